This design comes from an exercise in tuning for small area, a short achievable clock period and few clock cycles per item on the open sky130 flow, not from production work.
At most, simulation tests tie the RTL to the original design; equivalence was not proved.
Order is by start time. A run may have started before the one above it ended, and the first run may already hold edits.
Some runs may be left out. An edit can pass the tests and still lose a function that they never use.
For run 2, only the layout was checked, not whether the RTL still works.
Power and IR drop assume default switching activity.

===== design/flow/run.sh =====
#!/bin/bash
# synth_recipe.tcl (not shown) runs the flow's synth.tcl, then flattens the netlist and writes it again
# the make line also repeats each setting of config.mk as NAME=value (left out here)
make -C /OpenROAD-flow-scripts/flow DESIGN_CONFIG=/design/flow/config.mk WORK_HOME=/design/flow/orfs CLKGATE_MAP_FILE= SYNTH_SCRIPT=/design/flow/synth_recipe.tcl finish

===== design/flow/config.mk =====
export PLATFORM = sky130hd
export DESIGN_NAME = proc
export DESIGN_NICKNAME = proc
export VERILOG_FILES = /design/flow/design.v
export SDC_FILE = /design/flow/constraint.sdc
export NUM_CORES = 4
export LEC_CHECK = 0
export CAP_MARGIN = 20
export CORE_MARGIN = 2
export CORE_UTILIZATION = 40
export SLEW_MARGIN = 20

===== design/flow/constraint.sdc =====
create_clock -name core_clock -period 20.0 [get_ports {clk}]
set_input_delay 4.0000 -clock core_clock [delete_from_list [all_inputs] [get_ports {clk}]]
set_output_delay 4.0000 -clock core_clock [all_outputs]
set_load 0.01 [all_outputs]

===== design/flow/design.v =====
`timescale 1ns / 1ps
module REG_DRE_32(
    input [31:0] D,
    output [31:0] Q,
    input CLK,
    input RES,
    input ENABLE
    );
    reg [31:0] Q_tmp;
    assign Q=Q_tmp;
    always @(posedge CLK)
    begin
      if(RES==1'b1)
        Q_tmp<=32'd0;        
      else if(ENABLE==1'b1)
        Q_tmp<=D;
      else
        Q_tmp<=Q_tmp;
    end
endmodule
`timescale 1ns / 1ps
module MUX_2x1_32(
    input [31:0] I0,
    input [31:0] I1,
    input S,
    output [31:0] Y
    );
    assign Y= (S==1'b0) ? I0 : I1;
endmodule
`timescale 1ns / 1ps
module program_counter(
    input [31:0] D,          
    input MODE,              
    input ENABLE,            
    input RES,               
    input CLK,               
    output [31:0] PC_OUT     
    );
    reg [31:0] pc_reg;
    assign PC_OUT = pc_reg;
    always @ (posedge CLK) begin
        if (RES == 1) begin
            pc_reg <= 32'h1A00_0000;
        end else begin
            if (ENABLE == 1) begin
                if (MODE == 1) begin
                    pc_reg <= D;
                end else begin
                    pc_reg <= pc_reg + 4;    
                end
            end  
        end    
    end
endmodule
`timescale 1ns / 1ps
module register 
    # (
       parameter DATA_WIDTH = 32,
       parameter ADDR_WIDTH = 5
    )
    (
        input  [DATA_WIDTH-1:0]   D,             
        input  [ADDR_WIDTH-1:0]   A_D,           
        input  [ADDR_WIDTH-1:0]   A_Q0,          
        input  [ADDR_WIDTH-1:0]   A_Q1,
        input                     write_enable,  
        input                     RES,           
        input                     CLK,           
        output [DATA_WIDTH-1:0]   Q0,            
        output [DATA_WIDTH-1:0]   Q1             
    );
    reg [DATA_WIDTH-1:0] regset [2**ADDR_WIDTH-1:0];
    integer i;
    always @ (posedge CLK) begin
        if (RES) begin
            for (i=0; i<2**ADDR_WIDTH; i=i+1)
                regset[i] <= 0;        
        end else begin
            if (write_enable & A_D != 0)  
                regset[A_D] <= D;
        end
    end
    assign Q0 = regset[A_Q0];
    assign Q1 = regset[A_Q1];
endmodule
`timescale 1ns / 1ps
module imm_gen(
    input  [31:0] instr,
    output reg [31:0] imm
);
    reg [6:0] op_code;
    always @ (instr) begin
        op_code = instr[6:0];
        case (op_code)
            7'h13  :begin
                if (instr[14:12] == 3'b001 || instr[14:12] == 3'b101) begin
                    imm = $unsigned(instr[24:20]);
                end else begin
                    imm = $signed(instr[31:20]);    
                end
            end
            7'h03,
            7'h67   : imm = $signed(instr[31:20]);
            7'h23  : imm = $signed({instr[31:25],instr[11:7]});
            7'h63 : imm = $signed({instr[31],instr[7],instr[30:25],instr[11:8]});
            7'h6f    : imm = $signed({instr[31],instr[19:12],instr[20],instr[30:21]});
            7'h17  : imm = instr[31:12] << 12;
            7'h37    : imm = instr[31:12] << 12; 
            default        : imm = $signed(instr[31:20]);
        endcase
    end
endmodule
`timescale 1ns / 1ps
module ALU_control(
    input  [3:0] ALUOp,
    input  [4:0] func_bits,
    output [5:0] alu_ctr    
);   
    reg [4:0] func;
    assign alu_ctr[5] = (ALUOp == 4'b0100) ? 1'b1 : 1'b0;
    always @ (ALUOp, func_bits) begin
        case (ALUOp)
            4'b0000,
            4'b0101,
            4'b0110,
            4'b0111,
            4'b1000: func = func_bits;
            4'b0001: begin
                if (func_bits[2:0] == 3'b101) begin  
                    if (func_bits[4] == 1'b1) begin
                        func = 5'b10101;
                    end else begin
                        func = 5'b00101;
                    end
                end else begin
                    func = {2'b00, func_bits[2:0]};    
                end
            end
            4'b0100: func = {2'b00, func_bits[2:0]};
            4'b0010,
            4'b0011,
            4'b1001: func = 5'b00000;
            default: func = 5'b00000;
        endcase
    end
    assign alu_ctr[4:0] = func; 
endmodule
`timescale 1ns / 1ps
module alu(
    input       [5:0]  alu_ctr,
    input       [31:0] alu_rs1,
    input       [31:0] alu_rs2,
    output reg  [31:0] alu_res,
    output reg         alu_cmp
    );
    always @ (alu_ctr, alu_rs1, alu_rs2) begin
        alu_res = 32'd0; 
        alu_cmp = 1'b0;
        case (alu_ctr)
            6'b000000 : alu_res = $signed(alu_rs1) + $signed(alu_rs2);
            6'b001000 : alu_res = $signed(alu_rs1) * $signed(alu_rs2);    
            6'b010000 : alu_res = $signed(alu_rs1) - $signed(alu_rs2);
            6'b000001 : alu_res = alu_rs1 << alu_rs2[4:0];
            6'b000010 : alu_res = ($signed(alu_rs1) < $signed(alu_rs2))     ? 32'd1 : 32'd0;
            6'b000011: alu_res = ($unsigned(alu_rs1) < $unsigned(alu_rs2)) ? 32'd1 : 32'd0;
            6'b000100 : alu_res = alu_rs1 ^ alu_rs2;
            6'b000101 : alu_res = alu_rs1 >> alu_rs2[4:0];
            6'b010101 : alu_res = $signed(alu_rs1) >>> alu_rs2[4:0];
            6'b000110  : alu_res = alu_rs1 | alu_rs2;
            6'b000111 : alu_res = alu_rs1 & alu_rs2;
            6'b100000 : alu_cmp = ($signed(alu_rs1) == $signed(alu_rs2))    ? 1 : 0;
            6'b100001 : alu_cmp = ($signed(alu_rs1) != $signed(alu_rs2))    ? 1 : 0;
            6'b100100 : alu_cmp = ($signed(alu_rs1) <  $signed(alu_rs2))    ? 1 : 0;
            6'b100101 : alu_cmp = ($signed(alu_rs1) >=  $signed(alu_rs2))   ? 1 : 0;
            6'b100110: alu_cmp = ($unsigned(alu_rs1) < $unsigned(alu_rs2)) ? 1 : 0;
            6'b100111: alu_cmp = ($unsigned(alu_rs1) >= $unsigned(alu_rs2)) ? 1 : 0;
             default : begin alu_res = 32'd0; alu_cmp = 1'b0; end
        endcase
    end
 endmodule
`timescale 1ns / 1ps
module ctrl(
    input clk,
    input res,
    input         instr_gnt,
    input         instr_r_valid,
    input  [6:0]  instr_opcode, 
    output reg        instr_req,
    input         data_gnt,
    input         data_r_valid, 
    output reg        data_req,
    output reg        data_write_enable,
    input         irq,
    output reg        irq_ack,
    input         mret,  
    input  [1:0]  times_required,
    output reg        mem_access,
    output reg        mem_write, 
    output        finished_once,     
    output reg        pc_en,
    output reg        pc_backup_en,
    output reg        instr_en,
    output reg        instr_rst,
    output        instr_clr,
    output        irq_id_en,
    output reg        irq_ack_id_en,
    output reg        INT,
    output reg        instr_done,
    output reg [13:0] ctr_code
);
    reg int_Q;
    reg int_D;
    reg int_running_Q;     
    reg int_running_D;
    reg int_rst;
    parameter INITIAL = 0, INSTR_WAIT_GNT = 1, INSTR_WAIT_VALID = 2, INSTR_EXE = 3, READ_DATA_WAIT_GNT = 4, 
              WRITE_DATA_WAIT_GNT = 5, DATA_WAIT_VALID = 6, INT_PROC = 7;  
    reg [2:0] cur_state, next_state;   
    always @ (posedge clk) begin
        if (res) begin
            cur_state     <= INITIAL;  
            int_Q         <= 1'b1;
            int_running_Q <= 1'b0;
        end else begin
            cur_state     <= next_state;
            int_Q         <= int_D;
            int_running_Q <= int_running_D;
        end
    end
    always @ (int_Q, irq, int_rst) begin
        int_D = 1'b1;
        case (int_Q)
            1'b0: begin
                if (int_rst) begin
                    int_D = 1'b1;
                end else begin
                    int_D = 1'b0;     
                end
            end
            1'b1: begin
                if(irq) begin
                    int_D = 1'b0;    
                end
            end
            default: int_D = 1'b1;
        endcase
    end
    assign irq_id_en = int_Q;
    always @ (int_running_Q, INT, int_rst) begin
        int_running_D = 1'b0;
        case (int_running_Q)
            1'b0 : begin
                if (INT) begin
                    int_running_D = 1'b1;
                end
            end
            1'b1 : begin
                if (int_rst) begin
                    int_running_D = 1'b0;
                end else begin
                    int_running_D = 1'b1;
                end
           end
           default : int_running_D = 1'b0;
        endcase
    end
    always @ (cur_state,instr_gnt,instr_r_valid,mem_access,mem_write,times_required,data_gnt,data_r_valid,int_Q,int_running_Q) begin
        case(cur_state)
            INITIAL       : begin
                next_state = INSTR_WAIT_GNT;
            end
            INSTR_WAIT_GNT: begin
               if (instr_gnt) begin
                    next_state = INSTR_WAIT_VALID;
               end else begin
                    next_state = INSTR_WAIT_GNT;
               end 
            end            
            INSTR_WAIT_VALID: begin
               if (instr_r_valid) begin
                    next_state = INSTR_EXE;
               end else begin
                    next_state = INSTR_WAIT_VALID;
               end 
            end 
            INSTR_EXE: begin
                if (mem_access) begin
                    if(mem_write) begin
                        next_state = WRITE_DATA_WAIT_GNT;
                    end else begin
                        next_state = READ_DATA_WAIT_GNT;    
                    end
                end else if (!int_Q && !int_running_Q) begin
                    next_state = INT_PROC;
                end else begin
                    next_state = INSTR_WAIT_GNT;
                end   
            end
            INT_PROC: begin
                next_state = INSTR_WAIT_GNT;
            end
            READ_DATA_WAIT_GNT: begin
                if (data_gnt) begin
                    next_state = DATA_WAIT_VALID;
                end else begin
                    next_state = READ_DATA_WAIT_GNT;
                end    
            end
            DATA_WAIT_VALID: begin
                if (data_r_valid) begin
                    if (times_required != 2'b00) begin
                        next_state = READ_DATA_WAIT_GNT;
                    end else if (!int_Q && !int_running_Q) begin
                        next_state = INT_PROC;
                    end else begin
                        next_state = INSTR_WAIT_GNT;
                    end
                end else begin
                    next_state = DATA_WAIT_VALID;
                end
            end
            WRITE_DATA_WAIT_GNT: begin
                if (data_gnt) begin
                    if (times_required != 2'b00) begin
                        next_state = WRITE_DATA_WAIT_GNT;
                    end else if(!int_Q && !int_running_Q) begin
                        next_state = INT_PROC;
                    end else begin
                        next_state = INSTR_WAIT_GNT;    
                    end
                end else begin
                    next_state = WRITE_DATA_WAIT_GNT;
                end    
            end
            default: begin
                    next_state = INSTR_WAIT_GNT;
            end  
        endcase    
    end
    assign instr_clr = (next_state == INSTR_WAIT_GNT) || (next_state == INT_PROC);
    assign finished_once = (cur_state == DATA_WAIT_VALID) ? (data_r_valid) : 
                           (cur_state == WRITE_DATA_WAIT_GNT) ? (data_gnt) : 1'b0;
    always @ (cur_state) begin
        instr_req         = 1'b0;
        data_req          = 1'b0;
        pc_en             = 1'b0;
        pc_backup_en      = 1'b0;
        instr_en          = 1'b0;
        instr_rst         = 1'b0;
        irq_ack_id_en     = 1'b0;
        data_write_enable = 1'b0;
        INT               = 1'b0; 
        irq_ack           = 1'b0;                
        case (cur_state)
            INITIAL       : begin
            end
            INSTR_WAIT_GNT: begin
                instr_req = 1'b1; 
                instr_rst = 1'b1;                        
            end                         
            INSTR_WAIT_VALID: begin
                instr_req = 1'b0;   
                instr_en  = 1'b1;            
            end       
            INSTR_EXE: begin   
                pc_en = 1'b1;
            end  
            READ_DATA_WAIT_GNT: begin
                data_req = 1'b1;
            end
            WRITE_DATA_WAIT_GNT: begin
                data_req = 1'b1;
                data_write_enable = 1'b1;
            end
            DATA_WAIT_VALID: begin
                data_req  = 1'b0;               
            end
            INT_PROC: begin
                irq_ack       = 1'b1; 
                instr_rst     = 1'b1; 
                pc_en         = 1'b1; 
                pc_backup_en  = 1'b1; 
                irq_ack_id_en = 1'b1;
                INT           = 1'b1;         
            end    
            default: begin
                instr_req         = 1'b0;
                data_req          = 1'b0;
                pc_en             = 1'b0;
                pc_backup_en      = 1'b0;
                instr_en          = 1'b0;
                instr_rst         = 1'b0;
                irq_ack_id_en     = 1'b0;
                data_write_enable = 1'b0;
                INT               = 1'b0;
                irq_ack           = 1'b0;
            end
        endcase
    end
    always @ (instr_opcode,mret) begin
        mem_access = 1'b0;
        mem_write  = 1'b0;
        int_rst    = 1'b0;
        ctr_code   = 14'b00_0000_0000_0000;
        case (instr_opcode)
            7'h33     : ctr_code = 14'b00_0010_0000_0000;
            7'h13  : ctr_code = 14'b00_0110_0000_0001;  
            7'h23  : begin 
                ctr_code = 14'b00_0100_0000_0010;
                mem_access = 1'b1;
                mem_write = 1'b1;
             end
            7'h03   : begin
                ctr_code = 14'b00_1110_0000_0011;
                mem_access = 1'b1;
             end
            7'h63 : ctr_code = 14'b01_0000_0010_0100;
            7'h67   : ctr_code = 14'b00_0010_1100_0101;
            7'h6f    : ctr_code = 14'b00_0010_1110_0110;
            7'h17  : ctr_code = 14'b00_0010_1000_0111;
            7'h37    : ctr_code = 14'b00_0011_1000_1000;
            7'h73   : begin
                if (mret) begin
                    int_rst  = 1'b1;
                    ctr_code = 14'b00_0000_0001_1001;
                end else begin
                    ctr_code = 14'b10_0010_0000_1001;
                end
            end
            default        : ctr_code = 14'b00_0000_0000_0000;
        endcase    
    end
    always @ (cur_state, mem_access, data_r_valid, times_required) begin
        instr_done = 1'b0;
        case (cur_state)
            INSTR_EXE: begin 
                if (!mem_access)
                    instr_done = 1'b1;  
            end  
            DATA_WAIT_VALID: begin
                if (data_r_valid && times_required == 2'b00)
                    instr_done = 1'b1;              
            end
            WRITE_DATA_WAIT_GNT: begin
                if (data_gnt && times_required == 2'b00)
                    instr_done = 1'b1;
            end 
            default: instr_done = 1'b0;
        endcase        
    end
endmodule
`timescale 1ns / 1ps
module CSR
#(
    parameter ID = 1
)
(
    input clk,
    input res,
    input request,
    input instr_done,
    input [11:0] A,
    input [31:0] mode,
    output [31:0] Q
);
    reg [63:0] RDINSTRET;
    reg [31:0] reg_data;
    always @ (posedge clk) begin
        if (res) begin
            RDINSTRET <= 64'd0;
        end else begin
            if (instr_done)
                RDINSTRET <= RDINSTRET + 1;
        end
    end
    always @ (A, RDINSTRET) begin
        case (A)
            12'hC02:  reg_data = RDINSTRET[31:0];
            12'hC82: reg_data = RDINSTRET[63:32];     
            12'hF14:        reg_data = ID; 
            default:              reg_data = 32'd0;
        endcase
    end
    assign Q = reg_data;
endmodule
`timescale 1ns / 1ps
module int_proc(
    input clk,
    input res,
    input enable,
    input  [4:0] irq_id_D,
    output reg [4:0] irq_id_Q
);
    always @ (posedge clk) begin
        if (res) begin
            irq_id_Q <= 5'b00000;
        end else if (enable) begin
            irq_id_Q <= irq_id_D;
        end
    end
endmodule
`timescale 1ns / 1ps
module mem_access_ctrl(
    input clk,
    input res,
    input access,
    input write,
    input finished_once,
    input [2:0] width,
    input [31:0] addr_pre,
    input [31:0] data_from_mem,
    input [31:0] data_from_reg,
    output reg [1:0] times_required, 
    output reg [3:0]  data_be,
    output reg [31:0] addr_post,
    output reg [31:0] data_to_mem,
    output reg [31:0] data_to_reg
);
    reg  [31:0] prev_value_Q, prev_value_D;     
    wire [31:0] starting_addr = {addr_pre[31:2], 2'b00};
    wire [1:0] byte_offset = addr_pre[1:0];
    reg aligned;
    always @ (byte_offset, width) begin
        aligned = 1'b1;
        case (width)
            3'b000,
            3'b100: begin
                aligned = 1'b1;   
             end
            3'b001,
            3'b101: begin
                if (byte_offset == 2'b00 || byte_offset == 2'b01 || byte_offset == 2'b10) begin
                    aligned = 1'b1;                
                end else begin
                    aligned = 1'b0;
                end
             end
            3'b010: begin
                if (byte_offset == 2'b00) begin
                    aligned = 1'b1;                
                end else begin
                    aligned = 1'b0;
                end
             end  
             default: aligned = 1'b1;  
        endcase
    end
    parameter S0 = 0, S1 = 1, S2 = 2;
    reg [1:0] cur_state, next_state; 
    always @ (posedge clk) begin
        if (res) begin  
            cur_state <= S0;
            prev_value_Q <= 32'd0;   
        end else begin
            cur_state <= next_state;
            prev_value_Q <= prev_value_D;
        end
    end   
    always @ (cur_state, access, aligned, finished_once) begin
        next_state = S0;
        case (cur_state)
            S0 : begin
                if (access) begin
                    if (aligned)
                        next_state = S1;
                    else 
                        next_state = S2;
                end else begin
                    next_state = S0;
                end
            end
            S1 : begin
                if(finished_once) begin
                    next_state = S0;
                end else begin
                    next_state = S1;
                end
            end 
            S2 : begin
                if(finished_once) begin
                    next_state = S1;
                end else begin
                    next_state = S2;
                end
            end  
            default: next_state = S0;
        endcase
    end
    always @ (cur_state, finished_once) begin
        times_required = 2'b00;
        case (cur_state)
            S0 : begin
                times_required = 2'b00;    
            end
            S1 : begin
                if (finished_once) begin
                    times_required = 2'b00;
                end else begin
                    times_required = 2'b01;
                end
            end
            S2 : begin
                if (finished_once) begin
                    times_required = 2'b01;
                end else begin
                    times_required = 2'b10;    
                end
            end
            default : times_required = 2'b00;
        endcase 
    end
    always @ (cur_state, write, starting_addr, byte_offset, width, aligned, data_from_reg, data_from_mem, prev_value_Q) begin
        addr_post = 32'd0;
        data_to_mem = 32'd0;
        data_to_reg = 32'd0;
        data_be = 4'b0000;
        case (cur_state)
            S0 : begin
                addr_post = 32'd0;
                data_to_mem = 32'd0;
                data_to_reg = 32'd0; 
                data_be = 4'b0000;       
            end 
            S1 : begin
                case (width)
                    3'b000 : begin
                        addr_post = starting_addr;
                        if (write) begin
                            case (byte_offset) 
                                2'b00 : data_to_mem = {24'd0, data_from_reg[7:0]};
                                2'b01 : data_to_mem = {16'd0, data_from_reg[7:0], 8'd0};
                                2'b10 : data_to_mem = {8'd0, data_from_reg[7:0], 16'd0};
                                2'b11 : data_to_mem = {data_from_reg[7:0], 24'd0};
                                default : data_to_mem = 32'd0;
                            endcase    
                            data_be = 4'b0001 << byte_offset;    
                        end else begin
                            case (byte_offset) 
                                2'b00 : data_to_reg = {{24{data_from_mem[7]}}, data_from_mem[7:0]};
                                2'b01 : data_to_reg = {{24{data_from_mem[15]}}, data_from_mem[15:8]};
                                2'b10 : data_to_reg = {{24{data_from_mem[23]}}, data_from_mem[23:16]};
                                2'b11 : data_to_reg = {{24{data_from_mem[31]}}, data_from_mem[31:24]};
                                default : data_to_reg = 32'd0;
                            endcase    
                        end       
                    end
                    3'b100 : begin
                        addr_post = starting_addr;                       
                        case (byte_offset) 
                            2'b00 : data_to_reg = {24'd0, data_from_mem[7:0]};
                            2'b01 : data_to_reg = {24'd0, data_from_mem[15:8]};
                            2'b10 : data_to_reg = {24'd0, data_from_mem[23:16]};
                            2'b11 : data_to_reg = {24'd0, data_from_mem[31:24]};
                            default : data_to_reg = 32'd0;
                        endcase             
                    end
                    3'b001 : begin
                        if (aligned) begin
                            addr_post = starting_addr;
                             if (write) begin
                               case (byte_offset) 
                                 2'b00 : data_to_mem = {16'd0, data_from_reg[15:0]};
                                 2'b01 : data_to_mem = {8'd0, data_from_reg[15:0], 8'd0};
                                 2'b10 : data_to_mem = {data_from_reg[15:0], 16'd0};
                                 default : data_to_mem = 32'd0;
                             endcase    
                             data_be = 4'b0011 << byte_offset;     
                           end else begin
                               case (byte_offset) 
                                   2'b00 : data_to_reg = {{16{data_from_mem[15]}}, data_from_mem[15:0]};
                                   2'b01 : data_to_reg = {{16{data_from_mem[23]}}, data_from_mem[23:8]};
                                   2'b10 : data_to_reg = {{16{data_from_mem[31]}}, data_from_mem[31:16]};
                                   default : data_to_reg = 32'd0;
                               endcase     
                           end
                        end else begin
                            addr_post = starting_addr + 4;
                            if (write) begin
                                data_to_mem = {24'd0, data_from_reg[15:8]};
                                data_be = 4'b0001;    
                            end else begin
                                data_to_reg = {{16{data_from_mem[7]}},data_from_mem[7:0],prev_value_Q[7:0]};
                            end
                        end
                    end
                    3'b101 : begin
                        if (aligned) begin
                            addr_post = starting_addr;
                           case (byte_offset) 
                               2'b00 : data_to_reg = {16'd0, data_from_mem[15:0]};
                               2'b01 : data_to_reg = {16'd0, data_from_mem[23:8]};
                               2'b10 : data_to_reg = {16'd0, data_from_mem[31:16]};
                               default : data_to_reg = 32'd0;
                           endcase     
                        end else begin
                            addr_post = starting_addr + 4;
                            data_to_reg = {16'd0,data_from_mem[7:0],prev_value_Q[7:0]};
                        end    
                    end
                    3'b010 : begin
                        if (aligned) begin
                            addr_post = starting_addr;
                            if (write) begin
                                data_to_mem = data_from_reg;
                                data_be = 4'b1111;     
                            end else begin
                               data_to_reg = data_from_mem;    
                           end
                        end else begin
                            addr_post = starting_addr + 4;
                            if (write) begin
                                case (byte_offset)
                                    2'b01 : data_to_mem = {24'd0, data_from_reg[31:24]};
                                    2'b10 : data_to_mem = {16'd0, data_from_reg[31:16]};
                                    2'b11 : data_to_mem = {8'd0, data_from_reg[31:8]};
                                    default : data_to_mem = 32'd0;
                                endcase 
                                data_be = (byte_offset == 2'b01)?(4'b0001):(byte_offset == 2'b10)?(4'b0011):(byte_offset == 2'b11)?(4'b0111):(4'b0000);   
                            end else begin
                                case (byte_offset)
                                    2'b01 : data_to_reg = {data_from_mem[7:0], prev_value_Q[23:0]};
                                    2'b10 : data_to_reg = {data_from_mem[15:0],prev_value_Q[15:0]};
                                    2'b11 : data_to_reg = {data_from_mem[23:0],prev_value_Q[7:0]};
                                    default : data_to_reg = 32'd0;
                                endcase 
                            end
                        end
                    end 
                    default : begin
                        addr_post = 32'd0;
                        data_to_mem = 32'd0;
                        data_to_reg = 32'd0; 
                        data_be = 4'b0000;     
                    end
                endcase     
            end
            S2 : begin
                case (width)
                    3'b001 : begin
                        addr_post = starting_addr;
                        if (write) begin
                            data_to_mem = {data_from_reg[7:0], 24'd0};
                            data_be = 4'b1000;    
                        end else begin
                            data_to_reg = 32'd0;
                        end
                    end
                    3'b101 : begin
                        addr_post = starting_addr;
                        data_to_reg = 32'd0;
                    end
                    3'b010 : begin
                        addr_post = starting_addr;
                        if (write) begin
                            case (byte_offset)
                                2'b01 : data_to_mem = {data_from_reg[23:0], 8'd0};
                                2'b10 : data_to_mem = {data_from_reg[15:0], 16'd0};
                                2'b11 : data_to_mem = {data_from_reg[7:0], 24'd0};
                                default : data_to_mem = 32'd0;
                            endcase 
                            data_be = 4'b1111 << byte_offset;  
                        end else begin
                            data_to_reg = 32'd0;
                        end    
                    end 
                    default : begin
                        addr_post = 32'd0;
                        data_to_mem = 32'd0;
                        data_to_reg = 32'd0; 
                        data_be = 4'b0000;     
                    end
                endcase
            end
            default: begin
                addr_post = 32'd0;
                data_to_mem = 32'd0;
                data_to_reg = 32'd0; 
                data_be = 4'b0000; 
            end  
        endcase            
    end
    always @ (cur_state, width, byte_offset, data_from_reg, data_from_mem, prev_value_Q) begin
        prev_value_D = 32'd0;
        case (cur_state)
            S0,
            S1 : prev_value_D = prev_value_Q;
            S2 : begin
                case (width)
                    3'b001,
                    3'b101 : begin
                        prev_value_D = {24'd0, data_from_mem[31:24]};    
                    end
                    3'b010 : begin
                        case (byte_offset)
                            2'b01 : prev_value_D = {8'd0, data_from_mem[31:8]};
                            2'b10 : prev_value_D = {16'd0, data_from_mem[31:16]};
                            2'b11 : prev_value_D = {24'd0, data_from_mem[31:24]};
                            default : prev_value_D = 32'd0;  
                        endcase  
                    end
                    default : prev_value_D = 32'd0; 
                endcase        
            end
            default : prev_value_D = 32'd0;
        endcase
    end
endmodule
`timescale 1ns / 1ps
module proc
#(  
    parameter ID = 1
)
(
    input clk,
    input res,
    input         instr_gnt,
    input         instr_r_valid,
    input  [31:0] instr_read,
    output        instr_req,
    output [31:0] instr_addr,
    input         data_gnt,
    input         data_r_valid,
    input  [31:0] data_read,
    output        data_req,
    output        data_write_enable,
    output [3:0]  data_be,
    output [31:0] data_addr,   
    output [31:0] data_write
);
    wire         irq = 1'b0;
    wire  [4:0]  irq_id = 5'b00000;
    wire         irq_ack;
    wire  [4:0]  irq_ack_id;
    wire        pc_mode;
    wire        pc_en;
    wire        pc_backup_en;
    wire [31:0] pc_value;
    wire [31:0] pc_backup;
    wire [31:0] pc_jump_address;
    wire instr_reg_en;
    wire instr_reg_rst;
    wire instr_en;
    wire instr_rst;
    wire instr_clr;
    wire [31:0] instr;
    wire        mret;    
    wire        instr_done;
    wire        CSRReq, Branch, MemtoReg, ALUSrc, RegWrite, LUI, ALUtoMem, Jump, JAL, RET;
    wire [3:0]  ALUOp;
    wire [6:0]  instr_opcode;
    wire [13:0] ctr_code;
    wire        INT;
    wire        irq_id_en;
    wire        irq_ack_id_en;
    wire [4:0]  cur_irq_id;
    wire [31:0] reg_read_Q0, reg_read_Q1;
    wire [31:0] reg_write_data;
    wire        alu_cmp;
    wire [5:0]  alu_ctrl;
    wire [31:0] alu_result;
    wire [31:0] alu_rs1;
    wire [31:0] alu_rs2;
    wire [1:0] times_required;
    wire mem_access;
    wire mem_write;
    wire finished_once;
    wire [31:0] load_data;
    wire [31:0] imm;
    wire [31:0] csr_data;
    wire [31:0] post_mux_CSR;
    wire [31:0] data_LUI;
    wire [31:0] data_AUIPC;
    wire [31:0] post_mux_LUI;
    wire [31:0] post_mux_Jump;
    wire [31:0] data_prev_mem;
    wire [31:0] data_jump;
    assign pc_mode = (alu_cmp & Branch) | Jump | INT | RET;
    assign pc_jump_address = (INT == 1'b1) ? (32'h1C00_8000 + {cur_irq_id, 2'b0}) : 
                             (RET == 1'B1) ? (pc_backup) :
                             (JAL == 1'b1) ? (pc_value + {imm[30:0], 1'b0}) : (reg_read_Q0 + imm);
    program_counter pc(
        .D(pc_jump_address),     
        .MODE(pc_mode),          
        .ENABLE(pc_en),          
        .RES(res),               
        .CLK(clk),               
        .PC_OUT(pc_value)        
    );
    assign instr_addr = pc_value;    
    REG_DRE_32 pc_backup_reg(
        .D(pc_value),
        .Q(pc_backup),
        .CLK(clk),
        .RES(res),
        .ENABLE(pc_backup_en)    
    );
    assign instr_reg_en  = instr_r_valid & instr_en;
    assign instr_reg_rst = instr_clr | res;
    REG_DRE_32 instr_reg(
        .D(instr_read),
        .Q(instr),
        .CLK(clk),
        .RES(instr_reg_rst),
        .ENABLE(instr_reg_en)
    );
    assign instr_opcode = instr[6:0];
    ctrl ctrl_unit(
        .clk(clk),
        .res(res),
        .instr_gnt(instr_gnt),
        .instr_r_valid(instr_r_valid),
        .instr_req(instr_req),  
        .instr_opcode(instr_opcode),
        .data_gnt(data_gnt),
        .data_r_valid(data_r_valid),
        .data_req(data_req),
        .data_write_enable(data_write_enable),
        .irq(irq),
        .irq_ack(irq_ack),
        .mret(mret),
        .times_required(times_required),
        .mem_access(mem_access),
        .mem_write(mem_write), 
        .finished_once(finished_once),  
        .pc_en(pc_en),
        .pc_backup_en(pc_backup_en),
        .instr_en(instr_en),
        .instr_rst(instr_rst),
        .instr_clr(instr_clr),
        .irq_id_en(irq_id_en),
        .irq_ack_id_en(irq_ack_id_en),
        .INT(INT),
        .instr_done(instr_done),
        .ctr_code(ctr_code)
    ); 
    assign mret     = (instr_opcode == 7'h73 && instr[14:12] == 3'b000) ? 1'b1 : 1'b0;
    assign CSRReq   = ctr_code[13];
    assign Branch   = ctr_code[12];
    assign MemtoReg = ctr_code[11];
    assign ALUSrc   = ctr_code[10];
    assign RegWrite = ctr_code[9];
    assign LUI      = ctr_code[8];
    assign ALUtoMem = ctr_code[7];
    assign Jump     = ctr_code[6];
    assign JAL      = ctr_code[5];
    assign RET      = ctr_code[4];
    assign ALUOp    = ctr_code[3:0];
    CSR #(.ID(ID)) csr_unit(
        .clk(clk),
        .res(res),
        .request(CSRReq),
        .instr_done(instr_done),
        .A(instr[31:20]),
        .mode(reg_read_Q0),
        .Q(csr_data)
    );
    int_proc irq_id_reg(
        .clk(clk),
        .res(res),
        .enable(irq_id_en),
        .irq_id_D(irq_id),
        .irq_id_Q(cur_irq_id)
    );    
    assign irq_ack_id = irq_ack_id_en ? cur_irq_id : 5'b00000;
    register register_set(
        .D(reg_write_data),           
        .A_D(instr[11:7]),            
        .A_Q0(instr[19:15]),          
        .A_Q1(instr[24:20]),
        .write_enable(RegWrite & instr_done),     
        .RES(res),                   
        .CLK(clk),                   
        .Q0(reg_read_Q0),            
        .Q1(reg_read_Q1)             
    );
    imm_gen imm_gen_unit(
        .instr(instr),
        .imm(imm)
    );
    ALU_control alu_ctrl_unit(
        .ALUOp(ALUOp),
        .func_bits({instr[30],instr[25],instr[14:12]}),
        .alu_ctr(alu_ctrl)    
    );
    MUX_2x1_32 mux_alu_rs2(
        .I0(reg_read_Q1),
        .I1(imm),
        .S(ALUSrc),
        .Y(alu_rs2)
    );
    assign alu_rs1 = reg_read_Q0; 
    alu alu_unit(
        .alu_ctr(alu_ctrl),
        .alu_rs1(alu_rs1),
        .alu_rs2(alu_rs2),
        .alu_res(alu_result),
        .alu_cmp(alu_cmp)
    );
    mem_access_ctrl mem_access_ctrl_unit(
        .clk(clk),
        .res(res),
        .access(mem_access),
        .write(mem_write),
        .finished_once(finished_once),
        .width(instr[14:12]),
        .addr_pre(alu_result),
        .data_from_mem(data_read),
        .data_from_reg(reg_read_Q1),
        .times_required(times_required), 
        .data_be(data_be),
        .addr_post(data_addr),
        .data_to_mem(data_write),
        .data_to_reg(load_data)
    );
    assign data_LUI = imm;
    assign data_AUIPC = pc_value + imm;    
    MUX_2x1_32 mux_LUI(
        .I0(data_AUIPC),
        .I1(data_LUI),
        .S(LUI),
        .Y(post_mux_LUI)
    );
    assign data_jump = pc_value + 4;
    MUX_2x1_32 mux_Jump(
        .I0(post_mux_LUI),
        .I1(data_jump),
        .S(Jump),
        .Y(post_mux_Jump)
    );   
    MUX_2x1_32 mux_CSR(
        .I0(alu_result),
        .I1(csr_data),
        .S(CSRReq),
        .Y(post_mux_CSR)
    );
    MUX_2x1_32 mux_prev_mem(
        .I0(post_mux_CSR),
        .I1(post_mux_Jump),
        .S(ALUtoMem),
        .Y(data_prev_mem)
    );
    MUX_2x1_32 mux_post_mem(
        .I0(data_prev_mem),
        .I1(load_data),
        .S(MemtoReg),
        .Y(reg_write_data)
    );     
endmodule

==> impl_metrics.env, run 1 <==
export IMPL_run_status="no timing/DRC/antenna violations"
export IMPL_grt_pass1_wl_um=682000
export IMPL_first_global_vias=87300
export IMPL_clk_latency_ps=830
export IMPL_cts_resized_gates=0
export IMPL_cp_end_kind="primary output"
export IMPL_min_to="ctrl_unit.int_Q"
export IMPL_yosysTopAreaCell="edfxtp_1"
export IMPL_cp_common_cell="fa_1"
export IMPL_min_path_cells=1
export IMPL_relSlewSlack=0.145
export IMPL_wl_per_cell_um=37.1
export IMPL_dp_cells=13100
export IMPL_worst_path_buf_inv=6
export IMPL_multi_input_area_um2=58500
export IMPL_crit_path_max_fanout=33
export IMPL_start_kind="flip-flop"
export IMPL_gp_congestion=1.05
export IMPL_worst_setup_hold_path_clk_slew_ps=60
export IMPL_hold_start="ctrl_unit.int_Q"
export IMPL_start_util=0.403
export IMPL_async_flop_share=0
export IMPL_min_period_ps=18300
export IMPL_min_path_type="reg -> reg"
export IMPL_post_cts_buffers=0
export IMPL_cts_buffers=132
export IMPL_cts_tree="yes"
export IMPL_antenna_found_initial=29
export IMPL_cp_required_ps=16000
export IMPL_via_count=91800
export IMPL_max_freq_mhz=54.6
export IMPL_io_pins=173
export IMPL_fp_row_count=181
export IMPL_reg_top3="register_set.regset x1024, csr_unit.RDINSTRET x64"
export IMPL_design_area_um2=109000
export IMPL_setup_slack_ps=1700
export IMPL_ctsHoldBuffers=0
export IMPL_ant_nets=0
export IMPL_wirelength_um=496000
export IMPL_final_max_slew_viol_count=0
export IMPL_setup_viol=0
export IMPL_tightest_slew_ps=1280
export IMPL_grt_max_degree=164
export IMPL_die_x_um=500
export IMPL_core_area_um2=244000
export IMPL_die_area_um2=250000
export IMPL_synth_edf_count=1024
export IMPL_die_h_um=500
export IMPL_route_detailed_drc=0
export IMPL_clockRootBuffer="clkbuf_16"
export IMPL_tns_ps=0
export IMPL_regMostFlops="register_set.regset"
export IMPL_max_stage_delay_ps=870
export IMPL_worstPathArrival_ps=14300
export IMPL_vias_per_cell=6.86
export IMPL_instances_no_fill=13400
export IMPL_grt_util_all_layers=0.385
export IMPL_area_growth_pct=10.7
export IMPL_avgSynthCellArea_um2=9.63
export IMPL_dp_hpwl_um=339000
export IMPL_yosysSeqAreaShare=0.355
export IMPL_grt_overflow=0
export IMPL_fin_crit_sh=0.915
export IMPL_crit_family="adder cells"
export IMPL_cap_violations=0
export IMPL_placed_area_um2=104000
export IMPL_mappedNetlistArea_um2=98200
export IMPL_drive_gt1_frac=0.110
export IMPL_clockBufferDepth=3
export IMPL_crit_type="reg -> out"
export IMPL_yosysWarnings=10
export IMPL_seqCellArea_um2=34900
export IMPL_netlist_top_cells_count="nor2_1 (1,814), edfxtp_1 (1,024), nand2_1 (789)"
export IMPL_r2r_cells=32
export IMPL_fin_nets=10900
export IMPL_largest_reg_flops=1024
export IMPL_r2r_slack_ps=5890
export IMPL_crit_path_top_delay_cell="o21ai_2"
export IMPL_rsz0062_at_grt="false"
export IMPL_postSynthCellCount=10200
export IMPL_synth_ff_type="edfxtp_1"
export IMPL_synth_seq_cells=1231
export IMPL_timing_rr_end="register_set.regset[30][30]"
export IMPL_synth_cell_type_count=113
export IMPL_timing_final_hold_violations=0
export IMPL_synth_top_area_share=0.313
export IMPL_clock_skew_ps=70.3
export IMPL_yosys_top_cells_area="edfxtp_1 (31%), fa_1 (8.4%), nor2_1 (6.9%)"
export IMPL_dp_slack_ps=2890
export IMPL_cts_sinks=1231
export IMPL_fill_cells=23100
export IMPL_drtPass1Iterations=10
export IMPL_synth_most_common_cell="nor2_1"
export IMPL_drtIter0Drc=15600
export IMPL_io_buffer_count=170
export IMPL_htree_levels=4
==> metrics by stage <==
stage	hold slack, ps	utilization
finish	449	0.446
floorplan	406	-
detailed placement	434	0.427
global placement	420	0.427
CTS	451	0.446
global route	473	0.446
==> worst register-to-register path, delay by kind of cell, from the launching register on <==
family	cells	cell delay, ps
AND/OR/NAND/NOR	8	1690
adder cells (fa/ha/maj)	2	750
buffers and inverters	8	3210
flip-flops	1	810
multiplexers	3	1690
AO/OA/AOI/OAI	11	5650
==> layout make-up <==
cell class	instances	area share
repair buffers	508	0.0401
diodes	18	0.000414
inverters	597	0.0206
clock buffers	166	0.0324
flip-flops and latches	1231	0.321
clock inverters	74	0.0105
multi-input cells	7584	0.538
well taps	3202	0.0369
==> logic make-up (layout without fill, tap and decap cells) <==
kind of cell,after synthesis,in the layout,synth area share
compound gates,2217,2217,0.156
xor+xnor,262,262,0.0244
fa+ha+maj,765,765,0.129
buf+inv,1415,1345,0.0604
flops,1231,1231,0.355
mux,828,828,0.122
other cells,1,52,0.0000382
simple gates,3478,3478,0.153
==> metal layers <==
| metal | track usage | up-vias | part of all wire |
|---|---|---|---|
| met5 | 0.0145 | - | 0.0013 |
| met4 | 0.271 | 24 | 0.086 |
| met3 | 0.131 | 1887 | 0.15 |
| met2 | 0.551 | 7994 | 0.41 |
| met1 | 0.485 | 45300 | 0.36 |
| li1 | - | 36600 | - |
==> cell usage in the layout (no fill, tap or decap), types with 140 or more instances in the layout <==
master and n:
inv_1 573, edfxtp_1 1024, a21oi_1 473, a22oi_1 344
nand3_1 223, ha_1 349, a211oi_1 143, xnor2_1 152
nor3_1 140, dfxtp_1 198, mux4_2 293, nand2_1 726
clkdlybuf4s50_1 169, buf_4 329, o21ai_0 304, nor2_1 1809
mux2i_1 505, fa_1 413
==> worst max-delay path by stage <==
stage	from	to	slack, ps	cells after the start
after CTS	flip-flop	data_addr[31]	1990	35
after global placement	flip-flop	data_addr[31]	2920	35
after floorplan	flip-flop	data_addr[31]	5540	41
after detailed placement	flip-flop	data_addr[31]	2890	35
final	flip-flop	data_addr[31]	1700	34
after global routing	flip-flop	data_addr[31]	1310	34
Testbench counts, summed over its fixed seeds: cycles 114,744, instructions 33,484.
Power of run 1 is not shown: the default activity estimate is doubtful for this run.
==> inputs of run 2 (changes only) <==
==> design/flow/design.v (replaced) <==
`timescale 1ns / 1ps
module proc
#(
    parameter ID = 1
)
(
    input clk,
    input res,
    input         instr_gnt,
    input         instr_r_valid,
    input  [31:0] instr_read,
    output        instr_req,
    output [31:0] instr_addr,
    input         data_gnt,
    input         data_r_valid,
    input  [31:0] data_read,
    output        data_req,
    output        data_write_enable,
    output [3:0]  data_be,
    output [31:0] data_addr,
    output [31:0] data_write
);
    localparam [29:0] RESET_PC = 30'h0680_0000;  
    wire        d_adv;         
    wire        e_adv;         
    wire        e_redirect;    
    wire [29:0] e_target;
    reg  [29:0] pc_d;          
    reg  [29:0] pc_f;
    reg  [1:0]  inf;           
    reg  [1:0]  dead;          
    reg         req_hold;      
    reg         pend_dead;     
    reg         resync;        
    reg  [1:0]  ib_cnt;
    reg  [31:0] ib0, ib1;
    wire [1:0] live = inf - dead;
    wire can_fetch = ((ib_cnt == 2'd2) ? (live == 2'd0) : (live <= 2'd1)) && (inf != 2'd3);
    assign instr_req  = req_hold | (~resync & can_fetch);
    assign instr_addr = {pc_f, 2'b00};
    wire pending   = instr_req & ~instr_gnt;
    wire grant     = instr_req & instr_gnt;
    wire r_dead    = instr_r_valid & (dead != 2'd0);
    wire r_live    = instr_r_valid & (dead == 2'd0);
    wire overflow  = r_live & (ib_cnt == 2'd2) & ~d_adv;
    wire redirect  = e_redirect | overflow;
    wire [1:0] inf_n = inf + {1'b0, grant} - {1'b0, instr_r_valid};
    wire push      = r_live & ~redirect;
    always @(posedge clk) begin
        if (res) begin
            pc_f      <= RESET_PC;
            inf       <= 2'd0;
            dead      <= 2'd0;
            req_hold  <= 1'b0;
            pend_dead <= 1'b0;
            resync    <= 1'b0;
        end else begin
            req_hold <= pending;
            inf      <= inf_n;
            if (redirect)
                dead <= inf_n;
            else
                dead <= dead + {1'b0, grant & pend_dead} - {1'b0, r_dead};
            if (pending & redirect)
                pend_dead <= 1'b1;
            else if (grant)
                pend_dead <= 1'b0;
            if (pending) begin
                if (redirect) resync <= 1'b1;
            end else if (e_redirect) begin
                pc_f   <= e_target;
                resync <= 1'b0;
            end else if (overflow | resync) begin
                pc_f   <= pc_d + {28'd0, ib_cnt};
                resync <= 1'b0;
            end else if (grant) begin
                pc_f <= pc_f + 30'd1;
            end
        end
    end
    always @(posedge clk) begin
        if (res)
            ib_cnt <= 2'd0;
        else if (e_redirect)
            ib_cnt <= 2'd0;
        else
            ib_cnt <= ib_cnt - {1'b0, d_adv} + {1'b0, push};
    end
    always @(posedge clk) begin
        if (d_adv | (ib_cnt == 2'd0))
            ib0 <= (ib_cnt == 2'd2) ? ib1 : instr_read;
        if ((ib_cnt == 2'd1 & ~d_adv) | (ib_cnt == 2'd2 & d_adv))
            ib1 <= instr_read;
    end
    always @(posedge clk) begin
        if (res)
            pc_d <= RESET_PC;
        else if (e_redirect)
            pc_d <= e_target;
        else if (d_adv)
            pc_d <= pc_d + 30'd1;
    end
    reg         e_valid, e_we, e_load, e_store, e_mul, e_br, e_jal, e_jalr, e_sub;
    reg         e_fwa, e_fwb, e_fws, e_link, e_csr_lo, e_csr_hi;
    reg  [2:0]  e_f3;
    reg  [3:0]  e_alu;         
    reg         e_sra;
    reg  [4:0]  e_rd;
    reg  [31:0] e_a, e_b, e_s;
    reg  [29:0] e_tgt;
    reg         m_valid, m_we, m_load, m_store, m_two, m_gdone, m_rcv;
    reg  [4:0]  m_rd;
    reg  [31:0] m_res;         
    reg  [3:0]  m_be, m_behi;
    reg  [31:0] m_wdata;
    reg  [2:0]  m_lt;
    reg  [1:0]  m_off;
    reg         w_valid, w_we, w_load, w_two;
    reg  [4:0]  w_rd;
    reg  [31:0] w_res;
    reg  [1:0]  w_need;
    reg  [2:0]  w_lt;
    reg  [1:0]  w_off;
    reg  [31:0] lo_buf;
    wire        wb_en;
    wire [31:0] wb_data;
    reg  [31:1] rfv;
    wire [31:0] rq [0:31];
    assign rq[0] = 32'd0;
    genvar gi;
    generate
        for (gi = 1; gi < 32; gi = gi + 1) begin : g_rf
            reg [31:0] r;
            always @(posedge clk)
                if (wb_en && w_rd == gi) r <= wb_data;
            assign rq[gi] = r;
        end
    endgenerate
    always @(posedge clk) begin
        if (res)
            rfv <= 31'd0;
        else if (wb_en)
            rfv[w_rd] <= 1'b1;
    end
    wire [31:0] inst = ib0;
    wire        d_valid = (ib_cnt != 2'd0);
    wire [4:0]  opc = inst[6:2];
    wire [2:0]  f3  = inst[14:12];
    wire [4:0]  rs1 = inst[19:15];
    wire [4:0]  rs2 = inst[24:20];
    wire [4:0]  rd  = inst[11:7];
    wire is_load  = (opc == 5'b00000);
    wire is_opimm = (opc == 5'b00100);
    wire is_auipc = (opc == 5'b00101);
    wire is_store = (opc == 5'b01000);
    wire is_op    = (opc == 5'b01100);
    wire is_lui   = (opc == 5'b01101);
    wire is_br    = (opc == 5'b11000);
    wire is_jalr  = (opc == 5'b11001);
    wire is_jal   = (opc == 5'b11011);
    wire is_sys   = (opc == 5'b11100);
    wire is_mul   = is_op & inst[25];
    wire use_rs1 = is_op | is_opimm | is_load | is_store | is_br | is_jalr;
    wire use_rs2 = is_op | is_br | is_store;
    wire d_we    = (rd != 5'd0) & (is_op | is_opimm | is_lui | is_auipc | is_jal |
                                   is_jalr | is_load | (is_sys & (f3 != 3'd0)));
    wire [31:0] sel1 = (32'd1 << rs1) & {rfv, 1'b0};
    wire [31:0] sel2 = (32'd1 << rs2) & {rfv, 1'b0};
    reg  [31:0] rf1, rf2;
    integer k;
    always @* begin
        rf1 = 32'd0;
        rf2 = 32'd0;
        for (k = 1; k < 32; k = k + 1) begin
            rf1 = rf1 | ({32{sel1[k]}} & rq[k]);
            rf2 = rf2 | ({32{sel2[k]}} & rq[k]);
        end
    end
    wire e_fw  = e_valid & e_we & ~e_load;
    wire m_fw  = m_valid & m_we & ~m_load;
    wire w_fw  = w_valid & w_we;
    wire fwe1  = e_fw && e_rd == rs1;
    wire fwe2  = e_fw && e_rd == rs2;
    wire [31:0] rs1v = (m_fw && m_rd == rs1) ? m_res :
                       (w_fw && w_rd == rs1) ? wb_data : rf1;
    wire [31:0] rs2v = (m_fw && m_rd == rs2) ? m_res :
                       (w_fw && w_rd == rs2) ? wb_data : rf2;
    wire e_ld = e_valid & e_load & e_we;
    wire m_ld = m_valid & m_load & m_we;
    wire w_ld = w_valid & w_load & w_we & ~(data_r_valid & (w_need == 2'd1));
    wire hz1  = (e_ld && e_rd == rs1) | (m_ld && m_rd == rs1) | (w_ld && w_rd == rs1);
    wire hz2  = (e_ld && e_rd == rs2) | (m_ld && m_rd == rs2) | (w_ld && w_rd == rs2);
    wire hazard = (use_rs1 & hz1) | (use_rs2 & hz2);
    wire [31:0] imm_i = {{20{inst[31]}}, inst[31:20]};
    wire [31:0] imm_s = {{20{inst[31]}}, inst[31:25], inst[11:7]};
    wire [31:0] imm_b = {{19{inst[31]}}, inst[31], inst[7], inst[30:25], inst[11:8], 1'b0};
    wire [31:0] imm_u = {inst[31:12], 12'd0};
    wire [31:0] imm_j = {{11{inst[31]}}, inst[31], inst[19:12], inst[20], inst[30:21], 1'b0};
    wire [29:0] pc_inc = pc_d + 30'd1;
    wire [29:0] d_tgt  = pc_d + (is_jal ? imm_j[31:2] : imm_b[31:2]);
    wire [31:0] d_a = is_lui ? 32'd0 : is_auipc ? {pc_d, 2'b00} : rs1v;
    wire [31:0] d_b = (is_op | is_br) ? rs2v :
                      (is_lui | is_auipc) ? imm_u :
                      is_store ? imm_s : imm_i;
    wire [31:0] d_s = (is_jal | is_jalr) ? {pc_inc, 2'b00} : rs2v;
    wire [3:0]  d_alu = (is_op | is_opimm) ? {1'b0, f3} : 4'd0;
    wire        d_sub = is_br | ((is_op | is_opimm) & (f3 == 3'b010 | f3 == 3'b011)) |
                        (is_op & inst[30] & (f3 == 3'b000));
    wire d_stall = hazard;
    wire e_free;
    assign d_adv = d_valid & ~d_stall & e_free;
    always @(posedge clk) begin
        if (res)
            e_valid <= 1'b0;
        else if (e_free)
            e_valid <= d_adv & ~e_redirect;
    end
    always @(posedge clk) begin
        if (e_free) begin
            e_we     <= d_we;
            e_load   <= is_load;
            e_store  <= is_store;
            e_mul    <= is_mul;
            e_br     <= is_br;
            e_jal    <= is_jal;
            e_jalr   <= is_jalr;
            e_sub    <= d_sub;
            e_alu    <= d_alu;
            e_sra    <= inst[30];
            e_f3     <= f3;
            e_rd     <= rd;
            e_fwa    <= use_rs1 & ~is_lui & ~is_auipc & fwe1;
            e_fwb    <= (is_op | is_br) & fwe2;
            e_fws    <= ~is_jal & ~is_jalr & fwe2;
            e_link   <= is_jal | is_jalr;
            e_csr_lo <= is_sys & (inst[31:20] == 12'hC02);
            e_csr_hi <= is_sys & (inst[31:20] == 12'hC82);
            e_a      <= is_sys ? ((inst[31:20] == 12'hF14) ? ID : 32'd0) : d_a;
            e_b      <= is_sys ? 32'd0 : d_b;
            e_s      <= d_s;
            e_tgt    <= d_tgt;
        end
    end
    wire [31:0] a  = e_fwa ? m_res : e_a;
    wire [31:0] b  = e_fwb ? m_res : e_b;
    wire [31:0] sv = e_fws ? m_res : e_s;
    wire [32:0] sum33 = {1'b0, a} + {1'b0, b ^ {32{e_sub}}} + {32'd0, e_sub};
    wire [31:0] sum   = sum33[31:0];
    wire        ltu   = ~sum33[32];
    wire        lts   = (a[31] ^ b[31]) ? a[31] : sum[31];
    wire        eq    = (a == b);
    wire        shl   = (e_alu[2:0] == 3'b001);
    wire        sra   = e_sra & a[31] & ~shl;
    reg  [31:0] sh_in, sh_rev;
    integer j;
    always @* begin
        for (j = 0; j < 32; j = j + 1) sh_in[j] = shl ? a[31-j] : a[j];
    end
    wire [63:0] sh_wide = {{32{sra}}, sh_in} >> b[4:0];
    always @* begin
        for (j = 0; j < 32; j = j + 1) sh_rev[j] = shl ? sh_wide[31-j] : sh_wide[j];
    end
    reg [31:0] alu_res;
    always @* begin
        case (e_alu[2:0])
            3'b000: alu_res = sum;
            3'b001: alu_res = sh_rev;
            3'b010: alu_res = {31'd0, lts};
            3'b011: alu_res = {31'd0, ltu};
            3'b100: alu_res = a ^ b;
            3'b101: alu_res = sh_rev;
            3'b110: alu_res = a | b;
            default: alu_res = a & b;
        endcase
    end
    reg br_cond;
    always @* begin
        case ({e_f3[2], e_f3[1]})
            2'b00:   br_cond = eq;
            2'b10:   br_cond = lts;
            2'b11:   br_cond = ltu;
            default: br_cond = 1'b0;
        endcase
    end
    wire br_taken = e_br & (br_cond ^ e_f3[0]) & (e_f3[2] | ~e_f3[1]);
    reg  [63:0] instret;
    reg         inc_q;
    wire [63:0] instret_n = instret + {63'd0, inc_q};
    always @(posedge clk) begin
        if (res) begin
            instret <= 64'd0;
            inc_q   <= 1'b0;
        end else begin
            instret <= instret_n;
            inc_q   <= e_adv;
        end
    end
    reg  [2:0]  mcnt;
    reg  [31:0] ma, mb, macc;
    wire [31:0] mul_sum = macc + (mb[0] ? ma        : 32'd0) + (mb[1] ? ma << 1 : 32'd0) +
                                 (mb[2] ? ma << 2 : 32'd0) + (mb[3] ? ma << 3 : 32'd0) +
                                 (mb[4] ? ma << 4 : 32'd0) + (mb[5] ? ma << 5 : 32'd0) +
                                 (mb[6] ? ma << 6 : 32'd0) + (mb[7] ? ma << 7 : 32'd0);
    wire mul_go   = e_valid & e_mul;
    wire mul_last = (mcnt == 3'd4);
    wire m_free;
    assign e_adv   = e_valid & ~(e_mul & ~mul_last) & m_free;
    assign e_free  = ~e_valid | e_adv;
    always @(posedge clk) begin
        if (res)
            mcnt <= 3'd0;
        else if (e_adv)
            mcnt <= 3'd0;
        else if (mul_go & ~mul_last)
            mcnt <= mcnt + 3'd1;
    end
    always @(posedge clk) begin
        if (mul_go & ~mul_last) begin
            if (mcnt == 3'd0) begin
                ma   <= a;
                mb   <= b;
                macc <= 32'd0;
            end else begin
                ma   <= ma << 8;
                mb   <= mb >> 8;
                macc <= mul_sum;
            end
        end
    end
    wire [31:0] e_res = e_link   ? sv :
                        e_mul    ? mul_sum :
                        e_csr_lo ? instret_n[31:0] :
                        e_csr_hi ? instret_n[63:32] : alu_res;
    assign e_redirect = e_adv & (e_jal | e_jalr | br_taken);
    assign e_target   = e_jalr ? sum[31:2] : e_tgt;
    wire [1:0] off   = sum[1:0];
    wire [3:0] msk   = (e_f3[1:0] == 2'b00) ? 4'b0001 : (e_f3[1:0] == 2'b01) ? 4'b0011 : 4'b1111;
    wire [7:0] be8   = {4'b0000, msk} << off;
    reg  [31:0] st_rot;
    always @* begin
        case (off)
            2'd0: st_rot = sv;
            2'd1: st_rot = {sv[23:0], sv[31:24]};
            2'd2: st_rot = {sv[15:0], sv[31:16]};
            default: st_rot = {sv[7:0], sv[31:8]};
        endcase
    end
    wire m_mem   = m_load | m_store;
    assign data_req          = m_valid & m_mem & ~m_gdone;
    assign data_addr         = {m_res[31:2], 2'b00};
    assign data_be           = m_be;
    assign data_write        = m_wdata;
    assign data_write_enable = m_store;
    wire d_grant  = data_req & data_gnt;
    wire w_free;
    wire m_done   = ~m_mem | m_gdone | (d_grant & (m_behi == 4'd0));
    wire m_adv    = m_valid & m_done & w_free;
    assign m_free = ~m_valid | m_adv;
    wire resp_w   = data_r_valid & w_valid & w_load;
    wire resp_m   = data_r_valid & ~(w_valid & w_load);
    always @(posedge clk) begin
        if (res) begin
            m_valid <= 1'b0;
            m_gdone <= 1'b0;
            m_rcv   <= 1'b0;
        end else if (m_free) begin
            m_valid <= e_adv;
            m_gdone <= 1'b0;
            m_rcv   <= 1'b0;
        end else begin
            if (d_grant & (m_behi == 4'd0)) m_gdone <= 1'b1;
            if (resp_m) m_rcv <= 1'b1;
        end
    end
    always @(posedge clk) begin
        if (m_free) begin
            m_we    <= e_we;
            m_load  <= e_load;
            m_store <= e_store;
            m_rd    <= e_rd;
            m_res   <= (e_load | e_store) ? sum : e_res;
            m_be    <= be8[3:0];
            m_behi  <= be8[7:4];
            m_two   <= (be8[7:4] != 4'd0);
            m_wdata <= st_rot;
            m_lt    <= e_f3;
            m_off   <= off;
        end else if (d_grant & (m_behi != 4'd0)) begin
            m_res[31:2] <= m_res[31:2] + 30'd1;
            m_be        <= m_behi;
            m_behi      <= 4'd0;
        end
    end
    assign w_free = ~w_valid | ~w_load | (data_r_valid & (w_need == 2'd1));
    always @(posedge clk) begin
        if (res)
            w_valid <= 1'b0;
        else if (w_free)
            w_valid <= m_adv;
    end
    always @(posedge clk) begin
        if (w_free) begin
            w_we   <= m_we;
            w_load <= m_load;
            w_two  <= m_two;
            w_rd   <= m_rd;
            w_res  <= m_res;
            w_lt   <= m_lt;
            w_off  <= m_off;
            w_need <= (m_two ? 2'd2 : 2'd1) - {1'b0, m_rcv} - {1'b0, resp_m};
        end else if (resp_w) begin
            w_need <= w_need - 2'd1;
        end
        if (resp_m | (resp_w & (w_need == 2'd2)))
            lo_buf <= data_read;
    end
    reg [31:0] merged, ld_rot, ld_val;
    integer bi;
    always @* begin
        for (bi = 0; bi < 4; bi = bi + 1)
            merged[8*bi +: 8] = (w_two && bi >= w_off) ? lo_buf[8*bi +: 8] : data_read[8*bi +: 8];
        case (w_off)
            2'd0: ld_rot = merged;
            2'd1: ld_rot = {merged[7:0], merged[31:8]};
            2'd2: ld_rot = {merged[15:0], merged[31:16]};
            default: ld_rot = {merged[23:0], merged[31:24]};
        endcase
        case (w_lt)
            3'b000:  ld_val = {{24{ld_rot[7]}}, ld_rot[7:0]};
            3'b100:  ld_val = {24'd0, ld_rot[7:0]};
            3'b001:  ld_val = {{16{ld_rot[15]}}, ld_rot[15:0]};
            3'b101:  ld_val = {16'd0, ld_rot[15:0]};
            default: ld_val = ld_rot;
        endcase
    end
    assign wb_en   = w_valid & w_we & (~w_load | (data_r_valid & (w_need == 2'd1)));
    assign wb_data = w_load ? ld_val : w_res;
endmodule
==> impl_metrics.env, run 2 <==
export IMPL_relSlewSlack=0.104
export IMPL_die_x_um=482
export IMPL_yosysWarnings=1
export IMPL_yosysSeqAreaShare=0.518
export IMPL_clockBufferDepth=3
export IMPL_finalPower_mw=12.7
export IMPL_max_freq_mhz=108
export IMPL_grt_max_degree=95
export IMPL_instances_no_fill=11300
export IMPL_wl_per_cell_um=39.6
export IMPL_synth_compound_area_share=0.169
export IMPL_tns_ps=0
export IMPL_clock_skew_ps=72.4
export IMPL_synth_cell_type_count=90
export IMPL_route_detailed_drc=0
export IMPL_run_status="no timing/DRC/antenna violations"
export IMPL_ant_nets=0
export IMPL_seqCellArea_um2=47400
export IMPL_synth_most_common_cell="edfxtp_1"
export IMPL_synth_edf_count=1464
export IMPL_io_buffer_count=166
export IMPL_drtIter0Drc=15100
export IMPL_area_growth_pct=12.7
export IMPL_core_area_um2=227000
export IMPL_peakVddDrop_uv=76.3
export IMPL_layout_common_cells="edfxtp_1 (1,464), nand2_1 (603), nor2_1 (504)"
export IMPL_setup_viol=0
export IMPL_final_common_cell="edfxtp_1"
export IMPL_worstPathArrival_ps=10040
export IMPL_rsz0062_at_grt="false"
export IMPL_fin_nets=8537
export IMPL_io_pins=173
export IMPL_muxShareOfSynthArea=0.0487
export IMPL_drtPass1Iterations=13
export IMPL_timing_final_hold_violations=0
export IMPL_dp_hpwl_um=284000
export IMPL_fill_cells=20600
export IMPL_yosys_area_share_simple=0.117
export IMPL_worst_setup_hold_path_clk_slew_ps=60
export IMPL_fin_crit_sh=0.464
export IMPL_min_period_ps=9290
export IMPL_cp_end_kind="flip-flop"
export IMPL_die_h_um=482
export IMPL_final_max_slew_viol_count=0
export IMPL_async_flop_share=0
export IMPL_avgSynthCellArea_um2=11.3
export IMPL_crit_path_max_fanout=62
export IMPL_gp_congestion=1.02
export IMPL_wirelength_um=446000
export IMPL_dp_cells=10900
export IMPL_p_leak_nw=37.1
export IMPL_grt_pass1_wl_um=601000
export IMPL_min_path_type="reg -> reg"
export IMPL_cap_violations=0
export IMPL_fp_row_count=175
export IMPL_clockRootBuffer="clkbuf_16"
export IMPL_mappedNetlistArea_um2=91600
export IMPL_netlist_top_cells_count="edfxtp_1 (1,464), nand2_1 (604), clkbuf_1 (541)"
export IMPL_drive_gt1_frac=0.112
export IMPL_synth_seq_cells=1637
export IMPL_htree_levels=4
export IMPL_vias_per_cell=6.99
export IMPL_cts_buffers=175
export IMPL_start_kind="primary input"
export IMPL_grt_util_all_layers=0.372
export IMPL_synth_ff_type="edfxtp_1"
export IMPL_reg_top3="g_rf.r x992, instret x64"
export IMPL_via_count=78700
export IMPL_power_density_nw_per_um2=123
export IMPL_synth_xor_area_frac=0.0351
export IMPL_yosys_area_share_adder=0.0684
export IMPL_postSynthCellCount=8112
export IMPL_cts_sinks=1637
export IMPL_synth_top_family_by_area="compound AO/OA/AOI/OAI gates"
export IMPL_ctsHoldBuffers=0
export IMPL_crit_type="in -> reg"
export IMPL_cp_required_ps=20760
export IMPL_clk_latency_ps=900
export IMPL_post_cts_buffers=0
export IMPL_regMostFlops="g_rf.r"
export IMPL_largest_reg_flops=992
export IMPL_synth_top_area_share=0.480
export IMPL_start_util=0.403
export IMPL_first_global_vias=74300
export IMPL_tightest_slew_ps=1330
export IMPL_antenna_found_initial=42
export IMPL_yosys_top_cells_area="edfxtp_1 (48%), fa_1 (4.2%), dfxtp_1 (3.8%)"
export IMPL_yosysTopAreaCell="edfxtp_1"
export IMPL_grt_overflow=0
export IMPL_die_area_um2=233000
export IMPL_multi_input_area_um2=40900
export IMPL_cts_resized_gates=0
export IMPL_cts_tree="yes"
==> run 2: cell count changes in the layout (fill, tap and decap cells not counted), moves of 205 or more <==
cell / change
mux4_2: -245
a22o_1: +205
edfxtp_1: +440
inv_1: -232
a221oi_1: +231
fa_1: -223
nor2_1: -1305
mux2i_1: -297
==> run 2: worst paths after layout <==
kind | depth (start not counted) | startpoint | endpoint | slack [ps]
setup / recovery | 15 | data_gnt | pc_f[26] | 10710
hold / removal | 2 | pend_dead | pend_dead | 470
setup reg to reg | 16 | e_fwa | pc_f[26] | 12640
hold reg to reg | 2 | pend_dead | pend_dead | 470
==> run 2: area by class of cell <==
cell class	instances	share of cell area
diodes	31	0.000752
clock buffers	212	0.0452
clock inverters	109	0.0114
inverters	351	0.0128
multi-input cells	5461	0.397
flip-flops and latches	1637	0.460
well taps	3009	0.0365
repair buffers	455	0.0373
==> run 2: critical path, cell delays in order <==
cell and delay [ps]:
clkdlybuf4s50_1 610, a21boi_0 480, o21a_2 180, buf_4 470, clkinv_2 730, a21bo_4 610
nand4_1 410, and4_1 420, nor2_4 40, buf_4 310, a21oi_1 220, o22a_1 150
buf_4 360, nand2b_1 480, o32a_1 470
==> run 2: logic make-up after synthesis <==
family,after synthesis
DFF,1637
and+or+nand+nor,2209
other,1
AOI/OAI and AO/OA,2120
adders and majority gates,386
muxes,375
xor gates and xnor gates,367
buffers and inverters,1017
==> run 2: power by group <==
| part | switching, mW | internal (mW) | total (mW) | leakage, nW |
|---|---|---|---|---|
| combinational | 3.14 | 1.35 | 4.49 | 18.9 |
| clock | 1.52 | 1.85 | 3.37 | 2.82 |
| sequential | 0.346 | 4.50 | 4.85 | 15.4 |
| total | 5.00 | 7.70 | 12.7 | 37.1 |
==> run 2: metal layers <==
metal  wire [um]  vias up  global-route usage
li1            -    30800                   -
met1      155000    38600               0.461
met2      180000     7345               0.523
met3       70200     1989               0.154
met4       39600       27               0.255
met5         255        -             0.00531
==> run 2: stage by stage <==
step / setup slack [ps] / utilization / hold WS [ps] / area [um2]
after CTS: 10820 / 0.453 / 459 / 103000
after global placement: 10030 / 0.427 / 452 / 97200
after detailed placement: 9950 / 0.427 / 450 / 97200
final: 10710 / 0.454 / 468 / 103000
after floorplan: 11030 / - / 400 / 91600
after global routing: 10390 / 0.453 / 472 / 103000
==> inputs of run 3 (changes only) <==
==> design/flow/design.v (replaced) <==
`timescale 1ns / 1ps
module proc
#(
    parameter ID = 1
)
(
    input clk,
    input res,
    input         instr_gnt,
    input         instr_r_valid,
    input  [31:0] instr_read,
    output        instr_req,
    output [31:0] instr_addr,
    input         data_gnt,
    input         data_r_valid,
    input  [31:0] data_read,
    output        data_req,
    output        data_write_enable,
    output [3:0]  data_be,
    output [31:0] data_addr,
    output [31:0] data_write
);
    localparam [29:0] RESET_PC = 30'h0680_0000;  
    wire        d_adv;         
    wire        e_adv;         
    wire        e_redirect;    
    wire [29:0] e_target;
    wire        d_redirect;    
    wire [29:0] d_tgt;
    wire [29:0] d_next;        
    reg  [29:0] pc_d;          
    reg  [29:0] pc_f;
    reg  [1:0]  inf;           
    reg  [1:0]  dead;          
    reg         pend_dead;     
    reg         resync;        
    reg  [1:0]  ib_cnt;
    reg  [31:0] ib0, ib1;
    reg         req_q;         
    assign instr_req  = req_q;
    assign instr_addr = {pc_f, 2'b00};
    wire pending   = instr_req & ~instr_gnt;
    wire grant     = instr_req & instr_gnt;
    wire r_dead    = instr_r_valid & (dead != 2'd0);
    wire r_live    = instr_r_valid & (dead == 2'd0);
    wire overflow  = r_live & (ib_cnt == 2'd2) & ~d_adv;
    wire redirect  = e_redirect | d_redirect | overflow;
    reg         btb_v;
    reg  [29:0] btb_pc, btb_tgt;
    wire        hit_f = btb_v & (pc_f == btb_pc);
    wire [29:0] resync_pc = (ib_cnt == 2'd0) ? pc_d : d_next;
    wire [1:0] inf_n = inf + {1'b0, grant} - {1'b0, instr_r_valid};
    wire push      = r_live & ~redirect;
    wire [1:0] dead_n   = redirect ? inf_n : dead + {1'b0, grant & pend_dead} - {1'b0, r_dead};
    wire       resync_n = pending & (resync | redirect);
    wire [1:0] ib_cnt_n = (e_redirect | d_redirect) ? 2'd0 :
                          overflow ? 2'd1 : ib_cnt - {1'b0, d_adv} + {1'b0, push};
    wire [1:0] live_n   = inf_n - dead_n;
    wire can_fetch_n    = ((ib_cnt_n == 2'd2) ? (live_n == 2'd0) : (live_n <= 2'd1)) &&
                          (inf_n != 2'd3);
    always @(posedge clk) begin
        if (res) begin
            pc_f      <= RESET_PC;
            inf       <= 2'd0;
            dead      <= 2'd0;
            pend_dead <= 1'b0;
            resync    <= 1'b0;
            req_q     <= 1'b1;
        end else begin
            req_q    <= pending | (~resync_n & can_fetch_n);
            inf      <= inf_n;
            dead     <= dead_n;
            resync   <= resync_n;
            if (pending & redirect)
                pend_dead <= 1'b1;
            else if (grant)
                pend_dead <= 1'b0;
            if (pending) begin
            end else if (e_redirect) begin
                pc_f   <= e_target;
            end else if (d_redirect) begin
                pc_f   <= d_tgt;
            end else if (overflow | resync) begin
                pc_f   <= resync_pc;
            end else if (grant) begin
                pc_f <= hit_f ? btb_tgt : pc_f + 30'd1;
            end
        end
    end
    always @(posedge clk) begin
        if (res)
            ib_cnt <= 2'd0;
        else
            ib_cnt <= ib_cnt_n;
    end
    always @(posedge clk) begin
        if (d_adv | (ib_cnt == 2'd0))
            ib0 <= (ib_cnt == 2'd2) ? ib1 : instr_read;
        if ((ib_cnt == 2'd1 & ~d_adv) | (ib_cnt == 2'd2 & d_adv))
            ib1 <= instr_read;
    end
    always @(posedge clk) begin
        if (res)
            pc_d <= RESET_PC;
        else if (e_redirect)
            pc_d <= e_target;
        else if (d_adv)
            pc_d <= d_next;
    end
    always @(posedge clk) begin
        if (res)
            btb_v <= 1'b0;
        else if (d_redirect & ~ib0[2])     
            btb_v <= 1'b1;
    end
    always @(posedge clk) begin
        if (d_redirect & ~ib0[2]) begin
            btb_pc  <= pc_d;
            btb_tgt <= d_tgt;
        end
    end
    reg         e_valid, e_we, e_load, e_store, e_mul, e_br, e_jal, e_jalr, e_sub;
    reg         e_fwa, e_fwb, e_fws, e_link, e_csr_lo, e_csr_hi, e_pt;
    reg  [2:0]  e_f3;
    reg  [3:0]  e_alu;         
    reg         e_sra;
    reg  [4:0]  e_rd;
    reg  [31:0] e_a, e_b, e_s;
    reg         m_valid, m_we, m_load, m_store, m_two, m_gdone, m_got;
    reg  [1:0]  m_need;        
    reg  [4:0]  m_rd;
    reg  [31:0] m_res;         
    reg  [3:0]  m_be, m_behi;
    reg  [31:0] m_wdata;       
    reg  [2:0]  m_lt;
    reg  [1:0]  m_off;
    reg         w_valid, w_we, w_load, w_two, w_got;
    reg  [1:0]  w_need;
    reg  [4:0]  w_rd;
    reg  [31:0] w_res;         
    reg  [2:0]  w_lt;
    reg  [1:0]  w_off;
    reg         x_valid, x_we, x_load, x_two, x_got;
    reg  [1:0]  x_need;
    reg  [4:0]  x_rd;
    reg  [31:0] x_res;
    reg  [2:0]  x_lt;
    reg  [1:0]  x_off;
    wire        wb_en;
    wire [31:0] wb_data;
    reg  [31:1] rfv;
    wire [31:0] rq [0:31];
    assign rq[0] = 32'd0;
    genvar gi;
    generate
        for (gi = 1; gi < 32; gi = gi + 1) begin : g_rf
            reg [31:0] r;
            always @(posedge clk)
                if (wb_en && x_rd == gi) r <= wb_data;
            assign rq[gi] = r;
        end
    endgenerate
    always @(posedge clk) begin
        if (res)
            rfv <= 31'd0;
        else if (wb_en)
            rfv[x_rd] <= 1'b1;
    end
    wire [31:0] inst = ib0;
    wire        d_valid = (ib_cnt != 2'd0);
    wire [4:0]  opc = inst[6:2];
    wire [2:0]  f3  = inst[14:12];
    wire [4:0]  rs1 = inst[19:15];
    wire [4:0]  rs2 = inst[24:20];
    wire [4:0]  rd  = inst[11:7];
    wire is_load  = (opc == 5'b00000);
    wire is_opimm = (opc == 5'b00100);
    wire is_auipc = (opc == 5'b00101);
    wire is_store = (opc == 5'b01000);
    wire is_op    = (opc == 5'b01100);
    wire is_lui   = (opc == 5'b01101);
    wire is_br    = (opc == 5'b11000);
    wire is_jalr  = (opc == 5'b11001);
    wire is_jal   = (opc == 5'b11011);
    wire is_sys   = (opc == 5'b11100);
    wire is_mul   = is_op & inst[25];
    wire use_rs1 = is_op | is_opimm | is_load | is_store | is_br | is_jalr;
    wire use_rs2 = is_op | is_br | is_store;
    wire d_we    = (rd != 5'd0) & (is_op | is_opimm | is_lui | is_auipc | is_jal |
                                   is_jalr | is_load | (is_sys & (f3 != 3'd0)));
    wire [31:0] sel1 = (32'd1 << rs1) & {rfv, 1'b0};
    wire [31:0] sel2 = (32'd1 << rs2) & {rfv, 1'b0};
    reg  [31:0] rf1, rf2;
    integer k;
    always @* begin
        rf1 = 32'd0;
        rf2 = 32'd0;
        for (k = 1; k < 32; k = k + 1) begin
            rf1 = rf1 | ({32{sel1[k]}} & rq[k]);
            rf2 = rf2 | ({32{sel2[k]}} & rq[k]);
        end
    end
    wire e_fw  = e_valid & e_we & ~e_load;
    wire m_fw  = m_valid & m_we & ~m_load;
    wire w_fw  = w_valid & w_we & ~w_load;
    wire x_fw  = x_valid & x_we;
    wire fwe1  = e_fw && e_rd == rs1;
    wire fwe2  = e_fw && e_rd == rs2;
    wire [31:0] rs1v = (m_fw && m_rd == rs1) ? m_res :
                       (w_fw && w_rd == rs1) ? w_res :
                       (x_fw && x_rd == rs1) ? wb_data : rf1;
    wire [31:0] rs2v = (m_fw && m_rd == rs2) ? m_res :
                       (w_fw && w_rd == rs2) ? w_res :
                       (x_fw && x_rd == rs2) ? wb_data : rf2;
    wire e_ld = e_valid & e_load & e_we;
    wire m_ld = m_valid & m_load & m_we;
    wire w_ld = w_valid & w_load & w_we;
    wire x_ld = x_valid & x_load & x_we & (x_need != 2'd0);
    wire hz1  = (e_ld && e_rd == rs1) | (m_ld && m_rd == rs1) |
                (w_ld && w_rd == rs1) | (x_ld && x_rd == rs1);
    wire hz2  = (e_ld && e_rd == rs2) | (m_ld && m_rd == rs2) |
                (w_ld && w_rd == rs2) | (x_ld && x_rd == rs2);
    wire hazard = (use_rs1 & hz1) | (use_rs2 & hz2);
    wire [31:0] imm_i = {{20{inst[31]}}, inst[31:20]};
    wire [31:0] imm_s = {{20{inst[31]}}, inst[31:25], inst[11:7]};
    wire [31:0] imm_b = {{19{inst[31]}}, inst[31], inst[7], inst[30:25], inst[11:8], 1'b0};
    wire [31:0] imm_u = {inst[31:12], 12'd0};
    wire [31:0] imm_j = {{11{inst[31]}}, inst[31], inst[19:12], inst[20], inst[30:21], 1'b0};
    wire [29:0] pc_inc = pc_d + 30'd1;
    assign      d_tgt  = pc_d + (is_jal ? imm_j[31:2] : imm_b[31:2]);
    wire        pt_d   = is_jal | (is_br & inst[31]);
    wire        pred_d = btb_v & (pc_d == btb_pc);
    assign      d_next = pt_d ? d_tgt : pc_inc;
    wire [31:0] d_a = is_lui ? 32'd0 : (is_auipc | is_jal) ? {pc_d, 2'b00} : rs1v;
    wire [31:0] d_b = (is_op | is_br) ? rs2v :
                      (is_lui | is_auipc) ? imm_u :
                      is_jal ? 32'd4 :
                      is_store ? imm_s : imm_i;
    wire [31:0] d_s = (is_br & ~pt_d) ? {d_tgt, 2'b00} :
                      (is_br | is_jalr) ? {pc_inc, 2'b00} :
                      is_mul ? 32'd0 : rs2v;
    wire [3:0]  d_alu = (is_op | is_opimm) & ~is_mul ? {1'b0, f3} : 4'd0;
    wire        d_sub = is_br | ((is_op | is_opimm) & (f3 == 3'b010 | f3 == 3'b011)) |
                        (is_op & inst[30] & (f3 == 3'b000));
    wire e_free;
    assign d_adv = d_valid & ~hazard & e_free;
    assign d_redirect = d_adv & pt_d & ~pred_d;
    always @(posedge clk) begin
        if (res)
            e_valid <= 1'b0;
        else if (e_free)
            e_valid <= d_adv & ~e_redirect;
    end
    wire mul_step;
    wire [31:0] a, b, mul_sum;
    always @(posedge clk) begin
        if (e_free) begin
            e_we     <= d_we;
            e_load   <= is_load;
            e_store  <= is_store;
            e_mul    <= is_mul;
            e_br     <= is_br;
            e_jal    <= is_jal;
            e_jalr   <= is_jalr;
            e_sub    <= d_sub;
            e_alu    <= d_alu;
            e_sra    <= inst[30];
            e_f3     <= f3;
            e_rd     <= rd;
            e_fwa    <= use_rs1 & fwe1;
            e_fwb    <= (is_op | is_br) & fwe2;
            e_fws    <= is_store & fwe2;
            e_link   <= is_jalr;
            e_pt     <= pt_d;
            e_csr_lo <= is_sys & (inst[31:20] == 12'hC02);
            e_csr_hi <= is_sys & (inst[31:20] == 12'hC82);
            e_a      <= is_sys ? ((inst[31:20] == 12'hF14) ? ID : 32'd0) : d_a;
            e_b      <= is_sys ? 32'd0 : d_b;
            e_s      <= d_s;
        end else if (mul_step) begin
            e_fwa    <= 1'b0;
            e_fwb    <= 1'b0;
            if (e_fwa | e_fwb) begin
                e_a  <= a;
                e_b  <= b;
            end else begin
                e_a  <= e_a << 8;
                e_b  <= e_b >> 8;
                e_s  <= mul_sum;
            end
        end
    end
    assign      a  = e_fwa ? m_res : e_a;
    assign      b  = e_fwb ? m_res : e_b;
    wire [31:0] sv = e_fws ? m_res : e_s;
    wire [32:0] sum33 = {1'b0, a} + {1'b0, b ^ {32{e_sub}}} + {32'd0, e_sub};
    wire [31:0] sum   = sum33[31:0];
    wire        ltu   = ~sum33[32];
    wire        lts   = (a[31] ^ b[31]) ? a[31] : sum[31];
    wire        eq    = (a == b);
    wire        shl   = (e_alu[2:0] == 3'b001);
    wire        sra   = e_sra & a[31] & ~shl;
    reg  [31:0] sh_in, sh_rev;
    integer j;
    always @* begin
        for (j = 0; j < 32; j = j + 1) sh_in[j] = shl ? a[31-j] : a[j];
    end
    wire [63:0] sh_wide = {{32{sra}}, sh_in} >> b[4:0];
    always @* begin
        for (j = 0; j < 32; j = j + 1) sh_rev[j] = shl ? sh_wide[31-j] : sh_wide[j];
    end
    reg [31:0] alu_res;
    always @* begin
        case (e_alu[2:0])
            3'b000: alu_res = sum;
            3'b001: alu_res = sh_rev;
            3'b010: alu_res = {31'd0, lts};
            3'b011: alu_res = {31'd0, ltu};
            3'b100: alu_res = a ^ b;
            3'b101: alu_res = sh_rev;
            3'b110: alu_res = a | b;
            default: alu_res = a & b;
        endcase
    end
    reg br_cond;
    always @* begin
        case ({e_f3[2], e_f3[1]})
            2'b00:   br_cond = eq;
            2'b10:   br_cond = lts;
            2'b11:   br_cond = ltu;
            default: br_cond = 1'b0;
        endcase
    end
    wire br_taken = e_br & (br_cond ^ e_f3[0]) & (e_f3[2] | ~e_f3[1]);
    reg  [63:0] instret;
    reg         inc_q;
    wire [63:0] instret_n = instret + {63'd0, inc_q};
    always @(posedge clk) begin
        if (res) begin
            instret <= 64'd0;
            inc_q   <= 1'b0;
        end else begin
            instret <= instret_n;
            inc_q   <= e_adv;
        end
    end
    reg  [1:0]  mcnt;
    assign mul_sum = e_s + (e_b[0] ? e_a      : 32'd0) + (e_b[1] ? e_a << 1 : 32'd0) +
                           (e_b[2] ? e_a << 2 : 32'd0) + (e_b[3] ? e_a << 3 : 32'd0) +
                           (e_b[4] ? e_a << 4 : 32'd0) + (e_b[5] ? e_a << 5 : 32'd0) +
                           (e_b[6] ? e_a << 6 : 32'd0) + (e_b[7] ? e_a << 7 : 32'd0);
    wire mul_last = (mcnt == 2'd3) & ~e_fwa & ~e_fwb;
    assign mul_step = e_valid & e_mul & ~mul_last;
    wire m_free;
    assign e_adv   = e_valid & ~mul_step & m_free;
    assign e_free  = ~e_valid | e_adv;
    always @(posedge clk) begin
        if (res)
            mcnt <= 2'd0;
        else if (e_adv)
            mcnt <= 2'd0;
        else if (mul_step & ~e_fwa & ~e_fwb)
            mcnt <= mcnt + 2'd1;
    end
    wire [31:0] e_res = e_link   ? sv :
                        e_mul    ? mul_sum :
                        e_csr_lo ? instret_n[31:0] :
                        e_csr_hi ? instret_n[63:32] : alu_res;
    assign e_redirect = e_adv & (e_jalr | (e_br & (br_taken ^ e_pt)));
    assign e_target   = e_jalr ? sum[31:2] : e_s[31:2];
    wire [1:0] off   = sum[1:0];
    wire [3:0] msk   = (e_f3[1:0] == 2'b00) ? 4'b0001 : (e_f3[1:0] == 2'b01) ? 4'b0011 : 4'b1111;
    wire [7:0] be8   = {4'b0000, msk} << off;
    reg  [31:0] st_rot;
    always @* begin
        case (off)
            2'd0: st_rot = sv;
            2'd1: st_rot = {sv[23:0], sv[31:24]};
            2'd2: st_rot = {sv[15:0], sv[31:16]};
            default: st_rot = {sv[7:0], sv[31:8]};
        endcase
    end
    reg         pr_v, pr_we;
    reg  [29:0] pr_addr;
    reg  [3:0]  pr_be;
    reg  [31:0] pr_wdata;
    wire m_mem   = m_load | m_store;
    wire m_fire  = m_valid & m_mem & ~m_gdone & ~pr_v;
    wire m_last  = (m_behi == 4'd0);
    assign data_req          = pr_v | (m_valid & m_mem & ~m_gdone);
    assign data_addr         = {pr_v ? pr_addr : m_res[31:2], 2'b00};
    assign data_be           = pr_v ? pr_be : m_be;
    assign data_write        = pr_v ? pr_wdata : m_wdata;
    assign data_write_enable = pr_v ? pr_we : m_store;
    always @(posedge clk) begin
        if (res)
            pr_v <= 1'b0;
        else if (pr_v)
            pr_v <= ~data_gnt;
        else
            pr_v <= m_fire & ~data_gnt;
    end
    always @(posedge clk) begin
        if (~pr_v) begin
            pr_we    <= m_store;
            pr_addr  <= m_res[31:2];
            pr_be    <= m_be;
            pr_wdata <= m_wdata;
        end
    end
    wire x_wait = x_valid & x_load & (x_need != 2'd0);
    wire w_wait = w_valid & w_load & (w_need != 2'd0);
    wire resp_x = data_r_valid & x_wait;
    wire resp_w = data_r_valid & ~x_wait & w_wait;
    wire resp_m = data_r_valid & ~x_wait & ~w_wait;
    function [31:0] capture;
        input        two, got;
        input [1:0]  off;
        input [31:0] held, rd;
        integer n;
        begin
            for (n = 0; n < 4; n = n + 1)
                capture[8*n +: 8] = (two && got && n >= off) ? held[8*n +: 8] : rd[8*n +: 8];
        end
    endfunction
    wire w_free;
    wire m_done   = ~m_mem | m_gdone | (m_fire & m_last);
    wire m_adv    = m_valid & m_done & w_free;
    assign m_free = ~m_valid | m_adv;
    wire [1:0] m_need_n = m_need + {1'b0, m_fire & m_load} - {1'b0, resp_m};
    wire [31:0] m_word  = resp_m ? capture(m_two, m_got, m_off, m_wdata, data_read) : m_wdata;
    always @(posedge clk) begin
        if (res) begin
            m_valid <= 1'b0;
            m_gdone <= 1'b0;
        end else if (m_free) begin
            m_valid <= e_adv;
            m_gdone <= 1'b0;
        end else if (m_fire & m_last) begin
            m_gdone <= 1'b1;
        end
    end
    always @(posedge clk) begin
        if (m_free) begin
            m_we    <= e_we;
            m_load  <= e_load;
            m_store <= e_store;
            m_rd    <= e_rd;
            m_res   <= (e_load | e_store) ? sum : e_res;
            m_be    <= be8[3:0];
            m_behi  <= be8[7:4];
            m_two   <= (be8[7:4] != 4'd0);
            m_wdata <= st_rot;
            m_lt    <= e_f3;
            m_off   <= off;
            m_need  <= 2'd0;
            m_got   <= 1'b0;
        end else begin
            if (m_fire & ~m_last) begin
                m_res[31:2] <= m_res[31:2] + 30'd1;
                m_be        <= m_behi;
                m_behi      <= 4'd0;
            end
            m_need  <= m_need_n;
            m_wdata <= m_word;
            if (resp_m) m_got <= 1'b1;
        end
    end
    wire x_free;
    wire w_adv = w_valid & x_free;
    assign w_free = ~w_valid | w_adv;
    wire [31:0] w_word = resp_w ? capture(w_two, w_got, w_off, w_res, data_read) : w_res;
    always @(posedge clk) begin
        if (res)
            w_valid <= 1'b0;
        else if (w_free)
            w_valid <= m_adv;
    end
    always @(posedge clk) begin
        if (w_free) begin
            w_we   <= m_we;
            w_load <= m_load;
            w_two  <= m_two;
            w_rd   <= m_rd;
            w_res  <= m_load ? m_word : m_res;
            w_lt   <= m_lt;
            w_off  <= m_off;
            w_need <= m_need_n;
            w_got  <= m_got | resp_m;
        end else begin
            w_res  <= w_word;
            w_need <= w_need - {1'b0, resp_w};
            if (resp_w) w_got <= 1'b1;
        end
    end
    wire x_ready = ~x_load | (x_need == 2'd0);
    assign x_free = ~x_valid | x_ready;
    wire [31:0] x_word = resp_x ? capture(x_two, x_got, x_off, x_res, data_read) : x_res;
    always @(posedge clk) begin
        if (res)
            x_valid <= 1'b0;
        else if (x_free)
            x_valid <= w_adv;
    end
    always @(posedge clk) begin
        if (x_free) begin
            x_we   <= w_we;
            x_load <= w_load;
            x_two  <= w_two;
            x_rd   <= w_rd;
            x_res  <= w_word;
            x_lt   <= w_lt;
            x_off  <= w_off;
            x_need <= w_need - {1'b0, resp_w};
            x_got  <= w_got | resp_w;
        end else begin
            x_res  <= x_word;
            x_need <= x_need - {1'b0, resp_x};
            if (resp_x) x_got <= 1'b1;
        end
    end
    reg [31:0] ld_rot, ld_val;
    always @* begin
        case (x_off)
            2'd0: ld_rot = x_res;
            2'd1: ld_rot = {x_res[7:0], x_res[31:8]};
            2'd2: ld_rot = {x_res[15:0], x_res[31:16]};
            default: ld_rot = {x_res[23:0], x_res[31:24]};
        endcase
        case (x_lt)
            3'b000:  ld_val = {{24{ld_rot[7]}}, ld_rot[7:0]};
            3'b100:  ld_val = {24'd0, ld_rot[7:0]};
            3'b001:  ld_val = {{16{ld_rot[15]}}, ld_rot[15:0]};
            3'b101:  ld_val = {16'd0, ld_rot[15:0]};
            default: ld_val = ld_rot;
        endcase
    end
    assign wb_en   = x_valid & x_we & x_ready;
    assign wb_data = x_load ? ld_val : x_res;
endmodule
==> design/flow/flow/run.sh (new file) <==
#!/bin/bash
# Standard ORFS layout, with the resizer's setup repair aiming for extra slack
# (the clock and the constraints are the design's own).
set -euo pipefail
bash standard.sh SETUP_SLACK_MARGIN=14 finish > standard_flow.log 2>&1
==> design/flow/standard.sh (new file) <==
#!/bin/bash
# synth_recipe.tcl (not shown) runs the flow's synth.tcl, then flattens the netlist and writes it again
# the make line also repeats each setting of config.mk as NAME=value (left out here)
make -C /OpenROAD-flow-scripts/flow DESIGN_CONFIG=/design/flow/config.mk WORK_HOME=/design/flow/orfs CLKGATE_MAP_FILE= SYNTH_SCRIPT=/design/flow/synth_recipe.tcl "${@:-finish}"
removed: design/flow/run.sh
==> impl_metrics.env, run 3 <==
export IMPL_clock_skew_ps=104
export IMPL_crit_path_max_fanout=8
export IMPL_holdWs_ps=383
export IMPL_cp_common_cell="buf_12"
export IMPL_first_global_vias=81100
export IMPL_grt_util_all_layers=0.391
export IMPL_htree_levels=4
export IMPL_start_util=0.402
export IMPL_io_pins=173
export IMPL_crit_type="reg -> out"
export IMPL_peakVddDrop_uv=87.2
export IMPL_cp_cell_sequence="buf_12 -> buf_12 -> buf_12 -> buf_16 -> mux2_4 -> buf_6"
export IMPL_yosysSeqAreaShare=0.488
export IMPL_timing_rr_start="e_b[4]"
export IMPL_die_x_um=493
export IMPL_dp_hpwl_um=319000
export IMPL_setup_slack_ps=13690
export IMPL_wirelength_um=494000
export IMPL_final_max_slew_viol_count=0
export IMPL_min_period_ps=6310
export IMPL_dp_slack_ps=12790
export IMPL_max_freq_mhz=159
export IMPL_worst_setup_hold_path_clk_slew_ps=60
export IMPL_io_buffer_count=166
export IMPL_design_area_um2=111000
export IMPL_cp_end_kind="primary output"
export IMPL_layout_common_cells="edfxtp_1 (1,346), nor2_1 (603), nand2_1 (516)"
export IMPL_crit_family="buffers and inverters"
export IMPL_cts_tree="yes"
export IMPL_crit_path_top_delay_cell="dfxtp_4"
export IMPL_cp_required_ps=16000
export IMPL_area_growth_pct=16.1
export IMPL_die_h_um=493
export IMPL_finalPower_mw=14.5
export IMPL_die_area_um2=243000
export IMPL_synth_ff_type="edfxtp_1"
export IMPL_min_to="w_lt[2]"
export IMPL_async_flop_share=0
export IMPL_fin_crit_sh=0.315
export IMPL_fill_cells=21600
export IMPL_drtPass1Iterations=30
export IMPL_setup_viol=0
export IMPL_fp_row_count=179
export IMPL_min_path_cells=0
export IMPL_relSlewSlack=0.147
export IMPL_tns_ps=0
export IMPL_hold_start="m_lt[2]"
export IMPL_antenna_found_initial=37
export IMPL_clockRootBuffer="clkbuf_16"
export IMPL_yosysTopAreaCell="edfxtp_1"
export IMPL_synth_cell_type_count=91
export IMPL_grt_overflow=0
export IMPL_synth_edf_count=1346
export IMPL_clk_latency_ps=910
export IMPL_cts_sinks=1658
export IMPL_worst_path_buf_inv=5
export IMPL_drtIter0Drc=16500
export IMPL_r2r_slack_ps=13790
export IMPL_vias_per_cell=7.12
export IMPL_power_density_nw_per_um2=131
export IMPL_multi_input_area_um2=46500
export IMPL_via_count=87800
export IMPL_ctsHoldBuffers=0
export IMPL_finalCoreUtilization=0.467
export IMPL_fin_nets=9452
export IMPL_p_leak_nw=40.3
export IMPL_seqCellArea_um2=46700
export IMPL_ant_nets=0
export IMPL_r2r_cells=22
export IMPL_grt_max_degree=86
export IMPL_final_common_cell="edfxtp_1"
export IMPL_drive_gt1_frac=0.152
export IMPL_synth_seq_cells=1658
export IMPL_placed_area_um2=102000
export IMPL_mappedNetlistArea_um2=95600
export IMPL_timing_final_hold_violations=0
export IMPL_synth_top_area_share=0.423
export IMPL_cts_buffers=179
export IMPL_rsz0062_at_grt="true"
export IMPL_cap_violations=0
export IMPL_tightest_slew_ps=1280
export IMPL_min_path_type="reg -> reg"
export IMPL_wl_per_cell_um=40.0
export IMPL_core_area_um2=238000
export IMPL_yosys_top_cells_area="edfxtp_1 (42%), dfxtp_1 (6.5%), fa_1 (4.0%)"
export IMPL_run_status="no timing/DRC/antenna violations"
export IMPL_grt_pass1_wl_um=664000
export IMPL_synth_most_common_cell="edfxtp_1"
export IMPL_avgSynthCellArea_um2=10.8
export IMPL_yosysWarnings=1
export IMPL_route_detailed_drc=0
export IMPL_worstPathArrival_ps=2310
export IMPL_reg_top3="g_rf.r x992, instret x64"
export IMPL_regMostFlops="g_rf.r"
export IMPL_clockBufferDepth=3
export IMPL_start_kind="flip-flop"
export IMPL_largest_reg_flops=992
export IMPL_dp_cells=11900
export IMPL_gp_congestion=1.06
export IMPL_instances_no_fill=12300
export IMPL_netlist_top_cells_count="edfxtp_1 (1,346), nor2_1 (646), clkbuf_1 (629)"
export IMPL_postSynthCellCount=8887
export IMPL_timing_rr_end="m_res[25]"
export IMPL_max_stage_delay_ps=440
-- run 3: cell count changes after synthesis, moves of 40 or more --
cell      delta
nand2_1     -84
mux2i_1     +40
dfxtp_1    +139
clkbuf_1    +88
nor2_1     +109
a21oi_1    +178
edfxtp_1   -118
a211oi_1    +44
nor3_1      +42
o22ai_1     +66
mux2_2      +87
-- run 3: worst max path at each step --
| stage | startpoint | endpoint | cells after the start |
|---|---|---|---|
| 4_1_cts | pr_v | data_addr[30] | 6 |
| 2_1_floorplan | e_fwb | req_q | 28 |
| 5_1_grt | pr_v | data_write[17] | 6 |
| 3_3_place_gp | e_fwb | req_q | 24 |
| 3_5_place_dp | data_r_valid | w_res[22] | 9 |
| 6_report | pr_v | data_addr[29] | 6 |
-- run 3: area by class of cell --
type,instances,area share
Timing Repair Buffer,677,0.0579
Clock buffer,219,0.0431
Clock inverter,113,0.0115
Antenna cell,25,0.000563
Inverter,369,0.0125
Sequential cell,1658,0.420
Tap cell,3167,0.0357
Multi-Input combinational cell,6116,0.418
-- run 3: kinds of logic (layout without fill, tap and decap cells) --
kind of cell / count (synthesis) / count (layout) / share of synthesized area
buf+inv: 1116 / 1378 / 0.0444
xor+xnor: 388 / 388 / 0.0355
mux: 508 / 508 / 0.0624
fa+ha+maj: 381 / 381 / 0.0647
other cells: 1 / 29 / 0.0000392
flops: 1658 / 1658 / 0.488
simple gates: 2317 / 2317 / 0.117
compound gates: 2518 / 2518 / 0.187
-- run 3: report_power, final --
group	switching (mW)	internal, mW
combinational	3.97	1.88
sequential	0.566	4.65
clock	1.54	1.92
total	6.08	8.45
-- run 3: routing by layer --
metal	share of wire	wire, um	GRT usage	vias to the layer above
met4	0.10	51800	0.314	24
met1	0.33	164000	0.459	42600
li1	-	-	-	34200
met5	0.00035	172	0.00117	-
met3	0.15	74900	0.152	2547
met2	0.41	203000	0.569	8510
-- run 3: what timing repair did --
item	in CTS	in global routing
cloned	13	2
setup buffers	76	37
gates resized for setup	523	128
endpoints found under the setup margin	186	138
pin swaps	21	47
Testbench counts for the RTL of run 3, summed over its fixed seeds: cycles 45,334, instructions 33,484.
==> inputs of run 4 (changes only) <==
--- a/design/flow/design.v
+++ b/design/flow/design.v
@@ -30,7 +30,7 @@
     wire [29:0] d_next;        
     reg  [29:0] pc_d;          
     reg  [29:0] pc_f;
-    reg  [1:0]  inf;           
+    reg  [1:0]  live;          
     reg  [1:0]  dead;          
     reg         pend_dead;     
     reg         resync;        
@@ -49,26 +49,27 @@
     reg  [29:0] btb_pc, btb_tgt;
     wire        hit_f = btb_v & (pc_f == btb_pc);
     wire [29:0] resync_pc = (ib_cnt == 2'd0) ? pc_d : d_next;
-    wire [1:0] inf_n = inf + {1'b0, grant} - {1'b0, instr_r_valid};
+    wire [1:0] inf_n = live + dead + {1'b0, grant} - {1'b0, instr_r_valid};
     wire push      = r_live & ~redirect;
+    wire [1:0] live_s   = live + {1'b0, grant & ~pend_dead} - {1'b0, r_live};
+    wire [1:0] ib_cnt_s = ib_cnt - {1'b0, d_adv} + {1'b0, r_live};
     wire [1:0] dead_n   = redirect ? inf_n : dead + {1'b0, grant & pend_dead} - {1'b0, r_dead};
     wire       resync_n = pending & (resync | redirect);
-    wire [1:0] ib_cnt_n = (e_redirect | d_redirect) ? 2'd0 :
-                          overflow ? 2'd1 : ib_cnt - {1'b0, d_adv} + {1'b0, push};
-    wire [1:0] live_n   = inf_n - dead_n;
-    wire can_fetch_n    = ((ib_cnt_n == 2'd2) ? (live_n == 2'd0) : (live_n <= 2'd1)) &&
+    wire [1:0] ib_cnt_n = (e_redirect | d_redirect) ? 2'd0 : overflow ? 2'd1 : ib_cnt_s;
+    wire can_fetch_s    = ((ib_cnt_s == 2'd2) ? (live_s == 2'd0) : (live_s <= 2'd1)) &&
                           (inf_n != 2'd3);
+    wire req_n          = pending | (redirect ? (inf_n != 2'd3) : can_fetch_s);
     always @(posedge clk) begin
         if (res) begin
             pc_f      <= RESET_PC;
-            inf       <= 2'd0;
+            live      <= 2'd0;
             dead      <= 2'd0;
             pend_dead <= 1'b0;
             resync    <= 1'b0;
             req_q     <= 1'b1;
         end else begin
-            req_q    <= pending | (~resync_n & can_fetch_n);
-            inf      <= inf_n;
+            req_q    <= req_n;
+            live     <= redirect ? 2'd0 : live_s;
             dead     <= dead_n;
             resync   <= resync_n;
             if (pending & redirect)
@@ -126,12 +127,10 @@
     reg         e_sra;
     reg  [4:0]  e_rd;
     reg  [31:0] e_a, e_b, e_s;
-    reg         m_valid, m_we, m_load, m_store, m_two, m_gdone, m_got;
+    reg         m_valid, m_we, m_load, m_two, m_got;
     reg  [1:0]  m_need;        
     reg  [4:0]  m_rd;
     reg  [31:0] m_res;         
-    reg  [3:0]  m_be, m_behi;
-    reg  [31:0] m_wdata;       
     reg  [2:0]  m_lt;
     reg  [1:0]  m_off;
     reg         w_valid, w_we, w_load, w_two, w_got;
@@ -277,16 +276,18 @@
             e_a      <= is_sys ? ((inst[31:20] == 12'hF14) ? ID : 32'd0) : d_a;
             e_b      <= is_sys ? 32'd0 : d_b;
             e_s      <= d_s;
-        end else if (mul_step) begin
+        end else begin
             e_fwa    <= 1'b0;
             e_fwb    <= 1'b0;
-            if (e_fwa | e_fwb) begin
-                e_a  <= a;
-                e_b  <= b;
-            end else begin
+            e_fws    <= 1'b0;
+            if (mul_step & ~e_fwa & ~e_fwb) begin
                 e_a  <= e_a << 8;
                 e_b  <= e_b >> 8;
                 e_s  <= mul_sum;
+            end else begin
+                e_a  <= a;
+                e_b  <= b;
+                e_s  <= sv;
             end
         end
     end
@@ -345,14 +346,34 @@
         end
     end
     reg  [1:0]  mcnt;
-    assign mul_sum = e_s + (e_b[0] ? e_a      : 32'd0) + (e_b[1] ? e_a << 1 : 32'd0) +
-                           (e_b[2] ? e_a << 2 : 32'd0) + (e_b[3] ? e_a << 3 : 32'd0) +
-                           (e_b[4] ? e_a << 4 : 32'd0) + (e_b[5] ? e_a << 5 : 32'd0) +
-                           (e_b[6] ? e_a << 6 : 32'd0) + (e_b[7] ? e_a << 7 : 32'd0);
+    function [63:0] csa;       
+        input [31:0] x, y, z;
+        begin
+            csa[31:0]  = x ^ y ^ z;
+            csa[63:32] = {((x[30:0] & y[30:0]) | (x[30:0] & z[30:0]) | (y[30:0] & z[30:0])), 1'b0};
+        end
+    endfunction
+    wire [31:0] pp0 = e_b[0] ? e_a        : 32'd0;
+    wire [31:0] pp1 = e_b[1] ? e_a << 1 : 32'd0;
+    wire [31:0] pp2 = e_b[2] ? e_a << 2 : 32'd0;
+    wire [31:0] pp3 = e_b[3] ? e_a << 3 : 32'd0;
+    wire [31:0] pp4 = e_b[4] ? e_a << 4 : 32'd0;
+    wire [31:0] pp5 = e_b[5] ? e_a << 5 : 32'd0;
+    wire [31:0] pp6 = e_b[6] ? e_a << 6 : 32'd0;
+    wire [31:0] pp7 = e_b[7] ? e_a << 7 : 32'd0;
+    wire [63:0] l1a = csa(pp0, pp1, pp2);
+    wire [63:0] l1b = csa(pp3, pp4, pp5);
+    wire [63:0] l1c = csa(pp6, pp7, e_s);
+    wire [63:0] l2a = csa(l1a[31:0], l1a[63:32], l1b[31:0]);
+    wire [63:0] l2b = csa(l1b[63:32], l1c[31:0], l1c[63:32]);
+    wire [63:0] l3  = csa(l2a[31:0], l2a[63:32], l2b[31:0]);
+    wire [63:0] l4  = csa(l3[31:0], l3[63:32], l2b[63:32]);
+    assign mul_sum = l4[31:0] + l4[63:32];
     wire mul_last = (mcnt == 2'd3) & ~e_fwa & ~e_fwb;
     assign mul_step = e_valid & e_mul & ~mul_last;
     wire m_free;
-    assign e_adv   = e_valid & ~mul_step & m_free;
+    wire   n_full;
+    assign e_adv   = e_valid & ~mul_step & m_free & ~(n_full & (e_load | e_store));
     assign e_free  = ~e_valid | e_adv;
     always @(posedge clk) begin
         if (res)
@@ -380,32 +401,55 @@
             default: st_rot = {sv[7:0], sv[31:8]};
         endcase
     end
-    reg         pr_v, pr_we;
-    reg  [29:0] pr_addr;
-    reg  [3:0]  pr_be;
-    reg  [31:0] pr_wdata;
-    wire m_mem   = m_load | m_store;
-    wire m_fire  = m_valid & m_mem & ~m_gdone & ~pr_v;
-    wire m_last  = (m_behi == 4'd0);
-    assign data_req          = pr_v | (m_valid & m_mem & ~m_gdone);
-    assign data_addr         = {pr_v ? pr_addr : m_res[31:2], 2'b00};
-    assign data_be           = pr_v ? pr_be : m_be;
-    assign data_write        = pr_v ? pr_wdata : m_wdata;
-    assign data_write_enable = pr_v ? pr_we : m_store;
+    reg         b_v, b_we, n_v, n_we;
+    reg  [29:0] b_addr, n_addr;
+    reg  [3:0]  b_be, b_behi, n_be, n_behi;
+    reg  [31:0] b_wdata, n_wdata;
+    assign data_req          = b_v;
+    assign data_addr         = {b_addr, 2'b00};
+    assign data_be           = b_be;
+    assign data_write        = b_wdata;
+    assign data_write_enable = b_we;
+    assign n_full  = n_v;
+    wire e_req     = e_adv & (e_load | e_store);
+    wire b_part2   = b_v & data_gnt & (b_behi != 4'd0);
+    wire b_free_nx = ~b_v | (data_gnt & (b_behi == 4'd0));
+    wire n_to_b    = n_v & b_free_nx;
+    wire e_to_b    = e_req & b_free_nx & ~n_v;
+    wire e_to_n    = e_req & ~b_free_nx;
     always @(posedge clk) begin
-        if (res)
-            pr_v <= 1'b0;
-        else if (pr_v)
-            pr_v <= ~data_gnt;
-        else
-            pr_v <= m_fire & ~data_gnt;
+        if (res) begin
+            b_v <= 1'b0;
+            n_v <= 1'b0;
+        end else begin
+            b_v <= n_to_b | e_to_b | (b_v & ~b_free_nx);
+            n_v <= e_to_n | (n_v & ~b_free_nx);
+        end
     end
     always @(posedge clk) begin
-        if (~pr_v) begin
-            pr_we    <= m_store;
-            pr_addr  <= m_res[31:2];
-            pr_be    <= m_be;
-            pr_wdata <= m_wdata;
+        if (n_to_b) begin
+            b_we    <= n_we;
+            b_addr  <= n_addr;
+            b_be    <= n_be;
+            b_behi  <= n_behi;
+            b_wdata <= n_wdata;
+        end else if (e_to_b) begin
+            b_we    <= e_store;
+            b_addr  <= sum[31:2];
+            b_be    <= be8[3:0];
+            b_behi  <= be8[7:4];
+            b_wdata <= st_rot;
+        end else if (b_part2) begin
+            b_addr  <= b_addr + 30'd1;
+            b_be    <= b_behi;
+            b_behi  <= 4'd0;
+        end
+        if (~n_v) begin
+            n_we    <= e_store;
+            n_addr  <= sum[31:2];
+            n_be    <= be8[3:0];
+            n_behi  <= be8[7:4];
+            n_wdata <= st_rot;
         end
     end
     wire x_wait = x_valid & x_load & (x_need != 2'd0);
@@ -424,45 +468,29 @@
         end
     endfunction
     wire w_free;
-    wire m_done   = ~m_mem | m_gdone | (m_fire & m_last);
-    wire m_adv    = m_valid & m_done & w_free;
+    wire m_adv    = m_valid & w_free;
     assign m_free = ~m_valid | m_adv;
-    wire [1:0] m_need_n = m_need + {1'b0, m_fire & m_load} - {1'b0, resp_m};
-    wire [31:0] m_word  = resp_m ? capture(m_two, m_got, m_off, m_wdata, data_read) : m_wdata;
+    wire [31:0] m_word  = resp_m ? capture(m_two, m_got, m_off, m_res, data_read) : m_res;
     always @(posedge clk) begin
-        if (res) begin
+        if (res)
             m_valid <= 1'b0;
-            m_gdone <= 1'b0;
-        end else if (m_free) begin
+        else if (m_free)
             m_valid <= e_adv;
-            m_gdone <= 1'b0;
-        end else if (m_fire & m_last) begin
-            m_gdone <= 1'b1;
-        end
     end
     always @(posedge clk) begin
         if (m_free) begin
             m_we    <= e_we;
             m_load  <= e_load;
-            m_store <= e_store;
             m_rd    <= e_rd;
             m_res   <= (e_load | e_store) ? sum : e_res;
-            m_be    <= be8[3:0];
-            m_behi  <= be8[7:4];
             m_two   <= (be8[7:4] != 4'd0);
-            m_wdata <= st_rot;
             m_lt    <= e_f3;
             m_off   <= off;
-            m_need  <= 2'd0;
+            m_need  <= ~e_load ? 2'd0 : (be8[7:4] != 4'd0) ? 2'd2 : 2'd1;
             m_got   <= 1'b0;
         end else begin
-            if (m_fire & ~m_last) begin
-                m_res[31:2] <= m_res[31:2] + 30'd1;
-                m_be        <= m_behi;
-                m_behi      <= 4'd0;
-            end
-            m_need  <= m_need_n;
-            m_wdata <= m_word;
+            m_need  <= m_need - {1'b0, resp_m};
+            m_res   <= m_word;
             if (resp_m) m_got <= 1'b1;
         end
     end
@@ -485,7 +513,7 @@
             w_res  <= m_load ? m_word : m_res;
             w_lt   <= m_lt;
             w_off  <= m_off;
-            w_need <= m_need_n;
+            w_need <= m_need - {1'b0, resp_m};
             w_got  <= m_got | resp_m;
         end else begin
             w_res  <= w_word;
==> impl_metrics.env, run 4 <==
export IMPL_tns_ps=0
export IMPL_worstPathArrival_ps=6970
export IMPL_synth_top_area_share=0.420
export IMPL_drive_gt1_frac=0.117
export IMPL_clock_skew_ps=55.0
export IMPL_cp_end_kind="flip-flop"
export IMPL_fin_crit_sh=0.309
export IMPL_die_x_um=495
export IMPL_reg_top3="g_rf.r x992, instret x64"
export IMPL_p_comb_frac=0.335
export IMPL_route_detailed_drc=0
export IMPL_tightest_slew_ps=1320
export IMPL_max_freq_mhz=162
export IMPL_p_leak_nw=39.9
export IMPL_switching_share=0.397
export IMPL_final_common_cell="edfxtp_1"
export IMPL_grt_max_degree=77
export IMPL_core_area_um2=240000
export IMPL_io_pins=173
export IMPL_ant_nets=0
export IMPL_seq_power_share=0.392
export IMPL_io_buffer_count=166
export IMPL_drtIter0Drc=16100
export IMPL_antenna_found_initial=40
export IMPL_synth_edf_count=1347
export IMPL_p_sw_mw=5.15
export IMPL_run_status="no timing/DRC/antenna violations"
export IMPL_intPower_mw=7.84
export IMPL_rsz0062_at_grt="true"
export IMPL_fp_row_count=180
export IMPL_cp_cell_sequence="nor3b_1 -> and4b_2 -> buf_4 -> buf_4 -> a22oi_1 -> nand4_1 -> nor3_1 -> a211oi_1 -> a21oi_1 -> o21ai_0 -> a22oi_1 -> o21ai_0"
export IMPL_min_path_type="reg -> reg"
export IMPL_grt_overflow=0
export IMPL_yosysSeqAreaShare=0.492
export IMPL_drtPass1Iterations=10
export IMPL_vias_per_cell=6.92
export IMPL_wirelength_um=491000
export IMPL_setup_viol=0
export IMPL_regMostFlops="g_rf.r"
export IMPL_wl_per_cell_um=38.7
export IMPL_postSynthCellCount=9283
export IMPL_cts_sinks=1691
export IMPL_area_growth_pct=14.1
export IMPL_htree_levels=4
export IMPL_largest_reg_flops=992
export IMPL_min_period_ps=6170
export IMPL_worst_setup_hold_path_clk_slew_ps=70
export IMPL_die_h_um=495
export IMPL_grt_util_all_layers=0.390
export IMPL_mappedNetlistArea_um2=96300
export IMPL_clockBufferDepth=3
export IMPL_layout_common_cells="edfxtp_1 (1,347), nand2_1 (913), a22oi_1 (742)"
export IMPL_crit_type="reg -> reg"
export IMPL_grt_pass1_wl_um=667000
export IMPL_finalPower_mw=13.0
export IMPL_dp_hpwl_um=323000
export IMPL_max_stage_delay_ps=1040
export IMPL_clkPwrFrac=0.273
export IMPL_synth_most_common_cell="edfxtp_1"
export IMPL_yosys_top_cells_area="edfxtp_1 (42%), dfxtp_1 (7.2%), a22oi_1 (5.8%)"
export IMPL_via_count=87800
export IMPL_peakVddDrop_uv=97.2
export IMPL_synth_seq_cells=1691
export IMPL_synth_ff_type="edfxtp_1"
export IMPL_cp_required_ps=20800
export IMPL_clk_latency_ps=910
export IMPL_cts_buffers=186
export IMPL_start_util=0.401
export IMPL_crit_path_max_fanout=19
export IMPL_start_kind="flip-flop"
export IMPL_timing_final_hold_violations=0
export IMPL_final_max_slew_viol_count=0
export IMPL_clockRootBuffer="clkbuf_16"
export IMPL_cap_violations=0
export IMPL_crit_path_top_delay_cell="a211oi_1"
export IMPL_first_global_vias=82100
export IMPL_cts_tree="yes"
export IMPL_netlist_top_cells_count="edfxtp_1 (1,347), nand2_1 (918), a22oi_1 (742)"
export IMPL_synth_cell_type_count=93
export IMPL_power_density_nw_per_um2=118
export IMPL_fin_nets=9778
export IMPL_relSlewSlack=0.111
export IMPL_die_area_um2=245000
export IMPL_yosysTopAreaCell="edfxtp_1"
export IMPL_async_flop_share=0
export IMPL_avgSynthCellArea_um2=10.4
export IMPL_gp_congestion=1.07
export IMPL_yosysWarnings=1
run 4: changes by cell type in the layout (fill, tap and decap cells not counted), sizes merged, moves of 175 or more:
cell    before  now
buf        574  371
o21ai      285  497
nand2      520  918
a22oi      356  742
a22o       291  108
a221oi     306  131
run 4: power groups by stage:
stage               registers [mW]  logic, mW  clock network, mW
floorplan                     4.87       2.30                  0
finish                        5.10       4.35               3.54
CTS                           5.07       4.10               3.54
global placement              5.12       4.01                  0
detailed placement            5.12       4.06                  0
global route                  5.11       4.50               3.68
run 4: through the flow:
step	instance area (um2)	worst slack [ps]	hold WS, ps	instances	util
final	110000	13830	430	12700	0.458
after global routing	110000	13930	442	12700	0.458
after CTS	109000	13890	430	12700	0.456
after detailed placement	103000	12860	409	12300	0.428
after global placement	103000	12850	413	12300	0.428
after floorplan	96300	14150	400	9286	-
run 4: timing repair:
item                                    in CTS  in global routing
pin swaps                                    3                  6
buffers inserted                             7                 10
hold buffers                                 0                  0
endpoints found under the setup margin     118                 86
gates resized for setup                     92                 56
run 4: cell families after synthesis:
family,count (synthesis),synth area share
XOR/XNOR,387,0.0354
adder cells (fa/ha/maj),384,0.0646
AO/OA/AOI/OAI,2667,0.190
flip-flops,1691,0.492
buffers and inverters,1100,0.0434
other,1,0.0000390
multiplexers,404,0.0461
AND/OR/NAND/NOR,2649,0.129
run 4: final timing paths:
path	slack, ps	start	depth (start not counted)	to
worst max register to register	13830	ib0[21]	12	e_b[3]
worst min register to register	430	m_lt[2]	0	w_lt[2]
worst min-delay path	430	m_lt[2]	0	w_lt[2]
worst max-delay path	13830	ib0[21]	12	e_b[3]
run 4: layout make-up:
| class | count | area [um2] |
|---|---|---|
| Clock buffer | 208 | 4810 |
| Inverter | 412 | 1550 |
| Tap cell | 3185 | 3990 |
| Sequential cell | 1691 | 47400 |
| Antenna cell | 26 | 65.1 |
| Multi-Input combinational cell | 6495 | 46000 |
| Clock inverter | 142 | 1370 |
| Fill cell | 22300 | 130000 |
| Timing Repair Buffer | 538 | 4640 |
run 4: critical path: cells and delay by family, from the launching register on:
kind / cells / cell delay [ps]
DFF: 1 / 860
and+or+nand+nor: 4 / 1370
buffers and inverters: 2 / 1020
AOI/OAI and AO/OA: 6 / 2740
run 4: metal layers:
layer  vias up  GRT usage  routed length [um]  part of all wire
met1     42700      0.465              168000              0.34
met3      2403      0.140               66900              0.14
met4        42      0.323               52700              0.11
met2      7615      0.563              203000              0.41
met5         -    0.00900                 599            0.0012
li1      35100          -                   -                 -
Testbench counts for the RTL of run 4, summed over its fixed seeds: cycles 45,012, instructions 33,484.
==> inputs of run 5 (changes only) <==
==> design/flow/flow/run.sh (replaced) <==
#!/bin/bash
# Standard ORFS layout, with the resizer's setup repair aiming for extra slack
# (the clock and the constraints are the design's own).
set -euo pipefail
bash standard.sh SETUP_SLACK_MARGIN=15 finish > standard_flow.log 2>&1
==> impl_metrics.env, run 5 <==
export IMPL_first_global_vias=83400
export IMPL_mappedNetlistArea_um2=96300
export IMPL_dp_hpwl_um=322000
export IMPL_setup_viol=0
export IMPL_peakVddDrop_uv=80.2
export IMPL_yosys_top_cells_area="edfxtp_1 (42%), dfxtp_1 (7.2%), a22oi_1 (5.8%)"
export IMPL_start_util=0.401
export IMPL_relSlewSlack=-0.0340
export IMPL_die_x_um=495
export IMPL_placed_area_um2=103000
export IMPL_clock_skew_ps=61.8
export IMPL_finalCoreUtilization=0.481
export IMPL_core_area_um2=240000
export IMPL_min_period_ps=5570
export IMPL_layout_common_cells="edfxtp_1 (1,347), nand2_1 (891), a22oi_1 (739)"
export IMPL_start_kind="flip-flop"
export IMPL_io_buffer_count=166
export IMPL_cts_tree="yes"
export IMPL_largest_reg_flops=992
export IMPL_grt_overflow=0
export IMPL_max_freq_mhz=180
export IMPL_final_max_slew_viol_count=2
export IMPL_fin_crit_sh=0.279
export IMPL_final_common_cell="edfxtp_1"
export IMPL_worstPathArrival_ps=1570
export IMPL_reg_top3="g_rf.r x992, instret x64"
export IMPL_async_flop_share=0
export IMPL_crit_type="reg -> out"
export IMPL_p_leak_nw=42.4
export IMPL_htree_levels=4
export IMPL_cap_violations=1
export IMPL_fin_nets=10100
export IMPL_drtPass1Iterations=11
export IMPL_gp_congestion=1.04
export IMPL_synth_cell_type_count=93
export IMPL_worst_setup_hold_path_clk_slew_ps=60
export IMPL_tightest_slew_ps=1540
export IMPL_grt_util_all_layers=0.398
export IMPL_rsz0062_at_grt="true"
export IMPL_synth_seq_cells=1691
export IMPL_grt_max_degree=82
export IMPL_min_path_type="reg -> reg"
export IMPL_run_status="failed layout checks"
export IMPL_max_stage_delay_ps=500
export IMPL_wirelength_um=506000
export IMPL_postSynthCellCount=9283
export IMPL_cts_sinks=1691
export IMPL_design_area_um2=115000
export IMPL_crit_family="flip-flops"
export IMPL_ant_nets=0
export IMPL_grt_pass1_wl_um=679000
export IMPL_cp_cell_sequence="buf_6"
export IMPL_cts_buffers=181
export IMPL_via_count=89800
export IMPL_worst_path_buf_inv=1
export IMPL_cp_required_ps=16000
export IMPL_tns_ps=0
export IMPL_yosysSeqAreaShare=0.492
export IMPL_synth_most_common_cell="edfxtp_1"
export IMPL_yosysWarnings=1
export IMPL_cp_end_kind="primary output"
export IMPL_crit_path_max_fanout=4
export IMPL_avgSynthCellArea_um2=10.4
export IMPL_antenna_found_initial=22
export IMPL_netlist_top_cells_count="edfxtp_1 (1,347), nand2_1 (918), a22oi_1 (742)"
export IMPL_die_h_um=495
export IMPL_wl_per_cell_um=39.0
export IMPL_drtIter0Drc=16100
export IMPL_yosysTopAreaCell="edfxtp_1"
export IMPL_clockRootBuffer="clkbuf_16"
export IMPL_route_detailed_drc=0
export IMPL_fp_row_count=180
export IMPL_regMostFlops="g_rf.r"
export IMPL_so_faults="capacitance limit"
export IMPL_synth_top_area_share=0.420
export IMPL_clk_latency_ps=890
export IMPL_power_density_nw_per_um2=118
export IMPL_clockBufferDepth=3
export IMPL_vias_per_cell=6.92
export IMPL_synth_edf_count=1347
export IMPL_crit_path_top_delay_cell="edfxtp_1"
export IMPL_drive_gt1_frac=0.185
export IMPL_timing_final_hold_violations=0
export IMPL_synth_ff_type="edfxtp_1"
export IMPL_die_area_um2=245000
export IMPL_io_pins=173
export IMPL_area_growth_pct=19.8
export IMPL_r2r_slack_ps=14450
run 5: changes by cell type in the layout (fill, tap and decap cells not counted), moves of 32 or more:
cell and delta:
a21oi_1 -34, o21ai_1 +61, ha_1 -42, mux2_4 +32, buf_4 +207, o21ai_0 -80, mux2_2 -32, clkdlybuf4s50_1 -101
dfxtp_4 +37, buf_2 +49, buf_6 +82
run 5: final timing paths:
path | start | to | cells after the start
setup / recovery | b_addr[3] | data_addr[5] | 1
setup reg to reg | e_b[1] | m_res[21] | 22
hold reg to reg | w_lt[0] | x_lt[0] | 0
hold / removal | w_lt[0] | x_lt[0] | 0
run 5: per-layer routing:
metal  part of all wire  global-route usage
met1               0.34               0.471
met2               0.42               0.580
met4               0.11               0.328
met3               0.14               0.137
met5            0.00097              0.0119
run 5: logic make-up after synthesis:
logic type,after synthesis,share of synthesized area
compound gates,2667,0.190
simple gates,2649,0.129
flops,1691,0.492
buf+inv,1100,0.0434
mux,404,0.0461
xor+xnor,387,0.0354
fa+ha+maj,384,0.0646
other cells,1,0.0000390
run 5: timing repair:
action,CTS,global route
pin swaps,66,94
hold buffers,0,0
gates resized for setup,875,251
setup endpoints to repair,599,338
gates cloned,20,5
setup buffers,136,145
run 5: through the flow:
stage	total power, mW	hold slack (ps)	setup slack [ps]	std cells
CTS	13.1	460	14370	12800
global route	13.9	459	14390	13000
global placement	9.22	434	12510	12300
floorplan	7.25	400	14580	9286
detailed placement	9.29	415	12460	12300
finish	13.7	472	14430	13000
run 5: final cells by class:
type | count | area [um2]
Fill cell | 21800 | 125000
Antenna cell | 23 | 57.6
Multi-Input combinational cell | 6504 | 48500
Tap cell | 3185 | 3990
Timing Repair Buffer | 824 | 7470
Inverter | 412 | 1560
Clock inverter | 112 | 1330
Timing Repair inverter | 1 | 5.00
Clock buffer | 222 | 4840
Sequential cell | 1691 | 47500
run 5: power breakdown:
group | leakage (nW) | switching [mW] | internal [mW] | total (mW)
Combinational | 24.0 | 3.33 | 1.66 | 5.00
Clock | 3.02 | 1.54 | 2.01 | 3.55
Sequential | 15.4 | 0.520 | 4.60 | 5.12
==> inputs of run 6 (changes only) <==
--- a/design/flow/design.v
+++ b/design/flow/design.v
@@ -126,7 +126,7 @@
     reg  [3:0]  e_alu;         
     reg         e_sra;
     reg  [4:0]  e_rd;
-    reg  [31:0] e_a, e_b, e_s;
+    reg  [31:0] e_a, e_b, e_s, e_c;
     reg         m_valid, m_we, m_load, m_two, m_got;
     reg  [1:0]  m_need;        
     reg  [4:0]  m_rd;
@@ -251,7 +251,8 @@
             e_valid <= d_adv & ~e_redirect;
     end
     wire mul_step;
-    wire [31:0] a, b, mul_sum;
+    wire [31:0] a, b, mul_s, mul_c;
+    reg  [2:0]  mcnt;
     always @(posedge clk) begin
         if (e_free) begin
             e_we     <= d_we;
@@ -276,14 +277,19 @@
             e_a      <= is_sys ? ((inst[31:20] == 12'hF14) ? ID : 32'd0) : d_a;
             e_b      <= is_sys ? 32'd0 : d_b;
             e_s      <= d_s;
+            e_c      <= 32'd0;
         end else begin
             e_fwa    <= 1'b0;
             e_fwb    <= 1'b0;
             e_fws    <= 1'b0;
-            if (mul_step & ~e_fwa & ~e_fwb) begin
+            if (mul_step & ~e_fwa & ~e_fwb & (mcnt == 3'd3)) begin
+                e_a  <= mul_s;
+                e_b  <= mul_c;
+            end else if (mul_step & ~e_fwa & ~e_fwb) begin
                 e_a  <= e_a << 8;
                 e_b  <= e_b >> 8;
-                e_s  <= mul_sum;
+                e_s  <= mul_s;
+                e_c  <= mul_c;
             end else begin
                 e_a  <= a;
                 e_b  <= b;
@@ -345,7 +351,6 @@
             inc_q   <= e_adv;
         end
     end
-    reg  [1:0]  mcnt;
     function [63:0] csa;       
         input [31:0] x, y, z;
         begin
@@ -366,10 +371,12 @@
     wire [63:0] l1c = csa(pp6, pp7, e_s);
     wire [63:0] l2a = csa(l1a[31:0], l1a[63:32], l1b[31:0]);
     wire [63:0] l2b = csa(l1b[63:32], l1c[31:0], l1c[63:32]);
-    wire [63:0] l3  = csa(l2a[31:0], l2a[63:32], l2b[31:0]);
-    wire [63:0] l4  = csa(l3[31:0], l3[63:32], l2b[63:32]);
-    assign mul_sum = l4[31:0] + l4[63:32];
-    wire mul_last = (mcnt == 2'd3) & ~e_fwa & ~e_fwb;
+    wire [63:0] l3  = csa(l2a[31:0], l2a[63:32], e_c);
+    wire [63:0] l4  = csa(l3[31:0], l3[63:32], l2b[31:0]);
+    wire [63:0] l5  = csa(l4[31:0], l4[63:32], l2b[63:32]);
+    assign mul_s = l5[31:0];
+    assign mul_c = l5[63:32];
+    wire mul_last = (mcnt == 3'd4);
     assign mul_step = e_valid & e_mul & ~mul_last;
     wire m_free;
     wire   n_full;
@@ -377,14 +384,13 @@
     assign e_free  = ~e_valid | e_adv;
     always @(posedge clk) begin
         if (res)
-            mcnt <= 2'd0;
+            mcnt <= 3'd0;
         else if (e_adv)
-            mcnt <= 2'd0;
+            mcnt <= 3'd0;
         else if (mul_step & ~e_fwa & ~e_fwb)
-            mcnt <= mcnt + 2'd1;
+            mcnt <= mcnt + 3'd1;
     end
     wire [31:0] e_res = e_link   ? sv :
-                        e_mul    ? mul_sum :
                         e_csr_lo ? instret_n[31:0] :
                         e_csr_hi ? instret_n[63:32] : alu_res;
     assign e_redirect = e_adv & (e_jalr | (e_br & (br_taken ^ e_pt)));
@@ -417,6 +423,7 @@
     wire n_to_b    = n_v & b_free_nx;
     wire e_to_b    = e_req & b_free_nx & ~n_v;
     wire e_to_n    = e_req & ~b_free_nx;
+    wire b_keep    = ~n_to_b & ~e_to_b;
     always @(posedge clk) begin
         if (res) begin
             b_v <= 1'b0;
@@ -427,23 +434,14 @@
         end
     end
     always @(posedge clk) begin
-        if (n_to_b) begin
-            b_we    <= n_we;
-            b_addr  <= n_addr;
-            b_be    <= n_be;
-            b_behi  <= n_behi;
-            b_wdata <= n_wdata;
-        end else if (e_to_b) begin
-            b_we    <= e_store;
-            b_addr  <= sum[31:2];
-            b_be    <= be8[3:0];
-            b_behi  <= be8[7:4];
-            b_wdata <= st_rot;
-        end else if (b_part2) begin
-            b_addr  <= b_addr + 30'd1;
-            b_be    <= b_behi;
-            b_behi  <= 4'd0;
-        end
+        b_we    <= (n_to_b & n_we) | (e_to_b & e_store) | (b_keep & b_we);
+        b_addr  <= ({30{n_to_b}} & n_addr) | ({30{e_to_b}} & sum[31:2]) |
+                   ({30{b_keep}} & (b_addr + {29'd0, b_part2}));
+        b_be    <= ({4{n_to_b}} & n_be) | ({4{e_to_b}} & be8[3:0]) |
+                   ({4{b_keep}} & (b_part2 ? b_behi : b_be));
+        b_behi  <= ({4{n_to_b}} & n_behi) | ({4{e_to_b}} & be8[7:4]) |
+                   ({4{b_keep & ~b_part2}} & b_behi);
+        b_wdata <= ({32{n_to_b}} & n_wdata) | ({32{e_to_b}} & st_rot) | ({32{b_keep}} & b_wdata);
         if (~n_v) begin
             n_we    <= e_store;
             n_addr  <= sum[31:2];
==> design/flow/flow/run.sh (replaced) <==
#!/bin/bash
# Standard ORFS layout. Up to clock tree synthesis the resizer's setup repair
# aims for extra slack; after global routing it aims for less, so that it only
# fixes what routing broke (the clock and the constraints are the design's own).
set -euo pipefail
bash standard.sh SETUP_SLACK_MARGIN=15 cts > flow_to_cts.log 2>&1
bash standard.sh SETUP_SLACK_MARGIN=12 finish > flow_finish.log 2>&1
==> impl_metrics.env, run 6 <==
export IMPL_cp_cell_sequence="buf_4 -> nor3b_1 -> buf_4 -> and2_2 -> buf_4 -> a2111oi_0 -> nand3_1 -> nor4_1 -> a21oi_1 -> mux2i_1 -> a211oi_1 -> a21oi_1 -> o221ai_1"
export IMPL_grt_pass1_wl_um=766000
export IMPL_worst_path_buf_inv=3
export IMPL_tightest_slew_ps=1440
export IMPL_regMostFlops="g_rf.r"
export IMPL_start_kind="flip-flop"
export IMPL_yosysSeqAreaShare=0.480
export IMPL_intPower_mw=8.76
export IMPL_ant_nets=0
export IMPL_antenna_found_initial=91
export IMPL_fin_nets=10100
export IMPL_finalPower_mw=15.5
export IMPL_worstPathArrival_ps=6710
export IMPL_r2r_cells=13
export IMPL_area_growth_pct=16.4
export IMPL_crit_family="compound AO/OA/AOI/OAI gates"
export IMPL_fin_crit_sh=0.300
export IMPL_synth_cell_type_count=106
export IMPL_gp_congestion=1.10
export IMPL_route_detailed_drc=0
export IMPL_wl_met3_um=88600
export IMPL_drtPass1Iterations=14
export IMPL_min_to="x_lt[0]"
export IMPL_start_util=0.403
export IMPL_yosysTopAreaCell="edfxtp_1"
export IMPL_yosys_top_cells_area="edfxtp_1 (40%), dfxtp_1 (8.4%), fa_1 (4.3%)"
export IMPL_cp_common_cell="buf_4"
export IMPL_mappedNetlistArea_um2=99200
export IMPL_dp_slack_ps=12880
export IMPL_min_period_ps=6000
export IMPL_max_freq_mhz=167
export IMPL_clk_latency_ps=900
export IMPL_cp_end_kind="flip-flop"
export IMPL_synth_ff_type="edfxtp_1"
export IMPL_grt_overflow=0
export IMPL_cts_buffers=185
export IMPL_yosys_area_share_simple=0.148
export IMPL_largest_reg_flops=992
export IMPL_max_stage_delay_ps=1020
export IMPL_muxShareOfSynthArea=0.0572
export IMPL_design_area_um2=115000
export IMPL_min_path_type="reg -> reg"
export IMPL_synth_top_family_by_area="compound AO/OA/AOI/OAI gates"
export IMPL_synth_xor_area_frac=0.0325
export IMPL_htree_levels=4
export IMPL_synth_edf_count=1309
export IMPL_rsz0062_at_grt="false"
export IMPL_synth_compound_area_share=0.171
export IMPL_die_h_um=502
export IMPL_tns_ps=0
export IMPL_switching_share=0.436
export IMPL_via_count=96000
export IMPL_die_x_um=502
export IMPL_async_flop_share=0
export IMPL_reg_top3="g_rf.r x992, instret x64"
export IMPL_yosys_area_share_adder=0.0650
export IMPL_hold_start="w_lt[0]"
export IMPL_setup_viol=0
export IMPL_relSlewSlack=0.0155
export IMPL_dr_wl_met2_um=228000
export IMPL_holdWs_ps=432
export IMPL_final_max_slew_viol_count=0
export IMPL_drtIter0Drc=19800
export IMPL_synth_seq_cells=1723
export IMPL_highest_layer="met5"
export IMPL_grt_util_all_layers=0.443
export IMPL_seq_power_share=0.356
export IMPL_setup_slack_ps=14000
export IMPL_p_leak_nw=41.8
export IMPL_final_common_cell="edfxtp_1"
export IMPL_p_sw_mw=6.78
export IMPL_cap_violations=0
export IMPL_placed_area_um2=106000
export IMPL_multi_input_area_um2=49100
export IMPL_met1_length_um=192000
export IMPL_min_path_cells=0
export IMPL_clockRootBuffer="clkbuf_16"
export IMPL_die_area_um2=252000
export IMPL_crit_path_max_fanout=35
export IMPL_io_pins=173
export IMPL_crit_path_top_delay_cell="mux2i_1"
export IMPL_crit_type="reg -> reg"
export IMPL_p_comb_frac=0.405
export IMPL_power_density_nw_per_um2=135
export IMPL_postSynthCellCount=9510
export IMPL_fill_cells=22700
export IMPL_r2r_slack_ps=14000
export IMPL_avgSynthCellArea_um2=10.4
export IMPL_wirelength_um=574000
export IMPL_clockBufferDepth=3
export IMPL_synth_top_area_share=0.396
export IMPL_synth_most_common_cell="edfxtp_1"
export IMPL_vias_per_cell=7.26
export IMPL_yosysWarnings=1
export IMPL_first_global_vias=88800
export IMPL_finalCoreUtilization=0.469
export IMPL_peakVddDrop_uv=95.9
export IMPL_layout_common_cells="edfxtp_1 (1,309), nand2_1 (698), nor2_1 (559)"
export IMPL_core_area_um2=246000
export IMPL_seqCellArea_um2=47900
export IMPL_cts_tree="yes"
export IMPL_wl_per_cell_um=43.4
export IMPL_clock_skew_ps=75.1
export IMPL_grt_max_degree=88
export IMPL_cts_sinks=1723
export IMPL_timing_final_hold_violations=0
export IMPL_timing_rr_end="e_a[10]"
export IMPL_worst_setup_hold_path_clk_slew_ps=60
export IMPL_cp_required_ps=20720
export IMPL_dp_hpwl_um=375000
export IMPL_clkPwrFrac=0.239
export IMPL_timing_rr_start="ib0[18]"
export IMPL_fp_row_count=182
export IMPL_run_status="no timing/DRC/antenna violations"
export IMPL_io_buffer_count=166
export IMPL_netlist_top_cells_count="edfxtp_1 (1,309), nand2_1 (710), nor2_1 (603)"
export IMPL_ctsHoldBuffers=0
export IMPL_drive_gt1_frac=0.161
export IMPL_dp_cells=12600
export IMPL_instances_no_fill=13200
==> run 6: cell count changes in the layout (fill, tap and decap cells not counted), sizes merged, moves of 99 or more <==
cell	previous run	this run
o21ai	497	273
nand2	919	711
a22oi	742	540
and3	100	301
nand3	253	454
and2	163	285
buf	747	639
mux2i	283	383
o22ai	106	205
==> run 6: worst max path at each step <==
stage                   from             end  slack (ps)  cells past startpoint
finish               ib0[18]         e_a[10]       14000                     13
global route         ib0[18]         e_a[10]       14430                     13
detailed placement     e_fwa        pc_f[12]       12880                     14
CTS                 pc_f[22]  instr_addr[24]       14570                      1
floorplan           data_gnt      b_addr[20]       14370                     11
global placement       e_fwa         pc_f[3]       12930                     14
==> run 6: cell type report <==
cell class | instances | share of cell area
clock buffer | 223 | 0.0426
sequential | 1723 | 0.415
timing repair buffer | 709 | 0.0531
antenna | 107 | 0.00232
multi-input combinational | 6631 | 0.425
tap | 3312 | 0.0359
inverter | 398 | 0.0134
timing repair inverter | 1 | 0.0000433
clock inverter | 116 | 0.0127
==> run 6: power groups by stage <==
stage / combinational, mW / sequential, mW / clock [mW]
floorplan: 3.00 / 5.17 / 0
global placement: 5.56 / 5.52 / 0
detailed placement: 5.61 / 5.54 / 0
CTS: 5.93 / 5.47 / 3.70
global route: 6.37 / 5.52 / 3.84
finish: 6.29 / 5.54 / 3.72
==> run 6: layer usage <==
metal	track usage	vias to the layer above
li1	-	36400
met1	0.513	46500
met2	0.609	9746
met3	0.204	3259
met4	0.389	58
met5	0.0255	-
==> run 6: repair_timing <==
item | 4_1_cts | 5_1_grt
endpoints found under the setup margin | 431 | 0
buffers inserted | 131 | 0
resized for setup | 904 | 0
==> run 6: logic make-up after synthesis <==
| group | Yosys count |
|---|---|
| compound gates | 2415 |
| xor+xnor | 368 |
| fa+ha+maj | 386 |
| buf+inv | 1163 |
| flops | 1723 |
| mux | 522 |
| other cells | 1 |
| simple gates | 2932 |
==> run 6: worst register-to-register path, cell delays in order, from the launching register on <==
cell	delay, ps
edfxtp_1	330
buf_4	530
nor3b_1	280
buf_4	270
and2_2	430
buf_4	430
a2111oi_0	730
nand3_1	150
nor4_1	500
a21oi_1	330
mux2i_1	1020
a211oi_1	430
a21oi_1	220
o221ai_1	150
Testbench counts for the RTL of run 6, summed over its fixed seeds: cycles 45,377, instructions 33,484.
==> inputs of run 7 (changes only) <==
--- a/design/flow/design.v
+++ b/design/flow/design.v
@@ -187,30 +187,28 @@
     wire use_rs2 = is_op | is_br | is_store;
     wire d_we    = (rd != 5'd0) & (is_op | is_opimm | is_lui | is_auipc | is_jal |
                                    is_jalr | is_load | (is_sys & (f3 != 3'd0)));
-    wire [31:0] sel1 = (32'd1 << rs1) & {rfv, 1'b0};
-    wire [31:0] sel2 = (32'd1 << rs2) & {rfv, 1'b0};
-    reg  [31:0] rf1, rf2;
-    integer k;
-    always @* begin
-        rf1 = 32'd0;
-        rf2 = 32'd0;
-        for (k = 1; k < 32; k = k + 1) begin
-            rf1 = rf1 | ({32{sel1[k]}} & rq[k]);
-            rf2 = rf2 | ({32{sel2[k]}} & rq[k]);
-        end
-    end
     wire e_fw  = e_valid & e_we & ~e_load;
     wire m_fw  = m_valid & m_we & ~m_load;
     wire w_fw  = w_valid & w_we & ~w_load;
     wire x_fw  = x_valid & x_we;
     wire fwe1  = e_fw && e_rd == rs1;
     wire fwe2  = e_fw && e_rd == rs2;
-    wire [31:0] rs1v = (m_fw && m_rd == rs1) ? m_res :
-                       (w_fw && w_rd == rs1) ? w_res :
-                       (x_fw && x_rd == rs1) ? wb_data : rf1;
-    wire [31:0] rs2v = (m_fw && m_rd == rs2) ? m_res :
-                       (w_fw && w_rd == rs2) ? w_res :
-                       (x_fw && x_rd == rs2) ? wb_data : rf2;
+    wire m1 = m_fw && m_rd == rs1, w1 = w_fw && w_rd == rs1, x1 = x_fw && x_rd == rs1;
+    wire m2 = m_fw && m_rd == rs2, w2 = w_fw && w_rd == rs2, x2 = x_fw && x_rd == rs2;
+    wire f1m = m1, f1w = ~m1 & w1, f1x = ~m1 & ~w1 & x1, f1r = ~m1 & ~w1 & ~x1;
+    wire f2m = m2, f2w = ~m2 & w2, f2x = ~m2 & ~w2 & x2, f2r = ~m2 & ~w2 & ~x2;
+    wire [31:0] sel1 = (32'd1 << rs1) & {rfv, 1'b0} & {32{f1r}};
+    wire [31:0] sel2 = (32'd1 << rs2) & {rfv, 1'b0} & {32{f2r}};
+    reg  [31:0] rs1v, rs2v;
+    integer k;
+    always @* begin
+        rs1v = ({32{f1m}} & m_res) | ({32{f1w}} & w_res) | ({32{f1x}} & wb_data);
+        rs2v = ({32{f2m}} & m_res) | ({32{f2w}} & w_res) | ({32{f2x}} & wb_data);
+        for (k = 1; k < 32; k = k + 1) begin
+            rs1v = rs1v | ({32{sel1[k]}} & rq[k]);
+            rs2v = rs2v | ({32{sel2[k]}} & rq[k]);
+        end
+    end
     wire e_ld = e_valid & e_load & e_we;
     wire m_ld = m_valid & m_load & m_we;
     wire w_ld = w_valid & w_load & w_we;
@@ -230,14 +228,18 @@
     wire        pt_d   = is_jal | (is_br & inst[31]);
     wire        pred_d = btb_v & (pc_d == btb_pc);
     assign      d_next = pt_d ? d_tgt : pc_inc;
-    wire [31:0] d_a = is_lui ? 32'd0 : (is_auipc | is_jal) ? {pc_d, 2'b00} : rs1v;
-    wire [31:0] d_b = (is_op | is_br) ? rs2v :
-                      (is_lui | is_auipc) ? imm_u :
-                      is_jal ? 32'd4 :
-                      is_store ? imm_s : imm_i;
-    wire [31:0] d_s = (is_br & ~pt_d) ? {d_tgt, 2'b00} :
-                      (is_br | is_jalr) ? {pc_inc, 2'b00} :
-                      is_mul ? 32'd0 : rs2v;
+    wire        a_rs = ~(is_lui | is_auipc | is_jal | is_sys);
+    wire        a_pc = is_auipc | is_jal;
+    wire        a_id = is_sys & (inst[31:20] == 12'hF14);
+    wire [31:0] d_a  = ({32{a_rs}} & rs1v) | ({32{a_pc}} & {pc_d, 2'b00}) |
+                       ({32{a_id}} & ID);
+    wire        b_rs = is_op | is_br;
+    wire [31:0] b_im = (is_lui | is_auipc) ? imm_u : is_jal ? 32'd4 : is_store ? imm_s : imm_i;
+    wire [31:0] d_b  = ({32{b_rs}} & rs2v) | ({32{~b_rs & ~is_sys}} & b_im);
+    wire        s_rs = ~(is_br | is_jalr | is_mul);
+    wire [31:0] s_ot = (is_br & ~pt_d) ? {d_tgt, 2'b00} :
+                       (is_br | is_jalr) ? {pc_inc, 2'b00} : 32'd0;
+    wire [31:0] d_s  = ({32{s_rs}} & rs2v) | s_ot;
     wire [3:0]  d_alu = (is_op | is_opimm) & ~is_mul ? {1'b0, f3} : 4'd0;
     wire        d_sub = is_br | ((is_op | is_opimm) & (f3 == 3'b010 | f3 == 3'b011)) |
                         (is_op & inst[30] & (f3 == 3'b000));
@@ -274,8 +276,8 @@
             e_pt     <= pt_d;
             e_csr_lo <= is_sys & (inst[31:20] == 12'hC02);
             e_csr_hi <= is_sys & (inst[31:20] == 12'hC82);
-            e_a      <= is_sys ? ((inst[31:20] == 12'hF14) ? ID : 32'd0) : d_a;
-            e_b      <= is_sys ? 32'd0 : d_b;
+            e_a      <= d_a;
+            e_b      <= d_b;
             e_s      <= d_s;
             e_c      <= 32'd0;
         end else begin
==> design/flow/flow/run.sh (replaced) <==
#!/bin/bash
# Standard ORFS layout, with the resizer's setup repair aiming for extra slack
# (the clock and the constraints are the design's own); the design repair
# keeps more headroom below the max-capacitance and max-slew limits.
set -euo pipefail
bash standard.sh SETUP_SLACK_MARGIN=15 CAP_MARGIN=35 SLEW_MARGIN=35 finish > standard_flow.log 2>&1
==> impl_metrics.env, run 7 <==
export IMPL_cp_cell_sequence="buf_6"
export IMPL_clk_latency_ps=940
export IMPL_cts_tree="yes"
export IMPL_grt_use_met3=0.169
export IMPL_synth_most_common_cell="edfxtp_1"
export IMPL_cap_violations=0
export IMPL_setup_viol=0
export IMPL_holdWs_ps=432
export IMPL_clock_skew_ps=52.6
export IMPL_timing_final_hold_violations=0
export IMPL_seq_power_share=0.385
export IMPL_switching_share=0.373
export IMPL_reg_top3="g_rf.r x992, instret x64"
export IMPL_drtPass1Iterations=16
export IMPL_min_path_cells=0
export IMPL_p_comb_frac=0.324
export IMPL_core_area_um2=240000
export IMPL_grt_util_all_layers=0.408
export IMPL_fin_crit_sh=0.270
export IMPL_ctsHoldBuffers=0
export IMPL_io_buffer_count=166
export IMPL_min_path_type="reg -> reg"
export IMPL_regMostFlops="g_rf.r"
export IMPL_crit_path_top_delay_cell="dfxtp_4"
export IMPL_largest_reg_flops=992
export IMPL_ant_nets=0
export IMPL_antenna_found_initial=48
export IMPL_grt_pass1_wl_um=693000
export IMPL_met1_usage=0.463
export IMPL_dp_hpwl_um=334000
export IMPL_clkPwrFrac=0.291
export IMPL_clockBufferDepth=3
export IMPL_netlist_top_cells_count="edfxtp_1 (1,309), nand2_1 (758), nor2_1 (564)"
export IMPL_hold_start="m_lt[1]"
export IMPL_crit_family="flip-flops"
export IMPL_cp_end_kind="primary output"
export IMPL_relSlewSlack=0.211
export IMPL_worst_path_buf_inv=1
export IMPL_startpoint="pc_f[16]"
export IMPL_grt_overflow=0
export IMPL_async_flop_share=0
export IMPL_synth_ff_type="edfxtp_1"
export IMPL_crit_path_max_fanout=2
export IMPL_htree_levels=4
export IMPL_cp_required_ps=16000
export IMPL_synth_cell_type_count=98
export IMPL_yosysSeqAreaShare=0.494
export IMPL_die_x_um=495
export IMPL_grt_max_degree=67
export IMPL_synth_edf_count=1309
export IMPL_first_global_vias=84500
export IMPL_start_util=0.401
export IMPL_avgSynthCellArea_um2=10.6
export IMPL_cts_sinks=1723
export IMPL_final_common_cell="edfxtp_1"
export IMPL_route_detailed_drc=0
export IMPL_tns_ps=0
export IMPL_r2r_cells=18
export IMPL_tightest_slew_ps=1170
export IMPL_min_period_ps=5400
export IMPL_instances_no_fill=12800
export IMPL_wl_per_cell_um=40.3
export IMPL_clockRootBuffer="clkbuf_16"
export IMPL_max_stage_delay_ps=390
export IMPL_cp_depth=1
export IMPL_p_sw_mw=4.91
export IMPL_power_density_nw_per_um2=114
export IMPL_area_growth_pct=20.1
export IMPL_worstPathArrival_ps=1400
export IMPL_max_freq_mhz=185
export IMPL_dp_slack_ps=12890
export IMPL_yosys_top_cells_area="edfxtp_1 (41%), dfxtp_1 (8.6%), fa_1 (4.5%)"
export IMPL_gp_congestion=1.05
export IMPL_timing_rr_start="ib0[20]"
export IMPL_drtIter0Drc=16400
export IMPL_busiest_layer="met2"
export IMPL_peakVddDrop_uv=114
export IMPL_rsz0062_at_grt="true"
export IMPL_worst_setup_hold_path_clk_slew_ps=70
export IMPL_final_max_slew_viol_count=0
export IMPL_layout_common_cells="edfxtp_1 (1,309), nand2_1 (741), buf_4 (574)"
export IMPL_die_h_um=495
export IMPL_run_status="no timing/DRC/antenna violations"
export IMPL_postSynthCellCount=9054
export IMPL_start_kind="flip-flop"
export IMPL_vias_per_cell=7.04
export IMPL_die_area_um2=245000
export IMPL_fill_cells=21600
export IMPL_dp_cells=12100
export IMPL_via_count=89900
export IMPL_wirelength_um=515000
export IMPL_drive_gt1_frac=0.193
export IMPL_synth_seq_cells=1723
export IMPL_p_leak_nw=41.7
export IMPL_mappedNetlistArea_um2=96300
export IMPL_intPower_mw=8.26
export IMPL_io_pins=173
export IMPL_yosysTopAreaCell="edfxtp_1"
export IMPL_met2_usage=0.590
export IMPL_fin_nets=9848
export IMPL_crit_type="reg -> out"
export IMPL_cts_buffers=190
export IMPL_yosysWarnings=1
export IMPL_synth_top_area_share=0.408
export IMPL_setup_slack_ps=14600
export IMPL_fp_row_count=180
==> run 7: layout make-up <==
type	count	area, um2	share of cell area
sequential	1723	47900	0.414
multi-input combinational	6171	47100	0.407
timing repair buffer	872	8300	0.0718
clock buffer	223	5040	0.0436
tap	3185	3990	0.0345
clock inverter	133	1680	0.0145
inverter	435	1660	0.0143
antenna	30	75.1	0.000649
==> run 7: metal layers <==
metal / up-vias / wire [um]
met5: - / 456
met4: 44 / 58900
met3: 2865 / 75500
met2: 8171 / 211000
met1: 43800 / 169000
li1: 35000 / -
==> run 7: cell families after synthesis <==
logic type / after synthesis / synth area share
AO/OA/AOI/OAI: 2580 / 0.191
AND/OR/NAND/NOR: 2421 / 0.121
flip-flops: 1723 / 0.494
buffers and inverters: 1165 / 0.0479
multiplexers: 414 / 0.0452
adder cells (fa/ha/maj): 385 / 0.0668
XOR/XNOR: 365 / 0.0332
other: 1 / 0.0000389
==> run 7: final timing paths <==
kind                                       end  slack, ps
worst max-delay path            instr_addr[18]      14600
worst min register to register         w_lt[1]        430
worst min-delay path                   w_lt[1]        430
worst max register to register         e_s[18]      14880
==> run 7: stage by stage <==
step | power [mW] | utilization | area [um2]
detailed placement | 8.70 | 0.432 | 104000
finish | 13.2 | 0.482 | 116000
floorplan | 6.85 | - | 96900
CTS | 12.8 | 0.474 | 114000
global placement | 8.61 | 0.429 | 103000
global route | 13.4 | 0.482 | 116000
==> run 7: what timing repair did <==
item | CTS | global route
pin swaps | 43 | 79
buffers inserted | 195 | 104
gates cloned | 15 | 1
resized for setup | 866 | 191
setup endpoints to repair | 438 | 236
==> run 7: power by group through the flow <==
stage	Clock, mW	Combinational [mW]	Sequential (mW)
6_report	3.83	4.27	5.07
2_1_floorplan	0	1.94	4.91
3_5_place_dp	0	3.58	5.13
3_3_place_gp	0	3.49	5.12
5_1_grt	3.96	4.39	5.08
4_1_cts	3.82	3.93	5.05
Testbench counts for the RTL of run 7, summed over its fixed seeds: cycles 45,377, instructions 33,484.
==> inputs of run 8 (changes only) <==
==> design/flow/flow/run.sh (replaced) <==
#!/bin/bash
# Standard ORFS layout, with the resizer's setup repair aiming for extra slack
# (the clock and the constraints are the design's own); the core is filled to
# 55%, and the design repair keeps more headroom below the max-capacitance and
# max-slew limits.
set -euo pipefail
bash standard.sh SETUP_SLACK_MARGIN=15 CORE_UTILIZATION=55 CAP_MARGIN=35 SLEW_MARGIN=35 \
    finish > standard_flow.log 2>&1
==> impl_metrics.env, run 8 <==
export IMPL_synth_top_area_share=0.408
export IMPL_regMostFlops="g_rf.r"
export IMPL_crit_family="flip-flops"
export IMPL_synth_seq_cells=1723
export IMPL_timing_rr_start="ib0[20]"
export IMPL_fp_row_count=153
export IMPL_crit_path_top_delay_cell="dfxtp_4"
export IMPL_clock_skew_ps=88.1
export IMPL_cp_depth=1
export IMPL_avgSynthCellArea_um2=10.6
export IMPL_min_period_ps=5380
export IMPL_yosysWarnings=1
export IMPL_largest_reg_flops=992
export IMPL_worst_setup_hold_path_clk_slew_ps=60
export IMPL_drtIter0Drc=18200
export IMPL_crit_type="reg -> out"
export IMPL_grt_util_all_layers=0.526
export IMPL_multi_input_area_um2=47000
export IMPL_cp_end_kind="primary output"
export IMPL_start_util=0.554
export IMPL_synth_most_common_cell="edfxtp_1"
export IMPL_reg_top3="g_rf.r x992, instret x64"
export IMPL_io_buffer_count=166
export IMPL_area_growth_pct=17.3
export IMPL_max_stage_delay_ps=390
export IMPL_max_freq_mhz=186
export IMPL_cts_tree="yes"
export IMPL_grt_pass1_wl_um=657000
export IMPL_yosysSeqAreaShare=0.494
export IMPL_power_density_nw_per_um2=112
export IMPL_postSynthCellCount=9054
export IMPL_rsz0062_at_grt="true"
export IMPL_drtPass1Iterations=14
export IMPL_drive_gt1_frac=0.175
export IMPL_start_kind="flip-flop"
export IMPL_setup_slack_ps=14620
export IMPL_dp_hpwl_um=315000
export IMPL_die_h_um=422
export IMPL_cap_violations=0
export IMPL_relSlewSlack=0.246
export IMPL_cp_required_ps=16000
export IMPL_gp_congestion=1.09
export IMPL_antenna_found_initial=49
export IMPL_clockRootBuffer="clkbuf_16"
export IMPL_clockBufferDepth=3
export IMPL_final_common_cell="edfxtp_1"
export IMPL_netlist_top_cells_count="edfxtp_1 (1,309), nand2_1 (758), nor2_1 (564)"
export IMPL_grt_max_degree=75
export IMPL_dr_wl_met2_um=196000
export IMPL_hold_start="n_addr[11]"
export IMPL_met1_length_um=154000
export IMPL_synth_cell_type_count=98
export IMPL_io_pins=173
export IMPL_min_path_type="reg -> reg"
export IMPL_fin_crit_sh=0.269
export IMPL_grt_overflow=0
export IMPL_r2r_slack_ps=14840
export IMPL_worst_path_buf_inv=1
export IMPL_fin_nets=9751
export IMPL_htree_levels=4
export IMPL_wl_met3_um=78100
export IMPL_min_path_cells=2
export IMPL_synth_ff_type="edfxtp_1"
export IMPL_die_area_um2=178000
export IMPL_vias_per_cell=7.65
export IMPL_setup_viol=0
export IMPL_run_status="no timing/DRC/antenna violations"
export IMPL_r2r_cells=16
export IMPL_timing_rr_end="e_s[30]"
export IMPL_final_max_slew_viol_count=0
export IMPL_cts_sinks=1723
export IMPL_wl_per_cell_um=41.1
export IMPL_min_to="b_addr[11]"
export IMPL_synth_edf_count=1309
export IMPL_cp_cell_sequence="buf_6"
export IMPL_peakVddDrop_uv=124
export IMPL_die_x_um=422
export IMPL_highest_layer="met5"
export IMPL_tightest_slew_ps=1130
export IMPL_first_global_vias=83800
export IMPL_seqCellArea_um2=47900
export IMPL_yosysTopAreaCell="edfxtp_1"
export IMPL_timing_final_hold_violations=0
export IMPL_mappedNetlistArea_um2=96300
export IMPL_route_detailed_drc=0
export IMPL_p_leak_nw=40.7
export IMPL_core_area_um2=174000
export IMPL_wirelength_um=485000
export IMPL_ant_nets=0
export IMPL_clk_latency_ps=900
export IMPL_async_flop_share=0
export IMPL_dp_slack_ps=12990
export IMPL_ctsHoldBuffers=0
export IMPL_cts_buffers=180
export IMPL_crit_path_max_fanout=2
export IMPL_fill_cells=13700
export IMPL_layout_common_cells="edfxtp_1 (1,309), nand2_1 (743), a22oi_1 (530)"
export IMPL_yosys_top_cells_area="edfxtp_1 (41%), dfxtp_1 (8.6%), fa_1 (4.5%)"
export IMPL_worstPathArrival_ps=1380
export IMPL_via_count=90300
export IMPL_finalPower_mw=12.6
export IMPL_tns_ps=0
run 8: cell types whose count changed in the layout (fill, tap and decap cells not counted), sizes merged, moves of 2 or more:
| cell | change |
|---|---|
| buf | -91 |
| bufbuf | -3 |
| bufinv | -14 |
| clkbuf | +22 |
| clkinv | -15 |
| clkinvlp | -4 |
| dlygate4sd2 | -2 |
| inv | -6 |
run 8: repair_timing:
action	4_1_cts	5_1_grt
pin swaps	34	58
gates cloned	12	6
gates resized for setup	874	180
endpoints found under the setup margin	530	307
setup buffers	153	103
run 8: final cells by class:
type                       instances  share of cell area
clock inverter                    94             0.00950
multi-input combinational       6171               0.416
tap                             2325              0.0257
inverter                         435              0.0150
antenna                           29            0.000642
clock buffer                     239              0.0428
timing repair buffer             785              0.0669
sequential                      1723               0.424
run 8: worst max-delay path by stage:
| stage | endpoint | slack [ps] | start |
|---|---|---|---|
| floorplan | b_addr[13] | 14300 | data_gnt |
| global placement | pc_f[23] | 13040 | instr_r_valid |
| detailed placement | pc_f[23] | 12990 | instr_r_valid |
| CTS | instr_addr[2] | 14600 | pc_f[0] |
| global route | instr_addr[2] | 14600 | pc_f[0] |
| finish | instr_addr[14] | 14620 | pc_f[12] |
run 8: metal layers:
layer  track usage  vias up
li1              -    34800
met1         0.612    43300
met2         0.748     9047
met3         0.223     3112
met4         0.442       50
met5        0.0177        -
run 8: where the power goes:
part	leakage [nW]	total [mW]	internal, mW	switching, mW
Sequential	15.7	5.16	4.62	0.543
Clock	2.84	3.44	1.90	1.54
Combinational	22.2	4.04	1.39	2.65
run 8: logic make-up (layout without fill, tap and decap cells):
group                      after synthesis  after routing  synth area share
AOI/OAI and AO/OA                     2580           2581             0.191
and+or+nand+nor                       2421           2422             0.121
DFF                                   1723           1723             0.494
buffers and inverters                 1165           1553            0.0479
muxes                                  414            414            0.0452
adders and majority gates              385            385            0.0668
xor gates and xnor gates               365            365            0.0332
other                                    1             33         0.0000389
run 8: through the flow:
| step | utilization | std cells | cell area (um2) | hold slack (ps) |
|---|---|---|---|---|
| floorplan | - | 9057 | 96900 | 400 |
| global placement | 0.585 | 11100 | 102000 | 408 |
| detailed placement | 0.587 | 11200 | 102000 | 408 |
| CTS | 0.638 | 11700 | 111000 | 419 |
| global route | 0.650 | 11800 | 113000 | 436 |
| finish | 0.650 | 11800 | 113000 | 418 |

## re-timing with driven ports
How much do the figures lean on ideal ports? The routed layouts below were timed once more, with nothing changed but the port constraints. Step 1: set_driving_cell puts a clkbuf_16 on clk and a buf_2 on each other input, an assumption about the parent block. Step 2 times the ports against the registers' clock, not the clock port: input delays grow and output delays shrink by t, the midpoint of the rising clock arrivals with the driver on. a / b / c = no drivers / after step 1 / after step 2; a / b = the first two.
run | t (ns) | slack for setup (ns) | worst hold slack (ns) | worst setup path after step 2 | slew at the worst register clock pin (ns)
run 1 | 0.895 | 1.699 / 1.604 / 2.499 | 0.449 / 0.449 / 0.449 | register to output | 0.08 / 0.08
run 2 | 0.969 | 10.713 / 10.721 / 9.752 | 0.468 / 0.468 / 0.468 | input to register | 0.07 / 0.07
run 3 | 0.950 | 13.692 / 13.600 / 13.184 | 0.383 / 0.383 / 0.383 | input to register | 0.07 / 0.07
run 4 | 0.982 | 13.829 / 13.829 / 13.078 | 0.430 / 0.430 / 0.430 | input to register | 0.07 / 0.07
run 5 | 0.953 | 14.430 / 14.335 / 13.992 | 0.472 / 0.472 / 0.472 | input to register | 0.07 / 0.07
run 6 | 0.964 | 14.004 / 14.004 / 13.974 | 0.432 / 0.432 / 0.432 | input to register | 0.07 / 0.07
run 7 | 1.006 | 14.599 / 14.504 / 14.021 | 0.432 / 0.432 / 0.432 | input to register | 0.07 / 0.07
run 8 | 0.942 | 14.622 / 14.533 / 14.084 | 0.418 / 0.418 / 0.418 | input to register | 0.07 / 0.07
The setup slack of run 2, which loses most, moves by +0.008 ns with the drivers and by -0.961 ns with both steps.
